This design comes from an exercise in tuning for small area on the open sky130 flow, not from production work. In this exercise RTL edits were held to simulation tests only and were not proved equivalent to the original. The runs stand in the order in which they began. Some may have run side by side, so a run need not build on the results above it, and the first need not be the original design. Some runs may be left out. An edit can pass the tests and still lose a function that they never use. In runs 7 to 19 the design's own scripts or RTL, not TritonCTS, make the clock network. No driver is modelled on the clock port, so clock power and skew are understated where the tree is cut down; a real chip needs a root buffer or a tree. Power figures rest on the tool's default switching activity, not on a simulated workload.

[design/flow/config.mk]
export PLATFORM = sky130hd
export DESIGN_NAME = audiothrough
export DESIGN_NICKNAME = audiothrough
export VERILOG_FILES = /design/flow/design.v
export SDC_FILE = /design/flow/constraint.sdc
export NUM_CORES = 4
export LEC_CHECK = 0
export CAP_MARGIN = 20
export CORE_MARGIN = 2
export CORE_UTILIZATION = 40
export SLEW_MARGIN = 20
[design/flow/constraint.sdc]
create_clock -name core_clock -period 20.0 [get_ports {clk}]
set_input_delay 4.0000 -clock core_clock [delete_from_list [all_inputs] [get_ports {clk}]]
set_output_delay 4.0000 -clock core_clock [all_outputs]
set_load 0.01 [all_outputs]
[design/flow/run.sh]
#!/bin/bash
# synth_recipe.tcl (not shown) runs the flow's synth.tcl, then flattens the netlist and writes it again
# the make line also repeats each setting of config.mk as NAME=value (left out here)
make -C /OpenROAD-flow-scripts/flow DESIGN_CONFIG=/design/flow/config.mk WORK_HOME=/design/flow/orfs CLKGATE_MAP_FILE= SYNTH_SCRIPT=/design/flow/synth_recipe.tcl finish
[design/flow/design.v]
module clkdiv32(
    input clkin,
    input rst,
    output clkout,
    output rise,
    output fall
);
    reg [4:0] counter;
    always @ (posedge clkin)
        if (rst)
            counter <= 0;
        else
            counter <= counter + 1;
    assign clkout = counter[4];
    assign rise = (counter == 5'd15);
    assign fall = (counter == 5'd31);
endmodule
module adc(
    clk,
    rst,
    sclk,
    sclk_fall,
    start,
    done,
    dout,
    adc_cs,
    adc_clk,
    adc_din,
    adc_dout
);
input clk;
input rst;
input sclk;
input sclk_fall;
input start;
output done;
output reg [9:0] dout;
output adc_cs;
output adc_clk;
output reg adc_din;
input adc_dout;
assign adc_clk = sclk;
reg [5:0] state;
always @ (posedge clk)
    if (rst)
        state <= 6'd17;
    else if (sclk_fall)
        if (state == 6'd17)
            if (start == 1'b1)
                state <= 0;
            else
                state <= 6'd17;
        else
            state <= state + 1;
assign adc_cs = (state == 6'd17);
assign done = (state == 6'd17);
always @ (*)
    case (state)
        6'd0: adc_din = 1;  
        default: adc_din = 0;  
    endcase
always @ (posedge clk)
    if (rst)
        dout <= 0;
    else if (sclk_fall)
        if (state >= 6'd7 && state <= 6'd16)
            dout[6'd16 - state] <= adc_dout;
endmodule
module dac(
    clk,
    rst,
    sclk,
    sclk_fall,
    start,
    done,
    din,
    dac_cs,
    dac_clk,
    dac_sdi
);
input clk;
input rst;
input sclk;
input sclk_fall;
input start;
output done;
input [11:0] din;
output dac_cs;
output dac_clk;
output reg dac_sdi;
assign dac_clk = sclk;
reg [5:0] state;
always @ (posedge clk)
    if (rst)
        state <= 6'd17;
    else if (sclk_fall)
        if (state == 6'd17)
            if (start == 1'b1)
                state <= 0;
            else
                state <= 6'd17;
        else
            state <= state + 1;
assign dac_cs = (state == 6'd17);
assign done = (state == 6'd17);
always @ (*)
    if (state == 0)
        dac_sdi = 0;      
    else if (state == 1)
        dac_sdi = 0;      
    else if (state == 2)
        dac_sdi = 1;      
    else if (state == 3)
        dac_sdi = 1;      
    else if (state >= 4 && state <= 15)
        dac_sdi = din[15 - state];
    else
        dac_sdi = 0;
endmodule
module biquad_filter(
    clk,
    rst,
    en,
    x,
    y,
    x0,
    x0_neg,
    x1,
    x1_neg,
    x2,
    x2_neg,
    y1,
    y1_neg,
    y2,
    y2_neg
);
input clk, rst, en, x0_neg, x1_neg, x2_neg, y1_neg, y2_neg;
input [9:0] x;
input [16:0] x0, x1, x2, y1, y2;
output [9:0] y;
reg [9:0] x_1, x_2, y_1, y_2;
always @ (posedge clk) begin
    if (rst) begin
        x_1 <= 0;
        x_2 <= 0;
        y_1 <= 0;
        y_2 <= 0;
    end else if (en) begin
        x_1 <= x;
        x_2 <= x_1;
        y_1 <= y;
        y_2 <= y_1;
    end
end
wire [26:0] x0_calc, x1_calc, x2_calc, y1_calc, y2_calc;
assign x0_calc = (x0 * x) >> 10;
assign x1_calc = (x1 * x_1) >> 10;
assign x2_calc = (x2 * x_2) >> 10;
assign y1_calc = (y1 * y_1) >> 10;
assign y2_calc = (y2 * y_2) >> 10;
assign y = (x0_neg ? -x0_calc : x0_calc) + (x1_neg ? -x1_calc : x1_calc) + (x2_neg ? -x2_calc : x2_calc) + (y1_neg ? -y1_calc : y1_calc) + (y2_neg ? -y2_calc : y2_calc);
endmodule
module audiothrough(
    clk,
    rst,
    adc_cs,
    adc_clk,
    adc_din,
    adc_dout,
    dac_cs,
    dac_clk,
    dac_sdi,
    data_out,
    x0,
    x0_neg,
    x1,
    x1_neg,
    x2,
    x2_neg,
    y1,
    y1_neg,
    y2,
    y2_neg
);
output adc_cs, adc_clk, adc_din, dac_cs, dac_clk, dac_sdi;
input clk, rst, adc_dout, x0_neg, x1_neg, x2_neg, y1_neg, y2_neg;
input [16:0] x0, x1, x2, y1, y2;
output [9:0] data_out;
wire clk15;  
wire clk15_rise, clk15_fall;
clkdiv32 clkdiv32 (
    .clkin(clk),
    .rst(rst),
    .clkout(clk15),
    .rise(clk15_rise),
    .fall(clk15_fall)
);
reg [5:0] counter;
always @ (posedge clk)
    if (rst)
        counter <= 0;
    else if (clk15_rise)
        if (counter >= 21)
            counter <= 0;
        else
            counter <= counter + 1;
wire start;
assign start = (counter == 0);
reg [9:0] dac_in;
wire [9:0] adc_out, filter_out;
always @ (posedge clk)
    if (rst)
        dac_in <= 0;
    else if (clk15_rise)
        if (counter == 21)
            dac_in <= filter_out;
assign data_out = dac_in;
wire filter_step;
assign filter_step = clk15_rise && (counter == 20);
adc adc(
    .clk(clk),
    .rst(rst),
    .sclk(clk15),
    .sclk_fall(clk15_fall),
    .start(start),
    .done(),
    .dout(adc_out),
    .adc_cs(adc_cs),
    .adc_clk(adc_clk),
    .adc_din(adc_din),
    .adc_dout(adc_dout)
);
biquad_filter biquad_filter(
    .clk(clk),
    .rst(rst),
    .en(filter_step),
    .x(adc_out),
    .y(filter_out),
    .x0(x0),
    .x0_neg(x0_neg),
    .x1(x1),
    .x1_neg(x1_neg),
    .x2(x2),
    .x2_neg(x2_neg),
    .y1(y1),
    .y1_neg(y1_neg),
    .y2(y2),
    .y2_neg(y2_neg)
);
dac dac(
    .clk(clk),
    .rst(rst),
    .sclk(clk15),
    .sclk_fall(clk15_fall),
    .start(start),
    .done(),
    .din({dac_in, 2'b0}),
    .dac_cs(dac_cs),
    .dac_clk(dac_clk),
    .dac_sdi(dac_sdi)
);
endmodule
==> run summary, run 1 <==
The mean cell area of the mapped netlist is approximately 8.4 sq um. The critical path is of the primary input to register type. Ranked by total cell area, the synthesized netlist is headed by sky130_fd_sc_hd__fa_1 39%, sky130_fd_sc_hd__ha_1 10%, sky130_fd_sc_hd__nand2_1 8.3%.

In this run the power spent charging and discharging nets is roughly 0.00011 W. Along the worst path, the maximum fanout reaches 10. The detailed placement HPWL is approximately 56,000 microns. The number of iterations in the first detailed-routing pass is 6.

The mapped cell area came out at 0.0262 sq mm. Among cell families on the critical path, the largest total delay comes from adder cells. The total area inside the core boundary comes to between 0.06 and 0.07 sq mm.

The area growth from synthesis to final layout came out at 7.47%. The total number of yosys warnings came out at 5. IR analysis of the VDD net gives a maximum drop of approximately 0.000029 V.

Among all stages on the critical path, the largest delay is contributed by sky130_fd_sc_hd__clkdlybuf4s50_1. STA puts the critical path data arrival time at 14.03 ns. The switching power share of the total is 0.288. The detailed-route wire length on metal 1 is approximately 30,000 microns. The width of the die is around 260 microns.

The cts-stage hold buffer count came out at 0. The port buffer count came out at about 110. The number of setup buffers added after CTS is 0. The routed wire length came out at between 60,000 and 70,000 microns. Setup repair after global routing left no endpoint under its margin. The delay of the slowest cell on the worst path came out at roughly 0.73 ns. Of the total power, the clock network draws 0.442. The clock buffer count from CTS is 9. In the global route stage, overall resource usage came out at 0.212.

Clock-pin slew was measured on the worst setup and hold paths at roughly 0.070 ns. The final routed DRC violation total came out at 0. The power density relative to cell area is between 10 and 15 mW/mm^2. The count of H-tree levels built during CTS is 3. The async set-or-reset flop fraction in the synthesized netlist came out at 0.

TritonCTS built the clock tree. The setup-violating endpoint count in the final report came out at 0. Across the routed clock network, the largest skew measured is 0.0112 ns. The insertion delay of the later-clocked pin in the worst-skew pair is 0.36 ns.

No sink is reached through more buffers than the 2 on the longest clock path. The floorplan has between 90 and 100 rows. The cell leakage power is approximately 13 nW. Timing would allow up to around 72 MHz. The initial detailed-routing violation count came out at approximately 1,100. The worst-case hold slack came out at between 0.4 and 0.5 ns. The minimum clock period after layout is approximately 14 ns. The amount of wire on met3 after detailed routing is about 3000 microns. The synthesized netlist cell count is 3,119. The die is 260 microns tall. The share of synthesized area in the top cell type comes to 0.394. The number of clock sinks came out at 83. The number of max-slew violations in the final report came out at 0. The slew at the pin closest to its max-slew limit came out at slightly above 0.9 ns. The path class of the lowest-slack min-delay path is register to register. The number of library cell types mapped by synthesis is just over 70. The full die area is between 0.06 and 0.07 sq mm.

The top-level I/O count came out at approximately 110. The global-route wire length before repair came out at 114,000 microns. The average via count per standard cell came out at around 5. The net total in the final layout is about 3,900. The via count of the first global-routing pass is 21,200. The number of synthesized flops with an enable pin is 0. The share of total power dissipated in sequential elements is 0.426.

The launching element type of the critical path is a primary input. The startpoint identified for the worst register-to-register timing path is adc.dout[3]. The share of post-route cells with drive strength above 1 is 0.0181. The number of antenna violations at the first check in global routing is 0.

Across the run, the number of max-cap violations was 0. After detailed routing, the average wire length per cell comes to roughly 17 microns. Counting stages on the worst path, the most repeated cell is sky130_fd_sc_hd__fa_1.

Adding up every negative setup slack in the final design gives 0 ns. The worst pin sits at a relative slew slack of 0.395. The detailed router used layers up to and including met4. The post-synthesis sequential area ratio is 0.0634. The internal power of the cells totals around 0.00028 W.

The synthesized design spends more area on one cell type than any other, namely sky130_fd_sc_hd__fa_1. Together, buffers and inverters on the worst path number 6. The clock root buffer master is sky130_fd_sc_hd__clkbuf_16. STA classifies the critical path endpoint as a register. The run finished with no timing, DRC or antenna violations.

The total via count in the routed design came out at between 20,000 and 25,000. The post-CTS resize count is 0. The cell with the most instances after synthesis is sky130_fd_sc_hd__nand2_1. The congestion estimate from routability-driven global placement came to between 0.8 and 0.9. The final cycle utilization of the critical path is 0.692.

The maximum number of pins on one net before global-route repair is 74. By count the netlist is led by 577 x sky130_fd_sc_hd__nand2_1, 566 x sky130_fd_sc_hd__inv_1, 516 x sky130_fd_sc_hd__fa_1, 323 x sky130_fd_sc_hd__and2_1, 209 x sky130_fd_sc_hd__ha_1. The number of antenna diodes in the final layout is 0. The remaining antenna violation count after routing came out at 0. The hold path startpoint is clkdiv32.counter[0]. The residual overflow from global routing is 0.

At the worst endpoint, the required time is slightly above 20 ns. The length of routed met2 wiring came out at approximately 35,000 microns. The first element of the critical path is x0[7].

The synthesis-stage register bit count is 83. The net count after synthesis came out at between 3,000 and 4,000. The share of total power dissipated in combinational logic is 0.133. The final number of hold-violating endpoints is 0. The primary flip-flop cell chosen by synthesis mapping is sky130_fd_sc_hd__dfxtp_1.

The effective utilization at floorplan came out at 0.406.
==> cells in the final DEF (no fill, tap or decap), types with 5 or more instances in the layout <==
master	count
sky130_fd_sc_hd__and4_1	5
sky130_fd_sc_hd__a21oi_1	110
sky130_fd_sc_hd__a31oi_1	9
sky130_fd_sc_hd__or2_2	9
sky130_fd_sc_hd__nand3_1	25
sky130_fd_sc_hd__inv_1	566
sky130_fd_sc_hd__nor3b_1	7
sky130_fd_sc_hd__nor2_1	76
sky130_fd_sc_hd__fa_1	516
sky130_fd_sc_hd__nand2_1	577
sky130_fd_sc_hd__ha_1	209
sky130_fd_sc_hd__clkdlybuf4s50_1	107
sky130_fd_sc_hd__o21ai_0	49
sky130_fd_sc_hd__nor2b_1	19
sky130_fd_sc_hd__o211ai_1	9
sky130_fd_sc_hd__nand4_1	13
sky130_fd_sc_hd__and2_1	323
sky130_fd_sc_hd__nand2b_1	13
sky130_fd_sc_hd__a21o_1	15
sky130_fd_sc_hd__mux2i_1	17
sky130_fd_sc_hd__xor2_1	49
sky130_fd_sc_hd__clkbuf_16	9
sky130_fd_sc_hd__o31ai_1	7
sky130_fd_sc_hd__a211oi_1	6
sky130_fd_sc_hd__and3_1	12
sky130_fd_sc_hd__nor4_1	6
sky130_fd_sc_hd__o21bai_1	5
sky130_fd_sc_hd__or3_1	10
sky130_fd_sc_hd__buf_4	17
sky130_fd_sc_hd__dfxtp_1	83
sky130_fd_sc_hd__xnor3_1	6
sky130_fd_sc_hd__o21a_1	9
sky130_fd_sc_hd__xnor2_1	115
sky130_fd_sc_hd__nor3_1	22
==> final timing paths <==
check                                           end  slack, ns  depth (start not counted)
worst max-delay path                      dac_in[9]       6.17                         37
worst min-delay path            clkdiv32.counter[0]       0.45                          1
worst max register to register            dac_in[9]       9.87                         37
worst min register to register  clkdiv32.counter[0]       0.45                          1
==> worst register-to-register path: cells and delay by family (launching register included) <==
kind	cells	cell delay (ns)
simple gates	7	1.43
buf+inv	6	0.50
xor+xnor	11	2.95
compound gates	4	0.89
flops	1	0.52
fa+ha+maj	9	3.70
==> kinds of logic (layout without fill, tap and decap cells) <==
logic type	Yosys count	in the layout	share of synthesized area
and+or+nand+nor	1129	1129	0.207
adders and majority gates	725	725	0.494
buffers and inverters	723	706	0.104
AOI/OAI and AO/OA	268	268	0.0638
xor gates and xnor gates	170	170	0.0600
DFF	83	83	0.0634
muxes	21	21	0.00821
==> routing by layer <==
metal  vias up  global-route usage
met4         0              0.0388
met1     10200               0.284
met3        68              0.0163
li1       9373                   -
met5         -                   0
met2       452               0.379
==> final cells by class <==
class	instances	area, sq um
Clock buffer	9	225
Inverter	567	2130
Timing Repair Buffer	125	1200
Sequential cell	83	1660
Multi-Input combinational cell	2313	21800
Clock inverter	5	56.3
Fill cell	6513	36400
Tap cell	855	1070
==> stage by stage <==
step	power, W	instances	cell area [sq um]	utilization	setup slack (ns)
floorplan	0.000185	3119	26200	-	6.93
global placement	0.000221	3943	27900	0.432	5.98
detailed placement	0.000222	3943	27900	0.432	5.78
CTS	0.000393	3957	28200	0.436	6.15
global route	0.000404	3957	28200	0.436	5.44
finish	0.000390	3957	28200	0.436	6.17
==> registers in the layout, indices dropped and copies added, names as in the netlist <==
register	count
adc.dout	10
biquad_filter.x_1	10
biquad_filter.x_2	10
biquad_filter.y_1	10
biquad_filter.y_2	10
dac_in	10
adc.state	6
counter	6
dac.state	6
clkdiv32.counter	5
==> power groups by stage <==
| stage | Combinational (W) | Clock, W | Sequential [W] |
|---|---|---|---|
| 6_report | 0.0000518 | 0.000172 | 0.000166 |
| 5_1_grt | 0.0000548 | 0.000183 | 0.000166 |
| 4_1_cts | 0.0000519 | 0.000176 | 0.000166 |
| 3_5_place_dp | 0.0000518 | 0 | 0.000170 |
| 3_3_place_gp | 0.0000515 | 0 | 0.000170 |
| 2_1_floorplan | 0.0000150 | 0 | 0.000170 |
==> inputs of run 2 (changes only) <==
==> design/flow/design.v (replaced) <==
module audiothrough(
    clk,
    rst,
    adc_cs,
    adc_clk,
    adc_din,
    adc_dout,
    dac_cs,
    dac_clk,
    dac_sdi,
    data_out,
    x0,
    x0_neg,
    x1,
    x1_neg,
    x2,
    x2_neg,
    y1,
    y1_neg,
    y2,
    y2_neg
);
output adc_cs, adc_clk, adc_din, dac_cs, dac_clk, dac_sdi;
input clk, rst, adc_dout, x0_neg, x1_neg, x2_neg, y1_neg, y2_neg;
input [16:0] x0, x1, x2, y1, y2;
output [9:0] data_out;
reg [4:0] c;
reg [4:0] row;
reg act;         
always @ (posedge clk)
    if (rst) begin
        c <= 0;
        row <= 0;
        act <= 0;
    end else begin
        c <= c + 1;
        if (c == 31) begin
            row <= (row == 21) ? 5'd0 : row + 1;
            if (row == 21)
                act <= 1;
        end
    end
wire busy = act && row <= 16;
assign adc_clk = c[4];
assign dac_clk = c[4];
assign adc_cs = !busy;
assign dac_cs = !busy;
assign adc_din = act && row == 0;
reg [9:0] dout_r;
assign data_out = dout_r;
reg dbit;
always @ (*)
    case (row)
        5'd4: dbit = dout_r[9];
        5'd5: dbit = dout_r[8];
        5'd6: dbit = dout_r[7];
        5'd7: dbit = dout_r[6];
        5'd8: dbit = dout_r[5];
        5'd9: dbit = dout_r[4];
        5'd10: dbit = dout_r[3];
        5'd11: dbit = dout_r[2];
        5'd12: dbit = dout_r[1];
        5'd13: dbit = dout_r[0];
        5'd2, 5'd3: dbit = 1'b1;
        default: dbit = 1'b0;
    endcase
assign dac_sdi = act && dbit;
reg [16:0] coef;
reg neg, vsel, bsel_a, bsel_b, wr_a, wr_b, swp, op;
reg [4:0] c0;
always @ (*) begin
    coef = x0; neg = x0_neg; vsel = 0; bsel_a = 0; bsel_b = 0;
    wr_a = 0; wr_b = 0; swp = 0; op = 1; c0 = 0;
    case (row)
        5'd17: begin c0 = 10; coef = x0; neg = x0_neg; bsel_a = 1; wr_a = 1; end
        5'd18: begin c0 = 0; coef = x1; neg = x1_neg; bsel_b = 1; wr_b = 1; end
        5'd19: begin c0 = 1; coef = x0; neg = x0_neg; bsel_b = 1; wr_b = 1; end
        5'd20: begin c0 = 2; coef = y1; neg = y1_neg; vsel = 1; bsel_b = 1; wr_b = 1; end
        5'd21: begin c0 = 3; coef = y2; neg = y2_neg; vsel = 1; wr_a = 1; end
        5'd0:  begin c0 = 4; coef = x2; neg = x2_neg; bsel_a = 1; wr_a = 1; end
        5'd1:  begin c0 = 5; coef = x0; neg = !x0_neg; bsel_b = 1; wr_a = 1; swp = 1; end
        default: op = 0;
    endcase
end
wire [4:0] step = c - c0;
wire clr = op && step == 0;
wire add = op && c >= c0 && step <= 9;
wire wr  = op && c >= c0 && step >= 11 && step <= 20;
reg [10:0] rx, ra, rb;
reg [16:0] acc;
reg d, cy;
wire vbit = add && (vsel ? ra[0] : rx[0]);
wire [17:0] s = (clr ? 17'd0 : acc) + (vbit ? coef : 17'd0);
wire p = d ^ neg;
wire base = (bsel_a && ra[0]) || (bsel_b && rb[0]);
wire sum = base ^ p ^ cy;
wire cap = c == 31 && row >= 7 && row <= 16;
always @ (posedge clk) begin
    acc <= s[17:1];
    d <= s[0];
    cy <= wr ? (base & p | base & cy | p & cy) : neg;
    rx <= {act && (cap ? adc_dout : rx[0]), rx[10:1]};
    ra <= {act && (wr && wr_a ? sum : ra[0]), ra[10:1]};
    rb <= {act && (wr && wr_b ? sum : (wr && swp ? ra[0] : rb[0])), rb[10:1]};
end
always @ (posedge clk)
    if (rst)
        dout_r <= 0;
    else if (row == 21 && c == 15)
        dout_r <= {rb[8:0], rb[10]};
endmodule
==> run summary, run 2 <==
The residual overflow from global routing came out at 0 (unchanged). The count of buffers added by post-CTS timing repair for setup is 0 (unchanged). The cts-stage hold buffer count is 0 (unchanged). The effective utilization at floorplan is 0.409 (was 0.406).

The slew at the pin closest to its max-slew limit is 0.771 ns (was 0.907 ns). The setup-violating endpoint count in the final report was 0 (unchanged). The overall fraction of global-route tracks in use came out at 0.200 (was 0.212). The relative slew slack is 0.484 (was 0.395).

The chip height is 104 microns (was 260 microns). The maximum vdd drop came out at 0.0000320 V (was 0.0000286 V). The cell leakage power is 2.07 nW (was 13.5 nW). The number of synthesized flops with an enable pin is 0 (unchanged). The startpoint of the most critical register-to-register path is row[0] (was adc.dout[3]). The net count after synthesis came out at 583 (was 3,937).

The synthesized netlist cell count is 459 (was 3,119). The number of iterations in the first detailed-routing pass is 5 (was 6). The area growth from synthesis to final layout came out at 33.4% (was 7.47%). The routed wire length came to 10,300 microns (was 68,700 microns).

The final number of hold-violating endpoints came to 0 (unchanged). The mapped cell area came out at 0.00398 sq mm (was 0.0262 sq mm). Run status: finished clean (unchanged).

The met3 usage came out at 0.0497 (was 0.0163). The primary flip-flop cell chosen by synthesis mapping is sky130_fd_sc_hd__dfxtp_1 (unchanged). The port buffer count came to 108 (unchanged).

The launching element type of the critical path is a register (was primary input). The initial detailed-routing violation count was 147 (was 1,136). The post-route worst setup slack is 13.48 ns (was 6.17 ns).

The non-filler instance count after layout came to 696 (was 3,957). The minimum clock period after layout came to 6.52 ns (was 13.83 ns). The signal arrival time at the worst endpoint came out at 2.52 ns (was 14.03 ns). The remaining antenna violation count after routing is 0 (unchanged). The routing layer with the top usage in global route is met2 (unchanged). The placed instance count came out at 682 (was 3,943).

The synthesis-stage register bit count came out at 73 (was 83). The data required time of the critical path came out at 16.00 ns (was 20.20 ns). The clock root buffer master is sky130_fd_sc_hd__clkbuf_8 (was sky130_fd_sc_hd__clkbuf_16). The critical path goes through inv_1 -> nand3_1 -> a21oi_1 -> nor4b_1 -> clkdlybuf4s50_1.

The path class of the lowest-slack min-delay path is register to register (unchanged). The number of max-slew violations in the final report is 0 (unchanged). The share of the synthesized area in the top cell type came out at 0.367 (was 0.394).

The top cell type by total area after synthesis is sky130_fd_sc_hd__dfxtp_1 (was sky130_fd_sc_hd__fa_1). The share of post-route cells with drive strength above 1 came out at 0.0515 (was 0.0181). The cell area after placement came to 0.00515 sq mm (was 0.0279 sq mm). The cell with the most instances after synthesis is sky130_fd_sc_hd__dfxtp_1 (was sky130_fd_sc_hd__nand2_1). The global-route wire length before repair is 17,500 microns (was 114,000 microns).

The maximum clock frequency came out at 153 MHz (was 72.3 MHz). The number of antenna violations at the first check in global routing came out at 0 (unchanged). The reported max-cap violation count is 0 (unchanged). The clock slew at the register clock pins of the worst setup and hold paths was 0.07 ns (about the same). Highest-count cells in the layout ignoring fill and taps: 108 x sky130_fd_sc_hd__clkdlybuf4s50_1, 73 x sky130_fd_sc_hd__dfxtp_1, 58 x sky130_fd_sc_hd__nand2_1 (was 577 x sky130_fd_sc_hd__nand2_1, 566 x sky130_fd_sc_hd__inv_1, 516 x sky130_fd_sc_hd__fa_1). The detailed placement HPWL is 7870 microns (was 55,600 microns).

The met2 track demand over resource is 0.338 (was 0.379). The maximum clock path buffer count came out at 2 (unchanged). The number of antenna cells inserted came out at 0 (unchanged). The capture point of the worst reg-to-reg path is acc[11] (was dac_in[9]).

The met1 layer usage reported by global route came out at 0.238 (was 0.284). The number of flip-flops under the largest register name is 17. The total negative setup slack is 0 ns (unchanged).

The post-route clock skew is 0.0134 ns (was 0.0112 ns). Top cells by count, synth: 73 x sky130_fd_sc_hd__dfxtp_1, 58 x sky130_fd_sc_hd__nand2_1, 39 x sky130_fd_sc_hd__a22oi_1, 35 x sky130_fd_sc_hd__a21oi_1, 28 x sky130_fd_sc_hd__ha_1 (was 577 x sky130_fd_sc_hd__nand2_1, 566 x sky130_fd_sc_hd__inv_1, 516 x sky130_fd_sc_hd__fa_1, 323 x sky130_fd_sc_hd__and2_1, 209 x sky130_fd_sc_hd__ha_1). The row count was 36 (was 93). The post-route cell area is 0.00532 sq mm (was 0.0282 sq mm). The net total in the final layout came to 684 (was 3,917).

The top-level I/O count came to 109 (unchanged). The routed length per placed instance was 14.8 microns (was 17.4 microns). The maximum number of pins on one net before global-route repair came out at 25 (was 74).

The insertion delay of the later-clocked pin in the worst-skew pair is 0.35 ns (was 0.36 ns). Area contributors post-synth: sky130_fd_sc_hd__dfxtp_1 37%, sky130_fd_sc_hd__ha_1 8.8%, sky130_fd_sc_hd__a22oi_1 7.3% (was sky130_fd_sc_hd__fa_1 39%, sky130_fd_sc_hd__ha_1 10%, sky130_fd_sc_hd__nand2_1 8.3%). The destination of the worst hold path is ra[6] (was clkdiv32.counter[0]). The final cycle utilization of the critical path came out at 0.326 (was 0.692). The hold path startpoint is ra[7] (was clkdiv32.counter[0]). The power density relative to cell area was 51.9 mW/mm^2 (was 13.8 mW/mm^2). The post-synthesis sequential area ratio came out at 0.367 (was 0.0634). The total via count in the routed design came out at 3,666 (was 20,000). The cell with the largest stage delay on the worst path is sky130_fd_sc_hd__dfxtp_1 (was sky130_fd_sc_hd__clkdlybuf4s50_1). The final routed DRC violation total was 0 (unchanged). The total number of yosys warnings came to 1 (was 5). The area of the core is 0.00973 sq mm (was 0.0646 sq mm).

The mean cell area of the mapped netlist came to 8.68 sq um (was 8.40 sq um). The async set-or-reset flop fraction in the synthesized netlist is 0 (unchanged). The via count of the first global-routing pass was 3,734 (was 21,200).

The full die area came out at 0.0108 sq mm (was 0.0676 sq mm). The most common cell after layout, fill and taps aside is sky130_fd_sc_hd__clkdlybuf4s50_1 (was sky130_fd_sc_hd__nand2_1). The count of H-tree levels built during CTS is 3 (unchanged). The post-CTS resize count is 0 (unchanged). The logic depth of the worst register-to-register path is 20 (was 37). The endpoint kind of the worst setup timing path was a primary output (was register). The highest net fanout along the worst path was 19 (was 10). The CTS tree was yes (unchanged). The cell depth of the worst hold path is 0 (was 1). The final weighted congestion in routability-driven placement came out at 0.860 (was 0.891). The worst-case setup slack after placement came out at 13.21 ns (was 5.78 ns).

The final cell utilization of the core was 0.546 (was 0.436). The clock buffer count from CTS is 9 (unchanged). The category of the critical setup timing path is register to primary output (was primary input to register). The number of clock sinks was 73 (was 83). The flop-to-flop setup slack is 14.49 ns (was 9.87 ns). RSZ-0062 raised after global routing: false (unchanged). The width of the die came out at 104 microns (was 260 microns). Counting flops per register, the top entry is acc.

The average via count per standard cell came out at 5.27 (was 5.07). The layout filler cell count came out at 966 (was 6,513). The delay of the slowest cell on the worst path is 0.75 ns (was 0.73 ns).

The number of library cell types mapped by synthesis is 61 (was 71).
run 2: how the worst max path moves through the flow:
stage,to,slack (ns),cells past startpoint,startpoint
6_report,dac_sdi,13.48,5,row[2]
5_1_grt,dac_sdi,13.26,7,row[0]
4_1_cts,dac_sdi,13.46,7,row[0]
3_5_place_dp,acc[11],13.21,10,x2[0]
3_3_place_gp,acc[11],13.24,10,x2[0]
2_1_floorplan,acc[11],13.89,9,x2[0]
run 2: logic make-up after synthesis:
family | count (synthesis) | share of synthesized area
xor gates and xnor gates | 19 | 0.0418
muxes | 4 | 0.0104
DFF | 73 | 0.367
and+or+nand+nor | 149 | 0.187
AOI/OAI and AO/OA | 147 | 0.247
adders and majority gates | 31 | 0.103
buffers and inverters | 36 | 0.0440
run 2: through the flow:
stage	power, W	hold WS [ns]
6_report	0.000276	0.319
5_1_grt	0.000287	0.323
4_1_cts	0.000278	0.324
3_5_place_dp	0.000177	0.312
3_3_place_gp	0.000176	0.311
2_1_floorplan	0.000157	0.310
run 2: area by class of cell:
cell class                      count  area, sq um  area share
Inverter                           13         48.8     0.00918
Tap cell                          133          166      0.0313
Sequential cell                    73         1460       0.275
Clock buffer                       11          151      0.0285
Multi-Input combinational cell    350         2350       0.442
Timing Repair Buffer              113         1120       0.210
Clock inverter                      3         17.5     0.00329
run 2: worst max-delay path, delay by kind of cell, from the launching register on:
kind	cells	cell delay, ns
buffers and inverters	2	0.87
DFF	1	0.75
and+or+nand+nor	2	0.48
AOI/OAI and AO/OA	1	0.07
run 2: metal layers:
| layer | part of all wire | vias up |
|---|---|---|
| met5 | 0 | - |
| met4 | 0.030 | 0 |
| met3 | 0.052 | 22 |
| met2 | 0.47 | 98 |
| met1 | 0.45 | 1682 |
| li1 | - | 1864 |
run 2: power by group:
part	internal, W	total (W)	switching [W]
clock network	0.0000500	0.000102	0.0000525
registers	0.000146	0.000147	0.000000708
logic	0.0000195	0.0000267	0.00000718
==> inputs of run 3 (changes only) <==
==> design/flow/flow/run.sh (new file) <==
#!/bin/bash
# Standard layout, with each port buffered by the smallest buffer cell.
set -euo pipefail
export BUFFER_PORTS_ARGS="-buffer_cell sky130_fd_sc_hd__buf_1"
bash standard.sh > flow.log 2>&1
==> design/flow/standard.sh (new file) <==
#!/bin/bash
# synth_recipe.tcl (not shown) runs the flow's synth.tcl, then flattens the netlist and writes it again
# the make line also repeats each setting of config.mk as NAME=value (left out here)
make -C /OpenROAD-flow-scripts/flow DESIGN_CONFIG=/design/flow/config.mk WORK_HOME=/design/flow/orfs CLKGATE_MAP_FILE= SYNTH_SCRIPT=/design/flow/synth_recipe.tcl "${@:-finish}"
removed: design/flow/run.sh
==> run summary, run 3 <==
The internal power came out at 0.000237 W (was 0.000215 W). The detailed placement HPWL is 7470 microns (was 7870 microns). The final weighted congestion in routability-driven placement came out at 0.829 (was 0.860). The effective utilization at floorplan came out at 0.409 (unchanged). The synthesis-stage register bit count is 73 (unchanged). The post-synthesis sequential area ratio is 0.367 (unchanged). The maximum vdd drop was 0.0000373 V (was 0.0000320 V).

The number of library cell types mapped by synthesis was 61 (unchanged). The routed length per placed instance is 14.3 microns (was 14.8 microns). The setup-violating endpoint count in the final report is 0 (unchanged). The chip height is 104 microns (unchanged).

The port buffer count is 108 (unchanged). Highest-count cells in the layout ignoring fill and taps: 108 x sky130_fd_sc_hd__buf_1, 73 x sky130_fd_sc_hd__dfxtp_1, 58 x sky130_fd_sc_hd__nand2_1 (was 108 x sky130_fd_sc_hd__clkdlybuf4s50_1, 73 x sky130_fd_sc_hd__dfxtp_1, 58 x sky130_fd_sc_hd__nand2_1). The highest net fanout along the worst path is 4 (was 19).

Run status: finished clean (unchanged). The area growth from synthesis to final layout came out at 18.2% (was 33.4%). The top cell type by total area after synthesis is sky130_fd_sc_hd__dfxtp_1 (unchanged). The logic gate share of total power came to 0.051 (was 0.097). The number of iterations in the first detailed-routing pass came out at 4 (was 5). The signal arrival time at the worst endpoint was 6.36 ns (was 2.52 ns). The width of the die came out at 104 microns (unchanged). The total number of yosys warnings came out at 1 (unchanged). The final routed DRC violation total is 0 (unchanged).

The power density relative to cell area is 64.1 mW/mm^2 (was 51.9 mW/mm^2). The main combinational cell family by area after synthesis was compound AO/OA/AOI/OAI gates (unchanged). The post-route clock skew came to 0.0106 ns (was 0.0134 ns). The top-level I/O count is 109 (unchanged). The endpoint kind of the worst setup timing path is a register (was primary output). The maximum clock frequency is 163 MHz (was 153 MHz). The met2 track demand over resource is 0.345 (was 0.338).

The clock share of power came out at 0.464 (was 0.371). The net total in the final layout is 683 (was 684). The global-route wire length before repair was 16,700 microns (was 17,500 microns). The primary flip-flop cell chosen by synthesis mapping is sky130_fd_sc_hd__dfxtp_1 (unchanged).

The final cycle utilization of the critical path is 0.306 (was 0.326). The maximum clock path buffer count is 2 (unchanged). The category of the critical setup timing path is primary input to register (was register to primary output).

The mean cell area of the mapped netlist is 8.68 sq um (unchanged). The maximum number of pins on one net before global-route repair is 22 (was 25). Area contributors post-synth: sky130_fd_sc_hd__dfxtp_1 37%, sky130_fd_sc_hd__ha_1 8.8%, sky130_fd_sc_hd__a22oi_1 7.3% (unchanged). The number of max-slew violations in the final report is 0 (unchanged). The clock buffer count from CTS came to 9 (unchanged). The area fraction in compound gates after synthesis was 0.247 (unchanged). The met1 layer usage reported by global route came out at 0.230 (was 0.238). The most common cell after layout, fill and taps aside is sky130_fd_sc_hd__buf_1 (was sky130_fd_sc_hd__clkdlybuf4s50_1).

The switching power summed over all nets came out at 0.0000644 W (was 0.0000604 W). The share of post-route cells with drive strength above 1 came out at 0.0514 (was 0.0515). The row count is 36 (unchanged).

The number of synthesized flops with an enable pin came out at 0 (unchanged). The share of cell area taken by muxes after synthesis was 0.0104 (unchanged). The insertion delay of the later-clocked pin in the worst-skew pair is 0.35 ns (about the same).

The part of the power in registers came out at 0.486 (was 0.532). The via count of the first global-routing pass came to 3,551 (was 3,734). The number of flip-flops under the largest register name came out at 17 (unchanged). The cell with the most instances after synthesis was sky130_fd_sc_hd__dfxtp_1 (unchanged). The post-route worst setup slack came out at 13.88 ns (was 13.48 ns). The largest register by flop count is acc (unchanged). The number of antenna cells inserted is 0 (unchanged). The clock slew at the register clock pins of the worst setup and hold paths came out at 0.08 ns (was 0.07 ns).

The worst-case setup slack after placement was 13.50 ns (was 13.21 ns). The met3 usage is 0.0359 (was 0.0497). The routed wire length is 9970 microns (was 10,300 microns). The full die area came to 0.0108 sq mm (unchanged). The relative slew slack is 0.369 (was 0.484). The average via count per standard cell is 5.30 (was 5.27). The synthesized-area fraction occupied by adder cells is 0.103 (unchanged).

The reported max-cap violation count came out at 0 (unchanged). The cell leakage power is 1.81 nW (was 2.07 nW). The total negative setup slack came out at 0 ns (unchanged).

The path class of the lowest-slack min-delay path is register to register (unchanged). The post-CTS resize count came to 0 (unchanged). The share of the synthesized netlist area taken by xor and xnor gates came out at 0.0418 (unchanged). The residual overflow from global routing is 0 (unchanged).

The cts-stage hold buffer count is 0 (unchanged). The simple-gate share of the synthesized area is 0.187 (unchanged). The slew at the pin closest to its max-slew limit is 0.947 ns (was 0.771 ns). The area of the core is 0.00973 sq mm (unchanged). The clock root buffer master is sky130_fd_sc_hd__clkbuf_8 (unchanged). The net count after synthesis came to 583 (unchanged). The remaining antenna violation count after routing came out at 0 (unchanged). The mapped cell area came to 0.00398 sq mm (unchanged). The number of antenna violations at the first check in global routing came to 0 (unchanged). The routing layer with the top usage in global route is met2 (unchanged). The switching power share of the total is 0.214 (was 0.219). RSZ-0062 raised after global routing: false (unchanged). The data required time of the critical path is 20.24 ns (was 16.00 ns). The number of clock sinks was 73 (unchanged). The initial detailed-routing violation count came to 167 (was 147).

The total via count in the routed design is 3,691 (was 3,666). The async set-or-reset flop fraction in the synthesized netlist came to 0 (unchanged). The final cell utilization of the core is 0.484 (was 0.546).

The minimum clock period after layout is 6.12 ns (was 6.52 ns). Top cells by count, synth: 73 x sky130_fd_sc_hd__dfxtp_1, 58 x sky130_fd_sc_hd__nand2_1, 39 x sky130_fd_sc_hd__a22oi_1, 35 x sky130_fd_sc_hd__a21oi_1, 28 x sky130_fd_sc_hd__ha_1 (unchanged). The share of the synthesized area in the top cell type came out at 0.367 (unchanged). The count of buffers added by post-CTS timing repair for setup came out at 0 (unchanged). The launching element type of the critical path is a primary input (was register).

The worst-case hold slack was 0.326 ns (was 0.319 ns). The overall fraction of global-route tracks in use was 0.190 (was 0.200). The synthesized netlist cell count is 459 (unchanged). The final number of hold-violating endpoints is 0 (unchanged).

The count of H-tree levels built during CTS is 3 (unchanged). The CTS tree is yes (unchanged).
## run 3: final timing paths
| path | endpoint | slack [ns] | start | cells past startpoint |
|---|---|---|---|---|
| max | acc[11] | 13.88 | x2[0] | 10 |
| min | rx[6] | 0.33 | rx[7] | 0 |
| max reg2reg | acc[11] | 14.31 | row[0] | 21 |
| min reg2reg | rx[6] | 0.33 | rx[7] | 0 |
## run 3: metal layers
| metal | vias up | wire length, microns |
|---|---|---|
| met2 | 102 | 4940 |
| met1 | 1711 | 4370 |
| li1 | 1868 | - |
| met5 | - | 0 |
| met3 | 10 | 551 |
| met4 | 0 | 99 |
## run 3: area by class of cell
type	count	area [sq um]
inverter	13	48.8
tap	133	166
multi-input combinational	350	2350
clock buffer	10	128
timing repair buffer	112	435
fill	989	5020
sequential	73	1460
clock inverter	6	115
## run 3: cells by family (layout without fill, tap and decap cells)
group | count (synthesis) | count (layout)
simple gates | 149 | 149
compound gates | 147 | 147
flops | 73 | 73
buf+inv | 36 | 141
fa+ha+maj | 31 | 31
xor+xnor | 19 | 19
mux | 4 | 4
## run 3: critical path: stages
cell and delay [ns]:
sky130_fd_sc_hd__buf_1 0.07, sky130_fd_sc_hd__a22oi_1 0.16, sky130_fd_sc_hd__a31oi_1 0.15, sky130_fd_sc_hd__ha_1 0.27, sky130_fd_sc_hd__fa_1 0.42, sky130_fd_sc_hd__a211oi_1 0.31, sky130_fd_sc_hd__o211ai_1 0.15, sky130_fd_sc_hd__a41oi_1 0.33
sky130_fd_sc_hd__nor2b_1 0.15, sky130_fd_sc_hd__a311o_1 0.36
## run 3: power groups by stage
stage                     Sequential [W]  Clock [W]  Combinational, W
final                           0.000147   0.000140         0.0000153
after global routing            0.000147   0.000150         0.0000172
after CTS                       0.000147   0.000143         0.0000152
after detailed placement        0.000150          0         0.0000151
after global placement          0.000150          0         0.0000148
after floorplan                 0.000150          0        0.00000724
## run 3: stage by stage
stage | cells | cell area, sq um | total power (W)
finish | 697 | 4710 | 0.000302
global placement | 681 | 4460 | 0.000165
detailed placement | 681 | 4460 | 0.000165
floorplan | 459 | 3980 | 0.000157
CTS | 697 | 4710 | 0.000305
global route | 697 | 4710 | 0.000314
==> inputs of run 4 (changes only) <==
==> design/flow/run.sh (new file) <==
#!/bin/bash
# synth_recipe.tcl (not shown) runs the flow's synth.tcl, then flattens the netlist and writes it again
# the make line also repeats each setting of config.mk as NAME=value (left out here)
make -C /OpenROAD-flow-scripts/flow DESIGN_CONFIG=/design/flow/config.mk WORK_HOME=/design/flow/orfs CLKGATE_MAP_FILE= SYNTH_SCRIPT=/design/flow/synth_recipe.tcl finish
--- a/design/flow/config.mk
+++ b/design/flow/config.mk
@@ -8,4 +8,6 @@
 export CAP_MARGIN = 20
 export CORE_MARGIN = 2
 export CORE_UTILIZATION = 40
+export CTS_BUF_LIST = sky130_fd_sc_hd__clkbuf_4
+export CTS_CLUSTER_SIZE = 30
 export SLEW_MARGIN = 20
removed: design/flow/flow/run.sh
removed: design/flow/standard.sh
==> run summary, run 4 <==
The remaining antenna violation count after routing is 0 (unchanged). The most common cell after layout, fill and taps aside was sky130_fd_sc_hd__clkdlybuf4s50_1 (was sky130_fd_sc_hd__buf_1). The category of the critical setup timing path is register to primary output (was primary input to register).

The count of buffers added by post-CTS timing repair for setup came out at 0 (unchanged). The routed length per placed instance was 14.8 microns (was 14.3 microns). The number of max-slew violations in the final report is 0 (unchanged).

The post-route cell area is 0.00524 sq mm (was 0.00471 sq mm). The final routed DRC violation total is 0 (unchanged). The total negative setup slack came out at 0 ns (unchanged). The row count came out at 36 (unchanged). The launching element type of the critical path is a register (was primary input). The final weighted congestion in routability-driven placement is 0.860 (was 0.829).

The detailed-route wire length on metal 1 is 4510 microns (was 4370 microns). The final cycle utilization of the critical path is 0.329 (was 0.306). The routed wire length came to 10,300 microns (was 9970 microns).

The top cell type by total area after synthesis is sky130_fd_sc_hd__dfxtp_1 (unchanged). The multi-input gate area in the final layout is 0.00235 sq mm (unchanged). The maximum vdd drop came to 0.0000228 V (was 0.0000373 V).

The share of the synthesized netlist area taken by xor and xnor gates came out at 0.0418 (unchanged). Sequence of cells on the critical path: inv_1 -> ha_1 -> a22oi_1 -> a31oi_1 -> a311oi_1 -> nor4b_1 -> clkdlybuf4s50_1 (was buf_1 -> a22oi_1 -> a31oi_1 -> ha_1 -> fa_1 -> a211oi_1 -> o211ai_1 -> a41oi_1 -> nor2b_1 -> a311o_1). The port buffer count is 108 (unchanged). The final number of hold-violating endpoints came to 0 (unchanged).

The net total in the final layout was 684 (was 683). The total number of yosys warnings is 1 (unchanged). The final cell utilization of the core is 0.539 (was 0.484). The area of the core is 0.00973 sq mm (unchanged). The mapped cell area is 0.00398 sq mm (unchanged). The delay of the slowest cell on the worst path is 0.61 ns (was 0.42 ns).

The area fraction in compound gates after synthesis came out at 0.247 (unchanged). The number of clock sinks is 73 (unchanged). The endpoint kind of the worst setup timing path is a primary output (was register). The cell with the largest stage delay on the worst path is sky130_fd_sc_hd__clkdlybuf4s50_1 (was sky130_fd_sc_hd__fa_1). The total via count in the routed design was 3,661 (was 3,691). The cts-stage hold buffer count came out at 0 (unchanged). Highest-count cells in the layout ignoring fill and taps: 108 x sky130_fd_sc_hd__clkdlybuf4s50_1, 73 x sky130_fd_sc_hd__dfxtp_1, 58 x sky130_fd_sc_hd__nand2_1 (was 108 x sky130_fd_sc_hd__buf_1, 73 x sky130_fd_sc_hd__dfxtp_1, 58 x sky130_fd_sc_hd__nand2_1). The area growth from synthesis to final layout is 31.5% (was 18.2%).

The overall fraction of global-route tracks in use came out at 0.199 (was 0.190). The synthesized netlist cell count came out at 459 (unchanged). The number of antenna violations at the first check in global routing is 0 (unchanged).

The CTS tree was yes (unchanged). The share of post-route cells with drive strength above 1 came out at 0.0480 (was 0.0514). The chip height is 104 microns (unchanged).

The share of the synthesized area in the top cell type is 0.367 (unchanged). The average via count per standard cell was 5.26 (was 5.30). The mean cell area of the mapped netlist is 8.68 sq um (unchanged). The highest net fanout along the worst path was 8 (was 4). The maximum number of pins on one net before global-route repair is 25 (was 22).

The synthesized-area fraction occupied by adder cells is 0.103 (unchanged). The via count of the first global-routing pass came out at 3,742 (was 3,551). The setup-violating endpoint count in the final report is 0 (unchanged). The clock buffer count from CTS came to 9 (unchanged). The simple-gate share of the synthesized area came to 0.187 (unchanged). The number of library cell types mapped by synthesis came to 61 (unchanged). The full die area came out at 0.0108 sq mm (unchanged). The post-route clock skew was 0.0224 ns (was 0.0106 ns). The cell area after placement is 0.00515 sq mm (was 0.00446 sq mm).

The residual overflow from global routing is 0 (unchanged). The detailed placement HPWL is 7870 microns (was 7470 microns). The main combinational cell family by area after synthesis is compound AO/OA/AOI/OAI gates (unchanged). The post-synthesis sequential area ratio came out at 0.367 (unchanged). The insertion delay of the later-clocked pin in the worst-skew pair came out at 0.43 ns (was 0.35 ns). The cell with the most instances after synthesis was sky130_fd_sc_hd__dfxtp_1 (unchanged). The count of H-tree levels built during CTS is 3 (unchanged). The data required time of the critical path was 16.00 ns (was 20.24 ns). The initial detailed-routing violation count came out at 146 (was 167). Area contributors post-synth: sky130_fd_sc_hd__dfxtp_1 37%, sky130_fd_sc_hd__ha_1 8.8%, sky130_fd_sc_hd__a22oi_1 7.3% (unchanged). The amount of wire on met3 after detailed routing came out at 566 microns (was 551 microns). Run status: finished clean (unchanged). The signal arrival time at the worst endpoint is 2.59 ns (was 6.36 ns). The async set-or-reset flop fraction in the synthesized netlist is 0 (unchanged).

The number of antenna cells inserted came out at 0 (unchanged). The path class of the lowest-slack min-delay path is register to register (unchanged). The effective utilization at floorplan is 0.409 (unchanged). The share of cell area taken by muxes after synthesis came out at 0.0104 (unchanged). The critical path buffer and inverter count came out at 2 (was 1). The largest register by flop count is acc (unchanged). The post-CTS resize count is 0 (unchanged). The slew at the pin closest to its max-slew limit is 0.783 ns (was 0.947 ns). The global-route wire length before repair is 17,500 microns (was 16,700 microns).

The width of the die is 104 microns (unchanged). RSZ-0062 raised after global routing: false (unchanged). The top-level I/O count is 109 (unchanged). The minimum clock period after layout is 6.59 ns (was 6.12 ns).

The number of iterations in the first detailed-routing pass is 6 (was 4). The highest routed metal layer was met4 (unchanged). The primary flip-flop cell chosen by synthesis mapping is sky130_fd_sc_hd__dfxtp_1 (unchanged). The maximum clock path buffer count is 2 (unchanged). The area taken by flip-flops and latches came out at 0.00146 sq mm (unchanged). The clock root buffer master is sky130_fd_sc_hd__clkbuf_4 (was sky130_fd_sc_hd__clkbuf_8). The cell leakage power is 2.04 nW (was 1.81 nW). The number of flip-flops under the largest register name was 17 (unchanged). The net count after synthesis came out at 583 (unchanged). The power density relative to cell area is 46.8 mW/mm^2 (was 64.1 mW/mm^2).

The maximum clock frequency came to 152 MHz (was 163 MHz). The synthesis-stage register bit count is 73 (unchanged). The layout filler cell count came out at 972 (was 989). The length of routed met2 wiring is 4940 microns (unchanged). The reported max-cap violation count came to 0 (unchanged). The relative slew slack is 0.477 (was 0.369).

The clock slew at the register clock pins of the worst setup and hold paths came to 0.12 ns (was 0.08 ns). The number of synthesized flops with an enable pin came out at 0 (unchanged). Top cells by count, synth: 73 x sky130_fd_sc_hd__dfxtp_1, 58 x sky130_fd_sc_hd__nand2_1, 39 x sky130_fd_sc_hd__a22oi_1, 35 x sky130_fd_sc_hd__a21oi_1, 28 x sky130_fd_sc_hd__ha_1 (unchanged).

The top cell family by delay on the critical path is buffers and inverters (was compound AO/OA/AOI/OAI gates).
run 4: path summary, 6_finish.rpt:
check                            start      end  slack [ns]  cells past startpoint
worst max-delay path            row[1]  dac_sdi       13.41                      7
worst min-delay path            rx[10]    rx[9]        0.32                      0
worst max register to register  row[0]  acc[11]       14.48                     20
worst min register to register  rx[10]    rx[9]        0.32                      0
run 4: stage by stage:
stage               total power [W]  cells  worst slack, ns  hold WS, ns
detailed placement         0.000177    682            13.21        0.312
CTS                        0.000248    696            13.35        0.329
global placement           0.000176    682            13.24        0.311
finish                     0.000245    696            13.41        0.324
floorplan                  0.000157    459            13.89        0.310
global route               0.000257    696            13.16        0.336
run 4: power by group:
part | internal [W] | total [W] | switching [W] | leakage (nW)
registers | 0.000146 | 0.000147 | 0.000000706 | 0.589
logic | 0.0000195 | 0.0000267 | 0.00000718 | 1.39
clock network | 0.0000229 | 0.0000720 | 0.0000491 | 0.0525
run 4: layout make-up:
class                      count  area share
tap                          133      0.0318
clock inverter                 5     0.00478
inverter                      13     0.00931
multi-input combinational    350       0.449
clock buffer                   9      0.0129
timing repair buffer         113       0.213
sequential                    73       0.279
run 4: layer usage:
layer	vias up	global-route usage
li1	1865	-
met1	1667	0.236
met2	105	0.340
met3	24	0.0459
met4	0	0.0946
met5	-	0
run 4: worst reg2reg max path, cell delays in order (launching register included):
cell	delay (ns)
sky130_fd_sc_hd__dfxtp_1	0.45
sky130_fd_sc_hd__ha_1	0.37
sky130_fd_sc_hd__nor2b_1	0.23
sky130_fd_sc_hd__a21oi_1	0.06
sky130_fd_sc_hd__a2bb2oi_1	0.16
sky130_fd_sc_hd__nor2_1	0.12
sky130_fd_sc_hd__ha_1	0.18
sky130_fd_sc_hd__inv_1	0.07
sky130_fd_sc_hd__fa_1	0.40
sky130_fd_sc_hd__a21o_1	0.19
sky130_fd_sc_hd__a21oi_1	0.18
sky130_fd_sc_hd__xnor2_1	0.23
sky130_fd_sc_hd__nor3b_4	0.73
sky130_fd_sc_hd__nor2b_1	0.12
sky130_fd_sc_hd__ha_1	0.26
sky130_fd_sc_hd__fa_1	0.42
sky130_fd_sc_hd__a211oi_1	0.30
sky130_fd_sc_hd__o211ai_1	0.14
sky130_fd_sc_hd__a41oi_1	0.32
sky130_fd_sc_hd__nor2b_1	0.14
sky130_fd_sc_hd__a311o_1	0.37
run 4: logic make-up after synthesis:
| logic type | Yosys count |
|---|---|
| XOR/XNOR | 19 |
| flip-flops | 73 |
| adder cells (fa/ha/maj) | 31 |
| AO/OA/AOI/OAI | 147 |
| multiplexers | 4 |
| buffers and inverters | 36 |
| AND/OR/NAND/NOR | 149 |
==> inputs of run 5 (changes only) <==
==> design/flow/flow/run.sh (new file) <==
#!/bin/bash
# Standard layout, with each port buffered by the smallest buffer cell and
# a clock tree of few buffers and no dummy loads.
set -euo pipefail
export BUFFER_PORTS_ARGS="-buffer_cell sky130_fd_sc_hd__buf_1"
export CTS_ARGS="-sink_clustering_enable -repair_clock_nets -dont_use_dummy_load -buf_list sky130_fd_sc_hd__clkbuf_8 -sink_clustering_size 30 -sink_clustering_max_diameter 200"
bash standard.sh > flow.log 2>&1
==> design/flow/standard.sh (new file) <==
#!/bin/bash
# synth_recipe.tcl (not shown) runs the flow's synth.tcl, then flattens the netlist and writes it again
# the make line also repeats each setting of config.mk as NAME=value (left out here)
make -C /OpenROAD-flow-scripts/flow DESIGN_CONFIG=/design/flow/config.mk WORK_HOME=/design/flow/orfs CLKGATE_MAP_FILE= SYNTH_SCRIPT=/design/flow/synth_recipe.tcl "${@:-finish}"
--- a/design/flow/config.mk
+++ b/design/flow/config.mk
@@ -8,6 +8,4 @@
 export CAP_MARGIN = 20
 export CORE_MARGIN = 2
 export CORE_UTILIZATION = 40
-export CTS_BUF_LIST = sky130_fd_sc_hd__clkbuf_4
-export CTS_CLUSTER_SIZE = 30
 export SLEW_MARGIN = 20
removed: design/flow/run.sh
==> run summary, run 5 <==
The clock root buffer master is sky130_fd_sc_hd__clkbuf_8 (was sky130_fd_sc_hd__clkbuf_4). The clock share of power is 0.345 (was 0.294). RSZ-0062 raised after global routing: false (unchanged).

Run status: finished clean (unchanged). The area growth from synthesis to final layout came out at 15.2% (was 31.5%). The relative slew slack is 0.393 (was 0.477).

The data required time of the critical path came to 20.22 ns (was 16.00 ns). The mean cell area of the mapped netlist is 8.68 sq um (unchanged). The worst-case hold slack was 0.312 ns (was 0.324 ns). The row count is 36 (unchanged). The initial detailed-routing violation count is 188 (was 146). The reported max-cap violation count came out at 0 (unchanged). The global-route wire length before repair is 16,700 microns (was 17,500 microns). The maximum clock path buffer count is 2 (unchanged). The remaining antenna violation count after routing came out at 0 (unchanged). The port buffer count is 108 (unchanged). The net count after synthesis came out at 583 (unchanged). The cell with the most instances after synthesis is sky130_fd_sc_hd__dfxtp_1 (unchanged).

The full die area came out at 0.0108 sq mm (unchanged). The average via count per standard cell is 5.34 (was 5.26). The share of the synthesized area in the top cell type came out at 0.367 (unchanged). The top cell type by total area after synthesis was sky130_fd_sc_hd__dfxtp_1 (unchanged). The residual overflow from global routing came out at 0 (unchanged). The total negative setup slack came out at 0 ns (unchanged).

The count of buffers added by post-CTS timing repair for setup is 0 (unchanged). The slew at the pin closest to its max-slew limit came out at 0.910 ns (was 0.783 ns). The via count of the first global-routing pass is 3,555 (was 3,742). The net total in the final layout came out at 683 (was 684). The number of iterations in the first detailed-routing pass is 5 (was 6).

The signal arrival time at the worst endpoint was 6.36 ns (was 2.59 ns). The routed wire length is 9940 microns (was 10,300 microns). The met1 layer usage reported by global route came out at 0.229 (was 0.236). The minimum clock period after layout came out at 6.15 ns (was 6.59 ns). The part of the power in registers came to 0.593 (was 0.598). The final weighted congestion in routability-driven placement is 0.829 (was 0.860). The effective utilization at floorplan came out at 0.409 (unchanged). The synthesized netlist cell count was 459 (unchanged).

The insertion delay of the later-clocked pin in the worst-skew pair was 0.34 ns (was 0.43 ns). The total number of yosys warnings came to 1 (unchanged). The final routed DRC violation total came out at 0 (unchanged). The number of flip-flops under the largest register name is 17 (unchanged). The endpoint kind of the worst setup timing path is a register (was primary output). The logic gate share of total power is 0.062 (was 0.109). The number of synthesized flops with an enable pin is 0 (unchanged). The detailed placement HPWL was 7470 microns (was 7870 microns).

The share of post-route cells with drive strength above 1 came to 0.0413 (was 0.0480). The maximum clock frequency came out at 163 MHz (was 152 MHz). The met2 track demand over resource came out at 0.343 (was 0.340). The category of the critical setup timing path was primary input to register (was register to primary output). The placed instance count is 681 (was 682).

The non-filler instance count after layout is 690 (was 696). The post-route clock skew came to 0.0235 ns (was 0.0224 ns). The number of antenna violations at the first check in global routing came out at 0 (unchanged).

The launching element type of the critical path is a primary input (was register). The area of the core is 0.00973 sq mm (unchanged). Area contributors post-synth: sky130_fd_sc_hd__dfxtp_1 37%, sky130_fd_sc_hd__ha_1 8.8%, sky130_fd_sc_hd__a22oi_1 7.3% (unchanged). The mapped cell area is 0.00398 sq mm (unchanged). The most common cell after layout, fill and taps aside was sky130_fd_sc_hd__buf_1 (was sky130_fd_sc_hd__clkdlybuf4s50_1).

The cts-stage hold buffer count came out at 0 (unchanged). The maximum vdd drop is 0.0000291 V (was 0.0000228 V). The routed length per placed instance was 14.4 microns (was 14.8 microns). The cell leakage power is 1.76 nW (was 2.04 nW). The overall fraction of global-route tracks in use came to 0.190 (was 0.199). Top cells by count, synth: 73 x sky130_fd_sc_hd__dfxtp_1, 58 x sky130_fd_sc_hd__nand2_1, 39 x sky130_fd_sc_hd__a22oi_1, 35 x sky130_fd_sc_hd__a21oi_1, 28 x sky130_fd_sc_hd__ha_1 (unchanged). The clock slew at the register clock pins of the worst setup and hold paths came out at 0.08 ns (was 0.12 ns).

The routing layer with the top usage in global route is met2 (unchanged). The post-CTS resize count came out at 0 (unchanged). The total via count in the routed design is 3,687 (was 3,661).

The post-synthesis sequential area ratio is 0.367 (unchanged). The number of clock sinks is 73 (unchanged). The primary flip-flop cell chosen by synthesis mapping is sky130_fd_sc_hd__dfxtp_1 (unchanged).

The synthesis-stage register bit count came out at 73 (unchanged). The switching power share of the total came out at 0.215 (was 0.232). Highest-count cells in the layout ignoring fill and taps: 108 x sky130_fd_sc_hd__buf_1, 73 x sky130_fd_sc_hd__dfxtp_1, 58 x sky130_fd_sc_hd__nand2_1 (was 108 x sky130_fd_sc_hd__clkdlybuf4s50_1, 73 x sky130_fd_sc_hd__dfxtp_1, 58 x sky130_fd_sc_hd__nand2_1). The number of max-slew violations in the final report was 0 (unchanged).

The path class of the lowest-slack min-delay path is register to register (unchanged). The chip height is 104 microns (unchanged). The top-level I/O count came out at 109 (unchanged). The met3 usage came to 0.0415 (was 0.0459). The maximum number of pins on one net before global-route repair came out at 22 (was 25).

The async set-or-reset flop fraction in the synthesized netlist came to 0 (unchanged). The width of the die came out at 104 microns (unchanged). The final number of hold-violating endpoints is 0 (unchanged).

The highest net fanout along the worst path came out at 4 (was 8). The number of library cell types mapped by synthesis is 61 (unchanged). The largest register by flop count is acc (unchanged). The internal power came out at 0.000194 W (was 0.000188 W). The power density relative to cell area is 53.9 mW/mm^2 (was 46.8 mW/mm^2). The count of H-tree levels built during CTS is 3 (unchanged). The setup-violating endpoint count in the final report is 0 (unchanged). The number of antenna cells inserted is 0 (unchanged). The final cycle utilization of the critical path is 0.307 (was 0.329). The switching power summed over all nets was 0.0000533 W (was 0.0000570 W). The CTS tree is yes (unchanged). The clock buffer count from CTS came out at 9 (unchanged).
## run 5: cell type report
| class | instances | area (sq um) |
|---|---|---|
| inverter | 13 | 48.8 |
| clock buffer | 9 | 124 |
| sequential | 73 | 1460 |
| timing repair buffer | 112 | 435 |
| multi-input combinational | 350 | 2350 |
| fill | 1001 | 5140 |
| tap | 133 | 166 |
## run 5: path summary, 6_finish.rpt
path / end / slack, ns / cells after the start / from
worst max-delay path: acc[11] / 13.85 / 10 / x2[0]
worst min-delay path: rb[8] / 0.31 / 0 / rb[9]
worst max register to register: acc[11] / 14.31 / 21 / row[0]
worst min register to register: rb[8] / 0.31 / 0 / rb[9]
## run 5: metal layers
| metal | routed length (microns) | share of wire | vias to the layer above |
|---|---|---|---|
| met2 | 4960 | 0.50 | 99 |
| met4 | 96 | 0.0097 | 0 |
| met5 | 0 | 0 | - |
| met3 | 533 | 0.054 | 6 |
| met1 | 4340 | 0.44 | 1723 |
| li1 | - | - | 1859 |
## run 5: kinds of logic after synthesis
group / Yosys count / share of synthesized area
adder cells (fa/ha/maj): 31 / 0.103
AO/OA/AOI/OAI: 147 / 0.247
flip-flops: 73 / 0.367
buffers and inverters: 36 / 0.0440
AND/OR/NAND/NOR: 149 / 0.187
multiplexers: 4 / 0.0104
XOR/XNOR: 19 / 0.0418
## run 5: power by group through the flow
stage               clock network, W   logic [W]  registers (W)
CTS                        0.0000889   0.0000152       0.000147
finish                     0.0000855   0.0000152       0.000147
global route               0.0000964   0.0000172       0.000147
detailed placement                 0   0.0000151       0.000150
floorplan                          0  0.00000724       0.000150
global placement                   0   0.0000148       0.000150
## run 5: critical path, stage by stage
cell	delay, ns
sky130_fd_sc_hd__buf_1	0.07
sky130_fd_sc_hd__a22oi_1	0.16
sky130_fd_sc_hd__a31oi_1	0.14
sky130_fd_sc_hd__ha_1	0.26
sky130_fd_sc_hd__fa_1	0.42
sky130_fd_sc_hd__a211oi_1	0.31
sky130_fd_sc_hd__o211ai_1	0.15
sky130_fd_sc_hd__a41oi_1	0.33
sky130_fd_sc_hd__nor2b_1	0.15
sky130_fd_sc_hd__a311o_1	0.37
## run 5: stage by stage
step,power [W],setup slack (ns),cell area (sq um),util
floorplan,0.000157,13.89,3980,-
global placement,0.000165,13.55,4460,0.459
detailed placement,0.000165,13.50,4460,0.459
CTS,0.000251,13.85,4590,0.472
global route,0.000260,13.61,4590,0.472
finish,0.000247,13.85,4590,0.472
==> inputs of run 6 (changes only) <==
--- a/design/flow/design.v
+++ b/design/flow/design.v
@@ -67,45 +67,65 @@
 assign dac_sdi = act && dbit;
 reg [16:0] coef;
 reg neg, vsel, bsel_a, bsel_b, wr_a, wr_b, swp, op;
-reg [4:0] c0;
 always @ (*) begin
     coef = x0; neg = x0_neg; vsel = 0; bsel_a = 0; bsel_b = 0;
-    wr_a = 0; wr_b = 0; swp = 0; op = 1; c0 = 0;
+    wr_a = 0; wr_b = 0; swp = 0; op = 1;
     case (row)
-        5'd17: begin c0 = 10; coef = x0; neg = x0_neg; bsel_a = 1; wr_a = 1; end
-        5'd18: begin c0 = 0; coef = x1; neg = x1_neg; bsel_b = 1; wr_b = 1; end
-        5'd19: begin c0 = 1; coef = x0; neg = x0_neg; bsel_b = 1; wr_b = 1; end
-        5'd20: begin c0 = 2; coef = y1; neg = y1_neg; vsel = 1; bsel_b = 1; wr_b = 1; end
-        5'd21: begin c0 = 3; coef = y2; neg = y2_neg; vsel = 1; wr_a = 1; end
-        5'd0:  begin c0 = 4; coef = x2; neg = x2_neg; bsel_a = 1; wr_a = 1; end
-        5'd1:  begin c0 = 5; coef = x0; neg = !x0_neg; bsel_b = 1; wr_a = 1; swp = 1; end
+        5'd17: begin coef = x0; neg = x0_neg; bsel_a = 1; wr_a = 1; end
+        5'd18: begin coef = x1; neg = x1_neg; bsel_b = 1; wr_b = 1; end
+        5'd19: begin coef = x0; neg = x0_neg; bsel_b = 1; wr_b = 1; end
+        5'd20: begin coef = y1; neg = y1_neg; vsel = 1; bsel_b = 1; wr_b = 1; end
+        5'd21: begin coef = y2; neg = y2_neg; vsel = 1; wr_a = 1; end
+        5'd0:  begin coef = x2; neg = x2_neg; bsel_a = 1; wr_a = 1; end
+        5'd1:  begin coef = x0; neg = !x0_neg; bsel_b = 1; wr_a = 1; swp = 1; end
         default: op = 0;
     endcase
 end
-wire [4:0] step = c - c0;
-wire clr = op && step == 0;
-wire add = op && c >= c0 && step <= 9;
-wire wr  = op && c >= c0 && step >= 11 && step <= 20;
+reg [3:0] q;
+reg pa, pw;
+wire start = q == 10 && ((op && c <= 9) || (row == 17 && c == 31));
+always @ (posedge clk)
+    if (rst) begin
+        q <= 7;
+        pa <= 0;
+        pw <= 0;
+    end else begin
+        q <= (q == 10) ? 4'd0 : q + 1;
+        pa <= start || (pa && q != 9);
+        pw <= (pa && q == 9) || (pw && q != 8);
+    end
+wire clr = pa && q == 0;
 reg [10:0] rx, ra, rb;
 reg [16:0] acc;
-reg d, cy;
-wire vbit = add && (vsel ? ra[0] : rx[0]);
-wire [17:0] s = (clr ? 17'd0 : acc) + (vbit ? coef : 17'd0);
-wire p = d ^ neg;
+reg cy;
+wire vbit = pa && (vsel ? ra[10] : rx[0]);
+wire [16:0] acc_in = {acc[16:5], clr ? 5'd0 : acc[4:0]};
+wire [16:0] addend = vbit ? coef : 17'd0;
+wire [17:0] s;
+wire [17:0] ca;
+assign ca[0] = 1'b0;
+genvar gi;
+generate
+    for (gi = 0; gi < 17; gi = gi + 1) begin : fa
+        assign s[gi] = acc_in[gi] ^ addend[gi] ^ ca[gi];
+        assign ca[gi+1] = (acc_in[gi] & addend[gi]) | (acc_in[gi] & ca[gi]) | (addend[gi] & ca[gi]);
+    end
+endgenerate
+assign s[17] = ca[17];
+wire p = s[0] ^ neg;
 wire base = (bsel_a && ra[0]) || (bsel_b && rb[0]);
 wire sum = base ^ p ^ cy;
 wire cap = c == 31 && row >= 7 && row <= 16;
 always @ (posedge clk) begin
     acc <= s[17:1];
-    d <= s[0];
-    cy <= wr ? (base & p | base & cy | p & cy) : neg;
+    cy <= pw ? (base & p | base & cy | p & cy) : neg;
     rx <= {act && (cap ? adc_dout : rx[0]), rx[10:1]};
-    ra <= {act && (wr && wr_a ? sum : ra[0]), ra[10:1]};
-    rb <= {act && (wr && wr_b ? sum : (wr && swp ? ra[0] : rb[0])), rb[10:1]};
+    ra <= {act && (pw && wr_a ? sum : ra[0]), ra[10:1]};
+    rb <= {act && (pw && wr_b ? sum : (pw && swp ? ra[0] : rb[0])), rb[10:1]};
 end
 always @ (posedge clk)
     if (rst)
         dout_r <= 0;
     else if (row == 21 && c == 15)
-        dout_r <= {rb[8:0], rb[10]};
+        dout_r <= {rb[7:0], rb[10], rb[9]};
 endmodule
==> design/flow/flow/run.sh (replaced) <==
#!/bin/bash
# The standard layout (standard.sh) with three changes to how the
# layout is made:
#  - synthesis maps logic with an area-oriented ABC script (flow/abc.script)
#    in place of ORFS's abc_speed.script; the rest of the synthesis script
#    is ORFS's own, so registers and names are those of standard synthesis;
#  - each port is buffered by the smallest buffer cell;
#  - the clock tree uses sky130_fd_sc_hd__clkbuf_8 cells and no dummy loads.
set -euo pipefail
here=$(pwd)
rm -rf "$here/orfs_scripts"
cp -r "$FLOW_HOME/scripts" "$here/orfs_scripts"
cp "$here/flow/abc.script" "$here/orfs_scripts/abc_speed.script"
SCRIPTS_DIR="$here/orfs_scripts" bash standard.sh synth > synth.log 2>&1
export BUFFER_PORTS_ARGS="-buffer_cell sky130_fd_sc_hd__buf_1"
export CTS_ARGS="-sink_clustering_enable -repair_clock_nets -dont_use_dummy_load -buf_list sky130_fd_sc_hd__clkbuf_8"
bash standard.sh > flow.log 2>&1
==> design/flow/flow/abc.script (new file) <==
&get -n
&st
&deepsyn -T 30
&dch
&nf -R 1000
&put
topo
==> run summary, run 6 <==
Run status: finished clean (unchanged). The clock slew at the register clock pins of the worst setup and hold paths is 0.08 ns (about the same). Highest-count cells in the layout ignoring fill and taps: 108 x sky130_fd_sc_hd__buf_1, 78 x sky130_fd_sc_hd__dfxtp_1, 50 x sky130_fd_sc_hd__nand2_1 (was 108 x sky130_fd_sc_hd__buf_1, 73 x sky130_fd_sc_hd__dfxtp_1, 58 x sky130_fd_sc_hd__nand2_1). The post-CTS resize count is 0 (unchanged). The average via count per standard cell came out at 5.21 (was 5.34). The top cell type by total area after synthesis is sky130_fd_sc_hd__dfxtp_1 (unchanged).

The number of antenna cells inserted came out at 0 (unchanged). The slew at the pin closest to its max-slew limit is 0.776 ns (was 0.910 ns). The clock root buffer master was sky130_fd_sc_hd__clkbuf_8 (unchanged).

The remaining antenna violation count after routing came to 0 (unchanged). The post-synthesis sequential area ratio is 0.487 (was 0.367). The logic depth of the worst register-to-register path was 25 (was 21). The post-route total power was 0.000259 W (was 0.000247 W). The async set-or-reset flop fraction in the synthesized netlist is 0 (unchanged).

The cell with the most instances after synthesis is sky130_fd_sc_hd__dfxtp_1 (unchanged). The insertion delay of the later-clocked pin in the worst-skew pair is 0.34 ns (about the same). The setup-violating endpoint count in the final report was 0 (unchanged). The net count after synthesis came to 429 (was 583). The clock buffer count from CTS is 9 (unchanged). The cell leakage power is 1.51 nW (was 1.76 nW).

The number of iterations in the first detailed-routing pass is 5 (unchanged). The data required time of the critical path came out at 20.30 ns (was 20.22 ns). The startpoint of the most critical register-to-register path is row[1] (was row[0]). The CTS tree is yes (unchanged). The share of post-route cells with drive strength above 1 came out at 0.0350 (was 0.0413).

The chip height came to 93.5 microns (was 104 microns). The minimum clock period after layout was 10.77 ns (was 6.15 ns). The row count came to 32 (was 36). The via count of the first global-routing pass is 2,501 (was 3,555). The mapped cell area came out at 0.00320 sq mm (was 0.00398 sq mm).

The width of the die came out at 93.5 microns (was 104 microns). The category of the critical setup timing path was primary input to register (unchanged). The detailed placement HPWL came to 5500 microns (was 7470 microns). The maximum number of pins on one net before global-route repair is 18 (was 22). The share of the synthesized area in the top cell type is 0.487 (was 0.367).

The delay of the slowest cell on the worst path came out at 0.40 ns (was 0.42 ns). RSZ-0062 raised after global routing: false (unchanged). The number of library cell types mapped by synthesis came to 41 (was 61).

The port buffer count is 108 (unchanged). The number of flip-flops under the largest register name came out at 17 (unchanged). The signal arrival time at the worst endpoint was 11.06 ns (was 6.36 ns). The cell area after placement came out at 0.00376 sq mm (was 0.00446 sq mm).

The highest net fanout along the worst path is 1 (was 4). The effective utilization at floorplan is 0.415 (was 0.409). The endpoint kind of the worst setup timing path is a register (unchanged). The largest register by flop count is acc (unchanged). The number of antenna violations at the first check in global routing came out at 0 (unchanged). The number of synthesized flops with an enable pin came out at 0 (unchanged). The maximum vdd drop is 0.0000343 V (was 0.0000291 V). The net total in the final layout was 549 (was 683).

The most common cell after layout, fill and taps aside is sky130_fd_sc_hd__buf_1 (unchanged). The routed wire length came out at 7300 microns (was 9940 microns). The final cycle utilization of the critical path came to 0.538 (was 0.307). The initial detailed-routing violation count is 180 (was 188). The full die area came to 0.00874 sq mm (was 0.0108 sq mm). The routed length per placed instance came out at 13.8 microns (was 14.4 microns). The cts-stage hold buffer count came to 0 (unchanged).

The capture point of the worst reg-to-reg path is acc[15] (was acc[11]). The hold path startpoint is rx[3] (was rb[9]). The destination of the worst hold path is rx[2] (was rb[8]).

The area growth from synthesis to final layout was 21.2% (was 15.2%). The count of buffers added by post-CTS timing repair for setup is 0 (unchanged). The cell depth of the worst hold path came out at 0 (unchanged). The post-route cell area is 0.00388 sq mm (was 0.00459 sq mm).

The residual overflow from global routing came out at 0 (unchanged). The mean cell area of the mapped netlist came out at 10.3 sq um (was 8.68 sq um). The overall fraction of global-route tracks in use came to 0.172 (was 0.190). The power density relative to cell area was 66.7 mW/mm^2 (was 53.9 mW/mm^2). The area of the core was 0.00773 sq mm (was 0.00973 sq mm). The maximum clock path buffer count is 2 (unchanged). The path class of the lowest-slack min-delay path is register to register (unchanged).

The area taken by flip-flops and latches came out at 0.00156 sq mm (was 0.00146 sq mm). The final weighted congestion in routability-driven placement is 0.771 (was 0.829). The global-route wire length before repair came out at 11,700 microns (was 16,700 microns). The total via count in the routed design came out at 2,761 (was 3,687). The number of max-slew violations in the final report came to 0 (unchanged).

The synthesized netlist cell count came out at 310 (was 459). The launching element type of the critical path was a primary input (unchanged). Sequence of cells on the critical path: buf_1 -> a222oi_1 -> nand3_1 -> ha_1 -> fa_1 -> fa_1 -> fa_1 -> fa_1 -> fa_1 -> fa_1 -> fa_1 -> fa_1 -> fa_1 -> fa_1 -> fa_1 -> fa_1 -> fa_1 -> fa_1 -> fa_1 -> clkinv_1 -> fa_1 -> clkinv_1 (was buf_1 -> a22oi_1 -> a31oi_1 -> ha_1 -> fa_1 -> a211oi_1 -> o211ai_1 -> a41oi_1 -> nor2b_1 -> a311o_1).

Top cells by count, synth: 78 x sky130_fd_sc_hd__dfxtp_1, 50 x sky130_fd_sc_hd__nand2_1, 20 x sky130_fd_sc_hd__nand3_1, 18 x sky130_fd_sc_hd__a222oi_1 (was 73 x sky130_fd_sc_hd__dfxtp_1, 58 x sky130_fd_sc_hd__nand2_1, 39 x sky130_fd_sc_hd__a22oi_1, 35 x sky130_fd_sc_hd__a21oi_1, 28 x sky130_fd_sc_hd__ha_1). The final routed DRC violation total came to 0 (unchanged). The synthesis-stage register bit count came out at 78 (was 73). The multi-input gate area in the final layout came out at 0.00159 sq mm (was 0.00235 sq mm). Area contributors post-synth: sky130_fd_sc_hd__dfxtp_1 49%, sky130_fd_sc_hd__fa_1 11%, sky130_fd_sc_hd__nand2_1 5.9% (was sky130_fd_sc_hd__dfxtp_1 37%, sky130_fd_sc_hd__ha_1 8.8%, sky130_fd_sc_hd__a22oi_1 7.3%). The maximum clock frequency came out at 92.9 MHz (was 163 MHz). The total number of yosys warnings came to 1 (unchanged). The count of H-tree levels built during CTS is 3 (unchanged). The total negative setup slack came out at 0 ns (unchanged).

The cell with the largest stage delay on the worst path is sky130_fd_sc_hd__fa_1 (unchanged). The reported max-cap violation count came out at 0 (unchanged). The top-level I/O count came out at 109 (unchanged). The number of clock sinks is 78 (was 73).

The layout filler cell count is 759 (was 1,001). The post-route clock skew is 0.0191 ns (was 0.0235 ns). The library cell appearing most often on the critical path is sky130_fd_sc_hd__fa_1. The flop-to-flop setup slack came out at 11.24 ns (was 14.31 ns). The primary flip-flop cell chosen by synthesis mapping is sky130_fd_sc_hd__dfxtp_1 (unchanged). The final number of hold-violating endpoints came out at 0 (unchanged).

The relative slew slack is 0.483 (was 0.393).
-- run 6: cell types whose count changed in the layout (fill, tap and decap cells not counted), sizes merged, moves of 14 or more --
cell and delta:
fa +14, a31oi -16, nor2b -24, ha -19
a222oi +17, a22oi -38, a21oi -23, clkinv +14
-- run 6: critical path: cells and delay by family --
| kind | cells | cell delay [ns] |
|---|---|---|
| AND/OR/NAND/NOR | 1 | 0.13 |
| AO/OA/AOI/OAI | 1 | 0.33 |
| adder cells (fa/ha/maj) | 17 | 6.41 |
| buffers and inverters | 3 | 0.19 |
-- run 6: kinds of logic (layout without fill, tap and decap cells) --
group	count (synthesis)	in the layout	share of synthesized area
and+or+nand+nor	114	114	0.164
xor gates and xnor gates	5	5	0.0137
DFF	78	78	0.487
adders and majority gates	26	26	0.141
muxes	1	1	0.00312
AOI/OAI and AO/OA	70	70	0.169
buffers and inverters	16	134	0.0211
-- run 6: cell type report --
class / count / share of cell area
Clock buffer: 9 / 0.0319
Timing Repair Buffer: 111 / 0.110
Inverter: 14 / 0.0135
Multi-Input combinational cell: 216 / 0.409
Tap cell: 102 / 0.0329
Sequential cell: 78 / 0.402
-- run 6: how the worst max path moves through the flow --
stage | startpoint | to | slack (ns) | cells past startpoint
floorplan | y1[0] | acc[15] | 9.19 | 21
global placement | y1[0] | acc[15] | 8.96 | 22
detailed placement | y2[0] | acc[15] | 8.85 | 22
CTS | y1[0] | acc[15] | 9.21 | 22
global route | y1[0] | acc[15] | 8.99 | 22
finish | y1[0] | acc[15] | 9.23 | 22
-- run 6: power by group --
part,switching (W),internal [W]
sequential,0.00000244,0.000157
combinational,0.00000568,0.00000681
clock,0.0000468,0.0000402
total,0.0000549,0.000204
-- run 6: routing by layer --
metal / GRT usage / vias up / share of wire
met5: 0 / - / 0
met4: 0.0564 / 0 / 0.017
met3: 0.0532 / 9 / 0.047
met2: 0.270 / 76 / 0.49
met1: 0.225 / 1309 / 0.45
li1: - / 1367 / -
-- run 6: per-stage QoR --
step / util / instances / worst slack [ns] / hold WS (ns)
2_1_floorplan: - / 310 / 9.19 / 0.310
3_3_place_gp: 0.485 / 520 / 8.96 / 0.310
3_5_place_dp: 0.486 / 521 / 8.85 / 0.312
4_1_cts: 0.502 / 530 / 9.21 / 0.310
5_1_grt: 0.502 / 530 / 8.99 / 0.313
6_report: 0.502 / 530 / 9.23 / 0.306
==> inputs of run 7 (changes only) <==
--- a/design/flow/design.v
+++ b/design/flow/design.v
@@ -29,16 +29,12 @@
 reg act;         
 always @ (posedge clk)
     if (rst) begin
-        c <= 0;
-        row <= 0;
+        {row, c} <= 0;
         act <= 0;
     end else begin
-        c <= c + 1;
-        if (c == 31) begin
-            row <= (row == 21) ? 5'd0 : row + 1;
-            if (row == 21)
-                act <= 1;
-        end
+        {row, c} <= ({row, c} == 10'd703) ? 10'd0 : {row, c} + 10'd1;
+        if ({row, c} == 10'd703)
+            act <= 1;
     end
 wire busy = act && row <= 16;
 assign adc_clk = c[4];
==> design/flow/flow/run.sh (replaced) <==
#!/bin/bash
# The standard layout (standard.sh), run on a copy of ORFS's scripts
# with these changes to how the layout is made:
#  - synthesis maps logic with an area-oriented ABC script (flow/abc.script)
#    in place of abc_speed.script; the rest of the synthesis script is
#    ORFS's own, so registers and names are those of standard synthesis;
#  - each port is buffered by the smallest buffer cell (buf_1);
#  - the clock tree is built by flow/manual_cts.tcl in place of
#    clock_tree_synthesis: the clock port drives three clkbuf_16 cells,
#    each driving the clock pins of one group of nearby registers.  The
#    rest of ORFS's CTS step (placement legalisation, timing repair) runs
#    as usual.
# Each step's full output is in orfs/logs/; make's own output is in
# flow.log.
set -euo pipefail
here=$(pwd)
rm -rf "$here/orfs_scripts"
cp -r "$FLOW_HOME/scripts" "$here/orfs_scripts"
cp "$here/flow/abc.script" "$here/orfs_scripts/abc_speed.script"
python3 - "$here/orfs_scripts/cts.tcl" "$here/flow/manual_cts.tcl" <<'PY'
import sys
path, manual = sys.argv[1], sys.argv[2]
s = open(path).read()
old = "log_cmd clock_tree_synthesis {*}$cts_args"
assert s.count(old) == 1
s = s.replace(old, "source " + manual + "\nmanual_cts 3 sky130_fd_sc_hd__clkbuf_16")
open(path, "w").write(s)
PY
export SCRIPTS_DIR="$here/orfs_scripts"
export BUFFER_PORTS_ARGS="-buffer_cell sky130_fd_sc_hd__buf_1"
bash standard.sh > flow.log 2>&1
==> design/flow/flow/manual_cts.tcl (new file) <==
# Clock buffering by hand: the clock port drives NBUF buffers, each of
# which drives the clock pins of one group of registers, grouped by place.
proc manual_cts {nbuf master_name} {
  set block [ord::get_db_block]
  set db [ord::get_db]
  set master [$db findMaster $master_name]
  set clk [$block findNet clk]
  set sinks {}
  foreach it [$clk getITerms] {
    if {[$it isInputSignal] || [[$it getMTerm] getSigType] == "CLOCK" || [$it getIoType] == "INPUT"} {
      set box [[$it getInst] getBBox]
      lappend sinks [list $it [expr {([$box xMin] + [$box xMax]) / 2}] [expr {([$box yMin] + [$box yMax]) / 2}]]
    }
  }
  # Recursive bisection along the longer side into nbuf groups.
  set groups [list $sinks]
  while {[llength $groups] < $nbuf} {
    # split the largest group
    set bi 0; set bn 0
    for {set i 0} {$i < [llength $groups]} {incr i} {
      if {[llength [lindex $groups $i]] > $bn} { set bn [llength [lindex $groups $i]]; set bi $i }
    }
    set grp [lindex $groups $bi]
    set xs [lsort -integer [lmap s $grp {lindex $s 1}]]
    set ys [lsort -integer [lmap s $grp {lindex $s 2}]]
    set key [expr {([lindex $xs end] - [lindex $xs 0]) >= ([lindex $ys end] - [lindex $ys 0]) ? 1 : 2}]
    set grp [lsort -integer -index $key $grp]
    set h [expr {[llength $grp] / 2}]
    set groups [lreplace $groups $bi $bi [lrange $grp 0 [expr {$h - 1}]] [lrange $grp $h end]]
  }
  # Refine with a few rounds of k-means on the group centres.
  for {set it 0} {$it < 10} {incr it} {
    set cen {}
    foreach grp $groups {
      set sx 0; set sy 0
      foreach s $grp { incr sx [lindex $s 1]; incr sy [lindex $s 2] }
      lappend cen [list [expr {$sx / max(1,[llength $grp])}] [expr {$sy / max(1,[llength $grp])}]]
    }
    set newg {}
    foreach c $cen { lappend newg {} }
    foreach s $sinks {
      set bi 0; set bd -1
      for {set i 0} {$i < [llength $cen]} {incr i} {
        set c [lindex $cen $i]
        set d [expr {abs([lindex $s 1] - [lindex $c 0]) + abs([lindex $s 2] - [lindex $c 1])}]
        if {$bd < 0 || $d < $bd} { set bd $d; set bi $i }
      }
      lset newg $bi [concat [lindex $newg $bi] [list $s]]
    }
    set groups $newg
  }
  for {set g 0} {$g < $nbuf} {incr g} {
    set grp [lindex $groups $g]
    set sx 0; set sy 0
    foreach s $grp { incr sx [lindex $s 1]; incr sy [lindex $s 2] }
    set cx [expr {$sx / [llength $grp]}]
    set cy [expr {$sy / [llength $grp]}]
    set inst [odb::dbInst_create $block $master "clkbuf_manual_$g"]
    $inst setLocation $cx $cy
    $inst setPlacementStatus PLACED
    set net [odb::dbNet_create $block "clknet_manual_$g"]
    $net setSigType CLOCK
    foreach s $grp {
      set it [lindex $s 0]
      $it disconnect
      $it connect $net
    }
    [$inst findITerm A] connect $clk
    [$inst findITerm X] connect $net
  }
}
==> run summary, run 7 <==
The synthesis-stage register bit count was 78 (unchanged). Top cells by count, synth: 78 x sky130_fd_sc_hd__dfxtp_1, 34 x sky130_fd_sc_hd__nand2_1, 23 x sky130_fd_sc_hd__a22oi_1, 17 x sky130_fd_sc_hd__fa_1, 17 x sky130_fd_sc_hd__nor2_1 (was 78 x sky130_fd_sc_hd__dfxtp_1, 50 x sky130_fd_sc_hd__nand2_1, 20 x sky130_fd_sc_hd__nand3_1, 18 x sky130_fd_sc_hd__a222oi_1). The post-CTS resize count was 0 (unchanged). The post-route worst setup slack was 9.14 ns (was 9.23 ns). The net total in the final layout came out at 530 (was 549). The endpoint kind of the worst setup timing path is a register (unchanged). The final number of hold-violating endpoints came to 0 (unchanged). The setup-violating endpoint count in the final report is 0 (unchanged).

The post-synthesis sequential area ratio is 0.493 (was 0.487). The insertion delay of the later-clocked pin in the worst-skew pair came out at 0.17 ns (was 0.34 ns). The synthesized netlist cell count is 302 (was 310). The width of the die came out at 93.0 microns (was 93.5 microns).

The maximum vdd drop is 0.0000392 V (was 0.0000343 V). The minimum clock period after layout came out at 10.86 ns (was 10.77 ns). The via count of the first global-routing pass was 2,321 (was 2,501). The row count came out at 32 (unchanged). The number of antenna cells inserted is 0 (unchanged). The clock slew at the register clock pins of the worst setup and hold paths came out at 0.11 ns (was 0.08 ns). The port buffer count is 108 (unchanged). The area growth from synthesis to final layout came to 19.5% (was 21.2%). The number of synthesized flops with an enable pin came out at 0 (unchanged). RSZ-0062 raised after global routing: false (unchanged). The placed instance count came out at 512 (was 521). The final weighted congestion in routability-driven placement was 0.856 (was 0.771).

The effective utilization at floorplan was 0.412 (was 0.415). Area contributors post-synth: sky130_fd_sc_hd__dfxtp_1 49%, sky130_fd_sc_hd__fa_1 11%, sky130_fd_sc_hd__a22oi_1 5.5% (was sky130_fd_sc_hd__dfxtp_1 49%, sky130_fd_sc_hd__fa_1 11%, sky130_fd_sc_hd__nand2_1 5.9%). The power density relative to cell area was 62.3 mW/mm^2 (was 66.7 mW/mm^2). The remaining antenna violation count after routing is 0 (unchanged). The mapped cell area is 0.00317 sq mm (was 0.00320 sq mm). The cell leakage power is 1.46 nW (was 1.51 nW). The final cycle utilization of the critical path came out at 0.543 (was 0.538). The maximum number of pins on one net before global-route repair was 34 (was 18). The mean cell area of the mapped netlist came out at 10.5 sq um (was 10.3 sq um). The total negative setup slack was 0 ns (unchanged). The detailed placement HPWL came out at 5650 microns (was 5500 microns).

The routed wire length came out at 7210 microns (was 7300 microns). The hold path startpoint is rb[8] (was rx[3]). The number of flip-flops under the largest register name is 17 (unchanged). Highest-count cells in the layout ignoring fill and taps: 108 x sky130_fd_sc_hd__buf_1, 78 x sky130_fd_sc_hd__dfxtp_1, 34 x sky130_fd_sc_hd__nand2_1 (was 108 x sky130_fd_sc_hd__buf_1, 78 x sky130_fd_sc_hd__dfxtp_1, 50 x sky130_fd_sc_hd__nand2_1). The residual overflow from global routing came out at 0 (unchanged). The top-level I/O count is 109 (unchanged). The capture point of the worst reg-to-reg path was acc[15] (unchanged). The worst-case setup slack after placement is 8.88 ns (was 8.85 ns).

The most common cell after layout, fill and taps aside is sky130_fd_sc_hd__buf_1 (unchanged). The number of antenna violations at the first check in global routing is 0 (unchanged). The worst-case hold slack came out at 0.336 ns (was 0.306 ns). The signal arrival time at the worst endpoint is 10.99 ns (was 11.06 ns).

The count of buffers added by post-CTS timing repair for setup is 0 (unchanged). The total via count in the routed design is 2,734 (was 2,761). The non-filler instance count after layout was 515 (was 530).

The overall fraction of global-route tracks in use came to 0.159 (was 0.172). The net count after synthesis was 417 (was 429). The reported max-cap violation count is 0 (unchanged). The number of max-slew violations in the final report is 0 (unchanged). The startpoint of the most critical register-to-register path is row[1] (unchanged). The post-route clock skew came to 0.0265 ns (was 0.0191 ns). The number of library cell types mapped by synthesis is 37 (was 41). The path class of the lowest-slack min-delay path is register to register (unchanged). The logic depth of the worst register-to-register path is 28 (was 25).

The share of post-route cells with drive strength above 1 came out at 0.0169 (was 0.0350). The global-route wire length before repair came out at 11,400 microns (was 11,700 microns). The slew at the pin closest to its max-slew limit is 0.852 ns (was 0.776 ns). The flop-to-flop setup slack is 10.57 ns (was 11.24 ns).

The maximum clock frequency came out at 92.1 MHz (was 92.9 MHz). Run status: finished clean (unchanged). The destination of the worst hold path was rb[7] (was rx[2]). The largest register by flop count was acc (unchanged). The final routed DRC violation total is 0 (unchanged). The full die area came to 0.00864 sq mm (was 0.00874 sq mm). The top cell type by total area after synthesis is sky130_fd_sc_hd__dfxtp_1 (unchanged).

The launching element type of the critical path was a primary input (unchanged). The average via count per standard cell came out at 5.31 (was 5.21). The category of the critical setup timing path is primary input to register (unchanged).

The layout filler cell count is 752 (was 759). The chip height came out at 93.0 microns (was 93.5 microns). The share of the synthesized area in the top cell type was 0.493 (was 0.487).

The async set-or-reset flop fraction in the synthesized netlist came out at 0 (unchanged). The primary flip-flop cell chosen by synthesis mapping is sky130_fd_sc_hd__dfxtp_1 (unchanged). The highest net fanout along the worst path came out at 1 (unchanged). The total number of yosys warnings came out at 1 (unchanged). The routed length per placed instance is 14.0 microns (was 13.8 microns). The relative slew slack came out at 0.427 (was 0.483). The number of iterations in the first detailed-routing pass is 6 (was 5). The data required time of the critical path was 20.13 ns (was 20.30 ns). The initial detailed-routing violation count is 188 (was 180). The cell depth of the worst hold path came out at 0 (unchanged). The area of the core is 0.00769 sq mm (was 0.00773 sq mm). The first element of the critical path is y2[0] (was y1[0]). The cell with the most instances after synthesis is sky130_fd_sc_hd__dfxtp_1 (unchanged). The cts-stage hold buffer count is 0 (unchanged).
run 7: cell count changes after synthesis, moves of 2 or more:
cell	change
sky130_fd_sc_hd__a211oi_1	+2
sky130_fd_sc_hd__a222oi_1	-8
sky130_fd_sc_hd__a22oi_1	+22
sky130_fd_sc_hd__a31oi_1	+5
sky130_fd_sc_hd__and2_0	+3
sky130_fd_sc_hd__and3_1	+4
sky130_fd_sc_hd__ha_1	-4
sky130_fd_sc_hd__nand2_1	-16
sky130_fd_sc_hd__nand2b_1	-4
sky130_fd_sc_hd__nand3_1	-11
sky130_fd_sc_hd__nand4_1	-3
sky130_fd_sc_hd__nor3_1	+6
sky130_fd_sc_hd__o22ai_1	+3
run 7: power by group:
group | internal, W | total (W) | switching, W | leakage (nW)
clock | 0.0000275 | 0.0000629 | 0.0000353 | 0.0370
sequential | 0.000157 | 0.000160 | 0.00000257 | 0.630
combinational | 0.00000738 | 0.0000132 | 0.00000580 | 0.789
total | 0.000192 | 0.000236 | 0.0000437 | 1.46
run 7: worst max-delay path by stage:
stage          cells past startpoint       to  slack [ns]
3_3_place_gp                      22  acc[15]        9.04
4_1_cts                           22  acc[15]        8.90
2_1_floorplan                     21  acc[15]        9.22
5_1_grt                           22  acc[15]        8.90
6_report                          22  acc[15]        9.14
3_5_place_dp                      22  acc[15]        8.88
run 7: area by class of cell:
class | count | area [sq um] | share of cell area
flip-flops and latches | 78 | 1560 | 0.413
plain buffers | 3 | 75.1 | 0.0198
repair buffers | 110 | 420 | 0.111
multi-input cells | 209 | 1550 | 0.410
well taps | 102 | 128 | 0.0337
inverters | 13 | 48.8 | 0.0129
run 7: worst max-delay path, cell delays in order:
cell	delay [ns]
sky130_fd_sc_hd__buf_1	0.08
sky130_fd_sc_hd__a222oi_1	0.30
sky130_fd_sc_hd__nand2_1	0.09
sky130_fd_sc_hd__ha_1	0.19
sky130_fd_sc_hd__fa_1	0.38
sky130_fd_sc_hd__fa_1	0.39
sky130_fd_sc_hd__fa_1	0.38
sky130_fd_sc_hd__fa_1	0.39
sky130_fd_sc_hd__fa_1	0.38
sky130_fd_sc_hd__fa_1	0.38
sky130_fd_sc_hd__fa_1	0.40
sky130_fd_sc_hd__fa_1	0.39
sky130_fd_sc_hd__fa_1	0.38
sky130_fd_sc_hd__fa_1	0.39
sky130_fd_sc_hd__fa_1	0.38
sky130_fd_sc_hd__fa_1	0.38
sky130_fd_sc_hd__fa_1	0.39
sky130_fd_sc_hd__fa_1	0.40
sky130_fd_sc_hd__fa_1	0.37
sky130_fd_sc_hd__clkinv_1	0.06
sky130_fd_sc_hd__fa_1	0.40
sky130_fd_sc_hd__clkinv_1	0.05
run 7: through the flow:
stage	instance area (sq um)	utilization	total power [W]
5_1_grt	3780	0.492	0.000246
2_1_floorplan	3170	-	0.000168
4_1_cts	3780	0.492	0.000227
3_3_place_gp	3710	0.482	0.000176
6_report	3780	0.492	0.000236
3_5_place_dp	3710	0.482	0.000177
run 7: cells by family after synthesis:
logic type,count (synthesis),share of synthesized area
AO/OA/AOI/OAI,89,0.207
XOR/XNOR,5,0.0138
adder cells (fa/ha/maj),22,0.127
buffers and inverters,15,0.0201
flip-flops,78,0.493
AND/OR/NAND/NOR,93,0.139
run 7: per-layer routing:
metal  routed length [microns]  track usage  part of all wire  vias to the layer above
met1                      3260        0.242              0.45                     1304
met4                        65       0.0159            0.0090                        0
met3                       337       0.0121             0.047                        5
li1                          -            -                 -                     1348
met5                         0            0                 0                        -
met2                      3540        0.257              0.49                       77
==> inputs of run 8 (changes only) <==
--- a/design/flow/design.v
+++ b/design/flow/design.v
@@ -81,15 +81,14 @@
 reg pa, pw;
 wire start = q == 10 && ((op && c <= 9) || (row == 17 && c == 31));
 always @ (posedge clk)
-    if (rst) begin
+    if (rst)
         q <= 7;
-        pa <= 0;
-        pw <= 0;
-    end else begin
+    else
         q <= (q == 10) ? 4'd0 : q + 1;
-        pa <= start || (pa && q != 9);
-        pw <= (pa && q == 9) || (pw && q != 8);
-    end
+always @ (posedge clk) begin
+    pa <= start || (pa && q != 9);
+    pw <= (pa && q == 9) || (pw && q != 8);
+end
 wire clr = pa && q == 0;
 reg [10:0] rx, ra, rb;
 reg [16:0] acc;
==> design/flow/flow/run.sh (replaced) <==
#!/bin/bash
# The standard layout (standard.sh), run on a copy of ORFS's scripts
# with these changes to how the layout is made:
#  - synthesis maps logic with an area-oriented ABC script (flow/abc.script)
#    in place of abc_speed.script, and buffers pass-through wires with
#    buf_1 in place of buf_4; the rest of the synthesis script is ORFS's
#    own, so registers and names are those of standard synthesis;
#  - each port is buffered by the smallest buffer cell (buf_1);
#  - the clock tree is built by flow/manual_cts.tcl in place of
#    clock_tree_synthesis: the clock port drives three clkbuf_16 cells,
#    each driving the clock pins of one group of nearby registers.  The
#    rest of ORFS's CTS step (placement legalisation, timing repair) runs
#    as usual.
# Each step's full output is in orfs/logs/; make's own output is in
# flow.log.
set -euo pipefail
here=$(pwd)
rm -rf "$here/orfs_scripts"
cp -r "$FLOW_HOME/scripts" "$here/orfs_scripts"
cp "$here/flow/abc.script" "$here/orfs_scripts/abc_speed.script"
python3 - "$here/orfs_scripts" "$here/flow/manual_cts.tcl" <<'PY'
import sys
scripts, manual = sys.argv[1], sys.argv[2]
def edit(name, old, new):
    path = scripts + "/" + name
    s = open(path).read()
    assert s.count(old) == 1, (name, old)
    open(path, "w").write(s.replace(old, new))
edit("cts.tcl", "log_cmd clock_tree_synthesis {*}$cts_args",
     "source " + manual + "\nmanual_cts 3 sky130_fd_sc_hd__clkbuf_16")
edit("synth.tcl", "insbuf -buf {*}$::env(MIN_BUF_CELL_AND_PORTS)",
     "insbuf -buf sky130_fd_sc_hd__buf_1 A X")
PY
export SCRIPTS_DIR="$here/orfs_scripts"
export BUFFER_PORTS_ARGS="-buffer_cell sky130_fd_sc_hd__buf_1"
bash standard.sh > flow.log 2>&1
==> design/flow/flow/abc.script (replaced) <==
&get -n
&st
&deepsyn -T 30
&dch
&nf -R 1000
&put
mfs2
strash
&get -n
&dch
&nf -R 1000
&put
topo
==> run summary, run 8 <==
Run status: finished clean (unchanged). The path class of the lowest-slack min-delay path is register to register (unchanged). The net total in the final layout came out at 524 (was 530). The minimum clock period after layout came out at 10.92 ns (was 10.86 ns). The row count is 32 (unchanged). The chip height is 92.5 microns (was 93.0 microns). The number of synthesized flops with an enable pin came out at 0 (unchanged). The maximum clock frequency came to 91.6 MHz (was 92.1 MHz).

The via count of the first global-routing pass came out at 2,419 (was 2,321). The maximum vdd drop is 0.0000386 V (was 0.0000392 V). The largest register by flop count is acc (unchanged). The count of buffers added by post-CTS timing repair for setup came out at 0 (unchanged). The total via count in the routed design is 2,692 (was 2,734).

The insertion delay of the later-clocked pin in the worst-skew pair is 0.16 ns (was 0.17 ns). The effective utilization at floorplan is 0.410 (was 0.412). The clock slew at the register clock pins of the worst setup and hold paths is 0.10 ns (was 0.11 ns). The reported max-cap violation count is 0 (unchanged). The remaining antenna violation count after routing came out at 0 (unchanged). The highest net fanout along the worst path came out at 1 (unchanged). The most common cell after layout, fill and taps aside is sky130_fd_sc_hd__buf_1 (unchanged). The initial detailed-routing violation count came out at 223 (was 188). The share of post-route cells with drive strength above 1 is 0.0270 (was 0.0169). The average via count per standard cell came to 5.29 (was 5.31).

The overall fraction of global-route tracks in use is 0.163 (was 0.159). The net count after synthesis came out at 408 (was 417). The number of antenna violations at the first check in global routing came to 0 (unchanged). The number of iterations in the first detailed-routing pass was 5 (was 6).

The setup-violating endpoint count in the final report was 0 (unchanged). The endpoint kind of the worst setup timing path is a register (unchanged). The signal arrival time at the worst endpoint came out at 11.02 ns (was 10.99 ns). The top-level I/O count is 109 (unchanged). The top cell type by total area after synthesis is sky130_fd_sc_hd__dfxtp_1 (unchanged). Highest-count cells in the layout ignoring fill and taps: 108 x sky130_fd_sc_hd__buf_1, 78 x sky130_fd_sc_hd__dfxtp_1, 29 x sky130_fd_sc_hd__nand2_1 (was 108 x sky130_fd_sc_hd__buf_1, 78 x sky130_fd_sc_hd__dfxtp_1, 34 x sky130_fd_sc_hd__nand2_1). The global-route wire length before repair came out at 11,700 microns (was 11,400 microns). The total number of yosys warnings is 1 (unchanged).

The primary flip-flop cell chosen by synthesis mapping is sky130_fd_sc_hd__dfxtp_1 (unchanged). The synthesized netlist cell count is 293 (was 302). The number of max-slew violations in the final report came out at 0 (unchanged).

The area of the core is 0.00765 sq mm (was 0.00769 sq mm). The final number of hold-violating endpoints came to 0 (unchanged). The launching element type of the critical path is a primary input (unchanged). The cell leakage power is 1.50 nW (was 1.46 nW). The area growth from synthesis to final layout came out at 21.1% (was 19.5%). The final weighted congestion in routability-driven placement is 0.820 (was 0.856). The post-route clock skew was 0.0145 ns (was 0.0265 ns). The category of the critical setup timing path is primary input to register (unchanged).

The full die area is 0.00855 sq mm (was 0.00864 sq mm). The detailed placement HPWL is 5330 microns (was 5650 microns). The total negative setup slack came out at 0 ns (unchanged). The synthesis-stage register bit count is 78 (unchanged). The final cycle utilization of the critical path was 0.546 (was 0.543). The final routed DRC violation total came to 0 (unchanged). The post-CTS resize count came out at 0 (unchanged). Area contributors post-synth: sky130_fd_sc_hd__dfxtp_1 50%, sky130_fd_sc_hd__fa_1 11%, sky130_fd_sc_hd__a222oi_1 5.1% (was sky130_fd_sc_hd__dfxtp_1 49%, sky130_fd_sc_hd__fa_1 11%, sky130_fd_sc_hd__a22oi_1 5.5%). The power density relative to cell area is 65.0 mW/mm^2 (was 62.3 mW/mm^2).

The data required time of the critical path came out at 20.10 ns (was 20.13 ns). The routed wire length came to 7110 microns (was 7210 microns). The number of antenna cells inserted came to 0 (unchanged). The number of library cell types mapped by synthesis came out at 37 (unchanged). The cts-stage hold buffer count is 0 (unchanged).

The share of the synthesized area in the top cell type came to 0.499 (was 0.493). The routed length per placed instance came out at 14.0 microns (about the same). The slew at the pin closest to its max-slew limit came out at 0.988 ns (was 0.852 ns). The relative slew slack is 0.338 (was 0.427).

The number of flip-flops under the largest register name came out at 17 (unchanged). The post-synthesis sequential area ratio came to 0.499 (was 0.493). RSZ-0062 raised after global routing: false (unchanged). The post-route cell area came to 0.00379 sq mm (was 0.00378 sq mm). The cell area after placement is 0.00371 sq mm (about the same). The mean cell area of the mapped netlist is 10.7 sq um (was 10.5 sq um). The mapped cell area came out at 0.00313 sq mm (was 0.00317 sq mm).

Top cells by count, synth: 78 x sky130_fd_sc_hd__dfxtp_1, 29 x sky130_fd_sc_hd__nand2_1, 27 x sky130_fd_sc_hd__nor2_1, 17 x sky130_fd_sc_hd__fa_1 (was 78 x sky130_fd_sc_hd__dfxtp_1, 34 x sky130_fd_sc_hd__nand2_1, 23 x sky130_fd_sc_hd__a22oi_1, 17 x sky130_fd_sc_hd__fa_1, 17 x sky130_fd_sc_hd__nor2_1). The width of the die came out at 92.5 microns (was 93.0 microns). The maximum number of pins on one net before global-route repair came to 29 (was 34). The residual overflow from global routing was 0 (unchanged). The port buffer count was 108 (unchanged). The cell with the most instances after synthesis is sky130_fd_sc_hd__dfxtp_1 (unchanged). The async set-or-reset flop fraction in the synthesized netlist came to 0 (unchanged).
[run 8: kinds of logic (layout without fill, tap and decap cells)]
family / after synthesis / count (layout) / share of synthesized area
AO/OA/AOI/OAI: 78 / 78 / 0.190
XOR/XNOR: 7 / 7 / 0.0196
adder cells (fa/ha/maj): 22 / 22 / 0.129
buffers and inverters: 14 / 128 / 0.0168
flip-flops: 78 / 78 / 0.499
multiplexers: 4 / 4 / 0.0136
AND/OR/NAND/NOR: 90 / 90 / 0.133
[run 8: per-stage QoR]
| stage | hold slack, ns | worst slack (ns) | total power (W) | cells | util |
|---|---|---|---|---|---|
| after floorplan | 0.310 | 9.23 | 0.000176 | 293 | - |
| after global placement | 0.312 | 9.01 | 0.000185 | 506 | 0.485 |
| after detailed placement | 0.312 | 8.90 | 0.000186 | 506 | 0.485 |
| after CTS | 0.312 | 8.87 | 0.000237 | 509 | 0.495 |
| after global routing | 0.344 | 8.80 | 0.000258 | 509 | 0.496 |
| final | 0.335 | 9.08 | 0.000246 | 509 | 0.496 |
[run 8: report_power, final]
group          internal, W  total (W)  leakage (nW)  switching [W]
registers         0.000160   0.000165         0.631     0.00000536
logic           0.00000960  0.0000171         0.828     0.00000750
clock network    0.0000276  0.0000643        0.0370      0.0000368
[run 8: layout make-up]
| cell class | count | area, sq um |
|---|---|---|
| timing repair buffer | 113 | 443 |
| buffer | 3 | 75.1 |
| tap | 102 | 128 |
| multi-input combinational | 201 | 1540 |
| inverter | 12 | 45.0 |
| fill | 746 | 3850 |
| sequential | 78 | 1560 |
[run 8: worst paths after layout]
check / start / to / slack, ns / cells past startpoint
setup / recovery: x2[0] / acc[15] / 9.08 / 22
hold / removal: ra[5] / ra[4] / 0.33 / 0
setup reg to reg: row[1] / acc[15] / 11.00 / 30
hold reg to reg: ra[5] / ra[4] / 0.33 / 0
[run 8: metal layers]
| metal | routed length [microns] | GRT usage |
|---|---|---|
| met1 | 3240 | 0.241 |
| met5 | 0 | 0 |
| met4 | 96 | 0.0224 |
| met2 | 3380 | 0.269 |
| met3 | 392 | 0.0122 |
[run 8: worst max-delay path: stages]
cell                       delay [ns]
sky130_fd_sc_hd__buf_1           0.07
sky130_fd_sc_hd__a222oi_1        0.33
sky130_fd_sc_hd__nand2_1         0.10
sky130_fd_sc_hd__ha_1            0.20
sky130_fd_sc_hd__fa_1            0.38
sky130_fd_sc_hd__fa_1            0.38
sky130_fd_sc_hd__fa_1            0.38
sky130_fd_sc_hd__fa_1            0.38
sky130_fd_sc_hd__fa_1            0.39
sky130_fd_sc_hd__fa_1            0.39
sky130_fd_sc_hd__fa_1            0.39
sky130_fd_sc_hd__fa_1            0.39
sky130_fd_sc_hd__fa_1            0.39
sky130_fd_sc_hd__fa_1            0.39
sky130_fd_sc_hd__fa_1            0.39
sky130_fd_sc_hd__fa_1            0.39
sky130_fd_sc_hd__fa_1            0.39
sky130_fd_sc_hd__fa_1            0.39
sky130_fd_sc_hd__fa_1            0.37
sky130_fd_sc_hd__clkinv_1        0.07
sky130_fd_sc_hd__fa_1            0.41
sky130_fd_sc_hd__clkinv_1        0.05
==> inputs of run 9 (changes only) <==
--- a/design/flow/config.mk
+++ b/design/flow/config.mk
@@ -5,7 +5,7 @@
 export SDC_FILE = /design/flow/constraint.sdc
 export NUM_CORES = 4
 export LEC_CHECK = 0
-export CAP_MARGIN = 20
+export CAP_MARGIN = 0
 export CORE_MARGIN = 2
 export CORE_UTILIZATION = 40
-export SLEW_MARGIN = 20
+export SLEW_MARGIN = 0
==> run summary, run 9 <==
Run status: finished clean (unchanged). The top cell type by total area after synthesis is sky130_fd_sc_hd__dfxtp_1 (unchanged). The final routed DRC violation total is 0 (unchanged). The highest net fanout along the worst path was 1 (unchanged). The mapped cell area came to 0.00313 sq mm (unchanged). The initial detailed-routing violation count is 227 (was 223). The area of the core came out at 0.00765 sq mm (unchanged). The area taken by flip-flops and latches was 0.00156 sq mm (unchanged).

The flop-to-flop setup slack is 11.03 ns (was 11.00 ns). Area contributors post-synth: sky130_fd_sc_hd__dfxtp_1 50%, sky130_fd_sc_hd__fa_1 11%, sky130_fd_sc_hd__a222oi_1 5.1% (unchanged). The logic gate share of total power is 0.069 (about the same).

The capture point of the worst reg-to-reg path is acc[15] (unchanged). The routed length per placed instance came out at 13.9 microns (was 14.0 microns). The layout filler cell count is 747 (was 746). The residual overflow from global routing came out at 0 (unchanged). The number of flip-flops under the largest register name is 17 (unchanged). The cell leakage power came out at 1.50 nW (about the same). The number of library cell types mapped by synthesis came to 37 (unchanged). The mean cell area of the mapped netlist came to 10.7 sq um (unchanged). The global-route wire length before repair came out at 11,700 microns (unchanged). The net total in the final layout is 524 (unchanged). The logic depth of the worst register-to-register path came to 30 (unchanged).

The placed instance count is 506 (unchanged). The number of antenna violations at the first check in global routing came out at 0 (unchanged). The non-filler instance count after layout came out at 509 (unchanged). The port buffer count came out at 108 (unchanged). The startpoint of the most critical register-to-register path was row[1] (unchanged). The net count after synthesis came out at 408 (unchanged). The number of iterations in the first detailed-routing pass is 7 (was 5). The share of post-route cells with drive strength above 1 is 0.0270 (unchanged). The number of synthesized flops with an enable pin came to 0 (unchanged). The maximum number of pins on one net before global-route repair was 29 (unchanged). The average via count per standard cell is 5.29 (about the same).

The endpoint kind of the worst setup timing path was a register (unchanged). The post-synthesis sequential area ratio came out at 0.499 (unchanged). The share of the synthesized area in the top cell type is 0.499 (unchanged).

The total number of yosys warnings is 1 (unchanged). The cts-stage hold buffer count is 0 (unchanged). The primary flip-flop cell chosen by synthesis mapping was sky130_fd_sc_hd__dfxtp_1 (unchanged). The total via count in the routed design is 2,693 (was 2,692).

The switching power summed over all nets came out at 0.0000496 W (about the same). The insertion delay of the later-clocked pin in the worst-skew pair is 0.16 ns (about the same). The hold path startpoint is ra[5] (unchanged). The via count of the first global-routing pass came out at 2,419 (unchanged). The post-route clock skew came out at 0.0152 ns (was 0.0145 ns). The switching power share of the total is 0.201 (about the same).

The cell with the most instances after synthesis is sky130_fd_sc_hd__dfxtp_1 (unchanged). Top cells by count, synth: 78 x sky130_fd_sc_hd__dfxtp_1, 29 x sky130_fd_sc_hd__nand2_1, 27 x sky130_fd_sc_hd__nor2_1, 17 x sky130_fd_sc_hd__fa_1 (unchanged). The reported max-cap violation count is 0 (unchanged). The cell area after placement came to 0.00371 sq mm (unchanged). The power density relative to cell area was 65.1 mW/mm^2 (was 65.0 mW/mm^2).

The maximum clock frequency is 91.6 MHz (about the same). The number of antenna cells inserted came out at 0 (unchanged). The effective utilization at floorplan is 0.410 (unchanged). The clock slew at the register clock pins of the worst setup and hold paths came out at 0.10 ns (about the same).

The minimum clock period after layout came out at 10.91 ns (was 10.92 ns). The part of the power in registers is 0.670 (about the same). The full die area is 0.00855 sq mm (unchanged).

The internal power was 0.000197 W (about the same). The cell depth of the worst hold path came out at 0 (unchanged). The chip height is 92.5 microns (unchanged). The area growth from synthesis to final layout came out at 20.9% (was 21.1%). The final cycle utilization of the critical path is 0.546 (about the same). The slew at the pin closest to its max-slew limit came to 1.16 ns (was 0.988 ns). RSZ-0062 raised after global routing: false (unchanged). The path class of the lowest-slack min-delay path is register to register (unchanged). The total negative setup slack was 0 ns (unchanged). The post-CTS resize count is 0 (unchanged).

The row count was 32 (unchanged). The async set-or-reset flop fraction in the synthesized netlist came out at 0 (unchanged). The launching element type of the critical path was a primary input (unchanged). The setup-violating endpoint count in the final report came to 0 (unchanged). The count of buffers added by post-CTS timing repair for setup came to 0 (unchanged). Highest-count cells in the layout ignoring fill and taps: 108 x sky130_fd_sc_hd__buf_1, 78 x sky130_fd_sc_hd__dfxtp_1, 29 x sky130_fd_sc_hd__nand2_1 (unchanged). The remaining antenna violation count after routing is 0 (unchanged). The final number of hold-violating endpoints is 0 (unchanged).

The category of the critical setup timing path is primary input to register (unchanged). The clock share of power was 0.261 (about the same). The signal arrival time at the worst endpoint is 11.01 ns (was 11.02 ns). The routed wire length is 7090 microns (was 7110 microns). The synthesis-stage register bit count is 78 (unchanged). The overall fraction of global-route tracks in use was 0.163 (unchanged). The data required time of the critical path is 20.10 ns (about the same). The post-route cell area came out at 0.00379 sq mm (about the same). The multi-input gate area in the final layout is 0.00153 sq mm (was 0.00154 sq mm). The relative slew slack is 0.224 (was 0.338). The top-level I/O count is 109 (unchanged). The largest register by flop count is acc (unchanged). The most common cell after layout, fill and taps aside is sky130_fd_sc_hd__buf_1 (unchanged). The detailed placement HPWL came out at 5330 microns (unchanged).

The maximum vdd drop is 0.0000385 V (was 0.0000386 V). The destination of the worst hold path was ra[4] (unchanged). The number of max-slew violations in the final report is 0 (unchanged). The final weighted congestion in routability-driven placement came out at 0.820 (unchanged). The synthesized netlist cell count is 293 (unchanged). The width of the die came out at 92.5 microns (unchanged).
==> run 9: worst max-delay path by stage <==
stage | startpoint | endpoint | slack, ns | depth (start not counted)
4_1_cts | x2[0] | acc[15] | 8.87 | 22
6_report | x2[0] | acc[15] | 9.09 | 22
2_1_floorplan | x2[0] | acc[15] | 9.23 | 21
3_5_place_dp | x2[0] | acc[15] | 8.90 | 22
3_3_place_gp | x2[0] | acc[15] | 9.01 | 22
5_1_grt | x2[0] | acc[15] | 8.80 | 22
==> run 9: worst max-delay path: stages <==
cell and delay (ns):
sky130_fd_sc_hd__buf_1 0.07, sky130_fd_sc_hd__a222oi_1 0.32, sky130_fd_sc_hd__nand2_1 0.10, sky130_fd_sc_hd__ha_1 0.20
sky130_fd_sc_hd__fa_1 0.38, sky130_fd_sc_hd__fa_1 0.38, sky130_fd_sc_hd__fa_1 0.38, sky130_fd_sc_hd__fa_1 0.38
sky130_fd_sc_hd__fa_1 0.39, sky130_fd_sc_hd__fa_1 0.39, sky130_fd_sc_hd__fa_1 0.39, sky130_fd_sc_hd__fa_1 0.39
sky130_fd_sc_hd__fa_1 0.39, sky130_fd_sc_hd__fa_1 0.39, sky130_fd_sc_hd__fa_1 0.39, sky130_fd_sc_hd__fa_1 0.39
sky130_fd_sc_hd__fa_1 0.39, sky130_fd_sc_hd__fa_1 0.39, sky130_fd_sc_hd__fa_1 0.37, sky130_fd_sc_hd__clkinv_1 0.07
sky130_fd_sc_hd__fa_1 0.41, sky130_fd_sc_hd__clkinv_1 0.05
==> run 9: power groups by stage <==
stage | Clock [W] | Sequential, W | Combinational [W]
after floorplan | 0 | 0.000167 | 0.00000903
after global placement | 0 | 0.000168 | 0.0000167
after CTS | 0.0000507 | 0.000169 | 0.0000172
after global routing | 0.0000721 | 0.000166 | 0.0000201
after detailed placement | 0 | 0.000169 | 0.0000171
final | 0.0000643 | 0.000165 | 0.0000171
==> run 9: through the flow <==
step | setup slack [ns] | utilization | hold slack [ns] | power, W
finish | 9.09 | 0.495 | 0.335 | 0.000246
global route | 8.80 | 0.495 | 0.344 | 0.000258
CTS | 8.87 | 0.495 | 0.312 | 0.000237
detailed placement | 8.90 | 0.485 | 0.312 | 0.000186
global placement | 9.01 | 0.485 | 0.312 | 0.000185
floorplan | 9.23 | - | 0.310 | 0.000176
==> run 9: cell families after synthesis <==
| group | Yosys count | share of synthesized area |
|---|---|---|
| AO/OA/AOI/OAI | 78 | 0.190 |
| flip-flops | 78 | 0.499 |
| multiplexers | 4 | 0.0136 |
| AND/OR/NAND/NOR | 90 | 0.133 |
| adder cells (fa/ha/maj) | 22 | 0.129 |
| buffers and inverters | 14 | 0.0168 |
| XOR/XNOR | 7 | 0.0196 |
==> run 9: area by class of cell <==
type,instances,area share
Buffer,3,0.0198
Sequential cell,78,0.412
Inverter,12,0.0119
Multi-Input combinational cell,201,0.405
Tap cell,102,0.0337
Timing Repair Buffer,113,0.117
==> run 9: metal layers <==
layer  vias to the layer above  track usage  routed length [microns]
met5                         -            0                        0
met4                         0       0.0224                       89
met3                         9       0.0122                      419
met2                        78        0.269                     3380
met1                      1292        0.241                     3210
li1                       1314            -                        -
==> inputs of run 10 (changes only) <==
--- a/design/flow/config.mk
+++ b/design/flow/config.mk
@@ -5,7 +5,8 @@
 export SDC_FILE = /design/flow/constraint.sdc
 export NUM_CORES = 4
 export LEC_CHECK = 0
-export CAP_MARGIN = 0
+export CAP_MARGIN = 20
 export CORE_MARGIN = 2
 export CORE_UTILIZATION = 40
-export SLEW_MARGIN = 0
+export PLACE_DENSITY = 0.9
+export SLEW_MARGIN = 20
==> run summary, run 10 <==
Run status: finished clean (unchanged). The power density relative to cell area is 65.6 mW/mm^2 (was 65.1 mW/mm^2). The share of post-route cells with drive strength above 1 is 0.0122 (was 0.0270). The overall fraction of global-route tracks in use came to 0.173 (was 0.163).

The chip height is 92.7 microns (was 92.5 microns). The clock share of power is 0.261 (about the same). The slew at the pin closest to its max-slew limit came out at 0.836 ns (was 1.16 ns). The final routed DRC violation total came out at 0 (unchanged).

The average via count per standard cell came out at 5.51 (was 5.29). The maximum vdd drop is 0.0000470 V (was 0.0000385 V). The primary flip-flop cell chosen by synthesis mapping is sky130_fd_sc_hd__dfxtp_1 (unchanged). The reported max-cap violation count came to 0 (unchanged). The placed instance count came out at 508 (was 506). The startpoint of the most critical register-to-register path is row[2] (was row[1]). The category of the critical setup timing path was primary input to register (unchanged). The cell with the most instances after synthesis is sky130_fd_sc_hd__dfxtp_1 (unchanged). The number of library cell types mapped by synthesis is 34 (was 37). The final cell utilization of the core came to 0.490 (was 0.495). The launching element type of the critical path is a primary input (unchanged). Sequence of cells on the critical path: buf_1 -> a222oi_1 -> nand2_1 -> ha_1 -> fa_1 -> fa_1 -> fa_1 -> fa_1 -> fa_1 -> fa_1 -> fa_1 -> fa_1 -> fa_1 -> fa_1 -> fa_1 -> fa_1 -> fa_1 -> fa_1 -> fa_1 -> clkinv_1 -> fa_1 -> clkinv_1 (unchanged).

The logic gate share of total power is 0.068 (was 0.069). The area growth from synthesis to final layout is 19.7% (was 20.9%). The number of iterations in the first detailed-routing pass came out at 5 (was 7). The number of synthesized flops with an enable pin is 0 (unchanged). The number of max-slew violations in the final report is 0 (unchanged). The relative slew slack came out at 0.443 (was 0.224).

The setup-violating endpoint count in the final report came out at 0 (unchanged). The cell leakage power came out at 1.46 nW (was 1.50 nW). The delay of the slowest cell on the worst path was 0.41 ns (about the same). The synthesis-stage register bit count came to 78 (unchanged). The internal power was 0.000196 W (was 0.000197 W). The highest net fanout along the worst path came to 1 (unchanged).

The post-route worst setup slack came out at 9.13 ns (was 9.09 ns). The async set-or-reset flop fraction in the synthesized netlist is 0 (unchanged). The logic depth of the worst register-to-register path is 26 (was 30). The net count after synthesis came out at 414 (was 408).

The minimum clock period after layout came out at 10.87 ns (was 10.91 ns). The full die area came out at 0.00859 sq mm (was 0.00855 sq mm). The post-synthesis sequential area ratio came out at 0.497 (was 0.499). The area of the core was 0.00769 sq mm (was 0.00765 sq mm). The flop-to-flop setup slack came to 11.06 ns (was 11.03 ns). The cts-stage hold buffer count came out at 0 (unchanged). The final number of hold-violating endpoints is 0 (unchanged). The top cell type by total area after synthesis is sky130_fd_sc_hd__dfxtp_1 (unchanged). The residual overflow from global routing is 0 (unchanged). The initial detailed-routing violation count is 212 (was 227). The capture point of the worst reg-to-reg path was acc[15] (unchanged). The effective utilization at floorplan is 0.409 (was 0.410). The remaining antenna violation count after routing was 0 (unchanged).

The switching power share of the total is 0.207 (was 0.201). RSZ-0062 raised after global routing: false (unchanged). The switching power summed over all nets is 0.0000511 W (was 0.0000496 W). The cell with the largest stage delay on the worst path is sky130_fd_sc_hd__fa_1 (unchanged).

The global-route wire length before repair came out at 12,300 microns (was 11,700 microns). The routed wire length is 7700 microns (was 7090 microns). The hold path startpoint was ra[3] (was ra[5]). The routed length per placed instance was 15.1 microns (was 13.9 microns).

The post-route clock skew is 0.0311 ns (was 0.0152 ns). The share of the synthesized area in the top cell type is 0.497 (was 0.499). The total via count in the routed design is 2,815 (was 2,693). The number of antenna violations at the first check in global routing is 0 (unchanged). The maximum number of pins on one net before global-route repair was 34 (was 29). The maximum clock frequency is 92.0 MHz (was 91.6 MHz). The endpoint kind of the worst setup timing path is a register (unchanged). The post-CTS resize count came out at 0 (unchanged). The signal arrival time at the worst endpoint came to 11.01 ns (about the same). Top cells by count, synth: 78 x sky130_fd_sc_hd__dfxtp_1, 27 x sky130_fd_sc_hd__nand2_1, 26 x sky130_fd_sc_hd__nor2_1, 20 x sky130_fd_sc_hd__a22oi_1, 17 x sky130_fd_sc_hd__fa_1 (was 78 x sky130_fd_sc_hd__dfxtp_1, 29 x sky130_fd_sc_hd__nand2_1, 27 x sky130_fd_sc_hd__nor2_1, 17 x sky130_fd_sc_hd__fa_1). The non-filler instance count after layout came out at 511 (was 509). The total number of yosys warnings was 1 (unchanged). The clock slew at the register clock pins of the worst setup and hold paths is 0.11 ns (was 0.10 ns). The via count of the first global-routing pass was 2,668 (was 2,419). The synthesized netlist cell count came out at 299 (was 293). The mapped cell area came out at 0.00314 sq mm (was 0.00313 sq mm).

The worst-case setup slack after placement is 8.87 ns (was 8.90 ns). The port buffer count came out at 108 (unchanged). The path class of the lowest-slack min-delay path is register to register (unchanged). The mean cell area of the mapped netlist is 10.5 sq um (was 10.7 sq um).

The final cycle utilization of the critical path is 0.544 (was 0.546). The cell depth of the worst hold path is 0 (unchanged). The destination of the worst hold path was ra[2] (was ra[4]). Area contributors post-synth: sky130_fd_sc_hd__dfxtp_1 50%, sky130_fd_sc_hd__fa_1 11%, sky130_fd_sc_hd__a222oi_1 4.8% (was sky130_fd_sc_hd__dfxtp_1 50%, sky130_fd_sc_hd__fa_1 11%, sky130_fd_sc_hd__a222oi_1 5.1%). The top-level I/O count is 109 (unchanged). The most common cell after layout, fill and taps aside was sky130_fd_sc_hd__buf_1 (unchanged). Highest-count cells in the layout ignoring fill and taps: 108 x sky130_fd_sc_hd__buf_1, 78 x sky130_fd_sc_hd__dfxtp_1, 27 x sky130_fd_sc_hd__nand2_1 (was 108 x sky130_fd_sc_hd__buf_1, 78 x sky130_fd_sc_hd__dfxtp_1, 29 x sky130_fd_sc_hd__nand2_1). The largest register by flop count is acc (unchanged).

The width of the die is 92.7 microns (was 92.5 microns). The count of buffers added by post-CTS timing repair for setup is 0 (unchanged). The net total in the final layout was 526 (was 524).

The total negative setup slack is 0 ns (unchanged). The number of antenna cells inserted is 0 (unchanged). The row count is 32 (unchanged). The final weighted congestion in routability-driven placement came to 0.862 (was 0.820). The detailed placement HPWL is 5890 microns (was 5330 microns). The data required time of the critical path was 20.13 ns (was 20.10 ns). The number of flip-flops under the largest register name is 17 (unchanged).

The library cell appearing most often on the critical path is sky130_fd_sc_hd__fa_1 (unchanged). The part of the power in registers is 0.671 (was 0.670). The insertion delay of the later-clocked pin in the worst-skew pair is 0.17 ns (was 0.16 ns).
==> run 10: cell count changes in the layout (fill, tap and decap cells not counted), moves of 3 or more <==
cell,before,now
sky130_fd_sc_hd__a22oi_1,16,20
sky130_fd_sc_hd__nand3_1,3,12
sky130_fd_sc_hd__buf_4,5,1
sky130_fd_sc_hd__and3_1,4,7
sky130_fd_sc_hd__a31oi_1,5,2
sky130_fd_sc_hd__a21oi_1,11,14
==> run 10: cell families after synthesis <==
family          count (synthesis)  synth area share
fa+ha+maj                      22             0.128
xor+xnor                        4            0.0111
flops                          78             0.497
buf+inv                        13            0.0155
compound gates                 82             0.198
mux                             1           0.00318
simple gates                   99             0.147
==> run 10: worst max-delay path: cells and delay by family <==
family	cells	cell delay [ns]
buffers and inverters	3	0.18
AO/OA/AOI/OAI	1	0.31
AND/OR/NAND/NOR	1	0.10
adder cells (fa/ha/maj)	17	6.41
==> run 10: final cells by class <==
type | count | area (sq um)
timing repair buffer | 109 | 413
sequential | 78 | 1560
fill | 713 | 3920
multi-input combinational | 208 | 1550
inverter | 11 | 41.3
buffer | 3 | 75.1
tap | 102 | 128
==> run 10: power groups by stage <==
stage | Combinational [W] | Clock [W] | Sequential, W
2_1_floorplan | 0.00000789 | 0 | 0.000167
3_3_place_gp | 0.0000155 | 0 | 0.000169
3_5_place_dp | 0.0000167 | 0 | 0.000169
4_1_cts | 0.0000168 | 0.0000507 | 0.000169
5_1_grt | 0.0000193 | 0.0000721 | 0.000167
6_report | 0.0000167 | 0.0000645 | 0.000166
==> run 10: worst max-delay path by stage <==
stage	from	endpoint	slack [ns]	cells past startpoint
after floorplan	x2[0]	acc[15]	9.22	21
after global placement	x2[0]	acc[15]	9.05	22
after detailed placement	x2[0]	acc[15]	8.87	22
after CTS	x2[0]	acc[15]	8.86	22
after global routing	x2[0]	acc[15]	8.83	22
final	x2[0]	acc[15]	9.13	22
==> run 10: metrics by stage <==
stage | instance area (sq um) | total power [W] | hold WS, ns
2_1_floorplan | 3140 | 0.000175 | 0.310
3_3_place_gp | 3680 | 0.000184 | 0.312
3_5_place_dp | 3680 | 0.000186 | 0.314
4_1_cts | 3760 | 0.000237 | 0.314
5_1_grt | 3760 | 0.000258 | 0.344
6_report | 3760 | 0.000247 | 0.332
==> run 10: per-layer routing <==
layer,track usage,up-vias,wire [microns]
li1,-,1334,-
met1,0.238,1382,3260
met2,0.302,89,3970
met3,0.0130,10,342
met4,0.0319,0,123
met5,0,-,0
==> inputs of run 11 (changes only) <==
--- a/design/flow/design.v
+++ b/design/flow/design.v
@@ -81,14 +81,15 @@
 reg pa, pw;
 wire start = q == 10 && ((op && c <= 9) || (row == 17 && c == 31));
 always @ (posedge clk)
-    if (rst)
+    if (rst) begin
         q <= 7;
-    else
+        pa <= 0;
+        pw <= 0;
+    end else begin
         q <= (q == 10) ? 4'd0 : q + 1;
-always @ (posedge clk) begin
-    pa <= start || (pa && q != 9);
-    pw <= (pa && q == 9) || (pw && q != 8);
-end
+        pa <= start || (pa && q != 9);
+        pw <= (pa && q == 9) || (pw && q != 8);
+    end
 wire clr = pa && q == 0;
 reg [10:0] rx, ra, rb;
 reg [16:0] acc;
==> design/flow/flow/abc.script (replaced) <==
&get -n
&st
&deepsyn -J 500 -T 900
&dch
&nf -R 1000
&put
mfs2
strash
&get -n
&dch
&nf -R 1000
&put
topo
--- a/design/flow/config.mk
+++ b/design/flow/config.mk
@@ -8,5 +8,4 @@
 export CAP_MARGIN = 20
 export CORE_MARGIN = 2
 export CORE_UTILIZATION = 40
-export PLACE_DENSITY = 0.9
 export SLEW_MARGIN = 20
==> run summary, run 11 <==
The maximum vdd drop is 0.0000458 V (was 0.0000470 V). The width of the die is 92.6 microns (was 92.7 microns). The startpoint of the most critical register-to-register path is row[1] (was row[2]). The mean cell area of the mapped netlist came out at 10.5 sq um (about the same). The maximum clock frequency is 91.2 MHz (was 92.0 MHz). The most common cell after layout, fill and taps aside is sky130_fd_sc_hd__buf_1 (unchanged). The async set-or-reset flop fraction in the synthesized netlist is 0 (unchanged). The number of flip-flops under the largest register name came out at 17 (unchanged). The post-route total power came out at 0.000238 W (was 0.000247 W). The cell leakage power came out at 1.46 nW (about the same).

The data required time of the critical path is 20.09 ns (was 20.13 ns). The cell with the most instances after synthesis is sky130_fd_sc_hd__dfxtp_1 (unchanged). RSZ-0062 raised after global routing: false (unchanged). The clock slew at the register clock pins of the worst setup and hold paths is 0.10 ns (was 0.11 ns). The number of max-slew violations in the final report came to 0 (unchanged).

The cell depth of the worst hold path came out at 0 (unchanged). The path class of the lowest-slack min-delay path is register to register (unchanged). The initial detailed-routing violation count is 229 (was 212).

The synthesis-stage register bit count is 78 (unchanged). The share of the synthesized area in the top cell type was 0.497 (about the same). Highest-count cells in the layout ignoring fill and taps: 108 x sky130_fd_sc_hd__buf_1, 78 x sky130_fd_sc_hd__dfxtp_1, 32 x sky130_fd_sc_hd__nand2_1 (was 108 x sky130_fd_sc_hd__buf_1, 78 x sky130_fd_sc_hd__dfxtp_1, 27 x sky130_fd_sc_hd__nand2_1). The area growth from synthesis to final layout is 21.1% (was 19.7%).

The reported max-cap violation count came out at 0 (unchanged). The power density relative to cell area came out at 62.5 mW/mm^2 (was 65.6 mW/mm^2). The port buffer count came out at 108 (unchanged).

The layout filler cell count came out at 758 (was 713). The synthesized netlist cell count is 300 (was 299). The area of the core came out at 0.00769 sq mm (unchanged). The full die area was 0.00858 sq mm (was 0.00859 sq mm). The remaining antenna violation count after routing came out at 0 (unchanged). The total via count in the routed design came out at 2,734 (was 2,815). The net count after synthesis came out at 415 (was 414). The post-route clock skew came out at 0.0284 ns (was 0.0311 ns). The number of iterations in the first detailed-routing pass came out at 6 (was 5). The signal arrival time at the worst endpoint is 11.07 ns (was 11.01 ns). The cts-stage hold buffer count is 0 (unchanged). The via count of the first global-routing pass is 2,404 (was 2,668). The insertion delay of the later-clocked pin in the worst-skew pair came out at 0.17 ns (about the same). The total negative setup slack is 0 ns (unchanged). The logic gate share of total power is 0.058 (was 0.068). The overall fraction of global-route tracks in use is 0.167 (was 0.173). The average via count per standard cell came out at 5.30 (was 5.51). The routed length per placed instance is 14.2 microns (was 15.1 microns). The internal power is 0.000192 W (was 0.000196 W).

The chip height came out at 92.6 microns (was 92.7 microns). The final cycle utilization of the critical path is 0.549 (was 0.544). The number of antenna violations at the first check in global routing is 0 (unchanged). The logic depth of the worst register-to-register path is 29 (was 26). The global-route wire length before repair is 11,800 microns (was 12,300 microns).

The routed wire length came out at 7320 microns (was 7700 microns). The number of library cell types mapped by synthesis came out at 35 (was 34). The number of antenna cells inserted came out at 0 (unchanged). The first element of the critical path was x2[0] (unchanged). Run status: finished clean (unchanged). The launching element type of the critical path is a primary input (unchanged). The share of post-route cells with drive strength above 1 came out at 0.0290 (was 0.0122). The total number of yosys warnings is 1 (unchanged). Top cells by count, synth: 78 x sky130_fd_sc_hd__dfxtp_1, 32 x sky130_fd_sc_hd__nand2_1, 27 x sky130_fd_sc_hd__nor2_1, 17 x sky130_fd_sc_hd__a222oi_1, 17 x sky130_fd_sc_hd__fa_1 (was 78 x sky130_fd_sc_hd__dfxtp_1, 27 x sky130_fd_sc_hd__nand2_1, 26 x sky130_fd_sc_hd__nor2_1, 20 x sky130_fd_sc_hd__a22oi_1, 17 x sky130_fd_sc_hd__fa_1). The row count is 32 (unchanged). The relative slew slack was 0.365 (was 0.443). The number of synthesized flops with an enable pin is 0 (unchanged). The net total in the final layout is 531 (was 526). The final routed DRC violation total was 0 (unchanged). The part of the power in registers came out at 0.673 (was 0.671). The clock share of power came to 0.269 (was 0.261). The destination of the worst hold path is rb[7] (was ra[2]). The top cell type by total area after synthesis was sky130_fd_sc_hd__dfxtp_1 (unchanged). The maximum number of pins on one net before global-route repair came out at 33 (was 34). The area taken by flip-flops and latches was 0.00156 sq mm (unchanged). The top-level I/O count was 109 (unchanged).

The category of the critical setup timing path is primary input to register (unchanged). The final weighted congestion in routability-driven placement is 0.807 (was 0.862). The hold path startpoint is rb[8] (was ra[3]). The minimum clock period after layout came to 10.97 ns (was 10.87 ns).

Area contributors post-synth: sky130_fd_sc_hd__dfxtp_1 50%, sky130_fd_sc_hd__fa_1 11%, sky130_fd_sc_hd__a222oi_1 5.4% (was sky130_fd_sc_hd__dfxtp_1 50%, sky130_fd_sc_hd__fa_1 11%, sky130_fd_sc_hd__a222oi_1 4.8%). The effective utilization at floorplan was 0.409 (about the same). The primary flip-flop cell chosen by synthesis mapping is sky130_fd_sc_hd__dfxtp_1 (unchanged). The count of buffers added by post-CTS timing repair for setup came to 0 (unchanged). The endpoint kind of the worst setup timing path is a register (unchanged).

The detailed placement HPWL came out at 5720 microns (was 5890 microns). The final number of hold-violating endpoints is 0 (unchanged). The largest register by flop count is acc (unchanged).

The switching power summed over all nets came out at 0.0000456 W (was 0.0000511 W). The post-CTS resize count came out at 0 (unchanged). The flop-to-flop setup slack came out at 10.78 ns (was 11.06 ns). The highest net fanout along the worst path is 1 (unchanged). The residual overflow from global routing is 0 (unchanged). The slew at the pin closest to its max-slew limit is 0.953 ns (was 0.836 ns). The mapped cell area came out at 0.00314 sq mm (about the same).

The post-synthesis sequential area ratio came out at 0.497 (about the same). The switching power share of the total came out at 0.192 (was 0.207). The multi-input gate area in the final layout is 0.00154 sq mm (was 0.00155 sq mm).

The capture point of the worst reg-to-reg path is acc[15] (unchanged). The setup-violating endpoint count in the final report is 0 (unchanged).
run 11: cell count changes after synthesis, moves of 3 or more:
cell	delta
sky130_fd_sc_hd__a22oi_1	-4
sky130_fd_sc_hd__nand2_1	+5
sky130_fd_sc_hd__clkinv_1	+3
sky130_fd_sc_hd__o22ai_1	+5
sky130_fd_sc_hd__a21oi_1	-6
sky130_fd_sc_hd__and3_1	-5
sky130_fd_sc_hd__nand3_1	-6
sky130_fd_sc_hd__a31oi_1	+7
run 11: final cells by class:
| type | instances | share of cell area |
|---|---|---|
| Inverter | 14 | 0.0138 |
| Tap cell | 102 | 0.0335 |
| Multi-Input combinational cell | 206 | 0.405 |
| Sequential cell | 78 | 0.410 |
| Timing Repair Buffer | 113 | 0.117 |
| Buffer | 3 | 0.0197 |
run 11: worst max path at each step:
stage | endpoint | cells past startpoint | slack (ns)
2_1_floorplan | acc[15] | 21 | 9.23
3_3_place_gp | acc[15] | 22 | 9.00
3_5_place_dp | acc[15] | 22 | 8.89
4_1_cts | acc[15] | 22 | 8.88
5_1_grt | acc[15] | 22 | 8.77
6_report | acc[15] | 22 | 9.03
run 11: logic make-up (layout without fill, tap and decap cells):
kind of cell,count (synthesis),count (layout),synth area share
flip-flops,78,78,0.497
AND/OR/NAND/NOR,97,97,0.143
adder cells (fa/ha/maj),22,22,0.128
XOR/XNOR,5,5,0.0139
AO/OA/AOI/OAI,82,82,0.199
buffers and inverters,16,130,0.0191
run 11: critical path, cell delays in order:
cell,delay [ns]
sky130_fd_sc_hd__buf_1,0.07
sky130_fd_sc_hd__a222oi_1,0.38
sky130_fd_sc_hd__nand2_1,0.11
sky130_fd_sc_hd__ha_1,0.21
sky130_fd_sc_hd__fa_1,0.37
sky130_fd_sc_hd__fa_1,0.38
sky130_fd_sc_hd__fa_1,0.38
sky130_fd_sc_hd__fa_1,0.39
sky130_fd_sc_hd__fa_1,0.39
sky130_fd_sc_hd__fa_1,0.38
sky130_fd_sc_hd__fa_1,0.39
sky130_fd_sc_hd__fa_1,0.39
sky130_fd_sc_hd__fa_1,0.38
sky130_fd_sc_hd__fa_1,0.39
sky130_fd_sc_hd__fa_1,0.38
sky130_fd_sc_hd__fa_1,0.39
sky130_fd_sc_hd__fa_1,0.39
sky130_fd_sc_hd__fa_1,0.39
sky130_fd_sc_hd__fa_1,0.38
sky130_fd_sc_hd__clkinv_1,0.07
sky130_fd_sc_hd__fa_1,0.40
sky130_fd_sc_hd__clkinv_1,0.05
run 11: power groups by stage:
stage / Combinational (W) / Clock (W) / Sequential, W
CTS: 0.0000137 / 0.0000507 / 0.000164
finish: 0.0000137 / 0.0000640 / 0.000160
detailed placement: 0.0000136 / 0 / 0.000164
global placement: 0.0000133 / 0 / 0.000163
floorplan: 0.00000565 / 0 / 0.000163
global route: 0.0000154 / 0.0000726 / 0.000161
run 11: through the flow:
step                setup WS [ns]  utilization  cells  hold WS (ns)  area [sq um]
finish                       9.03        0.495    516         0.339          3800
global route                 8.77        0.495    516         0.349          3800
CTS                          8.88        0.493    515         0.313          3790
detailed placement           8.89        0.484    512         0.313          3720
global placement             9.00        0.484    512         0.310          3720
floorplan                    9.23            -    300         0.310          3140
run 11: layer usage:
metal / global-route usage / vias to the layer above / share of wire
li1: - / 1349 / -
met1: 0.259 / 1308 / 0.47
met2: 0.265 / 73 / 0.47
met3: 0.0138 / 4 / 0.052
met4: 0.0123 / 0 / 0.0075
met5: 0 / - / 0
==> inputs of run 12 (changes only) <==
==> design/flow/flow/abc.script (replaced) <==
&get -n
&st
&deepsyn -J 500 -T 900
&dch
&nf -R 1000
&put
mfs2
strash
&get -n
&dch
&nf -R 1000
&put
topo
stime -c
buffer -c
upsize -c
dnsize -c
==> run summary, run 12 <==
The number of antenna cells inserted is 0 (unchanged). The hold path startpoint is ra[1] (was rb[8]). The number of library cell types mapped by synthesis is 47 (was 35). The largest register by flop count is acc (unchanged). The final weighted congestion in routability-driven placement is 0.835 (was 0.807). The number of synthesized flops with an enable pin came out at 0 (unchanged).

The insertion delay of the later-clocked pin in the worst-skew pair is 0.16 ns (was 0.17 ns). The data required time of the critical path came to 20.11 ns (was 20.09 ns). The cell with the largest stage delay on the worst path is sky130_fd_sc_hd__fa_1 (unchanged). The count of buffers added by post-CTS timing repair for setup came out at 0 (unchanged).

The multi-input gate area in the final layout came out at 0.00158 sq mm (was 0.00154 sq mm). The path class of the lowest-slack min-delay path is register to register (unchanged). The chip height came out at 94.1 microns (was 92.6 microns). The final routed DRC violation total is 0 (unchanged). The cell depth of the worst hold path came out at 0 (unchanged). The share of post-route cells with drive strength above 1 is 0.0510 (was 0.0290). The layout filler cell count is 783 (was 758).

The port buffer count came out at 108 (unchanged). Area contributors post-synth: sky130_fd_sc_hd__dfxtp_1 48%, sky130_fd_sc_hd__fa_1 10%, sky130_fd_sc_hd__a222oi_1 5.2% (was sky130_fd_sc_hd__dfxtp_1 50%, sky130_fd_sc_hd__fa_1 11%, sky130_fd_sc_hd__a222oi_1 5.4%). The final cell utilization of the core is 0.490 (was 0.495). The highest net fanout along the worst path is 1 (unchanged). The setup-violating endpoint count in the final report is 0 (unchanged). The main combinational cell family by area after synthesis is compound AO/OA/AOI/OAI gates (unchanged).

The top-level I/O count is 109 (unchanged). The post-synthesis sequential area ratio is 0.481 (was 0.497). The routed length per placed instance came to 15.1 microns (was 14.2 microns). The average via count per standard cell is 5.35 (was 5.30). The slew at the pin closest to its max-slew limit was 1.15 ns (was 0.953 ns).

The share of cell area taken by muxes after synthesis is 0 (unchanged). The clock slew at the register clock pins of the worst setup and hold paths came out at 0.09 ns (was 0.10 ns). The area taken by flip-flops and latches came out at 0.00156 sq mm (unchanged). The non-filler instance count after layout is 514 (was 516). The area of the core was 0.00781 sq mm (was 0.00769 sq mm).

The relative slew slack came out at 0.228 (was 0.365). The final cycle utilization of the critical path came to 0.548 (was 0.549). The residual overflow from global routing is 0 (unchanged).

The startpoint of the most critical register-to-register path is row[1] (unchanged). The cell with the most instances after synthesis is sky130_fd_sc_hd__dfxtp_1 (unchanged). The synthesis-stage register bit count is 78 (unchanged).

The endpoint kind of the worst setup timing path was a register (unchanged). The cell leakage power is 1.50 nW (was 1.46 nW). The effective utilization at floorplan was 0.416 (was 0.409). Run status: finished clean (unchanged).

The share of the synthesized netlist area taken by xor and xnor gates is 0.0135 (was 0.0139). The post-CTS resize count came out at 0 (unchanged). The post-route clock skew came out at 0.00980 ns (was 0.0284 ns). Sequence of cells on the critical path: buf_1 -> a222oi_1 -> nand2_1 -> ha_1 -> fa_1 -> fa_1 -> fa_1 -> fa_1 -> fa_1 -> fa_1 -> fa_1 -> fa_1 -> fa_1 -> fa_1 -> fa_1 -> fa_1 -> fa_1 -> fa_1 -> fa_1 -> inv_1 -> fa_1 -> inv_1 (was buf_1 -> a222oi_1 -> nand2_1 -> ha_1 -> fa_1 -> fa_1 -> fa_1 -> fa_1 -> fa_1 -> fa_1 -> fa_1 -> fa_1 -> fa_1 -> fa_1 -> fa_1 -> fa_1 -> fa_1 -> fa_1 -> fa_1 -> clkinv_1 -> fa_1 -> clkinv_1).

The power density relative to cell area came to 62.3 mW/mm^2 (was 62.5 mW/mm^2). The destination of the worst hold path was ra[0] (was rb[7]). The logic depth of the worst register-to-register path came to 29 (unchanged). The clock share of power came out at 0.270 (was 0.269). The via count of the first global-routing pass is 2,392 (was 2,404). The detailed placement HPWL came to 6110 microns (was 5720 microns).

The total number of yosys warnings came to 1 (unchanged). The top cell type by total area after synthesis is sky130_fd_sc_hd__dfxtp_1 (unchanged). The flop-to-flop setup slack is 11.17 ns (was 10.78 ns). The width of the die is 94.1 microns (was 92.6 microns).

Highest-count cells in the layout ignoring fill and taps: 108 x sky130_fd_sc_hd__buf_1, 78 x sky130_fd_sc_hd__dfxtp_1, 32 x sky130_fd_sc_hd__nand2_1 (unchanged). The global-route wire length before repair is 11,900 microns (was 11,800 microns). The initial detailed-routing violation count is 195 (was 229). The library cell appearing most often on the critical path is sky130_fd_sc_hd__fa_1 (unchanged). The minimum clock period after layout came out at 10.97 ns (about the same). Top cells by count, synth: 78 x sky130_fd_sc_hd__dfxtp_1, 32 x sky130_fd_sc_hd__nand2_1, 27 x sky130_fd_sc_hd__nor2_1, 17 x sky130_fd_sc_hd__a222oi_1, 17 x sky130_fd_sc_hd__fa_1 (unchanged). The delay of the slowest cell on the worst path came out at 0.40 ns (about the same). The placed instance count came out at 511 (was 512).

The part of the power in registers is 0.671 (was 0.673). The full die area came to 0.00885 sq mm (was 0.00858 sq mm). The mean cell area of the mapped netlist came to 10.4 sq um (was 10.5 sq um). The launching element type of the critical path is a primary input (unchanged). The number of antenna violations at the first check in global routing came out at 0 (unchanged).

The most common cell after layout, fill and taps aside is sky130_fd_sc_hd__buf_1 (unchanged). The area fraction in compound gates after synthesis came out at 0.202 (was 0.199). The synthesized-area fraction occupied by adder cells was 0.124 (was 0.128). The capture point of the worst reg-to-reg path is acc[15] (unchanged). The maximum clock frequency was 91.2 MHz (about the same). The net count after synthesis is 427 (was 415).

The logic gate share of total power is 0.059 (was 0.058). The share of the synthesized area in the top cell type came out at 0.481 (was 0.497). The reported max-cap violation count is 0 (unchanged).

The maximum number of pins on one net before global-route repair was 30 (was 33). The post-route cell area is 0.00383 sq mm (was 0.00380 sq mm). The signal arrival time at the worst endpoint was 11.08 ns (was 11.07 ns). The cell area after placement came out at 0.00375 sq mm (was 0.00372 sq mm). The worst-case hold slack came to 0.334 ns (was 0.339 ns). The simple-gate share of the synthesized area is 0.142 (was 0.143).

The switching power summed over all nets is 0.0000464 W (was 0.0000456 W). The area growth from synthesis to final layout came out at 17.9% (was 21.1%). The mapped cell area came out at 0.00324 sq mm (was 0.00314 sq mm). The net total in the final layout came out at 529 (was 531). The total via count in the routed design is 2,749 (was 2,734). The number of max-slew violations in the final report came out at 0 (unchanged).

RSZ-0062 raised after global routing: false (unchanged). The remaining antenna violation count after routing is 0 (unchanged). The overall fraction of global-route tracks in use came out at 0.166 (was 0.167). The category of the critical setup timing path is primary input to register (unchanged). The internal power came out at 0.000192 W (about the same).

The number of iterations in the first detailed-routing pass is 8 (was 6). The cts-stage hold buffer count is 0 (unchanged). The routed wire length is 7790 microns (was 7320 microns). The final number of hold-violating endpoints is 0 (unchanged).

The switching power share of the total came out at 0.194 (was 0.192). The total negative setup slack is 0 ns (unchanged). The async set-or-reset flop fraction in the synthesized netlist is 0 (unchanged). The synthesized netlist cell count came to 312 (was 300). The maximum vdd drop came out at 0.0000427 V (was 0.0000458 V). The row count is 32 (unchanged). The number of flip-flops under the largest register name came to 17 (unchanged). The primary flip-flop cell chosen by synthesis mapping was sky130_fd_sc_hd__dfxtp_1 (unchanged).
run 12: area by class of cell:
class / count / share of cell area
Multi-Input combinational cell: 206 / 0.413
Tap cell: 102 / 0.0334
Sequential cell: 78 / 0.408
Buffer: 3 / 0.0196
Inverter: 14 / 0.0141
Timing Repair Buffer: 111 / 0.112
run 12: routing by layer:
metal / vias up / global-route usage / wire length (microns)
met5: - / 0 / 0
met4: 0 / 0.0169 / 63
met3: 5 / 0.00883 / 359
met2: 73 / 0.260 / 3780
met1: 1329 / 0.260 / 3580
li1: 1342 / - / -
run 12: logic make-up after synthesis:
| logic type | after synthesis |
|---|---|
| AO/OA/AOI/OAI | 82 |
| XOR/XNOR | 5 |
| adder cells (fa/ha/maj) | 22 |
| buffers and inverters | 28 |
| flip-flops | 78 |
| AND/OR/NAND/NOR | 97 |
run 12: critical path, delay by kind of cell:
kind,cells,cell delay [ns]
buffers and inverters,3,0.21
AOI/OAI and AO/OA,1,0.36
and+or+nand+nor,1,0.10
adders and majority gates,17,6.39
run 12: stage by stage:
step / worst slack (ns) / total power, W
after CTS: 8.86 / 0.000228
after detailed placement: 8.88 / 0.000178
after global routing: 8.77 / 0.000249
final: 9.03 / 0.000239
after global placement: 8.98 / 0.000177
after floorplan: 9.22 / 0.000169
run 12: how the worst max path moves through the flow:
stage                      from      end  slack, ns  depth (start not counted)
after global placement    x2[0]  acc[15]       8.98                         22
after CTS                 x2[0]  acc[15]       8.86                         22
after global routing      x2[0]  acc[15]       8.77                         22
after detailed placement  x2[0]  acc[15]       8.88                         22
after floorplan           x2[0]  acc[15]       9.22                         21
final                     y1[0]  acc[15]       9.03                         22
run 12: power by group through the flow:
| stage | combinational, W | sequential [W] | clock, W |
|---|---|---|---|
| 2_1_floorplan | 0.00000605 | 0.000163 | 0 |
| 3_3_place_gp | 0.0000137 | 0.000163 | 0 |
| 3_5_place_dp | 0.0000141 | 0.000164 | 0 |
| 4_1_cts | 0.0000142 | 0.000164 | 0.0000507 |
| 5_1_grt | 0.0000159 | 0.000160 | 0.0000732 |
| 6_report | 0.0000142 | 0.000160 | 0.0000644 |
==> inputs of run 13 (changes only) <==
==> design/flow/flow/abc.script (replaced) <==
&get -n
&st
&deepsyn -J 500 -T 900
&dch
&nf -R 1000
&put
mfs2
strash
&get -n
&dch
&nf -R 1000
&put
topo
--- a/design/flow/config.mk
+++ b/design/flow/config.mk
@@ -8,4 +8,5 @@
 export CAP_MARGIN = 20
 export CORE_MARGIN = 2
 export CORE_UTILIZATION = 40
+export GPL_TIMING_DRIVEN = 0
 export SLEW_MARGIN = 20
==> run summary, run 13 <==
The flop-to-flop setup slack is 10.73 ns (was 11.17 ns). The path class of the lowest-slack min-delay path is register to register (unchanged). The cell depth of the worst hold path was 0 (unchanged).

The setup-violating endpoint count in the final report was 0 (unchanged). The library cell appearing most often on the critical path was sky130_fd_sc_hd__fa_1 (unchanged). The final cycle utilization of the critical path came out at 0.549 (was 0.548). The synthesized netlist cell count came to 300 (was 312). The width of the die is 92.6 microns (was 94.1 microns). The largest register by flop count is acc (unchanged). The mapped cell area is 0.00314 sq mm (was 0.00324 sq mm). The hold path startpoint is ra[9] (was ra[1]). Sequence of cells on the critical path: buf_1 -> a222oi_1 -> nand2_1 -> ha_1 -> fa_1 -> fa_1 -> fa_1 -> fa_1 -> fa_1 -> fa_1 -> fa_1 -> fa_1 -> fa_1 -> fa_1 -> fa_1 -> fa_1 -> fa_1 -> fa_1 -> fa_1 -> clkinv_1 -> fa_1 -> clkinv_1 (was buf_1 -> a222oi_1 -> nand2_1 -> ha_1 -> fa_1 -> fa_1 -> fa_1 -> fa_1 -> fa_1 -> fa_1 -> fa_1 -> fa_1 -> fa_1 -> fa_1 -> fa_1 -> fa_1 -> fa_1 -> fa_1 -> fa_1 -> inv_1 -> fa_1 -> inv_1). Area contributors post-synth: sky130_fd_sc_hd__dfxtp_1 50%, sky130_fd_sc_hd__fa_1 11%, sky130_fd_sc_hd__a222oi_1 5.4% (was sky130_fd_sc_hd__dfxtp_1 48%, sky130_fd_sc_hd__fa_1 10%, sky130_fd_sc_hd__a222oi_1 5.2%). The post-CTS resize count was 0 (unchanged). The placed instance count came out at 514 (was 511).

The layout filler cell count came out at 777 (was 783). The number of synthesized flops with an enable pin came out at 0 (unchanged). The delay of the slowest cell on the worst path is 0.40 ns (about the same). The async set-or-reset flop fraction in the synthesized netlist came to 0 (unchanged). The count of buffers added by post-CTS timing repair for setup came out at 0 (unchanged).

The initial detailed-routing violation count is 209 (was 195). Highest-count cells in the layout ignoring fill and taps: 110 x sky130_fd_sc_hd__buf_1, 78 x sky130_fd_sc_hd__dfxtp_1, 32 x sky130_fd_sc_hd__nand2_1 (was 108 x sky130_fd_sc_hd__buf_1, 78 x sky130_fd_sc_hd__dfxtp_1, 32 x sky130_fd_sc_hd__nand2_1). The first element of the critical path is x2[0] (was y1[0]). The average via count per standard cell came out at 5.27 (was 5.35). The full die area is 0.00858 sq mm (was 0.00885 sq mm). The routed wire length is 7170 microns (was 7790 microns). The routed length per placed instance came out at 13.9 microns (was 15.1 microns).

The clock slew at the register clock pins of the worst setup and hold paths came to 0.12 ns (was 0.09 ns). The worst-case setup slack after placement is 8.81 ns (was 8.88 ns). The power density relative to cell area came out at 62.4 mW/mm^2 (was 62.3 mW/mm^2). The port buffer count came out at 108 (unchanged). The primary flip-flop cell chosen by synthesis mapping was sky130_fd_sc_hd__dfxtp_1 (unchanged).

The top cell type by total area after synthesis is sky130_fd_sc_hd__dfxtp_1 (unchanged). The number of antenna cells inserted was 0 (unchanged). The reported max-cap violation count is 0 (unchanged). The effective utilization at floorplan is 0.409 (was 0.416). The number of flip-flops under the largest register name is 17 (unchanged). The synthesis-stage register bit count is 78 (unchanged). The overall fraction of global-route tracks in use is 0.160 (was 0.166). The number of max-slew violations in the final report was 0 (unchanged). The residual overflow from global routing is 0 (unchanged). The cell leakage power came out at 1.46 nW (was 1.50 nW). The category of the critical setup timing path was primary input to register (unchanged).

The net total in the final layout came out at 532 (was 529). The area of the core came out at 0.00769 sq mm (was 0.00781 sq mm). The number of library cell types mapped by synthesis is 35 (was 47). The remaining antenna violation count after routing is 0 (unchanged). The cell area after placement is 0.00373 sq mm (was 0.00375 sq mm). The final routed DRC violation total was 0 (unchanged). The maximum number of pins on one net before global-route repair came out at 37 (was 30). The relative slew slack came out at 0.434 (was 0.228). The non-filler instance count after layout came out at 517 (was 514). The chip height is 92.6 microns (was 94.1 microns).

Run status: finished clean (unchanged). The top-level I/O count came out at 109 (unchanged). The launching element type of the critical path was a primary input (unchanged). The cell with the largest stage delay on the worst path is sky130_fd_sc_hd__fa_1 (unchanged).

The highest net fanout along the worst path is 1 (unchanged). The data required time of the critical path came out at 20.09 ns (was 20.11 ns). The signal arrival time at the worst endpoint was 11.08 ns (about the same). The share of post-route cells with drive strength above 1 came out at 0.0289 (was 0.0510). The share of the synthesized area in the top cell type is 0.497 (was 0.481). RSZ-0062 raised after global routing: false (unchanged).

The startpoint of the most critical register-to-register path was row[1] (unchanged). The cell with the most instances after synthesis is sky130_fd_sc_hd__dfxtp_1 (unchanged). The post-route clock skew came to 0.0358 ns (was 0.00980 ns). The maximum clock frequency is 91.1 MHz (was 91.2 MHz).

The cts-stage hold buffer count came out at 0 (unchanged). The insertion delay of the later-clocked pin in the worst-skew pair came to 0.17 ns (was 0.16 ns). Top cells by count, synth: 78 x sky130_fd_sc_hd__dfxtp_1, 32 x sky130_fd_sc_hd__nand2_1, 27 x sky130_fd_sc_hd__nor2_1, 17 x sky130_fd_sc_hd__a222oi_1, 17 x sky130_fd_sc_hd__fa_1 (unchanged).

The global-route wire length before repair is 11,500 microns (was 11,900 microns). The logic depth of the worst register-to-register path came to 29 (unchanged). The total number of yosys warnings came out at 1 (unchanged). The number of iterations in the first detailed-routing pass is 6 (was 8). The minimum clock period after layout came out at 10.98 ns (was 10.97 ns).

The mean cell area of the mapped netlist came to 10.5 sq um (was 10.4 sq um). The maximum vdd drop is 0.0000419 V (was 0.0000427 V). The final weighted congestion in routability-driven placement came out at 0.810 (was 0.835).

The detailed placement HPWL is 5710 microns (was 6110 microns). The slew at the pin closest to its max-slew limit was 0.849 ns (was 1.15 ns). The endpoint kind of the worst setup timing path is a register (unchanged). The net count after synthesis came out at 415 (was 427). The total via count in the routed design was 2,724 (was 2,749).

The post-synthesis sequential area ratio came out at 0.497 (was 0.481). The area growth from synthesis to final layout is 21.0% (was 17.9%). The via count of the first global-routing pass was 2,372 (was 2,392). The row count was 32 (unchanged). The final number of hold-violating endpoints came out at 0 (unchanged). The post-route cell area came out at 0.00380 sq mm (was 0.00383 sq mm). The total negative setup slack came out at 0 ns (unchanged). The most common cell after layout, fill and taps aside was sky130_fd_sc_hd__buf_1 (unchanged).

The number of antenna violations at the first check in global routing was 0 (unchanged). The post-route worst setup slack came out at 9.02 ns (was 9.03 ns).
[run 13: cell count changes in the layout (fill, tap and decap cells not counted), moves of 3 or more]
cell,previous run,this run
sky130_fd_sc_hd__and2_1,6,0
sky130_fd_sc_hd__inv_2,3,0
sky130_fd_sc_hd__a31oi_1,6,9
sky130_fd_sc_hd__and2_0,0,6
sky130_fd_sc_hd__inv_1,10,0
sky130_fd_sc_hd__clkinv_1,0,14
[run 13: where the power goes]
| group | switching, W | internal, W |
|---|---|---|
| Clock | 0.0000363 | 0.0000275 |
| Combinational | 0.00000652 | 0.00000722 |
| Sequential | 0.00000259 | 0.000157 |
| Total | 0.0000454 | 0.000192 |
[run 13: final timing paths]
path	end
min	ra[8]
min reg2reg	ra[8]
max	acc[15]
max reg2reg	acc[15]
[run 13: cell type report]
type | count | area, sq um | area share
sequential | 78 | 1560 | 0.411
buffer | 5 | 82.6 | 0.0217
multi-input combinational | 206 | 1550 | 0.406
timing repair buffer | 112 | 433 | 0.114
tap | 102 | 128 | 0.0336
inverter | 14 | 52.6 | 0.0138
[run 13: through the flow]
step                total power [W]  hold WS, ns  utilization
CTS                        0.000228        0.312        0.495
finish                     0.000237        0.289        0.495
detailed placement         0.000177        0.312        0.485
floorplan                  0.000169        0.310            -
global placement           0.000177        0.311        0.478
global route               0.000248        0.283        0.495
[run 13: cell families (layout without fill, tap and decap cells)]
kind of cell | count (synthesis) | after routing | synth area share
buffers and inverters | 16 | 131 | 0.0191
and+or+nand+nor | 97 | 97 | 0.143
AOI/OAI and AO/OA | 82 | 82 | 0.199
adders and majority gates | 22 | 22 | 0.128
DFF | 78 | 78 | 0.497
xor gates and xnor gates | 5 | 5 | 0.0139
[run 13: critical path: cells and delay by family]
family                   cells  cell delay, ns
adder cells (fa/ha/maj)     17            6.40
AO/OA/AOI/OAI                1            0.38
buffers and inverters        3            0.18
AND/OR/NAND/NOR              1            0.10
[run 13: per-layer routing]
layer | wire, microns | global-route usage | up-vias
met4 | 126 | 0.0233 | 0
met1 | 3370 | 0.247 | 1288
met2 | 3330 | 0.248 | 73
met5 | 0 | 0 | -
met3 | 340 | 0.0155 | 13
li1 | - | - | 1350
==> inputs of run 14 (changes only) <==
==> design/flow/flow/abc.script (replaced) <==
&get -n
&st
&deepsyn -J 500 -T 900
&dch
&nf -R 1000
&put
topo
--- a/design/flow/config.mk
+++ b/design/flow/config.mk
@@ -8,5 +8,4 @@
 export CAP_MARGIN = 20
 export CORE_MARGIN = 2
 export CORE_UTILIZATION = 40
-export GPL_TIMING_DRIVEN = 0
 export SLEW_MARGIN = 20
==> run summary, run 14 <==
The routed wire length is 7420 microns (was 7170 microns). The launching element type of the critical path is a primary input (unchanged). The category of the critical setup timing path was primary input to register (unchanged).

The width of the die is 92.9 microns (was 92.6 microns). The number of synthesized flops with an enable pin came out at 0 (unchanged). The maximum vdd drop is 0.0000383 V (was 0.0000419 V). The mean cell area of the mapped netlist is 10.5 sq um (about the same).

The number of iterations in the first detailed-routing pass is 5 (was 6). The number of max-slew violations in the final report came out at 0 (unchanged). The global-route wire length before repair was 11,400 microns (was 11,500 microns).

The synthesis-stage register bit count came out at 78 (unchanged). The share of the synthesized area in the top cell type came out at 0.494 (was 0.497). The clock slew at the register clock pins of the worst setup and hold paths came out at 0.11 ns (was 0.12 ns). The net count after synthesis is 417 (was 415). The mapped cell area is 0.00316 sq mm (was 0.00314 sq mm). The maximum number of pins on one net before global-route repair is 32 (was 37). The share of post-route cells with drive strength above 1 came out at 0.0169 (was 0.0289). The setup-violating endpoint count in the final report is 0 (unchanged).

The chip height was 92.9 microns (was 92.6 microns). The residual overflow from global routing is 0 (unchanged). The maximum clock frequency came out at 92.4 MHz (was 91.1 MHz). The average via count per standard cell is 5.38 (was 5.27). The post-route worst setup slack was 9.18 ns (was 9.02 ns).

The cell leakage power came out at 1.46 nW (about the same). The remaining antenna violation count after routing was 0 (unchanged). The insertion delay of the later-clocked pin in the worst-skew pair came out at 0.17 ns (about the same). The final number of hold-violating endpoints is 0 (unchanged). The worst-case setup slack after placement came out at 8.93 ns (was 8.81 ns).

Run status: finished clean (unchanged). The power density relative to cell area is 62.8 mW/mm^2 (was 62.4 mW/mm^2). The total number of yosys warnings is 1 (unchanged). The logic depth of the worst register-to-register path came to 28 (was 29). The cell depth of the worst hold path came to 0 (unchanged). The final routed DRC violation total is 0 (unchanged). Area contributors post-synth: sky130_fd_sc_hd__dfxtp_1 49%, sky130_fd_sc_hd__fa_1 11%, sky130_fd_sc_hd__a22oi_1 5.5% (was sky130_fd_sc_hd__dfxtp_1 50%, sky130_fd_sc_hd__fa_1 11%, sky130_fd_sc_hd__a222oi_1 5.4%). The area of the core is 0.00769 sq mm (unchanged). The final weighted congestion in routability-driven placement is 0.823 (was 0.810).

The cell with the most instances after synthesis is sky130_fd_sc_hd__dfxtp_1 (unchanged). The primary flip-flop cell chosen by synthesis mapping is sky130_fd_sc_hd__dfxtp_1 (unchanged). The async set-or-reset flop fraction in the synthesized netlist came out at 0 (unchanged). The net total in the final layout came out at 531 (was 532). The endpoint kind of the worst setup timing path is a register (unchanged). Top cells by count, synth: 78 x sky130_fd_sc_hd__dfxtp_1, 34 x sky130_fd_sc_hd__nand2_1, 23 x sky130_fd_sc_hd__a22oi_1, 17 x sky130_fd_sc_hd__fa_1, 17 x sky130_fd_sc_hd__nor2_1 (was 78 x sky130_fd_sc_hd__dfxtp_1, 32 x sky130_fd_sc_hd__nand2_1, 27 x sky130_fd_sc_hd__nor2_1, 17 x sky130_fd_sc_hd__a222oi_1, 17 x sky130_fd_sc_hd__fa_1). The top cell type by total area after synthesis is sky130_fd_sc_hd__dfxtp_1 (unchanged).

The effective utilization at floorplan came out at 0.411 (was 0.409). The signal arrival time at the worst endpoint is 10.95 ns (was 11.08 ns). The relative slew slack came out at 0.432 (was 0.434).

The final cycle utilization of the critical path came out at 0.541 (was 0.549). The most common cell after layout, fill and taps aside is sky130_fd_sc_hd__buf_1 (unchanged). The count of buffers added by post-CTS timing repair for setup came out at 0 (unchanged).

The path class of the lowest-slack min-delay path is register to register (unchanged). The top-level I/O count came out at 109 (unchanged). The detailed placement HPWL is 5790 microns (was 5710 microns).

The minimum clock period after layout is 10.82 ns (was 10.98 ns). The total via count in the routed design came to 2,775 (was 2,724). The area growth from synthesis to final layout came out at 19.9% (was 21.0%). The slew at the pin closest to its max-slew limit is 0.845 ns (was 0.849 ns). The cts-stage hold buffer count came out at 0 (unchanged).

The number of flip-flops under the largest register name is 17 (unchanged). The total negative setup slack was 0 ns (unchanged). The synthesized netlist cell count is 302 (was 300). The number of library cell types mapped by synthesis came out at 37 (was 35).

The reported max-cap violation count came out at 0 (unchanged). RSZ-0062 raised after global routing: false (unchanged). The post-route clock skew came out at 0.0211 ns (was 0.0358 ns). The port buffer count is 108 (unchanged). The post-CTS resize count is 0 (unchanged). The number of antenna violations at the first check in global routing came out at 0 (unchanged). The row count is 32 (unchanged). The full die area came out at 0.00862 sq mm (was 0.00858 sq mm). Highest-count cells in the layout ignoring fill and taps: 108 x sky130_fd_sc_hd__buf_1, 78 x sky130_fd_sc_hd__dfxtp_1, 34 x sky130_fd_sc_hd__nand2_1 (was 110 x sky130_fd_sc_hd__buf_1, 78 x sky130_fd_sc_hd__dfxtp_1, 32 x sky130_fd_sc_hd__nand2_1). The highest net fanout along the worst path came out at 1 (unchanged). The via count of the first global-routing pass came to 2,349 (was 2,372). The largest register by flop count is acc (unchanged).

The initial detailed-routing violation count came out at 187 (was 209). The routed length per placed instance came out at 14.4 microns (was 13.9 microns). The number of antenna cells inserted came out at 0 (unchanged).

The post-synthesis sequential area ratio is 0.494 (was 0.497). The overall fraction of global-route tracks in use came to 0.160 (about the same). The data required time of the critical path was 20.12 ns (was 20.09 ns).
## run 14: cell count changes after synthesis, sizes merged, moves of 2 or more
cell    change
a22oi       +7
nor2       -10
nand2       +2
a222oi      -7
a21oi       +3
and2        +2
o22ai       -2
nand3       +3
nand2b      -2
and3        +5
## run 14: where the power goes
part           internal, W  switching, W  total [W]
Clock            0.0000276     0.0000371  0.0000647
Combinational   0.00000738    0.00000583  0.0000132
Sequential        0.000157    0.00000258   0.000160
## run 14: logic make-up after synthesis
family                     Yosys count  share of synthesized area
AOI/OAI and AO/OA                   89                      0.208
buffers and inverters               15                     0.0178
DFF                                 78                      0.494
xor gates and xnor gates             5                     0.0139
and+or+nand+nor                     93                      0.139
adders and majority gates           22                      0.128
## run 14: worst max-delay path: stages
cell                       delay [ns]
sky130_fd_sc_hd__buf_1           0.07
sky130_fd_sc_hd__a222oi_1        0.29
sky130_fd_sc_hd__nand2_1         0.11
sky130_fd_sc_hd__ha_1            0.20
sky130_fd_sc_hd__fa_1            0.38
sky130_fd_sc_hd__fa_1            0.38
sky130_fd_sc_hd__fa_1            0.38
sky130_fd_sc_hd__fa_1            0.38
sky130_fd_sc_hd__fa_1            0.38
sky130_fd_sc_hd__fa_1            0.39
sky130_fd_sc_hd__fa_1            0.38
sky130_fd_sc_hd__fa_1            0.39
sky130_fd_sc_hd__fa_1            0.38
sky130_fd_sc_hd__fa_1            0.38
sky130_fd_sc_hd__fa_1            0.38
sky130_fd_sc_hd__fa_1            0.39
sky130_fd_sc_hd__fa_1            0.39
sky130_fd_sc_hd__fa_1            0.39
sky130_fd_sc_hd__fa_1            0.37
sky130_fd_sc_hd__clkinv_1        0.07
sky130_fd_sc_hd__fa_1            0.40
sky130_fd_sc_hd__clkinv_1        0.05
## run 14: worst paths after layout
| path | startpoint | end | slack, ns |
|---|---|---|---|
| max | y2[0] | acc[15] | 9.18 |
| max reg2reg | row[1] | acc[15] | 10.53 |
| min | rx[9] | rx[8] | 0.33 |
| min reg2reg | rx[9] | rx[8] | 0.33 |
## run 14: layout make-up
type / count / area, sq um
multi-input cells: 209 / 1550
repair buffers: 111 / 428
plain buffers: 3 / 75.1
well taps: 102 / 128
flip-flops and latches: 78 / 1560
inverters: 13 / 48.8
fillers: 766 / 3900
## run 14: metrics by stage
stage / total power, W / instances / util / hold slack, ns / cell area [sq um]
floorplan: 0.000168 / 302 / - / 0.310 / 3160
global placement: 0.000176 / 513 / 0.483 / 0.311 / 3710
detailed placement: 0.000177 / 513 / 0.483 / 0.313 / 3710
CTS: 0.000227 / 516 / 0.493 / 0.313 / 3790
global route: 0.000248 / 516 / 0.493 / 0.344 / 3790
finish: 0.000238 / 516 / 0.493 / 0.334 / 3790
## run 14: routing by layer
metal / part of all wire / global-route usage / wire (microns) / vias up
met5: 0 / 0 / 0 / -
met4: 0.012 / 0.0159 / 86 / 0
met3: 0.047 / 0.0114 / 352 / 9
met2: 0.48 / 0.259 / 3560 / 76
met1: 0.46 / 0.244 / 3420 / 1340
li1: - / - / - / 1350
==> inputs of run 15 (changes only) <==
==> design/flow/flow/abc.script (replaced) <==
&get -n
&st
&deepsyn -J 200 -T 900
&dch
&nf -R 1000
&put
mfs2
strash
&get -n
&dch
&nf -R 1000
&put
topo
==> run summary, run 15 <==
Run status: finished clean (unchanged). The count of buffers added by post-CTS timing repair for setup is 0 (unchanged). The share of the synthesized area in the top cell type came out at 0.497 (was 0.494). The post-route total power is 0.000238 W (about the same). The routed length per placed instance came out at 14.2 microns (was 14.4 microns).

Area contributors post-synth: sky130_fd_sc_hd__dfxtp_1 50%, sky130_fd_sc_hd__fa_1 11%, sky130_fd_sc_hd__a222oi_1 5.4% (was sky130_fd_sc_hd__dfxtp_1 49%, sky130_fd_sc_hd__fa_1 11%, sky130_fd_sc_hd__a22oi_1 5.5%). The top cell type by total area after synthesis is sky130_fd_sc_hd__dfxtp_1 (unchanged). The average via count per standard cell came out at 5.30 (was 5.38).

The minimum clock period after layout was 10.97 ns (was 10.82 ns). The final number of hold-violating endpoints is 0 (unchanged). The remaining antenna violation count after routing came out at 0 (unchanged). The maximum number of pins on one net before global-route repair is 33 (was 32). The internal power came out at 0.000192 W (about the same). The async set-or-reset flop fraction in the synthesized netlist came out at 0 (unchanged). The simple-gate share of the synthesized area came to 0.143 (was 0.139). The part of the power in registers is 0.673 (was 0.672). The main combinational cell family by area after synthesis is compound AO/OA/AOI/OAI gates (unchanged). The post-route clock skew is 0.0284 ns (was 0.0211 ns). The via count of the first global-routing pass came out at 2,404 (was 2,349). The final cycle utilization of the critical path is 0.549 (was 0.541).

The launching element type of the critical path was a primary input (unchanged). The total via count in the routed design came out at 2,734 (was 2,775). The post-synthesis sequential area ratio is 0.497 (was 0.494). The area fraction in compound gates after synthesis was 0.199 (was 0.208). The total negative setup slack came out at 0 ns (unchanged).

The data required time of the critical path is 20.09 ns (was 20.12 ns). The slew at the pin closest to its max-slew limit came out at 0.953 ns (was 0.845 ns). The number of flip-flops under the largest register name came out at 17 (unchanged). The highest net fanout along the worst path was 1 (unchanged).

The share of post-route cells with drive strength above 1 was 0.0290 (was 0.0169). The setup-violating endpoint count in the final report is 0 (unchanged). The routed wire length came out at 7320 microns (was 7420 microns).

The post-CTS resize count came out at 0 (unchanged). The insertion delay of the later-clocked pin in the worst-skew pair came out at 0.17 ns (about the same). The synthesized-area fraction occupied by adder cells came out at 0.128 (about the same). The cts-stage hold buffer count is 0 (unchanged).

The mean cell area of the mapped netlist came out at 10.5 sq um (about the same). Highest-count cells in the layout ignoring fill and taps: 108 x sky130_fd_sc_hd__buf_1, 78 x sky130_fd_sc_hd__dfxtp_1, 32 x sky130_fd_sc_hd__nand2_1 (was 108 x sky130_fd_sc_hd__buf_1, 78 x sky130_fd_sc_hd__dfxtp_1, 34 x sky130_fd_sc_hd__nand2_1). The switching power summed over all nets is 0.0000456 W (was 0.0000455 W).

The power density relative to cell area came out at 62.5 mW/mm^2 (was 62.8 mW/mm^2). The largest register by flop count is acc (unchanged). The cell leakage power is 1.46 nW (about the same).

The number of antenna violations at the first check in global routing came out at 0 (unchanged). The share of the synthesized netlist area taken by xor and xnor gates is 0.0139 (about the same). The full die area came to 0.00858 sq mm (was 0.00862 sq mm). The number of iterations in the first detailed-routing pass came to 6 (was 5). The overall fraction of global-route tracks in use came to 0.167 (was 0.160). The layout filler cell count came to 758 (was 766). The final routed DRC violation total came out at 0 (unchanged). The global-route wire length before repair is 11,800 microns (was 11,400 microns). The total number of yosys warnings was 1 (unchanged). The port buffer count is 108 (unchanged). The category of the critical setup timing path is primary input to register (unchanged).

The relative slew slack was 0.365 (was 0.432). The detailed placement HPWL is 5720 microns (was 5790 microns). The area growth from synthesis to final layout is 21.1% (was 19.9%).

The effective utilization at floorplan was 0.409 (was 0.411). The initial detailed-routing violation count came out at 229 (was 187). The signal arrival time at the worst endpoint is 11.07 ns (was 10.95 ns). The mapped cell area came out at 0.00314 sq mm (was 0.00316 sq mm). The number of antenna cells inserted came to 0 (unchanged).

The net count after synthesis is 415 (was 417). The clock slew at the register clock pins of the worst setup and hold paths came out at 0.10 ns (was 0.11 ns). The area of the core is 0.00769 sq mm (unchanged). The row count came to 32 (unchanged). The synthesized netlist cell count came out at 300 (was 302).

The endpoint kind of the worst setup timing path is a register (unchanged). Top cells by count, synth: 78 x sky130_fd_sc_hd__dfxtp_1, 32 x sky130_fd_sc_hd__nand2_1, 27 x sky130_fd_sc_hd__nor2_1, 17 x sky130_fd_sc_hd__a222oi_1, 17 x sky130_fd_sc_hd__fa_1 (was 78 x sky130_fd_sc_hd__dfxtp_1, 34 x sky130_fd_sc_hd__nand2_1, 23 x sky130_fd_sc_hd__a22oi_1, 17 x sky130_fd_sc_hd__fa_1, 17 x sky130_fd_sc_hd__nor2_1). The number of library cell types mapped by synthesis was 35 (was 37).

The number of max-slew violations in the final report is 0 (unchanged). The reported max-cap violation count is 0 (unchanged). The maximum clock frequency is 91.2 MHz (was 92.4 MHz). The primary flip-flop cell chosen by synthesis mapping was sky130_fd_sc_hd__dfxtp_1 (unchanged). RSZ-0062 raised after global routing: false (unchanged). The switching power share of the total came out at 0.192 (about the same). The synthesis-stage register bit count came to 78 (unchanged). The most common cell after layout, fill and taps aside is sky130_fd_sc_hd__buf_1 (unchanged). The path class of the lowest-slack min-delay path is register to register (unchanged). The logic gate share of total power is 0.058 (was 0.056). The chip height is 92.6 microns (was 92.9 microns). The number of synthesized flops with an enable pin came out at 0 (unchanged). The net total in the final layout was 531 (unchanged). The top-level I/O count is 109 (unchanged). The clock share of power came to 0.269 (was 0.272). The share of cell area taken by muxes after synthesis came to 0 (unchanged). The width of the die is 92.6 microns (was 92.9 microns). The residual overflow from global routing came to 0 (unchanged). The final weighted congestion in routability-driven placement came out at 0.807 (was 0.823). The maximum vdd drop came out at 0.0000458 V (was 0.0000383 V). The cell with the most instances after synthesis was sky130_fd_sc_hd__dfxtp_1 (unchanged).
run 15: changes by cell type in the layout (fill, tap and decap cells not counted), sizes merged, moves of 2 or more:
cell	delta
nor2	+10
nand2b	+2
a222oi	+7
nand3	-3
a21oi	-3
buf	+2
o22ai	+2
a22oi	-7
and3	-5
nand2	-2
and2	-2
run 15: cell type report:
cell class                      count  area (sq um)  area share
Sequential cell                    78          1560       0.410
Multi-Input combinational cell    206          1540       0.405
Timing Repair Buffer              113           447       0.117
Tap cell                          102           128      0.0335
Buffer                              3          75.1      0.0197
Inverter                           14          52.6      0.0138
run 15: cell families (layout without fill, tap and decap cells):
| group | Yosys count | after routing |
|---|---|---|
| and+or+nand+nor | 97 | 97 |
| buffers and inverters | 16 | 130 |
| adders and majority gates | 22 | 22 |
| xor gates and xnor gates | 5 | 5 |
| DFF | 78 | 78 |
| AOI/OAI and AO/OA | 82 | 82 |
run 15: power groups by stage:
stage           logic (W)  clock network [W]  registers (W)
6_report        0.0000137          0.0000640       0.000160
5_1_grt         0.0000154          0.0000726       0.000161
4_1_cts         0.0000137          0.0000507       0.000164
3_5_place_dp    0.0000136                  0       0.000164
3_3_place_gp    0.0000133                  0       0.000163
2_1_floorplan  0.00000565                  0       0.000163
run 15: metrics by stage:
stage / cells / hold slack (ns) / worst slack (ns) / cell area [sq um] / util
after floorplan: 300 / 0.310 / 9.23 / 3140 / -
after CTS: 515 / 0.313 / 8.88 / 3790 / 0.493
after global routing: 516 / 0.349 / 8.77 / 3800 / 0.495
after global placement: 512 / 0.310 / 9.00 / 3720 / 0.484
after detailed placement: 512 / 0.313 / 8.89 / 3720 / 0.484
final: 516 / 0.339 / 9.03 / 3800 / 0.495
run 15: final timing paths:
check,start,cells past startpoint,slack (ns),end
setup / recovery,x2[0],22,9.03,acc[15]
hold reg to reg,rb[8],0,0.34,rb[7]
setup reg to reg,row[1],29,10.78,acc[15]
hold / removal,rb[8],0,0.34,rb[7]
run 15: worst max-delay path, cell delays in order:
cell	delay, ns
sky130_fd_sc_hd__buf_1	0.07
sky130_fd_sc_hd__a222oi_1	0.38
sky130_fd_sc_hd__nand2_1	0.11
sky130_fd_sc_hd__ha_1	0.21
sky130_fd_sc_hd__fa_1	0.37
sky130_fd_sc_hd__fa_1	0.38
sky130_fd_sc_hd__fa_1	0.38
sky130_fd_sc_hd__fa_1	0.39
sky130_fd_sc_hd__fa_1	0.39
sky130_fd_sc_hd__fa_1	0.38
sky130_fd_sc_hd__fa_1	0.39
sky130_fd_sc_hd__fa_1	0.39
sky130_fd_sc_hd__fa_1	0.38
sky130_fd_sc_hd__fa_1	0.39
sky130_fd_sc_hd__fa_1	0.38
sky130_fd_sc_hd__fa_1	0.39
sky130_fd_sc_hd__fa_1	0.39
sky130_fd_sc_hd__fa_1	0.39
sky130_fd_sc_hd__fa_1	0.38
sky130_fd_sc_hd__clkinv_1	0.07
sky130_fd_sc_hd__fa_1	0.40
sky130_fd_sc_hd__clkinv_1	0.05
run 15: routing by layer:
metal,wire [microns],track usage,up-vias
met4,55,0.0123,0
li1,-,-,1349
met5,0,0,-
met3,377,0.0138,4
met1,3410,0.259,1308
met2,3470,0.265,73
==> inputs of run 16 (changes only) <==
==> design/flow/design.v (replaced) <==
module audiothrough(
    clk,
    rst,
    adc_cs,
    adc_clk,
    adc_din,
    adc_dout,
    dac_cs,
    dac_clk,
    dac_sdi,
    data_out,
    x0,
    x0_neg,
    x1,
    x1_neg,
    x2,
    x2_neg,
    y1,
    y1_neg,
    y2,
    y2_neg
);
output adc_cs, adc_clk, adc_din, dac_cs, dac_clk, dac_sdi;
input clk, rst, adc_dout, x0_neg, x1_neg, x2_neg, y1_neg, y2_neg;
input [16:0] x0, x1, x2, y1, y2;
output [9:0] data_out;
reg [4:0] c;
reg [4:0] r;     
reg act;         
wire [10:0] t_inc = {1'b0, r, c} + 11'd1;
wire frame_end = t_inc[10];      
always @ (posedge clk)
    if (rst) begin
        {r, c} <= 10'd320;
        act <= 0;
    end else begin
        {r, c} <= frame_end ? 10'd320 : t_inc[9:0];
        if (frame_end)
            act <= 1;
    end
wire busy = act && r <= 26;      
assign adc_clk = c[4];
assign dac_clk = c[4];
assign adc_cs = !busy;
assign dac_cs = !busy;
assign adc_din = act && r == 10;
reg [9:0] dout_r;
assign data_out = dout_r;
reg dbit;
always @ (*)
    case (r)
        5'd14: dbit = dout_r[9];
        5'd15: dbit = dout_r[8];
        5'd16: dbit = dout_r[7];
        5'd17: dbit = dout_r[6];
        5'd18: dbit = dout_r[5];
        5'd19: dbit = dout_r[4];
        5'd20: dbit = dout_r[3];
        5'd21: dbit = dout_r[2];
        5'd22: dbit = dout_r[1];
        5'd23: dbit = dout_r[0];
        5'd12, 5'd13: dbit = 1'b1;
        default: dbit = 1'b0;
    endcase
assign dac_sdi = act && dbit;
reg [16:0] coef;
reg neg, vsel, bsel_a, bsel_b, wr_a, wr_b, swp, op;
always @ (*) begin
    coef = x0; neg = x0_neg; vsel = 0; bsel_a = 0; bsel_b = 0;
    wr_a = 0; wr_b = 0; swp = 0; op = 1;
    case (r)             
        5'd27: begin coef = x0; neg = x0_neg; bsel_a = 1; wr_a = 1; end
        5'd28: begin coef = x1; neg = x1_neg; bsel_b = 1; wr_b = 1; end
        5'd29: begin coef = x0; neg = x0_neg; bsel_b = 1; wr_b = 1; end
        5'd30: begin coef = y1; neg = y1_neg; vsel = 1; bsel_b = 1; wr_b = 1; end
        5'd31: begin coef = y2; neg = y2_neg; vsel = 1; wr_a = 1; end
        5'd10: begin coef = x2; neg = x2_neg; bsel_a = 1; wr_a = 1; end
        5'd11: begin coef = x0; neg = !x0_neg; bsel_b = 1; wr_a = 1; swp = 1; end
        default: op = 0;
    endcase
end
reg [3:0] q;
reg pa, pw;
wire start = q == 10 && ((op && c <= 9) || (r == 27 && c == 31));
always @ (posedge clk)
    if (rst) begin
        q <= 7;
        pa <= 0;
        pw <= 0;
    end else begin
        q <= (q == 10) ? 4'd0 : q + 1;
        pa <= start || (pa && q != 9);
        pw <= (pa && q == 9) || (pw && q != 8);
    end
wire clr = pa && q == 0;
reg [10:0] rx, ra, rb;
reg [16:0] acc;
reg cy;
wire vbit = pa && (vsel ? ra[10] : rx[0]);
wire [16:0] acc_in = {acc[16:5], clr ? 5'd0 : acc[4:0]};
wire [16:0] addend = vbit ? coef : 17'd0;
wire [17:0] s;
wire [17:0] ca;
assign ca[0] = 1'b0;
genvar gi;
generate
    for (gi = 0; gi < 17; gi = gi + 1) begin : fa
        assign s[gi] = acc_in[gi] ^ addend[gi] ^ ca[gi];
        assign ca[gi+1] = (acc_in[gi] & addend[gi]) | (acc_in[gi] & ca[gi]) | (addend[gi] & ca[gi]);
    end
endgenerate
assign s[17] = ca[17];
wire p = s[0] ^ neg;
wire base = (bsel_a && ra[0]) || (bsel_b && rb[0]);
wire sum = base ^ p ^ cy;
wire cap = c == 31 && r >= 17 && r <= 26;    
always @ (posedge clk) begin
    acc <= s[17:1];
    cy <= pw ? (base & p | base & cy | p & cy) : neg;
    rx <= {act && (cap ? adc_dout : rx[0]), rx[10:1]};
    ra <= {act && (pw && wr_a ? sum : ra[0]), ra[10:1]};
    rb <= {act && (pw && wr_b ? sum : (pw && swp ? ra[0] : rb[0])), rb[10:1]};
end
always @ (posedge clk)
    if (rst)
        dout_r <= 0;
    else if (r == 31 && c == 15)
        dout_r <= {rb[7:0], rb[10], rb[9]};
endmodule
==> design/flow/flow/abc.script (replaced) <==
&get -n
&st
&deepsyn -J 500 -T 900
&dch
&nf -R 1000
&put
topo
==> run summary, run 16 <==
The clock share of power came to 0.273 (was 0.269). The row count is 32 (unchanged). Sequence of cells on the critical path: buf_1 -> a222oi_1 -> nand3_1 -> ha_1 -> fa_1 -> fa_1 -> fa_1 -> fa_1 -> fa_1 -> fa_1 -> fa_1 -> fa_1 -> fa_1 -> fa_1 -> fa_1 -> fa_1 -> fa_1 -> fa_1 -> fa_1 -> clkinv_1 -> fa_1 -> clkinv_1 (was buf_1 -> a222oi_1 -> nand2_1 -> ha_1 -> fa_1 -> fa_1 -> fa_1 -> fa_1 -> fa_1 -> fa_1 -> fa_1 -> fa_1 -> fa_1 -> fa_1 -> fa_1 -> fa_1 -> fa_1 -> fa_1 -> fa_1 -> clkinv_1 -> fa_1 -> clkinv_1).

The worst-case hold slack is 0.309 ns (was 0.339 ns). The setup-violating endpoint count in the final report is 0 (unchanged). The mean cell area of the mapped netlist came out at 10.1 sq um (was 10.5 sq um). The net total in the final layout came out at 538 (was 531). The number of library cell types mapped by synthesis is 36 (was 35). The net count after synthesis is 425 (was 415). The cell with the largest stage delay on the worst path is sky130_fd_sc_hd__fa_1 (unchanged). The share of post-route cells with drive strength above 1 came out at 0.0238 (was 0.0290).

The global-route wire length before repair came to 11,100 microns (was 11,800 microns). The switching power summed over all nets is 0.0000453 W (was 0.0000456 W). The logic gate share of total power came out at 0.052 (was 0.058). The cell area after placement is 0.00369 sq mm (was 0.00372 sq mm). The synthesized netlist cell count is 310 (was 300). The number of flip-flops under the largest register name came out at 17 (unchanged). The chip height is 92.5 microns (was 92.6 microns). The post-route cell area came out at 0.00379 sq mm (was 0.00380 sq mm). The routed wire length came out at 6740 microns (was 7320 microns). The delay of the slowest cell on the worst path came out at 0.40 ns (about the same). The routed length per placed instance is 12.9 microns (was 14.2 microns). The share of the synthesized area in the top cell type is 0.498 (was 0.497).

The worst-case setup slack after placement was 8.91 ns (was 8.89 ns). The cell with the most instances after synthesis is sky130_fd_sc_hd__dfxtp_1 (unchanged). The top cell type by total area after synthesis is sky130_fd_sc_hd__dfxtp_1 (unchanged). The initial detailed-routing violation count is 145 (was 229).

The count of buffers added by post-CTS timing repair for setup is 0 (unchanged). The post-route clock skew came out at 0.0263 ns (was 0.0284 ns). The maximum clock frequency is 91.8 MHz (was 91.2 MHz). The area of the core was 0.00765 sq mm (was 0.00769 sq mm). The switching power share of the total was 0.191 (was 0.192).

Top cells by count, synth: 78 x sky130_fd_sc_hd__dfxtp_1, 52 x sky130_fd_sc_hd__nand2_1, 20 x sky130_fd_sc_hd__nor2_1, 18 x sky130_fd_sc_hd__nand3_1 (was 78 x sky130_fd_sc_hd__dfxtp_1, 32 x sky130_fd_sc_hd__nand2_1, 27 x sky130_fd_sc_hd__nor2_1, 17 x sky130_fd_sc_hd__a222oi_1, 17 x sky130_fd_sc_hd__fa_1). The remaining antenna violation count after routing came out at 0 (unchanged). The clock slew at the register clock pins of the worst setup and hold paths was 0.11 ns (was 0.10 ns). The part of the power in registers is 0.675 (was 0.673).

The cts-stage hold buffer count is 0 (unchanged). The path class of the lowest-slack min-delay path is register to register (unchanged). The largest register by flop count is acc (unchanged).

The number of antenna violations at the first check in global routing came out at 0 (unchanged). The port buffer count came out at 108 (unchanged). The full die area came out at 0.00856 sq mm (was 0.00858 sq mm). The overall fraction of global-route tracks in use came to 0.153 (was 0.167).

The final weighted congestion in routability-driven placement is 0.774 (was 0.807). The post-CTS resize count came out at 0 (unchanged). The internal power came out at 0.000192 W (about the same). The post-synthesis sequential area ratio is 0.498 (was 0.497).

The synthesis-stage register bit count was 78 (unchanged). The effective utilization at floorplan is 0.410 (was 0.409). The number of iterations in the first detailed-routing pass came out at 7 (was 6). The width of the die is 92.5 microns (was 92.6 microns). The number of synthesized flops with an enable pin came out at 0 (unchanged).

The library cell appearing most often on the critical path is sky130_fd_sc_hd__fa_1 (unchanged). The residual overflow from global routing came out at 0 (unchanged). The detailed placement HPWL is 5110 microns (was 5720 microns). The highest net fanout along the worst path came out at 1 (unchanged). The top-level I/O count is 109 (unchanged).

The minimum clock period after layout is 10.89 ns (was 10.97 ns). The reported max-cap violation count was 0 (unchanged). The async set-or-reset flop fraction in the synthesized netlist came out at 0 (unchanged). The mapped cell area is 0.00313 sq mm (was 0.00314 sq mm).

The insertion delay of the later-clocked pin in the worst-skew pair came out at 0.17 ns (about the same). The layout filler cell count is 707 (was 758). The category of the critical setup timing path is primary input to register (unchanged).

The endpoint kind of the worst setup timing path is a register (unchanged). The total negative setup slack came out at 0 ns (unchanged). Run status: finished clean (unchanged). The final routed DRC violation total came to 0 (unchanged). The post-route worst setup slack is 9.11 ns (was 9.03 ns). Highest-count cells in the layout ignoring fill and taps: 108 x sky130_fd_sc_hd__buf_1, 78 x sky130_fd_sc_hd__dfxtp_1, 52 x sky130_fd_sc_hd__nand2_1 (was 108 x sky130_fd_sc_hd__buf_1, 78 x sky130_fd_sc_hd__dfxtp_1, 32 x sky130_fd_sc_hd__nand2_1). The signal arrival time at the worst endpoint is 11.00 ns (was 11.07 ns). The final number of hold-violating endpoints came to 0 (unchanged). The area growth from synthesis to final layout came out at 21.1% (about the same). The maximum vdd drop came out at 0.0000429 V (was 0.0000458 V). The maximum number of pins on one net before global-route repair is 32 (was 33).

RSZ-0062 raised after global routing: false (unchanged). The via count of the first global-routing pass came out at 2,445 (was 2,404). The launching element type of the critical path is a primary input (unchanged). The average via count per standard cell was 5.10 (was 5.30). The slew at the pin closest to its max-slew limit is 0.825 ns (was 0.953 ns).

The total number of yosys warnings came to 1 (unchanged). The total via count in the routed design is 2,668 (was 2,734). The cell leakage power was 1.45 nW (was 1.46 nW).

The number of antenna cells inserted is 0 (unchanged). The power density relative to cell area is 62.4 mW/mm^2 (was 62.5 mW/mm^2). The final cycle utilization of the critical path is 0.545 (was 0.549). The relative slew slack was 0.450 (was 0.365).

The number of max-slew violations in the final report is 0 (unchanged). The most common cell after layout, fill and taps aside is sky130_fd_sc_hd__buf_1 (unchanged). Area contributors post-synth: sky130_fd_sc_hd__dfxtp_1 50%, sky130_fd_sc_hd__fa_1 11%, sky130_fd_sc_hd__nand2_1 6.2% (was sky130_fd_sc_hd__dfxtp_1 50%, sky130_fd_sc_hd__fa_1 11%, sky130_fd_sc_hd__a222oi_1 5.4%).

The primary flip-flop cell chosen by synthesis mapping was sky130_fd_sc_hd__dfxtp_1 (unchanged). The data required time of the critical path is 20.11 ns (was 20.09 ns).
-- run 16: changes by cell type in the layout (fill, tap and decap cells not counted), sizes merged, moves of 3 or more --
cell	previous run	this run
nor2	27	20
a211oi	3	0
nand2b	2	5
a22oi	16	0
xnor2	4	1
buf	113	110
clkinv	14	10
a31oi	9	5
nand3	6	18
o21ai	6	11
a21oi	8	13
o22ai	5	2
nand2	32	52
-- run 16: cells by family after synthesis --
kind of cell,share of synthesized area
buffers and inverters,0.0144
AND/OR/NAND/NOR,0.188
multiplexers,0.00679
adder cells (fa/ha/maj),0.129
XOR/XNOR,0.00838
flip-flops,0.498
AO/OA/AOI/OAI,0.156
-- run 16: worst max-delay path, delay by kind of cell --
| family | cells | cell delay [ns] |
|---|---|---|
| fa+ha+maj | 17 | 6.37 |
| compound gates | 1 | 0.31 |
| buf+inv | 3 | 0.18 |
| simple gates | 1 | 0.12 |
-- run 16: area by class of cell --
type / instances / area, sq um / area share
plain buffers: 3 / 75.1 / 0.0198
inverters: 10 / 37.5 / 0.00989
multi-input cells: 220 / 1570 / 0.414
flip-flops and latches: 78 / 1560 / 0.411
well taps: 102 / 128 / 0.0336
repair buffers: 110 / 420 / 0.111
-- run 16: final timing paths --
| kind | to | slack (ns) | from | cells after the start |
|---|---|---|---|---|
| setup / recovery | acc[15] | 9.11 | y2[0] | 22 |
| hold / removal | ra[7] | 0.31 | ra[8] | 0 |
| setup reg to reg | acc[15] | 11.62 | r[0] | 24 |
| hold reg to reg | ra[7] | 0.31 | ra[8] | 0 |
-- run 16: through the flow --
step	cells	util	total power, W
after detailed placement	519	0.483	0.000176
after global routing	523	0.496	0.000248
after global placement	519	0.483	0.000175
after CTS	522	0.493	0.000226
final	523	0.496	0.000237
after floorplan	310	-	0.000168
-- run 16: power by group through the flow --
stage | logic [W] | clock network [W] | registers [W]
2_1_floorplan | 0.00000471 | 0 | 0.000163
3_5_place_dp | 0.0000122 | 0 | 0.000163
4_1_cts | 0.0000123 | 0.0000507 | 0.000163
6_report | 0.0000122 | 0.0000648 | 0.000160
3_3_place_gp | 0.0000119 | 0 | 0.000163
5_1_grt | 0.0000143 | 0.0000732 | 0.000160
-- run 16: metal layers --
layer / vias up / GRT usage / wire length [microns]
li1: 1341 / - / -
met1: 1252 / 0.224 / 3130
met2: 71 / 0.259 / 3210
met3: 4 / 0.0122 / 347
met4: 0 / 0.0112 / 49
met5: - / 0 / 0
==> inputs of run 17 (changes only) <==
--- a/design/flow/flow/run.sh
+++ b/design/flow/flow/run.sh
@@ -6,6 +6,9 @@
 #    buf_1 in place of buf_4; the rest of the synthesis script is ORFS's
 #    own, so registers and names are those of standard synthesis;
 #  - each port is buffered by the smallest buffer cell (buf_1);
+#  - right after the ports are buffered, each net that a logic cell drives
+#    into 12 or more loads gets one buf_1 (flow/buffer_fanout.tcl), so that
+#    repair_design need not upsize its driver;
 #  - the clock tree is built by flow/manual_cts.tcl in place of
 #    clock_tree_synthesis: the clock port drives three clkbuf_16 cells,
 #    each driving the clock pins of one group of nearby registers.  The
@@ -18,18 +21,21 @@
 rm -rf "$here/orfs_scripts"
 cp -r "$FLOW_HOME/scripts" "$here/orfs_scripts"
 cp "$here/flow/abc.script" "$here/orfs_scripts/abc_speed.script"
-python3 - "$here/orfs_scripts" "$here/flow/manual_cts.tcl" <<'PY'
+python3 - "$here/orfs_scripts" "$here/flow" <<'PY'
 import sys
-scripts, manual = sys.argv[1], sys.argv[2]
+scripts, flow = sys.argv[1], sys.argv[2]
 def edit(name, old, new):
     path = scripts + "/" + name
     s = open(path).read()
     assert s.count(old) == 1, (name, old)
     open(path, "w").write(s.replace(old, new))
 edit("cts.tcl", "log_cmd clock_tree_synthesis {*}$cts_args",
-     "source " + manual + "\nmanual_cts 3 sky130_fd_sc_hd__clkbuf_16")
+     "source " + flow + "/manual_cts.tcl\nmanual_cts 3 sky130_fd_sc_hd__clkbuf_16")
 edit("synth.tcl", "insbuf -buf {*}$::env(MIN_BUF_CELL_AND_PORTS)",
      "insbuf -buf sky130_fd_sc_hd__buf_1 A X")
+edit("global_place.tcl", "buffer_ports {*}[env_var_or_empty BUFFER_PORTS_ARGS]",
+     "buffer_ports {*}[env_var_or_empty BUFFER_PORTS_ARGS]\n    source " + flow
+     + "/buffer_fanout.tcl\n    buffer_high_fanout 12 sky130_fd_sc_hd__buf_1")
 PY
 export SCRIPTS_DIR="$here/orfs_scripts"
 export BUFFER_PORTS_ARGS="-buffer_cell sky130_fd_sc_hd__buf_1"
==> design/flow/flow/buffer_fanout.tcl (new file) <==
# Buffer each net that a logic cell drives into many loads with one buf_1,
# which can drive that load, so that repair_design need not upsize the
# driver to a much larger cell.
proc buffer_high_fanout {min_fanout buf_cell} {
  set block [ord::get_db_block]
  set nets {}
  foreach net [$block getNets] {
    set st [$net getSigType]
    if {$st == "POWER" || $st == "GROUND" || $st == "CLOCK"} { continue }
    if {[llength [$net getBTerms]] > 0} { continue }
    set drv ""
    set loads 0
    foreach it [$net getITerms] {
      if {[$it isOutputSignal]} {
        set drv [[[$it getInst] getMaster] getName]
      } else {
        incr loads
      }
    }
    if {$drv == "" || $loads < $min_fanout} { continue }
    if {[string match "*df*" $drv] || [string match "*buf*" $drv]} { continue }
    lappend nets [$net getName]
  }
  foreach n $nets {
    puts "buffer_high_fanout: $n"
    insert_buffer -buffer_cell $buf_cell -net $n
  }
}
--- a/design/flow/config.mk
+++ b/design/flow/config.mk
@@ -5,7 +5,7 @@
 export SDC_FILE = /design/flow/constraint.sdc
 export NUM_CORES = 4
 export LEC_CHECK = 0
-export CAP_MARGIN = 20
+export CAP_MARGIN = 0
 export CORE_MARGIN = 2
 export CORE_UTILIZATION = 40
-export SLEW_MARGIN = 20
+export SLEW_MARGIN = 0
==> run summary, run 17 <==
Run status: finished clean (unchanged). RSZ-0062 raised after global routing: false (unchanged). The via count of the first global-routing pass came out at 2,543 (was 2,445). The highest net fanout along the worst path came out at 1 (unchanged). The cts-stage hold buffer count came to 0 (unchanged). The final routed DRC violation total came to 0 (unchanged). The count of buffers added by post-CTS timing repair for setup is 0 (unchanged). The post-CTS resize count came to 0 (unchanged). The path class of the lowest-slack min-delay path is register to register (unchanged). The async set-or-reset flop fraction in the synthesized netlist is 0 (unchanged). The row count came out at 32 (unchanged). The share of the synthesized netlist area taken by xor and xnor gates came out at 0.00838 (unchanged). The chip height came to 92.5 microns (unchanged). The maximum number of pins on one net before global-route repair came out at 33 (was 32).

The overall fraction of global-route tracks in use is 0.158 (was 0.153). The synthesized netlist cell count is 310 (unchanged). Area contributors post-synth: sky130_fd_sc_hd__dfxtp_1 50%, sky130_fd_sc_hd__fa_1 11%, sky130_fd_sc_hd__nand2_1 6.2% (unchanged). The internal power came to 0.000192 W (about the same). The number of synthesized flops with an enable pin was 0 (unchanged). The mean cell area of the mapped netlist is 10.1 sq um (unchanged). The area of the core is 0.00765 sq mm (unchanged). The total via count in the routed design was 2,692 (was 2,668). The initial detailed-routing violation count came out at 126 (was 145). The relative slew slack is 0.459 (was 0.450). The reported max-cap violation count is 0 (unchanged). The mapped cell area is 0.00313 sq mm (unchanged). The port buffer count is 108 (unchanged).

The width of the die is 92.5 microns (unchanged). The total negative setup slack is 0 ns (unchanged). The minimum clock period after layout is 10.91 ns (was 10.89 ns).

The remaining antenna violation count after routing is 0 (unchanged). The area growth from synthesis to final layout is 20.4% (was 21.1%). The most common cell after layout, fill and taps aside is sky130_fd_sc_hd__buf_1 (unchanged). The detailed placement HPWL came out at 5250 microns (was 5110 microns). The global-route wire length before repair came out at 11,400 microns (was 11,100 microns). The main combinational cell family by area after synthesis is simple AND/OR/NAND/NOR gates (unchanged).

The signal arrival time at the worst endpoint came out at 11.01 ns (was 11.00 ns). The net count after synthesis is 425 (unchanged). The share of cell area taken by muxes after synthesis came out at 0.00679 (unchanged). The simple-gate share of the synthesized area is 0.188 (unchanged).

The endpoint kind of the worst setup timing path was a register (unchanged). The post-route clock skew came out at 0.0316 ns (was 0.0263 ns). The part of the power in registers is 0.671 (was 0.675). The logic gate share of total power is 0.052 (about the same).

The number of max-slew violations in the final report came out at 0 (unchanged). The full die area is 0.00856 sq mm (unchanged). The share of post-route cells with drive strength above 1 came to 0.0189 (was 0.0238).

The clock share of power came out at 0.278 (was 0.273). The cell with the most instances after synthesis is sky130_fd_sc_hd__dfxtp_1 (unchanged). The insertion delay of the later-clocked pin in the worst-skew pair came out at 0.18 ns (was 0.17 ns). The number of antenna cells inserted is 0 (unchanged). The area fraction in compound gates after synthesis is 0.156 (unchanged). The cell leakage power is 1.45 nW (about the same). The total number of yosys warnings came out at 1 (unchanged). The switching power share of the total came to 0.196 (was 0.191).

The final cell utilization of the core was 0.493 (was 0.496). The primary flip-flop cell chosen by synthesis mapping was sky130_fd_sc_hd__dfxtp_1 (unchanged). The residual overflow from global routing was 0 (unchanged). The number of antenna violations at the first check in global routing is 0 (unchanged). The clock slew at the register clock pins of the worst setup and hold paths came out at 0.12 ns (was 0.11 ns). The maximum vdd drop came to 0.0000416 V (was 0.0000429 V). The top-level I/O count is 109 (unchanged). The final number of hold-violating endpoints is 0 (unchanged). The power density relative to cell area was 63.2 mW/mm^2 (was 62.4 mW/mm^2).

The routed length per placed instance is 13.2 microns (was 12.9 microns). The maximum clock frequency is 91.7 MHz (was 91.8 MHz). The synthesized-area fraction occupied by adder cells came to 0.129 (unchanged). The average via count per standard cell came out at 5.12 (was 5.10). The final cycle utilization of the critical path is 0.545 (about the same). The effective utilization at floorplan is 0.410 (unchanged). The post-synthesis sequential area ratio is 0.498 (unchanged).

The category of the critical setup timing path is primary input to register (unchanged). Top cells by count, synth: 78 x sky130_fd_sc_hd__dfxtp_1, 52 x sky130_fd_sc_hd__nand2_1, 20 x sky130_fd_sc_hd__nor2_1, 18 x sky130_fd_sc_hd__nand3_1 (unchanged). The share of the synthesized area in the top cell type came to 0.498 (unchanged). The slew at the pin closest to its max-slew limit is 0.812 ns (was 0.825 ns). The net total in the final layout is 541 (was 538). The routed wire length is 6960 microns (was 6740 microns). The number of flip-flops under the largest register name came out at 17 (unchanged). The data required time of the critical path is 20.10 ns (was 20.11 ns).

Highest-count cells in the layout ignoring fill and taps: 108 x sky130_fd_sc_hd__buf_1, 78 x sky130_fd_sc_hd__dfxtp_1, 52 x sky130_fd_sc_hd__nand2_1 (unchanged). The setup-violating endpoint count in the final report came out at 0 (unchanged). The switching power summed over all nets came to 0.0000467 W (was 0.0000453 W).

The launching element type of the critical path is a primary input (unchanged). The synthesis-stage register bit count is 78 (unchanged). The number of iterations in the first detailed-routing pass came out at 9 (was 7).

The top cell type by total area after synthesis was sky130_fd_sc_hd__dfxtp_1 (unchanged). The final weighted congestion in routability-driven placement is 0.765 (was 0.774). The largest register by flop count was acc (unchanged). The number of library cell types mapped by synthesis is 36 (unchanged).
==> run 17: routing by layer <==
layer / global-route usage / vias to the layer above / part of all wire
li1: - / 1351 / -
met1: 0.221 / 1249 / 0.45
met2: 0.279 / 88 / 0.48
met3: 0.0106 / 4 / 0.059
met4: 0.0137 / 0 / 0.0073
met5: 0 / - / 0
==> run 17: cell families after synthesis <==
| logic type | Yosys count |
|---|---|
| xor+xnor | 3 |
| flops | 78 |
| fa+ha+maj | 22 |
| buf+inv | 12 |
| compound gates | 66 |
| mux | 2 |
| simple gates | 127 |
==> run 17: layout make-up <==
cell class / instances / area [sq um]
buffer: 3 / 75.1
fill: 745 / 3870
inverter: 10 / 37.5
multi-input combinational: 220 / 1530
sequential: 78 / 1560
tap: 102 / 128
timing repair buffer: 113 / 443
==> run 17: power by group through the flow <==
stage                     sequential (W)  clock [W]  combinational, W
after floorplan                 0.000163          0        0.00000471
after global placement          0.000163          0         0.0000118
after detailed placement        0.000163          0         0.0000124
after CTS                       0.000163  0.0000507         0.0000125
after global routing            0.000160  0.0000726         0.0000145
final                           0.000160  0.0000661         0.0000123
==> run 17: critical path, cell delays in order <==
cell and delay [ns]:
sky130_fd_sc_hd__buf_1 0.07, sky130_fd_sc_hd__a222oi_1 0.29, sky130_fd_sc_hd__nand3_1 0.12, sky130_fd_sc_hd__ha_1 0.20, sky130_fd_sc_hd__fa_1 0.38, sky130_fd_sc_hd__fa_1 0.38, sky130_fd_sc_hd__fa_1 0.38, sky130_fd_sc_hd__fa_1 0.38
sky130_fd_sc_hd__fa_1 0.40, sky130_fd_sc_hd__fa_1 0.39, sky130_fd_sc_hd__fa_1 0.39, sky130_fd_sc_hd__fa_1 0.38, sky130_fd_sc_hd__fa_1 0.39, sky130_fd_sc_hd__fa_1 0.39, sky130_fd_sc_hd__fa_1 0.39, sky130_fd_sc_hd__fa_1 0.39
sky130_fd_sc_hd__fa_1 0.39, sky130_fd_sc_hd__fa_1 0.39, sky130_fd_sc_hd__fa_1 0.37, sky130_fd_sc_hd__clkinv_1 0.07, sky130_fd_sc_hd__fa_1 0.41, sky130_fd_sc_hd__clkinv_1 0.05
==> run 17: path summary, 6_finish.rpt <==
check / startpoint / end / slack [ns] / cells past startpoint
max: y2[0] / acc[15] / 9.09 / 22
min reg2reg: rb[5] / rb[4] / 0.33 / 0
max reg2reg: r[0] / acc[15] / 11.62 / 25
min: rb[5] / rb[4] / 0.33 / 0
==> run 17: metrics by stage <==
| stage | instance area [sq um] | worst slack [ns] | hold slack (ns) | std cells | total power, W |
|---|---|---|---|---|---|
| global placement | 3700 | 8.99 | 0.312 | 523 | 0.000175 |
| detailed placement | 3700 | 8.89 | 0.313 | 523 | 0.000176 |
| floorplan | 3130 | 9.19 | 0.310 | 310 | 0.000168 |
| finish | 3770 | 9.09 | 0.330 | 526 | 0.000238 |
| global route | 3770 | 8.82 | 0.344 | 526 | 0.000247 |
| CTS | 3770 | 8.89 | 0.316 | 526 | 0.000227 |
==> inputs of run 18 (changes only) <==
==> design/flow/design.v: back to that of run 7 <==
==> run summary, run 18 <==
The mean cell area of the mapped netlist is 10.5 sq um (was 10.1 sq um). Run status: finished clean (unchanged). The number of synthesized flops with an enable pin came to 0 (unchanged). The number of library cell types mapped by synthesis is 37 (was 36). RSZ-0062 raised after global routing: false (unchanged). The setup-violating endpoint count in the final report is 0 (unchanged). The library cell appearing most often on the critical path was sky130_fd_sc_hd__fa_1 (unchanged). The minimum clock period after layout came to 10.87 ns (was 10.91 ns). The post-CTS resize count is 0 (unchanged). The via count of the first global-routing pass is 2,293 (was 2,543). Sequence of cells on the critical path: buf_1 -> a222oi_1 -> nand2_1 -> ha_1 -> fa_1 -> fa_1 -> fa_1 -> fa_1 -> fa_1 -> fa_1 -> fa_1 -> fa_1 -> fa_1 -> fa_1 -> fa_1 -> fa_1 -> fa_1 -> fa_1 -> fa_1 -> clkinv_1 -> fa_1 -> clkinv_1 (was buf_1 -> a222oi_1 -> nand3_1 -> ha_1 -> fa_1 -> fa_1 -> fa_1 -> fa_1 -> fa_1 -> fa_1 -> fa_1 -> fa_1 -> fa_1 -> fa_1 -> fa_1 -> fa_1 -> fa_1 -> fa_1 -> fa_1 -> clkinv_1 -> fa_1 -> clkinv_1). The routed wire length is 7430 microns (was 6960 microns). The final cycle utilization of the critical path came to 0.544 (was 0.545).

The switching power share of the total was 0.187 (was 0.196). The capture point of the worst reg-to-reg path is acc[15] (unchanged). The share of post-route cells with drive strength above 1 is 0.0145 (was 0.0189). The synthesis-stage register bit count was 78 (unchanged). The relative slew slack came out at 0.403 (was 0.459). The top cell family by delay on the critical path was adder cells (unchanged).

The synthesized netlist cell count is 302 (was 310). The maximum vdd drop was 0.0000466 V (was 0.0000416 V). The cell leakage power came out at 1.46 nW (was 1.45 nW).

The startpoint of the most critical register-to-register path is row[1] (was r[0]). The number of iterations in the first detailed-routing pass is 9 (unchanged). The mapped cell area came out at 0.00316 sq mm (was 0.00313 sq mm). The routed length per placed instance is 14.4 microns (was 13.2 microns). The net total in the final layout came out at 531 (was 541). The data required time of the critical path is 20.12 ns (was 20.10 ns). The width of the die is 92.9 microns (was 92.5 microns).

The path class of the lowest-slack min-delay path is register to register (unchanged). The top cell type by total area after synthesis is sky130_fd_sc_hd__dfxtp_1 (unchanged). The flop-to-flop setup slack is 10.52 ns (was 11.62 ns). The hold path startpoint is rx[10] (was rb[5]).

The endpoint kind of the worst setup timing path is a register (unchanged). The number of max-slew violations in the final report came out at 0 (unchanged). The remaining antenna violation count after routing came out at 0 (unchanged).

The maximum number of pins on one net before global-route repair is 31 (was 33). The delay of the slowest cell on the worst path came out at 0.40 ns (was 0.41 ns). The destination of the worst hold path was rx[9] (was rb[4]).

The share of the synthesized area in the top cell type is 0.494 (was 0.498). The insertion delay of the later-clocked pin in the worst-skew pair came out at 0.17 ns (was 0.18 ns). The part of the power in registers came out at 0.676 (was 0.671). The critical path buffer and inverter count came to 3 (unchanged). The chip height came to 92.9 microns (was 92.5 microns). The count of buffers added by post-CTS timing repair for setup came to 0 (unchanged). The slew at the pin closest to its max-slew limit came to 0.888 ns (was 0.812 ns). The overall fraction of global-route tracks in use is 0.161 (was 0.158).

The logic depth of the worst register-to-register path was 28 (was 25). The total number of yosys warnings came to 1 (unchanged). The residual overflow from global routing is 0 (unchanged).

The initial detailed-routing violation count came out at 164 (was 126). Top cells by count, synth: 78 x sky130_fd_sc_hd__dfxtp_1, 34 x sky130_fd_sc_hd__nand2_1, 23 x sky130_fd_sc_hd__a22oi_1, 17 x sky130_fd_sc_hd__fa_1, 17 x sky130_fd_sc_hd__nor2_1 (was 78 x sky130_fd_sc_hd__dfxtp_1, 52 x sky130_fd_sc_hd__nand2_1, 20 x sky130_fd_sc_hd__nor2_1, 18 x sky130_fd_sc_hd__nand3_1). The launching element type of the critical path is a primary input (unchanged). The largest register by flop count is acc (unchanged). The primary flip-flop cell chosen by synthesis mapping is sky130_fd_sc_hd__dfxtp_1 (unchanged). The post-route clock skew came to 0.0206 ns (was 0.0316 ns).

The maximum clock frequency came out at 92.0 MHz (was 91.7 MHz). The global-route wire length before repair came out at 11,500 microns (was 11,400 microns). The switching power summed over all nets came out at 0.0000441 W (was 0.0000467 W).

The category of the critical setup timing path is primary input to register (unchanged). The total via count in the routed design is 2,750 (was 2,692). The effective utilization at floorplan was 0.411 (was 0.410). The cell with the largest stage delay on the worst path was sky130_fd_sc_hd__fa_1 (unchanged). The clock share of power is 0.268 (was 0.278). The number of antenna cells inserted was 0 (unchanged).

The total negative setup slack is 0 ns (unchanged). The final cell utilization of the core came out at 0.492 (was 0.493). The most common cell after layout, fill and taps aside was sky130_fd_sc_hd__buf_1 (unchanged).

The average via count per standard cell came to 5.33 (was 5.12). The final weighted congestion in routability-driven placement came out at 0.819 (was 0.765). The area growth from synthesis to final layout was 19.7% (was 20.4%). The async set-or-reset flop fraction in the synthesized netlist is 0 (unchanged). The area of the core is 0.00769 sq mm (was 0.00765 sq mm). The reported max-cap violation count is 0 (unchanged). The clock slew at the register clock pins of the worst setup and hold paths is 0.10 ns (was 0.12 ns).

The number of antenna violations at the first check in global routing is 0 (unchanged). The signal arrival time at the worst endpoint is 10.99 ns (was 11.01 ns). The logic gate share of total power came out at 0.056 (was 0.052). The cell with the most instances after synthesis was sky130_fd_sc_hd__dfxtp_1 (unchanged). The cts-stage hold buffer count is 0 (unchanged). The top-level I/O count came to 109 (unchanged). The final number of hold-violating endpoints came out at 0 (unchanged). The final routed DRC violation total is 0 (unchanged). The row count is 32 (unchanged). The port buffer count came out at 108 (unchanged). Highest-count cells in the layout ignoring fill and taps: 108 x sky130_fd_sc_hd__buf_1, 78 x sky130_fd_sc_hd__dfxtp_1, 34 x sky130_fd_sc_hd__nand2_1 (was 108 x sky130_fd_sc_hd__buf_1, 78 x sky130_fd_sc_hd__dfxtp_1, 52 x sky130_fd_sc_hd__nand2_1). The internal power was 0.000192 W (about the same). The detailed placement HPWL came to 5720 microns (was 5250 microns). Area contributors post-synth: sky130_fd_sc_hd__dfxtp_1 49%, sky130_fd_sc_hd__fa_1 11%, sky130_fd_sc_hd__a22oi_1 5.5% (was sky130_fd_sc_hd__dfxtp_1 50%, sky130_fd_sc_hd__fa_1 11%, sky130_fd_sc_hd__nand2_1 6.2%).

The full die area is 0.00862 sq mm (was 0.00856 sq mm). The highest net fanout along the worst path came out at 1 (unchanged). The post-synthesis sequential area ratio is 0.494 (was 0.498). The net count after synthesis is 417 (was 425). The cell depth of the worst hold path is 0 (unchanged).

The power density relative to cell area is 62.4 mW/mm^2 (was 63.2 mW/mm^2). The number of flip-flops under the largest register name came out at 17 (unchanged).
[run 18: cell types whose count changed in the layout (fill, tap and decap cells not counted), moves of 3 or more]
cell                       change
sky130_fd_sc_hd__nor2_1        -3
sky130_fd_sc_hd__a21o_1        +3
sky130_fd_sc_hd__nand3_1       -9
sky130_fd_sc_hd__and3_1        +4
sky130_fd_sc_hd__a31oi_1       +4
sky130_fd_sc_hd__a211oi_1      +4
sky130_fd_sc_hd__a22oi_1      +23
sky130_fd_sc_hd__clkinv_1      +3
sky130_fd_sc_hd__xnor2_1       +3
sky130_fd_sc_hd__nand2_1      -18
sky130_fd_sc_hd__nand2b_1      -5
sky130_fd_sc_hd__a222oi_1      -7
sky130_fd_sc_hd__o21ai_0       -4
[run 18: per-stage QoR]
step	hold WS (ns)	instances	area (sq um)	power, W	setup WS [ns]
2_1_floorplan	0.310	302	3160	0.000168	9.22
3_3_place_gp	0.310	513	3710	0.000176	9.02
3_5_place_dp	0.315	513	3710	0.000177	8.95
4_1_cts	0.315	516	3780	0.000227	8.94
5_1_grt	0.337	516	3780	0.000247	8.88
6_report	0.332	516	3780	0.000236	9.13
[run 18: logic make-up (layout without fill, tap and decap cells)]
| logic type | count (synthesis) | after routing | synth area share |
|---|---|---|---|
| AOI/OAI and AO/OA | 89 | 89 | 0.208 |
| DFF | 78 | 78 | 0.494 |
| buffers and inverters | 15 | 127 | 0.0178 |
| adders and majority gates | 22 | 22 | 0.128 |
| and+or+nand+nor | 93 | 93 | 0.139 |
| xor gates and xnor gates | 5 | 5 | 0.0139 |
[run 18: per-layer routing]
metal | routed length, microns | vias up | global-route usage | part of all wire
li1 | - | 1346 | - | -
met1 | 3440 | 1325 | 0.253 | 0.46
met2 | 3550 | 68 | 0.255 | 0.48
met3 | 328 | 11 | 0.00976 | 0.044
met4 | 105 | 0 | 0.0135 | 0.014
met5 | 0 | - | 0 | 0
[run 18: worst max path at each step]
stage / to / depth (start not counted) / slack, ns / from
2_1_floorplan: acc[15] / 21 / 9.22 / y2[0]
3_3_place_gp: acc[15] / 22 / 9.02 / y2[0]
3_5_place_dp: acc[15] / 22 / 8.95 / y2[0]
4_1_cts: acc[15] / 22 / 8.94 / y2[0]
5_1_grt: acc[15] / 22 / 8.88 / y2[0]
6_report: acc[15] / 22 / 9.13 / y2[0]
[run 18: power groups by stage]
stage / Clock [W] / Combinational [W] / Sequential (W)
after global placement: 0 / 0.0000129 / 0.000163
after CTS: 0.0000507 / 0.0000133 / 0.000163
after global routing: 0.0000716 / 0.0000151 / 0.000160
after floorplan: 0 / 0.00000547 / 0.000163
final: 0.0000632 / 0.0000132 / 0.000160
after detailed placement: 0 / 0.0000132 / 0.000163
[run 18: cell type report]
| class | count | area [sq um] |
|---|---|---|
| well taps | 102 | 128 |
| fillers | 733 | 3910 |
| flip-flops and latches | 78 | 1560 |
| multi-input cells | 209 | 1540 |
| plain buffers | 3 | 75.1 |
| inverters | 13 | 48.8 |
| repair buffers | 111 | 428 |
==> inputs of run 19 (changes only) <==
==> design/flow/design.v: back to that of run 16 <==
==> design/flow/flow/run.sh (replaced) <==
#!/bin/bash
# The standard layout (standard.sh), run on a copy of ORFS's scripts
# with these changes to how the layout is made:
#  - synthesis maps logic with an area-oriented ABC script (flow/abc.script)
#    in place of abc_speed.script, and buffers pass-through wires with
#    buf_1 in place of buf_4; the rest of the synthesis script is ORFS's
#    own, so registers and names are those of standard synthesis;
#  - each port is buffered by the smallest buffer cell (buf_1);
#  - the clock tree is built by flow/manual_cts.tcl in place of
#    clock_tree_synthesis: the clock port drives three clkbuf_16 cells,
#    each driving the clock pins of one group of nearby registers.  The
#    rest of ORFS's CTS step (placement legalisation, timing repair) runs
#    as usual.
# Each step's full output is in orfs/logs/; make's own output is in
# flow.log.
set -euo pipefail
here=$(pwd)
rm -rf "$here/orfs_scripts"
cp -r "$FLOW_HOME/scripts" "$here/orfs_scripts"
cp "$here/flow/abc.script" "$here/orfs_scripts/abc_speed.script"
python3 - "$here/orfs_scripts" "$here/flow/manual_cts.tcl" <<'PY'
import sys
scripts, manual = sys.argv[1], sys.argv[2]
def edit(name, old, new):
    path = scripts + "/" + name
    s = open(path).read()
    assert s.count(old) == 1, (name, old)
    open(path, "w").write(s.replace(old, new))
edit("cts.tcl", "log_cmd clock_tree_synthesis {*}$cts_args",
     "source " + manual + "\nmanual_cts 3 sky130_fd_sc_hd__clkbuf_16")
edit("synth.tcl", "insbuf -buf {*}$::env(MIN_BUF_CELL_AND_PORTS)",
     "insbuf -buf sky130_fd_sc_hd__buf_1 A X")
PY
export SCRIPTS_DIR="$here/orfs_scripts"
export BUFFER_PORTS_ARGS="-buffer_cell sky130_fd_sc_hd__buf_1"
bash standard.sh > flow.log 2>&1
removed: design/flow/flow/buffer_fanout.tcl
==> run summary, run 19 <==
The number of iterations in the first detailed-routing pass is 8 (was 9). The switching power summed over all nets was 0.0000451 W (was 0.0000441 W). The number of antenna violations at the first check in global routing came out at 0 (unchanged). The path class of the lowest-slack min-delay path is register to register (unchanged).

The category of the critical setup timing path is primary input to register (unchanged). The cell leakage power was 1.44 nW (was 1.46 nW). The port buffer count came out at 108 (unchanged). The post-synthesis sequential area ratio came out at 0.498 (was 0.494). The highest routed metal layer is met4 (unchanged). The share of post-route cells with drive strength above 1 is 0.0214 (was 0.0145). The placed instance count is 519 (was 513). The final cycle utilization of the critical path is 0.545 (was 0.544). The total number of yosys warnings is 1 (unchanged).

The endpoint kind of the worst setup timing path is a register (unchanged). The final weighted congestion in routability-driven placement was 0.774 (was 0.819). The slew at the pin closest to its max-slew limit is 1.11 ns (was 0.888 ns). The top cell type by total area after synthesis is sky130_fd_sc_hd__dfxtp_1 (unchanged). The data required time of the critical path is 20.11 ns (was 20.12 ns). The non-filler instance count after layout is 522 (was 516).

The top-level I/O count came out at 109 (unchanged). The multi-input gate area in the final layout was 0.00155 sq mm (was 0.00154 sq mm). The length of routed met2 wiring came out at 3160 microns (was 3550 microns). The most common cell after layout, fill and taps aside is sky130_fd_sc_hd__buf_1 (unchanged). The amount of wire on met3 after detailed routing came out at 341 microns (was 328 microns). The count of buffers added by post-CTS timing repair for setup came out at 0 (unchanged).

The synthesis-stage register bit count is 78 (unchanged). The mean cell area of the mapped netlist is 10.1 sq um (was 10.5 sq um). The setup-violating endpoint count in the final report was 0 (unchanged). The final routed DRC violation total is 0 (unchanged).

The full die area is 0.00856 sq mm (was 0.00862 sq mm). The async set-or-reset flop fraction in the synthesized netlist came out at 0 (unchanged). The reported max-cap violation count is 0 (unchanged). The number of max-slew violations in the final report was 0 (unchanged). The clock share of power came out at 0.273 (was 0.268). The logic gate share of total power came out at 0.052 (was 0.056). The routed wire length came out at 6690 microns (was 7430 microns). The synthesized netlist cell count is 310 (was 302).

Area contributors post-synth: sky130_fd_sc_hd__dfxtp_1 50%, sky130_fd_sc_hd__fa_1 11%, sky130_fd_sc_hd__nand2_1 6.2% (was sky130_fd_sc_hd__dfxtp_1 49%, sky130_fd_sc_hd__fa_1 11%, sky130_fd_sc_hd__a22oi_1 5.5%). The detailed placement HPWL came out at 5110 microns (was 5720 microns). The maximum number of pins on one net before global-route repair is 32 (was 31). The relative slew slack is 0.253 (was 0.403). The clock slew at the register clock pins of the worst setup and hold paths came to 0.11 ns (was 0.10 ns).

The post-route total power is 0.000237 W (was 0.000236 W). The primary flip-flop cell chosen by synthesis mapping was sky130_fd_sc_hd__dfxtp_1 (unchanged). The total via count in the routed design came out at 2,658 (was 2,750). The power density relative to cell area is 62.8 mW/mm^2 (was 62.4 mW/mm^2).

The largest register by flop count was acc (unchanged). The internal power came to 0.000192 W (about the same). The number of synthesized flops with an enable pin came to 0 (unchanged). The part of the power in registers came to 0.676 (about the same). The chip height came to 92.5 microns (was 92.9 microns). Run status: finished clean (unchanged). The number of library cell types mapped by synthesis came out at 36 (was 37). The post-route clock skew came out at 0.0256 ns (was 0.0206 ns). The effective utilization at floorplan is 0.410 (was 0.411). The mapped cell area came out at 0.00313 sq mm (was 0.00316 sq mm). The insertion delay of the later-clocked pin in the worst-skew pair came out at 0.17 ns (about the same). The maximum clock frequency came out at 91.7 MHz (was 92.0 MHz). The highest net fanout along the worst path is 1 (unchanged). The number of antenna cells inserted came out at 0 (unchanged).

The detailed-route wire length on metal 1 is 3140 microns (was 3440 microns). Top cells by count, synth: 78 x sky130_fd_sc_hd__dfxtp_1, 52 x sky130_fd_sc_hd__nand2_1, 20 x sky130_fd_sc_hd__nor2_1, 18 x sky130_fd_sc_hd__nand3_1 (was 78 x sky130_fd_sc_hd__dfxtp_1, 34 x sky130_fd_sc_hd__nand2_1, 23 x sky130_fd_sc_hd__a22oi_1, 17 x sky130_fd_sc_hd__fa_1, 17 x sky130_fd_sc_hd__nor2_1). The switching power share of the total came to 0.190 (was 0.187). The minimum clock period after layout is 10.91 ns (was 10.87 ns). The net count after synthesis was 425 (was 417).

The residual overflow from global routing came out at 0 (unchanged). The signal arrival time at the worst endpoint is 11.01 ns (was 10.99 ns). The overall fraction of global-route tracks in use was 0.153 (was 0.161). The remaining antenna violation count after routing came out at 0 (unchanged). The share of the synthesized area in the top cell type is 0.498 (was 0.494). The final number of hold-violating endpoints came to 0 (unchanged). The global-route wire length before repair was 11,100 microns (was 11,500 microns). The initial detailed-routing violation count is 191 (was 164).

The post-CTS resize count came to 0 (unchanged). Highest-count cells in the layout ignoring fill and taps: 108 x sky130_fd_sc_hd__buf_1, 78 x sky130_fd_sc_hd__dfxtp_1, 52 x sky130_fd_sc_hd__nand2_1 (was 108 x sky130_fd_sc_hd__buf_1, 78 x sky130_fd_sc_hd__dfxtp_1, 34 x sky130_fd_sc_hd__nand2_1). The area of the core is 0.00765 sq mm (was 0.00769 sq mm). The net total in the final layout is 537 (was 531).

The area growth from synthesis to final layout is 20.2% (was 19.7%). The cell with the most instances after synthesis is sky130_fd_sc_hd__dfxtp_1 (unchanged). The maximum vdd drop is 0.0000429 V (was 0.0000466 V).

The via count of the first global-routing pass came out at 2,445 (was 2,293). The area taken by flip-flops and latches is 0.00156 sq mm (unchanged). The routed length per placed instance came to 12.8 microns (was 14.4 microns).

The number of flip-flops under the largest register name is 17 (unchanged). RSZ-0062 raised after global routing: false (unchanged). The layout filler cell count is 711 (was 733).

The cts-stage hold buffer count came to 0 (unchanged). The width of the die is 92.5 microns (was 92.9 microns). The total negative setup slack is 0 ns (unchanged). The flop-to-flop setup slack is 11.62 ns (was 10.52 ns).

The row count came out at 32 (unchanged). The average via count per standard cell is 5.09 (was 5.33). The launching element type of the critical path is a primary input (unchanged).
## run 19: cell count changes in the layout (fill, tap and decap cells not counted), moves of 5 or more
cell / change
sky130_fd_sc_hd__nand2_1: +18
sky130_fd_sc_hd__a22oi_1: -23
sky130_fd_sc_hd__nand3_1: +9
sky130_fd_sc_hd__a222oi_1: +7
sky130_fd_sc_hd__nand2b_1: +5
## run 19: layer usage
metal,vias up,global-route usage
li1,1340,-
met1,1245,0.224
met3,4,0.0122
met5,-,0
met4,0,0.0112
met2,69,0.259
## run 19: worst max-delay path: stages
cell and delay [ns]:
sky130_fd_sc_hd__buf_1 0.07, sky130_fd_sc_hd__a222oi_1 0.32, sky130_fd_sc_hd__nand3_1 0.13, sky130_fd_sc_hd__ha_1 0.20
sky130_fd_sc_hd__fa_1 0.38, sky130_fd_sc_hd__fa_1 0.38, sky130_fd_sc_hd__fa_1 0.38, sky130_fd_sc_hd__fa_1 0.38
sky130_fd_sc_hd__fa_1 0.38, sky130_fd_sc_hd__fa_1 0.38, sky130_fd_sc_hd__fa_1 0.38, sky130_fd_sc_hd__fa_1 0.39
sky130_fd_sc_hd__fa_1 0.39, sky130_fd_sc_hd__fa_1 0.38, sky130_fd_sc_hd__fa_1 0.39, sky130_fd_sc_hd__fa_1 0.40
sky130_fd_sc_hd__fa_1 0.39, sky130_fd_sc_hd__fa_1 0.40, sky130_fd_sc_hd__fa_1 0.37, sky130_fd_sc_hd__clkinv_1 0.06
sky130_fd_sc_hd__fa_1 0.40, sky130_fd_sc_hd__clkinv_1 0.05
## run 19: power by group through the flow
stage,combinational [W],sequential [W],clock (W)
floorplan,0.00000471,0.000163,0
global placement,0.0000119,0.000163,0
detailed placement,0.0000122,0.000163,0
CTS,0.0000123,0.000163,0.0000507
global route,0.0000143,0.000160,0.0000732
finish,0.0000122,0.000160,0.0000645
## run 19: worst paths after layout
check        start  endpoint  depth (start not counted)
max          x1[0]   acc[15]                         22
min          ra[8]     ra[7]                          0
max reg2reg   r[0]   acc[15]                         24
min reg2reg  ra[8]     ra[7]                          0
## run 19: area by class of cell
type,instances,share of cell area
Buffer,3,0.0199
Tap cell,102,0.0339
Sequential cell,78,0.414
Inverter,10,0.00996
Timing Repair Buffer,109,0.110
Multi-Input combinational cell,220,0.412
## run 19: cell families after synthesis
kind of cell	Yosys count	share of synthesized area
and+or+nand+nor	127	0.188
adders and majority gates	22	0.129
xor gates and xnor gates	3	0.00838
AOI/OAI and AO/OA	66	0.156
DFF	78	0.498
muxes	2	0.00679
buffers and inverters	12	0.0144
## run 19: per-stage QoR
stage	area, sq um	hold slack [ns]	util	setup WS [ns]
6_report	3770	0.309	0.493	9.09
5_1_grt	3770	0.321	0.493	8.81
4_1_cts	3770	0.312	0.493	8.90
3_5_place_dp	3690	0.312	0.483	8.91
3_3_place_gp	3690	0.311	0.483	8.99
2_1_floorplan	3130	0.310	-	9.19

-- port drivers added, routing unchanged --
The flow's constraints put no driver on any port. The routed layouts listed below were extracted and timed again, unchanged, in two steps.
Step 1 (the two cells are an assumption about what drives the block):
set clk [get_ports {clk}]
set_driving_cell -lib_cell sky130_fd_sc_hd__clkbuf_16 $clk
set_driving_cell -lib_cell sky130_fd_sc_hd__buf_2 [delete_from_list [all_inputs] $clk]
Step 2 moves the port delays by t, midway between the first and last clock arrival at a register: inputs arrive t later, outputs are due t later. That takes back most of the time a late clock gives input paths.
a / b / c = ideal ports / drivers / drivers and shift; a / b = the first two.
run | t (ns) | setup WS [ns] | worst hold slack (ns) | slew at the worst register clock pin (ns)
run 1 | 0.395 | 6.169 / 6.174 / 5.779 | 0.449 / 0.449 / 0.449 | 0.07 / 0.07
run 2 | 0.384 | 13.478 / 13.441 / 13.236 | 0.319 / 0.319 / 0.319 | 0.08 / 0.08
run 3 | 0.382 | 13.876 / 13.852 / 13.510 | 0.326 / 0.326 / 0.326 | 0.08 / 0.08
run 4 | 0.457 | 13.412 / 13.379 / 13.248 | 0.324 / 0.324 / 0.324 | 0.12 / 0.12
run 5 | 0.365 | 13.853 / 13.866 / 13.501 | 0.312 / 0.312 / 0.312 | 0.08 / 0.08
run 6 | 0.370 | 9.233 / 9.239 / 8.868 | 0.306 / 0.306 / 0.306 | 0.08 / 0.08
run 7 | 0.221 | 9.137 / 9.181 / 8.959 | 0.336 / 0.336 / 0.336 | 0.11 / 0.11
run 8 | 0.217 | 9.079 / 9.115 / 8.898 | 0.335 / 0.335 / 0.335 | 0.10 / 0.10
run 9 | 0.217 | 9.087 / 9.120 / 8.903 | 0.335 / 0.335 / 0.335 | 0.10 / 0.10
run 10 | 0.220 | 9.127 / 9.168 / 8.948 | 0.332 / 0.332 / 0.332 | 0.11 / 0.11
run 11 | 0.218 | 9.029 / 9.071 / 8.853 | 0.339 / 0.339 / 0.339 | 0.11 / 0.11
run 12 | 0.221 | 9.031 / 9.073 / 8.852 | 0.334 / 0.334 / 0.334 | 0.10 / 0.10
run 13 | 0.221 | 9.019 / 9.060 / 8.839 | 0.289 / 0.290 / 0.290 | 0.12 / 0.12
run 14 | 0.223 | 9.175 / 9.219 / 8.996 | 0.334 / 0.334 / 0.334 | 0.11 / 0.11
run 15 | 0.218 | 9.029 / 9.071 / 8.853 | 0.339 / 0.339 / 0.339 | 0.11 / 0.11
run 16 | 0.221 | 9.108 / 9.149 / 8.928 | 0.309 / 0.309 / 0.309 | 0.11 / 0.11
run 17 | 0.224 | 9.093 / 9.136 / 8.912 | 0.330 / 0.330 / 0.330 | 0.12 / 0.12
run 18 | 0.223 | 9.129 / 9.177 / 8.954 | 0.332 / 0.332 / 0.332 | 0.10 / 0.10
run 19 | 0.221 | 9.093 / 9.136 / 8.915 | 0.309 / 0.309 / 0.309 | 0.11 / 0.11
After both steps every run listed still meets setup and hold. For run 1, which loses most, drivers alone change the setup slack by +0.005 ns; drivers and shift together by -0.390 ns.
